From an optimization exercise on the open Yosys and OpenROAD flow, aimed at small area and a short achievable clock period; shortcuts taken in it are not production practice. Where RTL was checked, it was by simulation tests only, not by an equivalence proof against the original. Runs are listed by start time; runs that overlapped did not see each other's results, and the first one shown may already differ from the original design. The series may have gaps, and a smaller design here may also do less where the tests do not look. No functional check of the RTL was part of runs 2 to 5. No activity file was given, so power comes from the tool's default toggle rates.

**design/flow/config.mk**
```make
export PLATFORM = sky130hd
export DESIGN_NAME = ahblite_interconnect
export DESIGN_NICKNAME = ahblite_interconnect
export VERILOG_FILES = /design/flow/design.v
export SDC_FILE = /design/flow/constraint.sdc
export NUM_CORES = 4
export LEC_CHECK = 0
export CAP_MARGIN = 20
export CORE_MARGIN = 2
export CORE_UTILIZATION = 30
export SLEW_MARGIN = 20
```
**design/flow/constraint.sdc**
```tcl
create_clock -name core_clock -period 5.5 [get_ports {clk}]
set_input_delay 1.1000 -clock core_clock [delete_from_list [all_inputs] [get_ports {clk}]]
set_output_delay 1.1000 -clock core_clock [all_outputs]
set_load 0.01 [all_outputs]
```
**design/flow/design.v**
```verilog
module dff_rst
    (
    clk,
    rst,
    din,
    dout
    );
parameter DW = 1'b1;
parameter RST_VL = {DW{1'b0}};
input               clk;
input               rst;
input [DW-1:0]	    din;
output [DW-1:0]	    dout;
reg  [DW-1:0]	    dout;
always @(posedge clk)
    begin
    if(rst)
        dout <= RST_VL;
    else
        dout <= din;
    end
endmodule 
module mux4
    (
    sel0,
    in0,
    sel1,
    in1,
    sel2,
    in2,
    sel3,
    in3,
    out
    );
parameter DW = 1'b1;
input               sel0;
input [DW-1:0]	    in0;
input               sel1;
input [DW-1:0]	    in1;
input               sel2;
input [DW-1:0]	    in2;
input               sel3;
input [DW-1:0]	    in3;
output [DW-1:0]	    out;
assign out = ({DW{sel0}} & in0) |
             ({DW{sel1}} & in1) |
             ({DW{sel2}} & in2) |
             ({DW{sel3}} & in3);
endmodule 
module mux8
    (
    sel0,
    in0,
    sel1,
    in1,
    sel2,
    in2,
    sel3,
    in3,
    sel4,
    in4,
    sel5,
    in5,
    sel6,
    in6,
    sel7,
    in7,
    out
    );
parameter DW = 1'b1;
input               sel0;
input [DW-1:0]	    in0;
input               sel1;
input [DW-1:0]	    in1;
input               sel2;
input [DW-1:0]	    in2;
input               sel3;
input [DW-1:0]	    in3;
input               sel4;
input [DW-1:0]	    in4;
input               sel5;
input [DW-1:0]	    in5;
input               sel6;
input [DW-1:0]	    in6;
input               sel7;
input [DW-1:0]	    in7;
output [DW-1:0]	    out;
wire [DW-1:0]       out03;
wire [DW-1:0]       out47;
mux4   #(.DW(DW))   mux4_0 
    (
    .sel0  (sel0),
    .in0   (in0),
    .sel1  (sel1),
    .in1   (in1),
    .sel2  (sel2),
    .in2   (in2),
    .sel3  (sel3),
    .in3   (in3),
    .out   (out03)
    );
mux4   #(.DW(DW))   mux4_1 
    (
    .sel0  (sel4),
    .in0   (in4),
    .sel1  (sel5),
    .in1   (in5),
    .sel2  (sel6),
    .in2   (in6),
    .sel3  (sel7),
    .in3   (in7),
    .out   (out47)
    );
assign out = out03 | out47;
endmodule 
module ahblite_m_port
    (
    clk          ,
    rst          , 
    haddr_i      ,
    hwrite_i     ,
    htrans_i     ,
    hsize_i      ,
    hburst_i     ,
    hwdata_i     ,
    hmastlock_i  ,
    hprot_i      ,
    hreadyout_o  ,
    hresp_o      ,
    hrdata_o     ,
    s_grant_i    , 
    s_req_o      , 
    s_addr_base_i, 
    s_haddr_o    ,
    s_hwrite_o   ,
    s_htrans_o   ,
    s_hsize_o    ,
    s_hburst_o   ,
    s_hwdata_o   ,
    s_hready_i   , 
    s_hreadyout_o, 
    s_hmastlock_o,
    s_hprot_o    ,
    s_hresp_i    ,
    s_hrdata_i   
    );
parameter AHB_AW  = 32;
parameter AHB_DW  = 32;
parameter SLV_NUM = 8; 
input logic                              clk;
input logic                              rst;
input logic [AHB_AW-1:0]                 haddr_i;
input logic                              hwrite_i;
input logic [1:0]                        htrans_i;
input logic [2:0]                        hsize_i;
input logic [2:0]                        hburst_i;
input logic [3:0]                        hprot_i;
input logic [AHB_DW-1:0]                 hwdata_i;
input logic                              hmastlock_i;
output logic                             hreadyout_o;
output logic                             hresp_o;
output logic [AHB_DW-1:0]                hrdata_o;
input logic [SLV_NUM-1:0]                s_grant_i; 
output logic [SLV_NUM-1:0]               s_req_o; 
input  logic [SLV_NUM-1:0][AHB_AW-1:0]   s_addr_base_i; 
output logic [AHB_AW-1:0]                s_haddr_o;
output logic                             s_hwrite_o;
output logic [1:0]                       s_htrans_o;
output logic [2:0]                       s_hsize_o;
output logic [2:0]                       s_hburst_o;
output logic [AHB_DW-1:0]                s_hwdata_o;
input logic  [SLV_NUM-1:0]               s_hready_i; 
output logic                             s_hreadyout_o; 
output logic                             s_hmastlock_o;
output logic [3:0]                       s_hprot_o;
input logic  [SLV_NUM-1:0]               s_hresp_i;
input logic [SLV_NUM-1:0][AHB_DW-1:0]    s_hrdata_i;
logic                                    s0_addr_dec; 
logic                                    s1_addr_dec; 
logic                                    s2_addr_dec; 
logic                                    s3_addr_dec; 
logic                                    s4_addr_dec; 
logic                                    s5_addr_dec; 
logic                                    s6_addr_dec; 
logic                                    s7_addr_dec;
logic                                    non_seq;
logic [SLV_NUM-1:0]                      s_req;
logic [1:0]                              nxt_trans;
logic [2:0]                              nxt_size;
logic                                    nxt_write;
logic [2:0]                              nxt_burst;
logic                                    clr_vld;
logic [SLV_NUM-1:0]                      nxt_req;
logic [SLV_NUM-1:0]                      req;
logic [AHB_AW-1:0]                       nxt_haddr;
logic                                    nxt_hwrite;
logic [1:0]                              nxt_htrans;
logic [2:0]                              nxt_hsize;
logic [2:0]                              nxt_hburst;
logic                                    nxt_hmastlock;
logic [3:0]                              nxt_hprot;
logic [AHB_DW-1:0]                       nxt_hwdata;
assign s0_addr_dec = (haddr_i[31:16] == s_addr_base_i[0][31:16]); 
assign s1_addr_dec = (haddr_i[31:16] == s_addr_base_i[1][31:16]); 
assign s2_addr_dec = (haddr_i[31:16] == s_addr_base_i[2][31:16]); 
assign s3_addr_dec = (haddr_i[31:16] == s_addr_base_i[3][31:16]); 
assign s4_addr_dec = (haddr_i[31:16] == s_addr_base_i[4][31:16]); 
assign s5_addr_dec = (haddr_i[31:16] == s_addr_base_i[5][31:16]); 
assign s6_addr_dec = (haddr_i[31:16] == s_addr_base_i[6][31:16]); 
assign s7_addr_dec = (haddr_i[31:16] == s_addr_base_i[7][31:16]);
assign non_seq = (htrans_i == 2'b10) & hreadyout_o;  
assign s_req[0] = s0_addr_dec & non_seq;
assign s_req[1] = s1_addr_dec & non_seq;
assign s_req[2] = s2_addr_dec & non_seq;
assign s_req[3] = s3_addr_dec & non_seq;
assign s_req[4] = s4_addr_dec & non_seq;
assign s_req[5] = s5_addr_dec & non_seq;
assign s_req[6] = s6_addr_dec & non_seq;
assign s_req[7] = s7_addr_dec & non_seq;
assign nxt_req[0] = s_grant_i[0] ? 1'b0 : 
                    s_req[0]     ? 1'b1 : req[0];
assign nxt_req[1] = s_grant_i[1] ? 1'b0 : 
                    s_req[1]     ? 1'b1 : req[1];
assign nxt_req[2] = s_grant_i[2] ? 1'b0 : 
                    s_req[2]     ? 1'b1 : req[2];
assign nxt_req[3] = s_grant_i[3] ? 1'b0 : 
                    s_req[3]     ? 1'b1 : req[3];
assign nxt_req[4] = s_grant_i[4] ? 1'b0 : 
                    s_req[4]     ? 1'b1 : req[4];
assign nxt_req[5] = s_grant_i[5] ? 1'b0 : 
                    s_req[5]     ? 1'b1 : req[5];
assign nxt_req[6] = s_grant_i[6] ? 1'b0 : 
                    s_req[6]     ? 1'b1 : req[6];
assign nxt_req[7] = s_grant_i[7] ? 1'b0 : 
                    s_req[7]     ? 1'b1 : req[7];
dff_rst  #(8)  dff_req  (clk,rst,nxt_req,req);
assign s_req_o = req | s_req;
mux8  #(.DW(1))  mux8_hresp
    (
    .in0(s_hresp_i[0]), .sel0(s_grant_i[0]),
    .in1(s_hresp_i[1]), .sel1(s_grant_i[1]),
    .in2(s_hresp_i[2]), .sel2(s_grant_i[2]),
    .in3(s_hresp_i[3]), .sel3(s_grant_i[3]),
    .in4(s_hresp_i[4]), .sel4(s_grant_i[4]),
    .in5(s_hresp_i[5]), .sel5(s_grant_i[5]),
    .in6(s_hresp_i[6]), .sel6(s_grant_i[6]),
    .in7(s_hresp_i[7]), .sel7(s_grant_i[7]),
    .out(hresp_o)
    );
assign hreadyout_o =  
                     s_grant_i[0] ? s_hready_i[0] :
                     s_grant_i[1] ? s_hready_i[1] :
                     s_grant_i[2] ? s_hready_i[2] :
                     s_grant_i[3] ? s_hready_i[3] :
                     s_grant_i[4] ? s_hready_i[4] :
                     s_grant_i[5] ? s_hready_i[5] :
                     s_grant_i[6] ? s_hready_i[6] :
                     s_grant_i[7] ? s_hready_i[7] : 
                     (|req)       ? 1'b0          : 1'b1;
mux8  #(.DW(32))  mux8_hrdata
    (
    .in0(s_hrdata_i[0]), .sel0(s_grant_i[0]),
    .in1(s_hrdata_i[1]), .sel1(s_grant_i[1]),
    .in2(s_hrdata_i[2]), .sel2(s_grant_i[2]),
    .in3(s_hrdata_i[3]), .sel3(s_grant_i[3]),
    .in4(s_hrdata_i[4]), .sel4(s_grant_i[4]),
    .in5(s_hrdata_i[5]), .sel5(s_grant_i[5]),
    .in6(s_hrdata_i[6]), .sel6(s_grant_i[6]),
    .in7(s_hrdata_i[7]), .sel7(s_grant_i[7]),
    .out(hrdata_o)
    );
assign nxt_haddr = hreadyout_o ? haddr_i : s_haddr_o;
dff_rst  #(32)  dff_haddr (clk,rst,nxt_haddr,s_haddr_o);
assign nxt_hwrite = hreadyout_o ? hwrite_i : s_hwrite_o;
dff_rst  #(1)  dff_hwrite (clk,rst,nxt_hwrite,s_hwrite_o);
assign nxt_htrans = hreadyout_o ? htrans_i : s_htrans_o;
dff_rst  #(2) dff_htrans (clk,rst,nxt_htrans,s_htrans_o);
assign nxt_hsize = hreadyout_o ? hsize_i : s_hsize_o;
dff_rst  #(3) dff_hsize (clk,rst,nxt_hsize,s_hsize_o);
assign nxt_hburst = hreadyout_o ? hburst_i : s_hburst_o;
dff_rst  #(3) dff_hburst (clk,rst,nxt_hburst,s_hburst_o);
assign nxt_hmastlock = hreadyout_o ? hmastlock_i : s_hmastlock_o;
dff_rst  #(1) dff_hmastlock (clk,rst,nxt_hmastlock,s_hmastlock_o);
assign nxt_hprot = hreadyout_o ? hprot_i : s_hprot_o;
dff_rst  #(4) dff_hprot (clk,rst,nxt_hprot,s_hprot_o);
assign nxt_hwdata = hreadyout_o ? hwdata_i : s_hwdata_o;
dff_rst  #(32) dff_hwdata (clk,rst,nxt_hwdata,s_hwdata_o);
assign s_hreadyout_o = hreadyout_o;
endmodule 
module ahblite_s_port
    (
    clk          ,
    rst          , 
    hsel_o       ,
    haddr_o      ,
    hwrite_o     ,
    htrans_o     ,
    hsize_o      ,
    hburst_o     ,
    hwdata_o     ,
    hready_o     ,
    hmastlock_o  ,
    hprot_o      ,
    hreadyout_i  ,
    hresp_i      ,
    hrdata_i     ,
    s_grant_o    , 
    s_req_i      , 
    s_haddr_i    ,
    s_hwrite_i   ,
    s_htrans_i   ,
    s_hsize_i    ,
    s_hburst_i   ,
    s_hwdata_i   ,
    s_hready_o   , 
    s_hreadyout_i,
    s_hmastlock_i,
    s_hprot_i    ,
    s_hresp_o    ,
    s_hrdata_o   
    );
parameter AHB_AW  = 32;
parameter AHB_DW  = 32;
parameter MST_NUM = 4; 
parameter IDLE    = 2'b00;
parameter ARB     = 2'b01;
parameter ACCESS  = 2'b10;
input logic                              clk;
input logic                              rst;
output logic                             hsel_o;
output logic [AHB_AW-1:0]                haddr_o;
output logic                             hwrite_o;
output logic [1:0]                       htrans_o;
output logic [2:0]                       hsize_o;
output logic [2:0]                       hburst_o;
output logic [3:0]                       hprot_o;
output logic [AHB_DW-1:0]                hwdata_o;
output logic                             hready_o;
output logic                             hmastlock_o;
input logic                              hreadyout_i;
input logic                              hresp_i;
input logic [AHB_DW-1:0]                 hrdata_i;
output logic [MST_NUM-1:0]               s_grant_o; 
input logic [MST_NUM-1:0]                s_req_i; 
input logic [MST_NUM-1:0][AHB_AW-1:0]    s_haddr_i;
input logic [MST_NUM-1:0]                s_hwrite_i;
input logic [MST_NUM-1:0][1:0]           s_htrans_i;
input logic [MST_NUM-1:0][2:0]           s_hsize_i;
input logic [MST_NUM-1:0][2:0]           s_hburst_i;
input logic [MST_NUM-1:0][AHB_DW-1:0]    s_hwdata_i;
output logic                             s_hready_o; 
input logic [MST_NUM-1:0]                s_hreadyout_i; 
input logic [MST_NUM-1:0]                s_hmastlock_i;
input logic [MST_NUM-1:0][3:0]           s_hprot_i;
output logic                             s_hresp_o;
output logic [AHB_DW-1:0]                s_hrdata_o;  
logic [MST_NUM-1:0]                      grant;
logic [2:0]                              burst_type;
logic                                    single;
logic                                    wrap4;
logic                                    incr4;
logic                                    incr8;
logic                                    wrap8;
logic                                    incr16;
logic                                    wrap16;
logic [4:0]                              burst_len;
logic                                    clr_burst_cnt;
logic [4:0]                              nxt_burst_cnt;
logic [4:0]                              burst_cnt;
logic                                    has_req;
logic                                    idle_to_arb;
logic                                    access_to_idle;
logic                                    access_to_arb;
logic                                    st_idle;
logic                                    st_access;
logic                                    st_arb;
logic                                    en_arb;
logic [1:0]                              cur_mst_tmp;
logic [1:0]                              cur_mst;
logic [1:0]                              nxt_cur_mst;
logic                                    nxt_gen_hready;
logic                                    burst_cnt_eq_len;
logic [1:0]                              nxt_state;
logic [1:0]                              state;
logic                                    slv_hready;
logic [1:0]                              mux_htrans;
logic [2:0]                              mux_hsize;
logic                                    mux_hwrite;
logic                                    mux_latch_hwrite;
logic [AHB_AW-1:0]                       mux_haddr;
mux4  #(.DW(3))  mux4_burst_type
    (
    .in0(s_hburst_i[0]), .sel0(grant[0]),
    .in1(s_hburst_i[1]), .sel1(grant[1]),
    .in2(s_hburst_i[2]), .sel2(grant[2]),
    .in3(s_hburst_i[3]), .sel3(grant[3]),
    .out (burst_type)
    );
assign single = (burst_type == 3'b000);
assign wrap4  = (burst_type == 3'b010);
assign incr4  = (burst_type == 3'b011);
assign wrap8  = (burst_type == 3'b100);
assign incr8  = (burst_type == 3'b101);
assign wrap16 = (burst_type == 3'b110);
assign incr16 = (burst_type == 3'b111);
mux4  #(.DW(5))  mux4_burst_len
    (
    .in0(5'd1) , .sel0(single)         ,
    .in1(5'd4) , .sel1(wrap4 | incr4)  ,
    .in2(5'd8) , .sel2(wrap8 | incr8)  ,
    .in3(5'd16), .sel3(wrap16 | incr16),
    .out (burst_len)
    );
assign clr_burst_cnt = burst_cnt_eq_len & slv_hready;
assign nxt_burst_cnt = clr_burst_cnt ? 5'd0 :
                       (slv_hready & st_access) ? (burst_cnt + 1'b1) : burst_cnt; 
dff_rst  #(5)  dff_burst_cnt  (clk,rst,nxt_burst_cnt,burst_cnt);
assign burst_cnt_eq_len = (burst_cnt == burst_len);
assign has_req = |s_req_i;
assign idle_to_arb = has_req & st_idle;
assign access_to_idle = clr_burst_cnt & (~has_req) & st_access;
assign access_to_arb = clr_burst_cnt & has_req & st_access; 
always_comb
    begin
    case (state)
    	IDLE :
            begin
    	    nxt_state = idle_to_arb ? ARB : IDLE;
    	    end	
    	ARB :
    	    begin
    	    nxt_state = ACCESS;
    	    end
    	ACCESS :
    	    begin
    	    nxt_state = access_to_idle ? IDLE : 
                        access_to_arb  ? ARB  : ACCESS;
    	    end	
    	default :
    	    begin
    	    nxt_state = IDLE;
    	    end	
    endcase
    end
dff_rst  #(2)  dff_arb_state  (clk,rst,nxt_state,state);
assign st_idle   = (state == IDLE);
assign st_access = (state == ACCESS);
assign st_arb    = (state == ARB);
assign en_arb = st_arb;
always_comb
    begin
    case (cur_mst)
    	2'd0 :
            begin
    	    cur_mst_tmp = s_req_i[1] ? 2'd1 :
                          s_req_i[2] ? 2'd2 :
                          s_req_i[3] ? 2'd3 : 2'd0;
    	    end	
    	2'd1 :
            begin
    	    cur_mst_tmp = s_req_i[2] ? 2'd2 :
                          s_req_i[3] ? 2'd3 :
                          s_req_i[0] ? 2'd0 : 2'd1;
    	    end	
    	2'd2 :
            begin
    	    cur_mst_tmp = s_req_i[3] ? 2'd3 :
                          s_req_i[0] ? 2'd0 :
                          s_req_i[1] ? 2'd1 : 2'd2;
    	    end	
    	2'd3 :
            begin
    	    cur_mst_tmp = s_req_i[0] ? 2'd0 :
                          s_req_i[1] ? 2'd1 :
                          s_req_i[2] ? 2'd2 : 2'd3;
    	    end	
    	default :
    	    begin
    	    cur_mst_tmp = 2'd0;
    	    end	
    endcase
    end
assign nxt_cur_mst = en_arb ? cur_mst_tmp : cur_mst;  
dff_rst  #(2)  dff_cur_master  (clk,rst,nxt_cur_mst,cur_mst);
assign grant[0] = (cur_mst == 2'd0) & st_access;
assign grant[1] = (cur_mst == 2'd1) & st_access;
assign grant[2] = (cur_mst == 2'd2) & st_access;
assign grant[3] = (cur_mst == 2'd3) & st_access;
logic    st_arb_1;
dff_rst  #(1)  dff_st_arb_1 (clk,rst,st_arb,st_arb_1);
logic [31:0]    nxt_gen_haddr;
logic [31:0]    gen_haddr;
logic [31:0]    gen_haddr1;
assign nxt_gen_haddr = (~hready_o) ? 32'd0          :
                       hready_o    ? (gen_haddr1 + 32'd4) : gen_haddr1;
dff_rst #(32) dff_gen_haddr (clk,rst,nxt_gen_haddr,gen_haddr);
assign gen_haddr1 = st_arb_1 ? mux_haddr : gen_haddr;
logic hready_1;
assign hready_o = hreadyout_i & st_access; 
dff_rst #(1) dff_s_hready (clk,rst,hready_o,hready_1);
assign s_hready_o = mux_hwrite ? hready_o : (hready_o & (~st_arb_1));
mux4  #(.DW(AHB_AW))  mux4_haddr
    (
    .in0(s_haddr_i[0]), .sel0(grant[0]),
    .in1(s_haddr_i[1]), .sel1(grant[1]),
    .in2(s_haddr_i[2]), .sel2(grant[2]),
    .in3(s_haddr_i[3]), .sel3(grant[3]),
    .out(mux_haddr)
    );
assign haddr_o = gen_haddr1;
mux4  #(.DW(1))  mux4_hwrite
    (
    .in0(s_hwrite_i[0]), .sel0(grant[0]),
    .in1(s_hwrite_i[1]), .sel1(grant[1]),
    .in2(s_hwrite_i[2]), .sel2(grant[2]),
    .in3(s_hwrite_i[3]), .sel3(grant[3]),
    .out(mux_hwrite)
    );
assign hwrite_o = mux_hwrite;
mux4  #(.DW(2))  mux4_htrans
    (
    .in0(s_htrans_i[0]), .sel0(grant[0]),
    .in1(s_htrans_i[1]), .sel1(grant[1]),
    .in2(s_htrans_i[2]), .sel2(grant[2]),
    .in3(s_htrans_i[3]), .sel3(grant[3]),
    .out(mux_htrans)
    );
assign htrans_o = mux_htrans;
mux4  #(.DW(3))  mux4_hsize
    (
    .in0(s_hsize_i[0]), .sel0(grant[0]),
    .in1(s_hsize_i[1]), .sel1(grant[1]),
    .in2(s_hsize_i[2]), .sel2(grant[2]),
    .in3(s_hsize_i[3]), .sel3(grant[3]),
    .out(mux_hsize)
    );
assign hsize_o = mux_hsize;
assign hburst_o = burst_type;
mux4  #(.DW(AHB_DW))  mux4_hwdata
    (
    .in0(s_hwdata_i[0]), .sel0(grant[0]),
    .in1(s_hwdata_i[1]), .sel1(grant[1]),
    .in2(s_hwdata_i[2]), .sel2(grant[2]),
    .in3(s_hwdata_i[3]), .sel3(grant[3]),
    .out(hwdata_o)
    );
mux4  #(.DW(1))  mux4_hready
    (
    .in0(s_hreadyout_i[0]), .sel0(grant[0]),
    .in1(s_hreadyout_i[1]), .sel1(grant[1]),
    .in2(s_hreadyout_i[2]), .sel2(grant[2]),
    .in3(s_hreadyout_i[3]), .sel3(grant[3]),
    .out(slv_hready)
    );
mux4  #(.DW(1))  mux4_hmastlock
    (
    .in0(s_hmastlock_i[0]), .sel0(grant[0]),
    .in1(s_hmastlock_i[1]), .sel1(grant[1]),
    .in2(s_hmastlock_i[2]), .sel2(grant[2]),
    .in3(s_hmastlock_i[3]), .sel3(grant[3]),
    .out(hmastlock_o)
    );
mux4  #(.DW(4))  mux4_hprot
    (
    .in0(s_hprot_i[0]), .sel0(grant[0]),
    .in1(s_hprot_i[1]), .sel1(grant[1]),
    .in2(s_hprot_i[2]), .sel2(grant[2]),
    .in3(s_hprot_i[3]), .sel3(grant[3]),
    .out(hprot_o)
    );
assign s_grant_o  = grant;
assign s_hresp_o  = hresp_i;
assign s_hrdata_o = hrdata_i;  
assign hsel_o = st_arb | st_access;
endmodule 
module ahblite_interconnect
    (
    clk        ,
    rst        , 
    haddr_i    ,
    hwrite_i   ,
    htrans_i   ,
    hsize_i    ,
    hburst_i   ,
    hwdata_i   ,
    hmastlock_i,
    hprot_i    ,
    hreadyout_o,
    hresp_o    ,
    hrdata_o   ,
    hsel_o     ,
    haddr_o    ,
    hwrite_o   ,
    htrans_o   ,
    hsize_o    ,
    hburst_o   ,
    hwdata_o   ,
    hready_o   ,
    hmastlock_o,
    hprot_o    ,
    hreadyout_i,
    hresp_i    ,
    hrdata_i
    );
parameter AHB_AW  = 32;
parameter AHB_DW  = 32;
parameter SLV_NUM = 8; 
parameter MST_NUM = 4; 
parameter OFFSET_7 = 32'h0007_0000;
parameter OFFSET_6 = 32'h0006_0000;
parameter OFFSET_5 = 32'h0005_0000;
parameter OFFSET_4 = 32'h0004_0000;
parameter OFFSET_3 = 32'h0003_0000;
parameter OFFSET_2 = 32'h0002_0000;
parameter OFFSET_1 = 32'h0001_0000;
parameter OFFSET_0 = 32'h0000_0000;
input logic                              clk;
input logic                              rst;
input logic [MST_NUM-1:0][AHB_AW-1:0]    haddr_i;
input logic [MST_NUM-1:0]                hwrite_i;
input logic [MST_NUM-1:0][1:0]           htrans_i;
input logic [MST_NUM-1:0][2:0]           hsize_i;
input logic [MST_NUM-1:0][2:0]           hburst_i;
input logic [MST_NUM-1:0][3:0]           hprot_i;
input logic [MST_NUM-1:0][AHB_DW-1:0]    hwdata_i;
input logic [MST_NUM-1:0]                hmastlock_i;
output logic [MST_NUM-1:0]               hreadyout_o;
output logic [MST_NUM-1:0]               hresp_o;
output logic [MST_NUM-1:0][AHB_DW-1:0]   hrdata_o;
output logic [SLV_NUM-1:0]               hsel_o;
output logic [SLV_NUM-1:0][AHB_AW-1:0]   haddr_o;
output logic [SLV_NUM-1:0]               hwrite_o;
output logic [SLV_NUM-1:0][1:0]          htrans_o;
output logic [SLV_NUM-1:0][2:0]          hsize_o;
output logic [SLV_NUM-1:0][2:0]          hburst_o;
output logic [SLV_NUM-1:0][3:0]          hprot_o;
output logic [SLV_NUM-1:0][AHB_DW-1:0]   hwdata_o;
output logic [SLV_NUM-1:0]               hready_o;
output logic [SLV_NUM-1:0]               hmastlock_o;
input logic [SLV_NUM-1:0]                hreadyout_i;
input logic [SLV_NUM-1:0]                hresp_i;
input logic [SLV_NUM-1:0][AHB_DW-1:0]    hrdata_i;
logic [MST_NUM-1:0][SLV_NUM-1:0]                m_grant;
logic [MST_NUM-1:0][SLV_NUM-1:0]                m_req;
logic [MST_NUM-1:0][AHB_AW-1:0]                 m_haddr;
logic [MST_NUM-1:0]                             m_hwrite;
logic [MST_NUM-1:0][1:0]                        m_htrans;
logic [MST_NUM-1:0][2:0]                        m_hsize;
logic [MST_NUM-1:0][2:0]                        m_hburst;
logic [MST_NUM-1:0][AHB_AW-1:0]                 m_hwdata;
logic [MST_NUM-1:0][SLV_NUM-1:0]                m_hready;
logic [MST_NUM-1:0]                             m_hreadyout;
logic [MST_NUM-1:0]                             m_hmastlock;
logic [MST_NUM-1:0][3:0]                        m_hprot;
logic [MST_NUM-1:0][SLV_NUM-1:0]                m_hresp;
logic [MST_NUM-1:0][SLV_NUM-1:0][AHB_AW-1:0]    m_hrdata;
wire  [SLV_NUM-1:0][AHB_AW-1:0]                 m_addr_base; 
logic [SLV_NUM-1:0][MST_NUM-1:0]                s_grant;
logic [SLV_NUM-1:0][MST_NUM-1:0]                s_req;
logic [SLV_NUM-1:0][MST_NUM-1:0][AHB_AW-1:0]    s_haddr;
logic [SLV_NUM-1:0][MST_NUM-1:0]                s_hwrite;
logic [SLV_NUM-1:0][MST_NUM-1:0][1:0]           s_htrans;
logic [SLV_NUM-1:0][MST_NUM-1:0][2:0]           s_hsize;
logic [SLV_NUM-1:0][MST_NUM-1:0][2:0]           s_hburst;
logic [SLV_NUM-1:0][MST_NUM-1:0][AHB_DW-1:0]    s_hwdata;
logic [SLV_NUM-1:0]                             s_hready;
logic [SLV_NUM-1:0][MST_NUM-1:0]                s_hreadyout;
logic [SLV_NUM-1:0][MST_NUM-1:0]                s_hmastlock;
logic [SLV_NUM-1:0]                             s_hresp;
logic [SLV_NUM-1:0][AHB_DW-1:0]                 s_hrdata;
logic [SLV_NUM-1:0][MST_NUM-1:0][3:0]           s_hprot;
assign m_addr_base = {OFFSET_7,
                      OFFSET_6,
                      OFFSET_5,
                      OFFSET_4,
                      OFFSET_3,
                      OFFSET_2,
                      OFFSET_1,
                      OFFSET_0};
genvar k;
generate
    for(k=0; k<MST_NUM; k=k+1)
        begin : ahblite_m_port_label
        ahblite_m_port   #(.AHB_AW(AHB_AW),
                           .AHB_DW(AHB_DW),
                           .SLV_NUM(SLV_NUM))   ahblite_m_port_inst
            (
            .clk           (clk)           ,
            .rst           (rst)           , 
            .haddr_i       (haddr_i[k])    ,
            .hwrite_i      (hwrite_i[k])   ,
            .htrans_i      (htrans_i[k])   ,
            .hsize_i       (hsize_i[k])    ,
            .hburst_i      (hburst_i[k])   ,
            .hwdata_i      (hwdata_i[k])   ,
            .hmastlock_i   (hmastlock_i[k]),
            .hprot_i       (hprot_i[k])    ,
            .hreadyout_o   (hreadyout_o[k]),
            .hresp_o       (hresp_o[k])    ,
            .hrdata_o      (hrdata_o[k])   ,
            .s_grant_i     (m_grant[k])    , 
            .s_req_o       (m_req[k])      , 
            .s_addr_base_i (m_addr_base)   , 
            .s_haddr_o     (m_haddr[k])    ,
            .s_hwrite_o    (m_hwrite[k])   ,
            .s_htrans_o    (m_htrans[k])   ,
            .s_hsize_o     (m_hsize[k])    ,
            .s_hburst_o    (m_hburst[k])   ,
            .s_hwdata_o    (m_hwdata[k])   ,
            .s_hready_i    (m_hready[k])   , 
            .s_hreadyout_o (m_hreadyout[k]), 
            .s_hmastlock_o (m_hmastlock[k]),
            .s_hprot_o     (m_hprot[k])    ,
            .s_hresp_i     (m_hresp[k])    ,
            .s_hrdata_i    (m_hrdata[k])   
            );
        assign m_grant[k] = {s_grant[7][k],s_grant[6][k],s_grant[5][k],s_grant[4][k],
                             s_grant[3][k],s_grant[2][k],s_grant[1][k],s_grant[0][k]};
        assign m_hready[k] = {s_hready[7],s_hready[6],s_hready[5],s_hready[4],
                              s_hready[3],s_hready[2],s_hready[1],s_hready[0]};   
        assign m_hresp[k] = {s_hresp[7],s_hresp[6],s_hresp[5],s_hresp[4],
                             s_hresp[3],s_hresp[2],s_hresp[1],s_hresp[0]};
        assign m_hrdata[k] = {s_hrdata[7],s_hrdata[6],s_hrdata[5],s_hrdata[4],
                              s_hrdata[3],s_hrdata[2],s_hrdata[1],s_hrdata[0]};
        end
endgenerate
genvar k1;
generate
    for(k1=0; k1<SLV_NUM; k1=k1+1)
        begin : ahblite_s_port_label
        ahblite_s_port   #(.AHB_AW(AHB_AW),
                           .AHB_DW(AHB_DW),
                           .MST_NUM(MST_NUM))   ahblite_s_port_inst
            (
            .clk           (clk)            ,
            .rst           (rst)            , 
            .hsel_o        (hsel_o[k1])     ,
            .haddr_o       (haddr_o[k1])    ,
            .hwrite_o      (hwrite_o[k1])   ,
            .htrans_o      (htrans_o[k1])   ,
            .hsize_o       (hsize_o[k1])    ,
            .hburst_o      (hburst_o[k1])   ,
            .hwdata_o      (hwdata_o[k1])   ,
            .hready_o      (hready_o[k1])   ,
            .hmastlock_o   (hmastlock_o[k1]), 
            .hprot_o       (hprot_o[k1])    ,
            .hreadyout_i   (hreadyout_i[k1]),
            .hresp_i       (hresp_i[k1])    ,
            .hrdata_i      (hrdata_i[k1])   ,
            .s_grant_o     (s_grant[k1])    , 
            .s_req_i       (s_req[k1])      , 
            .s_haddr_i     (s_haddr[k1])    ,
            .s_hwrite_i    (s_hwrite[k1])   ,
            .s_htrans_i    (s_htrans[k1])   ,
            .s_hsize_i     (s_hsize[k1])    ,
            .s_hburst_i    (s_hburst[k1])   ,
            .s_hwdata_i    (s_hwdata[k1])   ,
            .s_hready_o    (s_hready[k1])   , 
            .s_hreadyout_i (s_hreadyout[k1]),
            .s_hmastlock_i (s_hmastlock[k1]),
            .s_hprot_i     (s_hprot[k1])    ,
            .s_hresp_o     (s_hresp[k1])    , 
            .s_hrdata_o    (s_hrdata[k1])
            );
        assign s_req[k1]    = {m_req[3][k1],m_req[2][k1],m_req[1][k1],m_req[0][k1]};
        assign s_haddr[k1]  = {m_haddr[3],m_haddr[2],m_haddr[1],m_haddr[0]};
        assign s_hwrite[k1] = {m_hwrite[3],m_hwrite[2],m_hwrite[1],m_hwrite[0]};
        assign s_htrans[k1] = {m_htrans[3],m_htrans[2],m_htrans[1],m_htrans[0]};
        assign s_hsize[k1]  = {m_hsize[3],m_hsize[2],m_hsize[1],m_hsize[0]};
        assign s_hburst[k1] = {m_hburst[3],m_hburst[2],m_hburst[1],m_hburst[0]};
        assign s_hwdata[k1] = {m_hwdata[3],m_hwdata[2],m_hwdata[1],m_hwdata[0]};
        assign s_hreadyout[k1] = {m_hreadyout[3],m_hreadyout[2],m_hreadyout[1],
                                 m_hreadyout[0]};
        assign s_hmastlock[k1] = {m_hmastlock[3],m_hmastlock[2],m_hmastlock[1],
                                 m_hmastlock[0]};
        assign s_hprot[k1] = {m_hprot[3],m_hprot[2],m_hprot[1],m_hprot[0]};
        end
endgenerate
endmodule 
```
**design/flow/run.sh**
```bash
#!/bin/bash
# synth_recipe.tcl (not shown) runs the flow's synth.tcl, then flattens the netlist and writes it again
# the make line also repeats each setting of config.mk as NAME=value (left out here)
make -C /OpenROAD-flow-scripts/flow DESIGN_CONFIG=/design/flow/config.mk WORK_HOME=/design/flow/orfs CLKGATE_MAP_FILE= SYNTH_SCRIPT=/design/flow/synth_recipe.tcl finish
```
==> impl_metrics.csv, run 1 <==
group,metric,value,unit
run_status,status,"timing/DRC/antenna clean",
sta,finalSetupViolCount,0,
synthesis,yosysWarnings,8,
sta,hold_violations,0,
global_routing,grt_usage,42.4,%
route,route.vias.total,67300,
synthesis,synth_flop_cell,"dfxtp_1",
cts,postCtsSetupRepairBufs,0,
final_layout,multi_input_comb_area,35300,µm²
critical_path,critPathKind,"reg -> out",
sta,whs,461,ps
synthesis,syn-cell-area,52900,µm²
synthesis,synth.avg_cell_area,8.03,µm²
power,powerDensity,183,nW/µm²
final_layout,final_cells,9871,
final_layout,final_util,40.6,%
sta,rsz0062_at_grt,"no",
final_layout,fillers,17600,
synthesis,syn-instance-count,6588,
power,p_comb_share,10.1,%
synthesis,ys_seq_area_share,25.7,%
sta,worst_pin_slew,1440,ps
power,p_total,13.1,mW
cts,cts_resized,0,
route,antenna_left,0,
cts,clkSlewWorstSetupHoldPaths,60,ps
floorplanning,start_util,30.1,%
place,io_buffer_count,1361,
cts,cts_tree,"yes",
power,peakVddDrop,247,µV
route,drc,0,
sta,finClkSkew,74.4,ps
sta,min_period,5420,ps
cts,cts-root-buf,"clkbuf_16",
cts,clock-sinks,680,
final_layout,fin_nets,8055,
sta,clock.fmax,185,MHz
sta,fin_setup_tns,0,ps
place,dp_cells,9670,
final_layout,area_delta_synth_final,34.9,%
synthesis,synth_seq_cells,680,
global_routing,grt_pass1_vias,61400,
cts,cts-htree-levels,3,
cts,cts_buffer_depth,3,
floorplanning,dieArea,180000,µm²
critical_path,crit_family,"buffers and inverters",
synthesis,async_flop_share,0,%
floorplanning,die_y,424,µm
route,viasPerCell,6.81,
final_layout,drive_gt1_share,9.68,%
critical_path,reg2reg_slack,910,ps
critical_path,critPathCaptureType,"primary output",
critical_path,cp.arrival,4320,ps
critical_path,cp_slowest_cell,"clkdlybuf4s50_1",
global_routing,antenna_found_initial,59,
critical_path,required,4400,ps
hold_path,hold_class,"reg -> reg",
cts,numCtsBuffers,87,
global_routing,grt_pass1_wl,536000,µm
floorplanning,die_w,424,µm
final_layout,final_common_cell,"clkdlybuf4s50_1",
synthesis,synth_cell_type_count,91,
global_routing,overflow,0,
route,firstDrtPassIters,10,
synthesis,syn_nets,7223,
critical_path,cp.buffers_inverters,4,
hold_path,min_path_cells,2,
power,pwr-share-seq,42.8,%
critical_path,cp_max_fo,78,
floorplanning,num_io_pins,1362,
power,swShare,30.1,%
critical_path,path_cells,"inv_1 -> ha_1 -> buf_4 -> nor3b_2 -> buf_12 -> a221o_1 -> clkdlybuf4s50_1",
route,route.detailed.wl_per_inst,40.8,µm
final_layout,ff_latch_area,13600,µm²
sta,slew_viol_final,0,
route,finalWirelength,403000,µm
floorplanning,row_count,154,
global_routing,grt_start_max_net_pins,185,
power,p_int,9.13,mW
sta,slew_headroom,4.14,%
flow_run,maxCapViolCount,0,
final_layout,mostFrequentLayoutCells,"1352 x clkdlybuf4s50_1, 929 x nand2_1, 666 x dfxtp_1, 623 x a22oi_1, 477 x a21oi_1",
synthesis,synth-edff-count,0,
critical_path,startpoint_type,"register",
floorplanning,core_area,176000,µm²
critical_path,worstRegToRegCells,11,
power,clkPwrFrac,47.1,%
cts,clk_latency,750,ps
sta,min_period_over_period,98.5,%
power,p_switching,3.94,mW
place,hpwl,297000,µm
critical_path,max_stage_delay,920,ps
place,gp_congestion,1.09,
route,drt_iter0_drc,12500,
power,leakagePower,25.5,nW
cts,ctsHoldBuffers,0,
[worst max path at each step]
stage,start,endpoint,depth (start not counted)
2_1_floorplan,hreadyout_i[3],hreadyout_o[3],9
3_3_place_gp,hreadyout_i[1],register,12
3_5_place_dp,hreadyout_i[1],register,12
4_1_cts,register,hrdata_o[66],6
5_1_grt,register,hwdata_o[216],8
6_report,register,hwdata_o[221],7
[power by group through the flow]
stage / clock network [mW] / registers, mW / logic (mW)
after floorplan: 0 / 5.25 / 0.535
after global placement: 0 / 5.64 / 1.24
after detailed placement: 0 / 5.65 / 1.24
after CTS: 6.13 / 5.54 / 1.25
after global routing: 6.31 / 5.57 / 1.32
final: 6.15 / 5.60 / 1.32
[metrics by stage]
step | setup WS (ps) | cell area (µm²)
floorplan | 1320 | 52900
finish | 82.1 | 71400
global route | 179 | 71300
global placement | 594 | 68300
detailed placement | 536 | 68300
CTS | 304 | 71200
[flip-flops by register name (all words and copies together), names as in the netlist, 8 cells and up]
signal                                                        flops
ahblite_m_port_label.ahblite_m_port_inst.dff_htrans.dout          8
ahblite_s_port_label.ahblite_s_port_inst.dff_st_arb_1.dout        8
ahblite_s_port_label.ahblite_s_port_inst.dff_arb_state.dout      16
ahblite_m_port_label.ahblite_m_port_inst.dff_haddr.dout         128
ahblite_m_port_label.ahblite_m_port_inst.dff_hburst.dout         12
ahblite_m_port_label.ahblite_m_port_inst.dff_hwdata.dout        128
ahblite_m_port_label.ahblite_m_port_inst.dff_hsize.dout          12
ahblite_s_port_label.ahblite_s_port_inst.dff_gen_haddr.dout     256
ahblite_m_port_label.ahblite_m_port_inst.dff_req.dout            32
ahblite_s_port_label.ahblite_s_port_inst.dff_cur_master.dout     16
ahblite_m_port_label.ahblite_m_port_inst.dff_hprot.dout          16
ahblite_s_port_label.ahblite_s_port_inst.dff_burst_cnt.dout      40
[per-layer routing]
metal | vias to the layer above | part of all wire, % | routed length, µm | global-route usage (%)
met5 | - | 0.037 | 149 | 0.403
li1 | 26700 | - | - | -
met2 | 6197 | 41 | 167000 | 61.6
met3 | 1490 | 14 | 55900 | 16.4
met4 | 24 | 10 | 41800 | 35.5
met1 | 32800 | 34 | 138000 | 48.9
[synthesized netlist by cell type (all sizes together), types with 72 or more instances]
cell type	number	area [µm²]
nand3	157	786
a22o	431	3770
buf	248	1280
xnor2	121	1060
o21ai	101	505
and3	72	450
mux4	238	5400
a221oi	86	753
nor3	114	576
clkbuf	575	2160
nand2	934	3510
nor2	367	1380
a22oi	623	4680
dfxtp	680	13600
a221o	253	2530
a21oi	478	2390
inv	200	751
nand4	123	769
[area by class of cell]
type                    instances  share of cell area, %
multi-input cells            4882                   49.5
diodes                         42                  0.147
clock inverters                37                  0.615
flip-flops and latches        680                   19.1
well taps                    2340                   4.10
clock buffers                 121                   3.56
repair buffers               1566                   21.9
inverters                     203                   1.08
[logic make-up (layout without fill, tap and decap cells)]
| kind of cell | after synthesis | in the layout | share of synthesized area [%] |
|---|---|---|---|
| buffers and inverters | 1026 | 1927 | 7.94 |
| other | 0 | 42 | 0 |
| muxes | 330 | 330 | 12.1 |
| adders and majority gates | 49 | 49 | 1.16 |
| xor gates and xnor gates | 166 | 166 | 2.75 |
| and+or+nand+nor | 2127 | 2127 | 18.9 |
| AOI/OAI and AO/OA | 2210 | 2210 | 31.5 |
| DFF | 680 | 680 | 25.7 |
[tightest hold or removal path: cells and delay by family, from the launching register on]
| kind | cells | cell delay [ps] |
|---|---|---|
| AOI/OAI and AO/OA | 1 | 50 |
| DFF | 1 | 310 |
| and+or+nand+nor | 1 | 50 |
==> run 2, diff against run 1 <==
==> design/flow/design.v (replaced) <==
module ahblite_interconnect
    (
    clk        ,
    rst        ,
    haddr_i    ,
    hwrite_i   ,
    htrans_i   ,
    hsize_i    ,
    hburst_i   ,
    hwdata_i   ,
    hmastlock_i,
    hprot_i    ,
    hreadyout_o,
    hresp_o    ,
    hrdata_o   ,
    hsel_o     ,
    haddr_o    ,
    hwrite_o   ,
    htrans_o   ,
    hsize_o    ,
    hburst_o   ,
    hwdata_o   ,
    hready_o   ,
    hmastlock_o,
    hprot_o    ,
    hreadyout_i,
    hresp_i    ,
    hrdata_i
    );
parameter AHB_AW  = 32;
parameter AHB_DW  = 32;
parameter SLV_NUM = 8;
parameter MST_NUM = 4;
input logic                              clk;
input logic                              rst;
input logic [MST_NUM-1:0][AHB_AW-1:0]    haddr_i;
input logic [MST_NUM-1:0]                hwrite_i;
input logic [MST_NUM-1:0][1:0]           htrans_i;
input logic [MST_NUM-1:0][2:0]           hsize_i;
input logic [MST_NUM-1:0][2:0]           hburst_i;
input logic [MST_NUM-1:0][3:0]           hprot_i;
input logic [MST_NUM-1:0][AHB_DW-1:0]    hwdata_i;
input logic [MST_NUM-1:0]                hmastlock_i;
output logic [MST_NUM-1:0]               hreadyout_o;
output logic [MST_NUM-1:0]               hresp_o;
output logic [MST_NUM-1:0][AHB_DW-1:0]   hrdata_o;
output logic [SLV_NUM-1:0]               hsel_o;
output logic [SLV_NUM-1:0][AHB_AW-1:0]   haddr_o;
output logic [SLV_NUM-1:0]               hwrite_o;
output logic [SLV_NUM-1:0][1:0]          htrans_o;
output logic [SLV_NUM-1:0][2:0]          hsize_o;
output logic [SLV_NUM-1:0][2:0]          hburst_o;
output logic [SLV_NUM-1:0][3:0]          hprot_o;
output logic [SLV_NUM-1:0][AHB_DW-1:0]   hwdata_o;
output logic [SLV_NUM-1:0]               hready_o;
output logic [SLV_NUM-1:0]               hmastlock_o;
input logic [SLV_NUM-1:0]                hreadyout_i;
input logic [SLV_NUM-1:0]                hresp_i;
input logic [SLV_NUM-1:0][AHB_DW-1:0]    hrdata_i;
logic [MST_NUM-1:0][AHB_AW-1:0]          m_addr;
logic [MST_NUM-1:0][AHB_DW-1:0]          m_wdata;
logic [MST_NUM-1:0]                      m_write;
logic [MST_NUM-1:0]                      m_lock;
logic [MST_NUM-1:0][1:0]                 m_trans;
logic [MST_NUM-1:0][2:0]                 m_size;
logic [MST_NUM-1:0][2:0]                 m_burst;
logic [MST_NUM-1:0][3:0]                 m_prot;
logic [MST_NUM-1:0][SLV_NUM-1:0]         req;        
logic [SLV_NUM-1:0]                      st_arb;     
logic [SLV_NUM-1:0]                      st_acc;     
logic [SLV_NUM-1:0]                      st_arb_1;   
logic [SLV_NUM-1:0][1:0]                 cur_mst;
logic [SLV_NUM-1:0][4:0]                 burst_cnt;
logic [SLV_NUM-1:0][AHB_AW-1:0]          gen_haddr;
logic [SLV_NUM-1:0][MST_NUM-1:0]         grant;      
logic [MST_NUM-1:0][SLV_NUM-1:0]         s_req;      
logic [MST_NUM-1:0]                      non_seq;
logic [SLV_NUM-1:0]                      slv_hready;
logic [SLV_NUM-1:0]                      clr_cnt;
genvar m, s;
generate
for (m = 0; m < MST_NUM; m = m + 1) begin : g_mst
    logic [SLV_NUM-1:0] gm;         
    logic [SLV_NUM-1:0] first;      
    logic [SLV_NUM-1:0] rdy_term;
    logic [AHB_DW-1:0]  rdata;
    logic               resp;
    for (s = 0; s < SLV_NUM; s = s + 1) begin : g_gm
        assign gm[s] = grant[s][m];
        if (s == 0) begin : g_f0
            assign first[s] = gm[s];
        end else begin : g_fn
            assign first[s] = gm[s] & ~(|gm[s-1:0]);
        end
        assign rdy_term[s] = first[s] & hreadyout_i[s] & (m_write[m] | ~st_arb_1[s]);
        assign s_req[m][s] = req[m][s] |
                             ((haddr_i[m][31:16] == s) & non_seq[m]);
    end
    assign hreadyout_o[m] = (|rdy_term) | ~((|gm) | (|req[m]));
    assign non_seq[m]     = (htrans_i[m] == 2'b10) & hreadyout_o[m];
    always_comb begin
        rdata = '0;
        resp  = 1'b0;
        for (int i = 0; i < SLV_NUM; i++) begin
            rdata = rdata | ({AHB_DW{gm[i]}} & hrdata_i[i]);
            resp  = resp  | (gm[i] & hresp_i[i]);
        end
    end
    assign hrdata_o[m] = rdata;
    assign hresp_o[m]  = resp;
    always_ff @(posedge clk) begin
        if (rst)
            req[m] <= '0;
        else
            req[m] <= s_req[m] & ~gm;
    end
    always_ff @(posedge clk) begin
        if (hreadyout_o[m]) begin
            m_addr[m]  <= haddr_i[m];
            m_wdata[m] <= hwdata_i[m];
            m_write[m] <= hwrite_i[m];
            m_lock[m]  <= hmastlock_i[m];
            m_trans[m] <= htrans_i[m];
            m_size[m]  <= hsize_i[m];
            m_burst[m] <= hburst_i[m];
            m_prot[m]  <= hprot_i[m];
        end
    end
end
endgenerate
generate
for (s = 0; s < SLV_NUM; s = s + 1) begin : g_slv
    logic [MST_NUM-1:0] gs;
    logic [MST_NUM-1:0] r;
    logic [1:0]         rr_mst;
    logic [2:0]         btype;
    logic               cnt_eq;
    logic               has_req;
    logic [AHB_AW-1:0]  maddr;
    logic               hwr;
    logic [1:0]         htr;
    logic [2:0]         hsz;
    logic               hml;
    logic [3:0]         hpr;
    logic [AHB_DW-1:0]  hwd;
    logic [AHB_AW-1:0]  addr;
    for (m = 0; m < MST_NUM; m = m + 1) begin : g_gs
        assign gs[m] = st_acc[s] & (cur_mst[s] == m);
        assign grant[s][m] = gs[m];
        assign r[m] = s_req[m][s];
    end
    always_comb begin
        maddr = '0; hwr = 1'b0; htr = '0; hsz = '0; hml = 1'b0; hpr = '0;
        hwd = '0; btype = '0;
        for (int i = 0; i < MST_NUM; i++) begin
            maddr = maddr | ({AHB_AW{gs[i]}} & m_addr[i]);
            hwd   = hwd   | ({AHB_DW{gs[i]}} & m_wdata[i]);
            hwr   = hwr   | (gs[i] & m_write[i]);
            hml   = hml   | (gs[i] & m_lock[i]);
            htr   = htr   | ({2{gs[i]}} & m_trans[i]);
            hsz   = hsz   | ({3{gs[i]}} & m_size[i]);
            btype = btype | ({3{gs[i]}} & m_burst[i]);
            hpr   = hpr   | ({4{gs[i]}} & m_prot[i]);
        end
    end
    always_comb begin
        case (cur_mst[s])
        2'd0:    rr_mst = r[1] ? 2'd1 : r[2] ? 2'd2 : r[3] ? 2'd3 : 2'd0;
        2'd1:    rr_mst = r[2] ? 2'd2 : r[3] ? 2'd3 : r[0] ? 2'd0 : 2'd1;
        2'd2:    rr_mst = r[3] ? 2'd3 : r[0] ? 2'd0 : r[1] ? 2'd1 : 2'd2;
        default: rr_mst = r[0] ? 2'd0 : r[1] ? 2'd1 : r[2] ? 2'd2 : 2'd3;
        endcase
    end
    always_comb begin
        case (btype)
        3'b000:         cnt_eq = (burst_cnt[s] == 5'd1);
        3'b001:         cnt_eq = (burst_cnt[s] == 5'd0);
        3'b010, 3'b011: cnt_eq = (burst_cnt[s] == 5'd4);
        3'b100, 3'b101: cnt_eq = (burst_cnt[s] == 5'd8);
        default:        cnt_eq = (burst_cnt[s] == 5'd16);
        endcase
    end
    assign has_req       = |r;
    assign slv_hready[s] = |(gs & hreadyout_o);
    assign clr_cnt[s]    = cnt_eq & slv_hready[s];
    assign addr = st_arb_1[s] ? maddr : gen_haddr[s];
    always_ff @(posedge clk) begin
        if (rst) begin
            st_arb[s]    <= 1'b0;
            st_acc[s]    <= 1'b0;
            st_arb_1[s]  <= 1'b0;
            cur_mst[s]   <= 2'd0;
            burst_cnt[s] <= 5'd0;
        end else begin
            st_arb[s]   <= has_req & ((~st_arb[s] & ~st_acc[s]) | (st_acc[s] & clr_cnt[s]));
            st_acc[s]   <= st_arb[s] | (st_acc[s] & ~clr_cnt[s]);
            st_arb_1[s] <= st_arb[s];
            if (st_arb[s])
                cur_mst[s] <= rr_mst;
            if (clr_cnt[s])
                burst_cnt[s] <= 5'd0;
            else if (slv_hready[s])
                burst_cnt[s] <= burst_cnt[s] + 5'd1;
        end
    end
    always_ff @(posedge clk) begin
        if (rst | ~hready_o[s])
            gen_haddr[s] <= '0;
        else
            gen_haddr[s] <= addr + 32'd4;
    end
    assign hsel_o[s]      = st_arb[s] | st_acc[s];
    assign hready_o[s]    = hreadyout_i[s] & st_acc[s];
    assign haddr_o[s]     = addr;
    assign hwrite_o[s]    = hwr;
    assign htrans_o[s]    = htr;
    assign hsize_o[s]     = hsz;
    assign hburst_o[s]    = btype;
    assign hwdata_o[s]    = hwd;
    assign hmastlock_o[s] = hml;
    assign hprot_o[s]     = hpr;
end
endgenerate
endmodule
==> design/flow/flow/run.sh (new file) <==
#!/bin/bash
set -euo pipefail
bash standard.sh "BUFFER_PORTS_ARGS=-buffer_cell sky130_fd_sc_hd__buf_1" finish > flow_make.log 2>&1
==> design/flow/standard.sh (new file) <==
#!/bin/bash
# synth_recipe.tcl (not shown) runs the flow's synth.tcl, then flattens the netlist and writes it again
# the make line also repeats each setting of config.mk as NAME=value (left out here)
make -C /OpenROAD-flow-scripts/flow DESIGN_CONFIG=/design/flow/config.mk WORK_HOME=/design/flow/orfs CLKGATE_MAP_FILE= SYNTH_SCRIPT=/design/flow/synth_recipe.tcl "${@:-finish}"
--- a/design/flow/config.mk
+++ b/design/flow/config.mk
@@ -5,7 +5,9 @@
 export SDC_FILE = /design/flow/constraint.sdc
 export NUM_CORES = 4
 export LEC_CHECK = 0
+export ABC_CLOCK_PERIOD_IN_PS = 3000
 export CAP_MARGIN = 20
 export CORE_MARGIN = 2
-export CORE_UTILIZATION = 30
+export CORE_UTILIZATION = 50
+export SETUP_SLACK_MARGIN = 2.5
 export SLEW_MARGIN = 20
removed: design/flow/run.sh
==> run 2 against run 1 <==
Against the previous run:
- synthesized cell count down 16%
- the run now fails in I/O pin placement (3_2_place_iop)
- area after synthesis down 2.7%
==> impl_metrics.csv, run 2 <==
group,metric,value,unit
synthesis,synth-edff-count,312,
synthesis,synth_flop_cell,"dfxtp_1",
synthesis,async_flop_share,0,%
run_status,error,"[ERROR PPL-0024] Number of IO pins (1362) exceeds maximum number of available positions (1172). Increase the die perimeter from 1299.12um to 1852.32um.",
floorplanning,row_count,117,
floorplanning,die_w,325,µm
synthesis,ys_top_cells_by_area,"edfxtp_1 18%, dfxtp_1 14%, a22oi_1 14%",
synthesis,synth.avg_cell_area,9.29,µm²
floorplanning,start_util,50.5,%
synthesis,ys_seq_area_share,32.5,%
synthesis,synth_most_common_cell,"a22oi_1",
synthesis,syn-cell-area,51500,µm²
synthesis,synth_commonest_cells,"928 x a22oi_1, 426 x clkbuf_1, 374 x nand2_1",
synthesis,synth_seq_cells,680,
synthesis,syn-instance-count,5536,
synthesis,syn_nets,6146,
floorplanning,die_y,325,µm
synthesis,synth_cell_type_count,104,
synthesis,yosys.area.top_type,"edfxtp_1",
run_status,status,"did not finish",
run_status,lastStage,"I/O pin placement (3_2_place_iop)",
synthesis,yosysTopAreaCellShare,18.2,%
synthesis,yosysWarnings,1,
[run 2: changes by cell type after synthesis, moves of 26 or more]
cell,previous run,this run
a21oi_1,478,133
clkbuf_2,1,54
clkbuf_1,574,426
nor2_1,367,337
nand2_1,934,374
mux2_2,38,4
mux2i_1,53,27
dfxtp_1,680,368
mux4_2,227,260
a221o_1,253,139
a22oi_1,623,928
edfxtp_1,0,312
a22o_1,431,289
[run 2: cell families after synthesis]
kind of cell	count (synthesis)	synth area share (%)
mux	291	12.0
xor+xnor	181	3.08
buf+inv	877	7.08
simple gates	1582	15.9
compound gates	1901	28.8
fa+ha+maj	24	0.584
flops	680	32.5
==> run 3, diff against run 2 <==
==> design/flow/run.sh (new file) <==
#!/bin/bash
# synth_recipe.tcl (not shown) runs the flow's synth.tcl, then flattens the netlist and writes it again
# the make line also repeats each setting of config.mk as NAME=value (left out here)
make -C /OpenROAD-flow-scripts/flow DESIGN_CONFIG=/design/flow/config.mk WORK_HOME=/design/flow/orfs CLKGATE_MAP_FILE= SYNTH_SCRIPT=/design/flow/synth_recipe.tcl finish
removed: design/flow/flow/run.sh
removed: design/flow/standard.sh
==> run 3 against run 2 <==
Against the previous run:
- the run again fails in I/O pin placement (3_2_place_iop)
- synthesized cell count unchanged
- area after synthesis unchanged
==> impl_metrics.csv, run 3 <==
group,metric,value,unit
synthesis,syn_nets,6146,
synthesis,syn-cell-area,51500,µm²
synthesis,synth.avg_cell_area,9.29,µm²
synthesis,synth-edff-count,312,
synthesis,synth_top_family_by_area,"compound AO/OA/AOI/OAI gates",
synthesis,yosysWarnings,1,
synthesis,synth_adder_area_share,0.584,%
synthesis,muxShareOfSynthArea,12.0,%
floorplanning,start_util,50.5,%
floorplanning,row_count,117,
run_status,lastStage,"I/O pin placement (3_2_place_iop)",
synthesis,synth_seq_cells,680,
synthesis,ys_seq_area_share,32.5,%
synthesis,synthXorXnorAreaFrac,3.08,%
run_status,error,"[ERROR PPL-0024] Number of IO pins (1362) exceeds maximum number of available positions (1172). Increase the die perimeter from 1299.12um to 1852.32um.",
synthesis,ys_top_cells_by_area,"edfxtp_1 18%, dfxtp_1 14%, a22oi_1 14%",
synthesis,async_flop_share,0,%
synthesis,synth_flop_cell,"dfxtp_1",
run_status,status,"did not finish",
floorplanning,die_y,325,µm
synthesis,syn-instance-count,5536,
synthesis,synth_compound_area_share,28.8,%
synthesis,synth_commonest_cells,"928 x a22oi_1, 426 x clkbuf_1, 374 x nand2_1",
synthesis,synth_most_common_cell,"a22oi_1",
synthesis,yosysTopAreaCellShare,18.2,%
synthesis,synth-simple-area-share,15.9,%
synthesis,yosys.area.top_type,"edfxtp_1",
synthesis,synth_cell_type_count,104,
floorplanning,die_w,325,µm
==> run 3: cell counts after synthesis <==
No cell type changed its count.
==> run 3: cell families after synthesis <==
logic type,count (synthesis)
adder cells (fa/ha/maj),24
AND/OR/NAND/NOR,1582
AO/OA/AOI/OAI,1901
XOR/XNOR,181
multiplexers,291
buffers and inverters,877
flip-flops,680
==> run 4, diff against run 3 <==
==> design/flow/flow/run.sh (new file) <==
#!/bin/bash
set -euo pipefail
bash standard.sh "BUFFER_PORTS_ARGS=-buffer_cell sky130_fd_sc_hd__buf_1" finish > flow_make.log 2>&1
==> design/flow/standard.sh (new file) <==
#!/bin/bash
# synth_recipe.tcl (not shown) runs the flow's synth.tcl, then flattens the netlist and writes it again
# the make line also repeats each setting of config.mk as NAME=value (left out here)
make -C /OpenROAD-flow-scripts/flow DESIGN_CONFIG=/design/flow/config.mk WORK_HOME=/design/flow/orfs CLKGATE_MAP_FILE= SYNTH_SCRIPT=/design/flow/synth_recipe.tcl "${@:-finish}"
--- a/design/flow/config.mk
+++ b/design/flow/config.mk
@@ -7,7 +7,7 @@
 export LEC_CHECK = 0
 export ABC_CLOCK_PERIOD_IN_PS = 3000
 export CAP_MARGIN = 20
-export CORE_MARGIN = 2
-export CORE_UTILIZATION = 50
+export CORE_AREA = 5 5 385 385
+export DIE_AREA = 0 0 390 390
 export SETUP_SLACK_MARGIN = 2.5
 export SLEW_MARGIN = 20
removed: design/flow/run.sh
==> run 4 against run 3 <==
Against the previous run:
- the run fails in global routing (5_1_grt)
- synthesized cell count unchanged
- area after synthesis unchanged
==> impl_metrics.csv, run 4 <==
group,metric,value,unit
place,gp_congestion,1.09,
synthesis,synth_most_common_cell,"a22oi_1",
synthesis,syn-cell-area,51500,µm²
place,io_buffer_count,1361,
cts,cts-htree-levels,3,
synthesis,ys_top_cells_by_area,"edfxtp_1 18%, dfxtp_1 14%, a22oi_1 14%",
run_status,error,"[ERROR GRT-0232] Routing congestion too high. Check the congestion heatmap in the GUI.",
global_routing,grt_usage,76.7,%
synthesis,ys_seq_area_share,32.5,%
synthesis,synth_commonest_cells,"928 x a22oi_1, 426 x clkbuf_1, 374 x nand2_1",
floorplanning,row_count,139,
cts,ctsHoldBuffers,0,
cts,numCtsBuffers,83,
global_routing,overflow,31,
global_routing,grt_start_max_net_pins,57,
run_status,status,"did not finish",
synthesis,yosysWarnings,1,
floorplanning,die_y,390,µm
synthesis,synth_seq_cells,680,
synthesis,yosys.area.top_type,"edfxtp_1",
synthesis,synth.avg_cell_area,9.29,µm²
synthesis,synth_flop_cell,"dfxtp_1",
place,hpwl,313000,µm
cts,clock-sinks,680,
synthesis,synth-edff-count,312,
floorplanning,num_io_pins,1362,
synthesis,synth_cell_type_count,104,
floorplanning,start_util,35.9,%
cts,cts-root-buf,"clkbuf_16",
synthesis,async_flop_share,0,%
synthesis,yosysTopAreaCellShare,18.2,%
synthesis,syn_nets,6146,
run_status,lastStage,"global routing (5_1_grt)",
cts,cts_buffer_depth,3,
floorplanning,die_w,390,µm
synthesis,syn-instance-count,5536,
-- run 4: stage by stage --
step	cell area [µm²]	setup WS (ps)	hold WS [ps]	std cells	util, %
after floorplan	51900	2150	462	5536	-
after global placement	58000	1030	473	8278	40.4
after detailed placement	58100	1160	486	8281	40.5
after CTS	89400	1600	496	9879	62.3
-- run 4: worst min path at each step --
stage          cells past startpoint  slack (ps)       endpoint          start
2_1_floorplan                      2         460  burst_cnt[11]  burst_cnt[11]
3_3_place_gp                       2         470  burst_cnt[11]  burst_cnt[11]
3_5_place_dp                       2         490  burst_cnt[11]  burst_cnt[11]
4_1_cts                            2         500  burst_cnt[11]  burst_cnt[11]
-- run 4: cell families after synthesis --
group | after synthesis | share of synthesized area, %
mux | 291 | 12.0
simple gates | 1582 | 15.9
fa+ha+maj | 24 | 0.584
buf+inv | 877 | 7.08
flops | 680 | 32.5
xor+xnor | 181 | 3.08
compound gates | 1901 | 28.8
-- run 4: power by group through the flow --
stage                     registers (mW)  clock network (mW)  logic (mW)
after global placement              6.05                   0       0.684
after detailed placement            6.05                   0       0.676
after CTS                           5.84                5.80       0.955
after floorplan                     5.60                   0       0.352
-- run 4: routing by layer --
metal	GRT overflow	GRT usage, %
met5	0	35.8
met4	13	77.3
met3	0	65.4
met2	18	91.1
met1	0	74.9
-- run 4: repair_timing --
item | CTS
hold endpoints to repair | 0
gates cloned | 244
pin swaps | 808
setup endpoints to repair | 1358
resized for setup | 3297
buffers inserted | 1200
==> run 5, diff against run 4 <==
==> design/flow/run.sh (new file) <==
#!/bin/bash
# synth_recipe.tcl (not shown) runs the flow's synth.tcl, then flattens the netlist and writes it again
# the make line also repeats each setting of config.mk as NAME=value (left out here)
make -C /OpenROAD-flow-scripts/flow DESIGN_CONFIG=/design/flow/config.mk WORK_HOME=/design/flow/orfs CLKGATE_MAP_FILE= SYNTH_SCRIPT=/design/flow/synth_recipe.tcl finish
removed: design/flow/flow/run.sh
removed: design/flow/standard.sh
==> run 5 against run 4 <==
Against the previous run:
- the run again fails in global routing (5_1_grt)
- synthesized cell count unchanged
- area after synthesis stayed put
==> impl_metrics.csv, run 5 <==
group,metric,value,unit
run_status,status,"did not finish",
run_status,lastStage,"global routing (5_1_grt)",
run_status,error,"[ERROR GRT-0232] Routing congestion too high. Check the congestion heatmap in the GUI.",
synthesis,synth-edff-count,312,
floorplanning,die_w,390,µm
synthesis,ys_top_cells_by_area,"edfxtp_1 18%, dfxtp_1 14%, a22oi_1 14%",
synthesis,synth_seq_cells,680,
global_routing,overflow,1,
cts,cts-htree-levels,3,
synthesis,synth_cell_type_count,104,
floorplanning,start_util,35.9,%
synthesis,async_flop_share,0,%
place,place_area,66900,µm²
floorplanning,die_y,390,µm
synthesis,synth_most_common_cell,"a22oi_1",
synthesis,syn-instance-count,5536,
cts,ctsHoldBuffers,0,
synthesis,yosysWarnings,1,
global_routing,grt_start_max_net_pins,54,
place,hpwl,324000,µm
floorplanning,row_count,139,
place,dp_cells,8328,
synthesis,synth_commonest_cells,"928 x a22oi_1, 426 x clkbuf_1, 374 x nand2_1",
synthesis,ys_seq_area_share,32.5,%
synthesis,synth.avg_cell_area,9.29,µm²
cts,clock-sinks,680,
place,io_buffer_count,1361,
synthesis,synth_flop_cell,"dfxtp_1",
cts,cts-root-buf,"clkbuf_16",
synthesis,yosys.area.top_type,"edfxtp_1",
synthesis,syn_nets,6146,
place,gp_congestion,1.07,
global_routing,grt_usage,74.3,%
cts,numCtsBuffers,86,
synthesis,syn-cell-area,51500,µm²
place,dp_worst_setup_slack,719,ps
floorplanning,num_io_pins,1362,
cts,cts_buffer_depth,3,
synthesis,yosysTopAreaCellShare,18.2,%
[run 5: cell counts after synthesis]
Identical to the previous run, type by type.
[run 5: logic make-up after synthesis]
family,count (synthesis),synth area share (%)
simple gates,1582,15.9
xor+xnor,181,3.08
mux,291,12.0
compound gates,1901,28.8
fa+ha+maj,24,0.584
flops,680,32.5
buf+inv,877,7.08
[run 5: what timing repair did]
item                        CTS
cloned                      171
setup endpoints to repair  1366
pin swaps                   667
setup buffers              1268
resized for setup          5317
[run 5: worst max-delay path by stage]
stage	from	endpoint	slack (ps)
after floorplan	hreadyout_i[3]	hreadyout_o[2]	2150
after global placement	hreadyout_i[4]	hreadyout_o[1]	730
after detailed placement	hreadyout_i[6]	hreadyout_o[0]	720
after CTS	cur_mst[4]	hreadyout_o[2]	1530
[run 5: power groups by stage]
stage	combinational, mW	sequential (mW)	clock [mW]
4_1_cts	1.19	5.86	6.45
3_5_place_dp	0.946	6.06	0
3_3_place_gp	0.954	6.06	0
2_1_floorplan	0.352	5.60	0
[run 5: stage by stage]
stage | util, % | hold WS [ps] | total power, mW
2_1_floorplan | - | 462 | 5.95
3_3_place_gp | 46.6 | 491 | 7.01
3_5_place_dp | 46.7 | 487 | 7.01
4_1_cts | 64.3 | 496 | 13.5
[run 5: metal layers]
layer | GRT overflow | track usage (%)
met2 | 1 | 90.4
met4 | 0 | 73.0
met1 | 0 | 73.4
met3 | 0 | 61.4
met5 | 0 | 30.1
==> run 6, diff against run 5 <==
--- a/design/flow/design.v
+++ b/design/flow/design.v
@@ -70,9 +70,9 @@
 logic [SLV_NUM-1:0]                      st_acc;     
 logic [SLV_NUM-1:0]                      st_arb_1;   
 logic [SLV_NUM-1:0][1:0]                 cur_mst;
+logic [SLV_NUM-1:0][MST_NUM-1:0]         grant;      
 logic [SLV_NUM-1:0][4:0]                 burst_cnt;
 logic [SLV_NUM-1:0][AHB_AW-1:0]          gen_haddr;
-logic [SLV_NUM-1:0][MST_NUM-1:0]         grant;      
 logic [MST_NUM-1:0][SLV_NUM-1:0]         s_req;      
 logic [MST_NUM-1:0]                      non_seq;
 logic [SLV_NUM-1:0]                      slv_hready;
@@ -144,16 +144,17 @@
     logic [3:0]         hpr;
     logic [AHB_DW-1:0]  hwd;
     logic [AHB_AW-1:0]  addr;
+    logic [MST_NUM-1:0] gs1;        
     for (m = 0; m < MST_NUM; m = m + 1) begin : g_gs
-        assign gs[m] = st_acc[s] & (cur_mst[s] == m);
-        assign grant[s][m] = gs[m];
         assign r[m] = s_req[m][s];
     end
+    assign gs  = grant[s];
+    assign gs1 = gs & {MST_NUM{st_arb_1[s]}};
     always_comb begin
         maddr = '0; hwr = 1'b0; htr = '0; hsz = '0; hml = 1'b0; hpr = '0;
         hwd = '0; btype = '0;
         for (int i = 0; i < MST_NUM; i++) begin
-            maddr = maddr | ({AHB_AW{gs[i]}} & m_addr[i]);
+            maddr = maddr | ({AHB_AW{gs1[i]}} & m_addr[i]);
             hwd   = hwd   | ({AHB_DW{gs[i]}} & m_wdata[i]);
             hwr   = hwr   | (gs[i] & m_write[i]);
             hml   = hml   | (gs[i] & m_lock[i]);
@@ -183,13 +184,14 @@
     assign has_req       = |r;
     assign slv_hready[s] = |(gs & hreadyout_o);
     assign clr_cnt[s]    = cnt_eq & slv_hready[s];
-    assign addr = st_arb_1[s] ? maddr : gen_haddr[s];
+    assign addr = maddr | gen_haddr[s];
     always_ff @(posedge clk) begin
         if (rst) begin
             st_arb[s]    <= 1'b0;
             st_acc[s]    <= 1'b0;
             st_arb_1[s]  <= 1'b0;
             cur_mst[s]   <= 2'd0;
+            grant[s]     <= '0;
             burst_cnt[s] <= 5'd0;
         end else begin
             st_arb[s]   <= has_req & ((~st_arb[s] & ~st_acc[s]) | (st_acc[s] & clr_cnt[s]));
@@ -197,6 +199,10 @@
             st_arb_1[s] <= st_arb[s];
             if (st_arb[s])
                 cur_mst[s] <= rr_mst;
+            if (st_arb[s])
+                grant[s] <= 4'b0001 << rr_mst;
+            else if (clr_cnt[s])
+                grant[s] <= '0;
             if (clr_cnt[s])
                 burst_cnt[s] <= 5'd0;
             else if (slv_hready[s])
==> design/flow/flow/run.sh (new file) <==
#!/bin/bash
set -euo pipefail
bash standard.sh "BUFFER_PORTS_ARGS=-buffer_cell sky130_fd_sc_hd__buf_1" finish > flow_make.log 2>&1
==> design/flow/standard.sh (new file) <==
#!/bin/bash
# synth_recipe.tcl (not shown) runs the flow's synth.tcl, then flattens the netlist and writes it again
# the make line also repeats each setting of config.mk as NAME=value (left out here)
make -C /OpenROAD-flow-scripts/flow DESIGN_CONFIG=/design/flow/config.mk WORK_HOME=/design/flow/orfs CLKGATE_MAP_FILE= SYNTH_SCRIPT=/design/flow/synth_recipe.tcl "${@:-finish}"
==> design/flow/config.mk (replaced) <==
export PLATFORM = sky130hd
export DESIGN_NAME = ahblite_interconnect
export DESIGN_NICKNAME = ahblite_interconnect
export VERILOG_FILES = /design/flow/design.v
export SDC_FILE = /design/flow/constraint.sdc
export NUM_CORES = 4
export LEC_CHECK = 0
export ABC_CLOCK_PERIOD_IN_PS = 3500
export CAP_MARGIN = 20
export CORE_AREA = 5 5 415 415
export DIE_AREA = 0 0 420 420
export SETUP_SLACK_MARGIN = 1.2
export SLEW_MARGIN = 20
export TNS_END_PERCENT = 5
removed: design/flow/run.sh
==> run 6 against run 5 <==
Against the previous run:
- the run now finishes clean
- synthesized cell count grew 10%
- area after synthesis shrank 3.4%
==> impl_metrics.csv, run 6 <==
group,metric,value,unit
run_status,status,"timing/DRC/antenna clean",
critical_path,r2r_end,"gen_haddr[58]",
power,leakagePower,20.3,nW
power,p_int,9.33,mW
floorplanning,start_util,29.7,%
critical_path,critPathKind,"reg -> out",
synthesis,synth.avg_cell_area,8.14,µm²
synthesis,synth-edff-count,312,
cts,cts-root-buf,"clkbuf_16",
global_routing,grt_pass1_wl,487000,µm
floorplanning,dieArea,176000,µm²
final_layout,multi_input_comb_area,28400,µm²
route,finalWirelength,369000,µm
synthesis,syn-instance-count,6111,
sta,min_period_over_period,83.1,%
synthesis,synth_flop_cell,"dfxtp_1",
floorplanning,die_w,420,µm
global_routing,grt_pass1_vias,57900,
synthesis,synth_seq_cells,712,
power,clkPwrFrac,49.1,%
floorplanning,num_io_pins,1362,
final_layout,fin_nets,7481,
sta,clock.fmax,219,MHz
final_layout,largest_reg_flops,256,
final_layout,drive_gt1_share,6.12,%
route,drt_iter0_drc,12500,
route,route.detailed.wl_per_inst,40.2,µm
final_layout,ff_latch_area,17500,µm²
power,p_comb_share,3.6,%
synthesis,ys_seq_area_share,34.9,%
sta,finClkSkew,73.5,ps
route,antenna_left,0,
synthesis,async_flop_share,0,%
global_routing,antenna_found_initial,78,
critical_path,cp.arrival,3470,ps
sta,setup_slack,927,ps
synthesis,yosysWarnings,1,
critical_path,crit_end,"hwdata_o[41]",
power,p_switching,3.55,mW
global_routing,grt_start_max_net_pins,85,
place,io_buffer_count,1361,
critical_path,startpoint_type,"register",
critical_path,cp.buffers_inverters,3,
sta,slew_headroom,22.9,%
cts,cts_buffer_depth,3,
critical_path,cp_max_fo,41,
synthesis,yosys.area.top_type,"a22oi_1",
cts,cts-htree-levels,3,
hold_path,hold_class,"reg -> reg",
place,gp_congestion,1.00,
cts,ctsHoldBuffers,0,
route,viasPerCell,6.91,
place,hpwl,268000,µm
critical_path,reg2reg_slack,1240,ps
critical_path,critPathCaptureType,"primary output",
critical_path,worstRegToRegCells,11,
power,peakVddDrop,329,µV
synthesis,syn_nets,6721,
sta,rsz0062_at_grt,"yes",
floorplanning,row_count,150,
sta,min_period,4570,ps
place,dp_worst_setup_slack,987,ps
global_routing,grt_usage,39.0,%
sta,fin_setup_tns,0,ps
synthesis,synth_most_common_cell,"a22oi_1",
sta,hold_violations,0,
final_layout,fillers,17800,
critical_path,max_stage_delay,810,ps
floorplanning,core_area,167000,µm²
global_routing,overflow,0,
cts,cts_tree,"yes",
cts,numCtsBuffers,89,
sta,worst_pin_slew,1150,ps
critical_path,rr_startpoint,"grant[4]",
final_layout,mostFrequentLayoutCells,"1438 x a22oi_1, 1354 x buf_1, 672 x nand2_1, 365 x dfxtp_1, 328 x nor2_1",
synthesis,syn-cell-area,49700,µm²
cts,clkSlewWorstSetupHoldPaths,60,ps
power,powerDensity,219,nW/µm²
power,p_total,12.9,mW
synthesis,synth_commonest_cells,"1438 x a22oi_1, 672 x nand2_1, 493 x clkbuf_1",
sta,finalSetupViolCount,0,
synthesis,yosysTopAreaCellShare,21.7,%
power,pwr-share-seq,47.4,%
final_layout,reg.largest.list,"gen_haddr: 256 flops, m_addr: 128 flops, m_wdata: 128 flops",
final_layout,area_delta_synth_final,18.4,%
critical_path,required,4400,ps
critical_path,path_cells,"buf_4 -> buf_4 -> a22oi_1 -> nand2_1 -> buf_1",
critical_path,crit_family,"buffers and inverters",
critical_path,critPathLaunch,"grant[6]",
floorplanning,die_y,420,µm
route,drc,0,
power,swShare,27.5,%
critical_path,critPathMostFrequentCell,"buf_4",
cts,clock-sinks,712,
synthesis,ys_top_cells_by_area,"a22oi_1 22%, edfxtp_1 19%, dfxtp_1 16%",
critical_path,cp_slowest_cell,"buf_1",
final_layout,largest-register,"gen_haddr",
sta,slew_viol_final,0,
final_layout,final_common_cell,"a22oi_1",
critical_path,worstSetupPathDepth,5,
synthesis,synth_cell_type_count,96,
route,route.vias.total,63500,
route,firstDrtPassIters,13,
flow_run,maxCapViolCount,0,
cts,clk_latency,750,ps
==> run 6: cell types whose count changed after synthesis, sizes merged, moves of 36 or more <==
cell | before | now
nand2 | 375 | 673
a22o | 289 | 172
nand4 | 138 | 181
nor2b | 82 | 46
a221o | 139 | 34
a22oi | 928 | 1438
buf | 204 | 326
mux4 | 260 | 0
a21oi | 134 | 184
a31oi | 20 | 58
==> run 6: cell families (layout without fill, tap and decap cells) <==
logic type / count (synthesis) / after routing / synth area share [%]
mux: 19 / 19 / 0.393
xor+xnor: 192 / 192 / 3.38
simple gates: 1822 / 1824 / 17.6
fa+ha+maj: 24 / 24 / 0.604
buf+inv: 1022 / 1855 / 8.16
other cells: 0 / 41 / 0
compound gates: 2320 / 2320 / 34.9
flops: 712 / 712 / 34.9
==> run 6: worst min-delay path: cells and delay by family (launching register included) <==
kind | cells | cell delay (ps)
AOI/OAI and AO/OA | 1 | 60
DFF | 1 | 320
and+or+nand+nor | 1 | 60
==> run 6: through the flow <==
step | hold slack [ps] | utilization [%] | cells | cell area, µm²
final | 482 | 35.2 | 9191 | 58900
after global routing | 497 | 35.2 | 9182 | 58900
after CTS | 464 | 35.1 | 9148 | 58700
after detailed placement | 459 | 33.3 | 8977 | 55600
after global placement | 459 | 33.3 | 8977 | 55600
after floorplan | 433 | - | 6111 | 49700
==> run 6: metal layers <==
metal / global-route usage (%) / part of all wire [%]
met5: 0.750 / 0.074
met4: 33.8 / 11
met3: 15.2 / 14
met2: 56.4 / 41
met1: 44.7 / 33
==> run 6: layout make-up <==
| class | count | area share [%] |
|---|---|---|
| Clock buffer | 117 | 4.13 |
| Inverter | 188 | 1.20 |
| Antenna cell | 41 | 0.174 |
| Multi-Input combinational cell | 4379 | 48.2 |
| Tap cell | 2204 | 4.68 |
| Timing Repair Buffer | 1501 | 10.9 |
| Clock inverter | 49 | 1.02 |
| Sequential cell | 712 | 29.7 |
==> run 6: timing repair <==
item	4_1_cts	5_1_grt
setup buffers	3	2
pin swaps	2	0
gates cloned	2	0
gates resized for setup	8	10
endpoints found under the setup margin	69	59
==> run 6: worst min path at each step <==
stage	from	endpoint	slack, ps	cells past startpoint
after floorplan	st_acc[0]	st_arb[0]	430	2
after global placement	st_acc[0]	st_arb[0]	460	2
after detailed placement	st_acc[0]	st_arb[0]	460	2
after CTS	hwdata_i[5]	m_wdata[5]	460	1
after global routing	hwdata_i[5]	m_wdata[5]	500	1
final	st_acc[0]	st_arb[0]	480	2
==> run 6: power by group through the flow <==
stage	Sequential [mW]	Clock [mW]	Combinational (mW)
4_1_cts	6.05	6.35	0.428
6_report	6.10	6.32	0.458
3_5_place_dp	6.17	0	0.426
3_3_place_gp	6.16	0	0.425
5_1_grt	6.08	6.54	0.460
2_1_floorplan	5.77	0	0.282
==> run 7, diff against run 6 <==
--- a/design/flow/config.mk
+++ b/design/flow/config.mk
@@ -9,6 +9,5 @@
 export CAP_MARGIN = 20
 export CORE_AREA = 5 5 415 415
 export DIE_AREA = 0 0 420 420
-export SETUP_SLACK_MARGIN = 1.2
+export SETUP_SLACK_MARGIN = 1.8
 export SLEW_MARGIN = 20
-export TNS_END_PERCENT = 5
==> run 7 against run 6 <==
Against the previous run:
- still clean on timing, DRC and antenna
- non-clock buffer count up 124
- core utilization up 1.5 points
- cell area up 4.2%
- clock power about the same
- largest cell class unchanged
- largest power group unchanged
==> impl_metrics.csv, run 7 <==
group,metric,value,unit
hold_path,hold_end,"burst_cnt[36]",
cts,numCtsBuffers,89,
final_layout,final_common_cell,"a22oi_1",
route,finalWirelength,387000,µm
critical_path,path_cells,"inv_1 -> o211ai_1 -> a311oi_4 -> or3_4 -> buf_6",
sta,finalSetupViolCount,0,
cts,cts-root-buf,"clkbuf_16",
sta,clock.fmax,262,MHz
floorplanning,die_w,420,µm
cts,cts_buffer_depth,3,
critical_path,critPathKind,"reg -> out",
critical_path,worstRegToRegCells,10,
global_routing,grt_pass1_vias,58900,
critical_path,cp_slowest_cell,"inv_1",
synthesis,yosysTopAreaCellShare,21.7,%
sta,min_period_over_period,69.5,%
synthesis,async_flop_share,0,%
place,gp_congestion,1.03,
synthesis,syn_nets,6721,
final_layout,reg.largest.list,"gen_haddr: 256 flops, m_addr: 128 flops, m_wdata: 128 flops",
power,leakagePower,21.6,nW
cts,clk_latency,750,ps
critical_path,reg2reg_slack,1880,ps
sta,worst_pin_slew,1030,ps
route,antenna_left,0,
final_layout,drive_gt1_share,9.61,%
hold_path,hold_class,"reg -> reg",
power,powerDensity,210,nW/µm²
cts,clkSlewWorstSetupHoldPaths,60,ps
route,viasPerCell,6.96,
final_layout,largest_reg_flops,256,
critical_path,required,4400,ps
floorplanning,core_area,167000,µm²
critical_path,crit_family,"buffers and inverters",
synthesis,yosys.area.top_type,"a22oi_1",
synthesis,synth_seq_cells,712,
sta,slew_headroom,31.5,%
global_routing,grt_start_max_net_pins,79,
critical_path,rr_startpoint,"grant[19]",
flow_run,maxCapViolCount,0,
global_routing,overflow,0,
route,drt_iter0_drc,12900,
floorplanning,start_util,29.7,%
route,route.vias.total,64900,
final_layout,final_util,36.7,%
final_layout,area_delta_synth_final,23.4,%
synthesis,synth_commonest_cells,"1438 x a22oi_1, 672 x nand2_1, 493 x clkbuf_1",
sta,min_period,3820,ps
synthesis,synth_most_common_cell,"a22oi_1",
place,hpwl,269000,µm
sta,rsz0062_at_grt,"yes",
route,firstDrtPassIters,10,
final_layout,fin_nets,7606,
critical_path,r2r_end,"grant[29]",
cts,clock-sinks,712,
hold_path,min_from,"burst_cnt[36]",
route,drc,0,
critical_path,cp_max_fo,12,
cts,cts_tree,"yes",
synthesis,syn-instance-count,6111,
global_routing,antenna_found_initial,88,
cts,cts-htree-levels,3,
global_routing,grt_pass1_wl,509000,µm
power,peakVddDrop,236,µV
sta,finClkSkew,68.1,ps
critical_path,critPathCaptureType,"primary output",
hold_path,min_path_cells,2,
critical_path,cp.arrival,2720,ps
synthesis,synth-edff-count,312,
sta,fin_setup_tns,0,ps
critical_path,max_stage_delay,550,ps
place,io_buffer_count,1361,
floorplanning,dieArea,176000,µm²
floorplanning,num_io_pins,1362,
synthesis,ys_seq_area_share,34.9,%
synthesis,synth_cell_type_count,96,
synthesis,syn-cell-area,49700,µm²
final_layout,mostFrequentLayoutCells,"1437 x a22oi_1, 1283 x buf_1, 670 x nand2_1, 363 x dfxtp_1, 328 x nor2_1",
floorplanning,row_count,150,
synthesis,ys_top_cells_by_area,"a22oi_1 22%, edfxtp_1 19%, dfxtp_1 16%",
sta,slew_viol_final,0,
critical_path,critPathLaunch,"st_arb_1[7]",
synthesis,synth.avg_cell_area,8.14,µm²
critical_path,startpoint_type,"register",
global_routing,grt_usage,41.2,%
run_status,status,"timing/DRC/antenna clean",
final_layout,largest-register,"gen_haddr",
synthesis,yosysWarnings,1,
synthesis,synth_flop_cell,"dfxtp_1",
sta,hold_violations,0,
critical_path,cp.buffers_inverters,2,
floorplanning,die_y,420,µm
route,route.detailed.wl_per_inst,41.5,µm
[run 7: logic make-up (layout without fill, tap and decap cells)]
logic type,count (synthesis),in the layout,share of synthesized area [%]
XOR/XNOR,192,192,3.38
buffers and inverters,1022,1977,8.16
AND/OR/NAND/NOR,1822,1824,17.6
AO/OA/AOI/OAI,2320,2321,34.9
multiplexers,19,19,0.393
adder cells (fa/ha/maj),24,24,0.604
other,0,57,0
flip-flops,712,712,34.9
[run 7: cell type report]
cell class / instances / area, µm²
diodes: 57 / 143
clock buffers: 113 / 2420
clock inverters: 51 / 613
fillers: 17500 / 106000
inverters: 188 / 708
multi-input cells: 4380 / 28700
flip-flops and latches: 712 / 17500
well taps: 2204 / 2760
repair buffers: 1625 / 8530
[run 7: worst max-delay path by stage]
stage | to | slack [ps] | depth (start not counted)
after floorplan | hreadyout_o[3] | 1840 | 5
after CTS | hreadyout_o[2] | 1570 | 5
final | hreadyout_o[3] | 1680 | 5
after global routing | hreadyout_o[2] | 1660 | 5
after detailed placement | hreadyout_o[3] | 960 | 6
after global placement | hreadyout_o[3] | 1050 | 6
[run 7: layer usage]
metal | wire length [µm] | up-vias | part of all wire (%) | GRT usage, %
met4 | 44500 | 54 | 11 | 34.7
li1 | - | 25100 | - | -
met3 | 59900 | 2004 | 15 | 18.7
met2 | 156000 | 6929 | 40 | 59.3
met1 | 126000 | 30800 | 33 | 46.1
met5 | 757 | - | 0.20 | 1.78
[run 7: repair_timing]
| item | in CTS | in global routing |
|---|---|---|
| hold buffers | 0 | 0 |
| gates resized for setup | 257 | 81 |
| setup buffers | 86 | 37 |
| setup endpoints to repair | 805 | 142 |
| cloned | 11 | 2 |
| pin swaps | 16 | 16 |
[run 7: tightest hold or removal path: stages, from the launching register on]
cell     delay, ps
dfxtp_1        330
nand3_1         70
a21oi_1         50
[run 7: where the power goes]
part           leakage [nW]  internal [mW]  switching, mW
sequential             6.55           5.63          0.435
clock                  1.48           3.61           2.72
combinational          13.6          0.146          0.357
[run 7: per-stage QoR]
stage | instances | power (mW) | hold slack [ps] | setup WS [ps] | cell area [µm²]
finish | 9330 | 12.9 | 506 | 1680 | 61400
global route | 9308 | 13.1 | 506 | 1660 | 61300
CTS | 9234 | 12.8 | 475 | 1570 | 60600
detailed placement | 8973 | 6.58 | 493 | 963 | 55500
global placement | 8973 | 6.57 | 484 | 1050 | 55500
floorplan | 6111 | 6.05 | 433 | 1840 | 49800
==> run 8, diff against run 7 <==
--- a/design/flow/design.v
+++ b/design/flow/design.v
@@ -66,38 +66,45 @@
 logic [MST_NUM-1:0][2:0]                 m_burst;
 logic [MST_NUM-1:0][3:0]                 m_prot;
 logic [MST_NUM-1:0][SLV_NUM-1:0]         req;        
+logic [MST_NUM-1:0][SLV_NUM-1:0]         rdy_sel;
 logic [SLV_NUM-1:0]                      st_arb;     
 logic [SLV_NUM-1:0]                      st_acc;     
-logic [SLV_NUM-1:0]                      st_arb_1;   
 logic [SLV_NUM-1:0][1:0]                 cur_mst;
 logic [SLV_NUM-1:0][MST_NUM-1:0]         grant;      
+logic [SLV_NUM-1:0][MST_NUM-1:0]         grant1;     
 logic [SLV_NUM-1:0][4:0]                 burst_cnt;
 logic [SLV_NUM-1:0][AHB_AW-1:0]          gen_haddr;
 logic [MST_NUM-1:0][SLV_NUM-1:0]         s_req;      
 logic [MST_NUM-1:0]                      non_seq;
 logic [SLV_NUM-1:0]                      slv_hready;
 logic [SLV_NUM-1:0]                      clr_cnt;
+logic [SLV_NUM-1:0][MST_NUM-1:0]         nxt_grant;
+logic [SLV_NUM-1:0][MST_NUM-1:0]         nxt_grant1;
 genvar m, s;
 generate
 for (m = 0; m < MST_NUM; m = m + 1) begin : g_mst
     logic [SLV_NUM-1:0] gm;         
-    logic [SLV_NUM-1:0] first;      
-    logic [SLV_NUM-1:0] rdy_term;
+    logic [SLV_NUM-1:0] ngm;        
+    logic [SLV_NUM-1:0] nfirst;     
+    logic [SLV_NUM-1:0] nxt_req;
+    logic               nxt_write;
     logic [AHB_DW-1:0]  rdata;
     logic               resp;
     for (s = 0; s < SLV_NUM; s = s + 1) begin : g_gm
-        assign gm[s] = grant[s][m];
+        assign gm[s]  = grant[s][m];
+        assign ngm[s] = nxt_grant[s][m];
         if (s == 0) begin : g_f0
-            assign first[s] = gm[s];
+            assign nfirst[s] = ngm[s];
         end else begin : g_fn
-            assign first[s] = gm[s] & ~(|gm[s-1:0]);
-        end
-        assign rdy_term[s] = first[s] & hreadyout_i[s] & (m_write[m] | ~st_arb_1[s]);
+            assign nfirst[s] = ngm[s] & ~(|ngm[s-1:0]);
+        end
         assign s_req[m][s] = req[m][s] |
                              ((haddr_i[m][31:16] == s) & non_seq[m]);
     end
-    assign hreadyout_o[m] = (|rdy_term) | ~((|gm) | (|req[m]));
+    assign hreadyout_o[m] = (|(rdy_sel[m] & hreadyout_i)) | ~((|gm) | (|req[m]));
     assign non_seq[m]     = (htrans_i[m] == 2'b10) & hreadyout_o[m];
+    assign nxt_req        = s_req[m] & ~gm;
+    assign nxt_write      = hreadyout_o[m] ? hwrite_i[m] : m_write[m];
     always_comb begin
         rdata = '0;
         resp  = 1'b0;
@@ -109,10 +116,13 @@
     assign hrdata_o[m] = rdata;
     assign hresp_o[m]  = resp;
     always_ff @(posedge clk) begin
-        if (rst)
-            req[m] <= '0;
-        else
-            req[m] <= s_req[m] & ~gm;
+        if (rst) begin
+            req[m]      <= '0;
+            rdy_sel[m]  <= '0;
+        end else begin
+            req[m]      <= nxt_req;
+            rdy_sel[m]  <= nfirst & ({SLV_NUM{nxt_write}} | ~st_arb);
+        end
     end
     always_ff @(posedge clk) begin
         if (hreadyout_o[m]) begin
@@ -133,6 +143,7 @@
     logic [MST_NUM-1:0] gs;
     logic [MST_NUM-1:0] r;
     logic [1:0]         rr_mst;
+    logic [MST_NUM-1:0] rr_dec;
     logic [2:0]         btype;
     logic               cnt_eq;
     logic               has_req;
@@ -144,17 +155,15 @@
     logic [3:0]         hpr;
     logic [AHB_DW-1:0]  hwd;
     logic [AHB_AW-1:0]  addr;
-    logic [MST_NUM-1:0] gs1;        
     for (m = 0; m < MST_NUM; m = m + 1) begin : g_gs
         assign r[m] = s_req[m][s];
     end
-    assign gs  = grant[s];
-    assign gs1 = gs & {MST_NUM{st_arb_1[s]}};
+    assign gs = grant[s];
     always_comb begin
         maddr = '0; hwr = 1'b0; htr = '0; hsz = '0; hml = 1'b0; hpr = '0;
         hwd = '0; btype = '0;
         for (int i = 0; i < MST_NUM; i++) begin
-            maddr = maddr | ({AHB_AW{gs1[i]}} & m_addr[i]);
+            maddr = maddr | ({AHB_AW{grant1[s][i]}} & m_addr[i]);
             hwd   = hwd   | ({AHB_DW{gs[i]}} & m_wdata[i]);
             hwr   = hwr   | (gs[i] & m_write[i]);
             hml   = hml   | (gs[i] & m_lock[i]);
@@ -172,6 +181,7 @@
         default: rr_mst = r[0] ? 2'd0 : r[1] ? 2'd1 : r[2] ? 2'd2 : 2'd3;
         endcase
     end
+    assign rr_dec = 4'b0001 << rr_mst;
     always_comb begin
         case (btype)
         3'b000:         cnt_eq = (burst_cnt[s] == 5'd1);
@@ -184,25 +194,24 @@
     assign has_req       = |r;
     assign slv_hready[s] = |(gs & hreadyout_o);
     assign clr_cnt[s]    = cnt_eq & slv_hready[s];
+    assign nxt_grant[s]  = rst        ? '0 :
+                           st_arb[s]  ? rr_dec :
+                           clr_cnt[s] ? '0 : gs;
+    assign nxt_grant1[s] = (rst | ~st_arb[s]) ? '0 : rr_dec;
     assign addr = maddr | gen_haddr[s];
     always_ff @(posedge clk) begin
+        grant[s]  <= nxt_grant[s];
+        grant1[s] <= nxt_grant1[s];
         if (rst) begin
             st_arb[s]    <= 1'b0;
             st_acc[s]    <= 1'b0;
-            st_arb_1[s]  <= 1'b0;
             cur_mst[s]   <= 2'd0;
-            grant[s]     <= '0;
             burst_cnt[s] <= 5'd0;
         end else begin
             st_arb[s]   <= has_req & ((~st_arb[s] & ~st_acc[s]) | (st_acc[s] & clr_cnt[s]));
             st_acc[s]   <= st_arb[s] | (st_acc[s] & ~clr_cnt[s]);
-            st_arb_1[s] <= st_arb[s];
             if (st_arb[s])
                 cur_mst[s] <= rr_mst;
-            if (st_arb[s])
-                grant[s] <= 4'b0001 << rr_mst;
-            else if (clr_cnt[s])
-                grant[s] <= '0;
             if (clr_cnt[s])
                 burst_cnt[s] <= 5'd0;
             else if (slv_hready[s])
==> design/flow/flow/run.sh (replaced) <==
#!/bin/bash
set -euo pipefail
bash standard.sh "BUFFER_PORTS_ARGS=-buffer_cell sky130_fd_sc_hd__buf_1" \
  "PLACE_PINS_ARGS=-min_distance 1 -min_distance_in_tracks" finish > flow_make.log 2>&1
--- a/design/flow/config.mk
+++ b/design/flow/config.mk
@@ -7,7 +7,9 @@
 export LEC_CHECK = 0
 export ABC_CLOCK_PERIOD_IN_PS = 3500
 export CAP_MARGIN = 20
-export CORE_AREA = 5 5 415 415
-export DIE_AREA = 0 0 420 420
+export CORE_AREA = 5 5 335 335
+export CTS_CLUSTER_DIAMETER = 300
+export CTS_CLUSTER_SIZE = 50
+export DIE_AREA = 0 0 340 340
 export SETUP_SLACK_MARGIN = 1.8
 export SLEW_MARGIN = 20
==> run 8 against run 7 <==
Against the previous run:
- the flow now stops in global routing (5_1_grt)
- area after synthesis shrank 0.59%
- synthesized cell count shrank 2.9%
==> impl_metrics.csv, run 8 <==
group,metric,value,unit
synthesis,syn-cell-area,49400,µm²
floorplanning,die_y,340,µm
global_routing,grt_start_max_net_pins,60,
run_status,error,"[ERROR GRT-0116] Global routing finished with congestion. Check the congestion regions in the DRC Viewer.",
cts,cts_buffer_depth,3,
floorplanning,num_io_pins,1362,
synthesis,yosys.area.top_type,"a22oi_1",
synthesis,synth.avg_cell_area,8.33,µm²
synthesis,yosysWarnings,1,
synthesis,synth_commonest_cells,"1274 x a22oi_1, 753 x nand2_1, 501 x clkbuf_1",
place,place_area,54500,µm²
synthesis,synth_seq_cells,768,
synthesis,syn_nets,6542,
place,hpwl,219000,µm
synthesis,ys_seq_area_share,37.3,%
synthesis,synth_most_common_cell,"a22oi_1",
cts,cts-root-buf,"clkbuf_16",
synthesis,synth-edff-count,308,
place,io_buffer_count,1361,
global_routing,grt_pass1_vias,60500,
synthesis,yosysTopAreaCellShare,19.3,%
global_routing,grt_usage,53.7,%
synthesis,syn-instance-count,5932,
cts,cts-htree-levels,1,
place,gp_congestion,1.14,
run_status,status,"did not finish",
cts,numCtsBuffers,19,
synthesis,ys_top_cells_by_area,"a22oi_1 19%, edfxtp_1 19%, dfxtp_1 19%",
synthesis,synth_cell_type_count,98,
floorplanning,row_count,121,
global_routing,grt_pass1_wl,457000,µm
floorplanning,die_w,340,µm
synthesis,async_flop_share,0,%
cts,ctsHoldBuffers,0,
cts,clock-sinks,768,
place,dp_cells,8073,
synthesis,synth_flop_cell,"dfxtp_1",
floorplanning,start_util,45.5,%
run_status,lastStage,"global routing (5_1_grt)",
global_routing,overflow,24,
## run 8: power by group through the flow
stage,Clock (mW),Sequential [mW],Combinational [mW]
after CTS,2.56,6.40,0.378
after detailed placement,0,6.52,0.368
after global placement,0,6.52,0.365
after floorplan,0,6.18,0.297
## run 8: repair_timing
action                                  CTS
pin swaps                                 8
endpoints found under the setup margin  474
resized for setup                       189
buffers inserted                         25
gates cloned                              3
endpoints found under the hold margin     0
## run 8: routing by layer
metal | GRT overflow | global-route usage (%)
met1 | 0 | 61.6
met2 | 16 | 74.2
met5 | 0 | 4.83
met4 | 8 | 40.8
met3 | 0 | 28.8
## run 8: metrics by stage
stage               setup slack [ps]  power [mW]  hold WS [ps]
floorplan                       1820        6.47           462
global placement                 535        6.89           486
detailed placement               436        6.89           493
CTS                             1710        9.34           520
## run 8: worst max-delay path by stage
stage / startpoint / endpoint / slack [ps] / cells past startpoint
after CTS: grant[18] / hreadyout_o[2] / 1710 / 5
after detailed placement: haddr_i[59] / rdy_sel[6] / 440 / 11
after global placement: haddr_i[59] / rdy_sel[6] / 530 / 11
after floorplan: hreadyout_i[6] / rdy_sel[12] / 1820 / 9
## run 8: kinds of logic after synthesis
group | after synthesis | share of synthesized area, %
flops | 768 | 37.3
simple gates | 1806 | 17.7
buf+inv | 878 | 6.96
fa+ha+maj | 24 | 0.608
compound gates | 2272 | 34.1
xor+xnor | 176 | 3.12
mux | 8 | 0.167
==> run 9, diff against run 8 <==
==> design/flow/flow/run.sh (replaced) <==
#!/bin/bash
set -euo pipefail
bash standard.sh "BUFFER_PORTS_ARGS=-buffer_cell sky130_fd_sc_hd__buf_1" finish > flow_make.log 2>&1
--- a/design/flow/config.mk
+++ b/design/flow/config.mk
@@ -7,9 +7,9 @@
 export LEC_CHECK = 0
 export ABC_CLOCK_PERIOD_IN_PS = 3500
 export CAP_MARGIN = 20
-export CORE_AREA = 5 5 335 335
-export CTS_CLUSTER_DIAMETER = 300
-export CTS_CLUSTER_SIZE = 50
-export DIE_AREA = 0 0 340 340
+export CORE_AREA = 5 5 415 415
+export CTS_CLUSTER_DIAMETER = 150
+export CTS_CLUSTER_SIZE = 20
+export DIE_AREA = 0 0 420 420
 export SETUP_SLACK_MARGIN = 1.8
 export SLEW_MARGIN = 20
==> run 9 against run 8 <==
Against the previous run:
- now clean on timing, DRC and antenna
- area after synthesis did not move
- synthesized cell count did not move
==> impl_metrics.csv, run 9 <==
group,metric,value,unit
final_layout,reg.largest.list,"gen_haddr: 256 flops, m_addr: 128 flops, m_wdata: 128 flops",
sta,fin_setup_tns,0,ps
route,route.vias.total,64500,
final_layout,mostFrequentLayoutCells,"1329 x buf_1, 1261 x a22oi_1, 749 x nand2_1, 417 x dfxtp_1, 387 x a21oi_1",
global_routing,grt_pass1_vias,57800,
floorplanning,row_count,150,
cts,clkSlewWorstSetupHoldPaths,100,ps
final_layout,drive_gt1_share,8.61,%
critical_path,r2r_end,"gen_haddr[254]",
sta,slew_viol_final,0,
critical_path,critPathCaptureType,"primary output",
critical_path,crit_family,"simple AND/OR/NAND/NOR gates",
route,drt_iter0_drc,15300,
critical_path,cp.arrival,2730,ps
synthesis,yosysTopAreaCellShare,19.3,%
critical_path,cp.buffers_inverters,2,
route,drc,0,
hold_path,min_path_cells,2,
final_layout,largest_reg_flops,256,
synthesis,synth_adder_area_share,0.608,%
sta,finClkSkew,105,ps
synthesis,synth.avg_cell_area,8.33,µm²
critical_path,worstRegToRegCells,11,
synthesis,synth-simple-area-share,17.7,%
sta,min_period,3830,ps
hold_path,hold_class,"reg -> reg",
place,io_buffer_count,1361,
synthesis,async_flop_share,0,%
final_layout,fin_nets,7500,
cts,cts_tree,"yes",
critical_path,cp_max_fo,41,
route,firstDrtPassIters,14,
hold_path,hold_end,"gen_haddr[128]",
final_layout,final_cells,9236,
global_routing,grt_usage,40.4,%
synthesis,synth_top_family_by_area,"compound AO/OA/AOI/OAI gates",
route,antenna_left,0,
critical_path,path_cells,"buf_8 -> a22oi_1 -> nand4_1 -> buf_2",
synthesis,synthXorXnorAreaFrac,3.12,%
cts,numCtsBuffers,46,
critical_path,critPathKind,"reg -> out",
synthesis,synth_compound_area_share,34.1,%
synthesis,syn_nets,6542,
floorplanning,num_io_pins,1362,
synthesis,synth_cell_type_count,98,
sta,hold_violations,0,
synthesis,ys_top_cells_by_area,"a22oi_1 19%, edfxtp_1 19%, dfxtp_1 19%",
synthesis,synth_flop_cell,"dfxtp_1",
floorplanning,die_y,420,µm
sta,clock.fmax,261,MHz
global_routing,grt_start_max_net_pins,60,
floorplanning,start_util,29.6,%
critical_path,max_stage_delay,610,ps
cts,cts_buffer_depth,3,
power,powerDensity,181,nW/µm²
critical_path,startpoint_type,"register",
critical_path,required,4400,ps
cts,cts-root-buf,"clkbuf_16",
critical_path,rr_startpoint,"grant1[30]",
final_layout,final_common_cell,"buf_1",
place,dp_cells,8899,
synthesis,synth_commonest_cells,"1274 x a22oi_1, 753 x nand2_1, 501 x clkbuf_1",
synthesis,ys_seq_area_share,37.3,%
place,gp_congestion,1.06,
power,leakagePower,21.5,nW
route,finalWirelength,383000,µm
cts,cts-htree-levels,2,
floorplanning,die_w,420,µm
global_routing,overflow,0,
sta,worst_pin_slew,830,ps
cts,ctsHoldBuffers,0,
floorplanning,dieArea,176000,µm²
global_routing,antenna_found_initial,150,
floorplanning,core_area,167000,µm²
final_layout,largest-register,"gen_haddr",
hold_path,min_from,"gen_haddr[128]",
final_layout,area_delta_synth_final,22.0,%
sta,min_period_over_period,69.6,%
sta,finalSetupViolCount,0,
synthesis,syn-cell-area,49400,µm²
critical_path,worstSetupPathDepth,4,
synthesis,muxShareOfSynthArea,0.167,%
sta,setup_slack,1670,ps
sta,slew_headroom,44.6,%
flow_run,maxCapViolCount,0,
route,viasPerCell,6.98,
sta,whs,513,ps
synthesis,synth_most_common_cell,"a22oi_1",
synthesis,yosys.area.top_type,"a22oi_1",
route,route.detailed.wl_per_inst,41.5,µm
synthesis,synth_seq_cells,768,
power,peakVddDrop,272,µV
cts,clk_latency,740,ps
synthesis,yosysWarnings,1,
place,dp_worst_setup_slack,338,ps
synthesis,synth-edff-count,308,
global_routing,grt_pass1_wl,500000,µm
run_status,status,"timing/DRC/antenna clean",
sta,rsz0062_at_grt,"yes",
place,hpwl,274000,µm
critical_path,cp_slowest_cell,"nand4_1",
cts,clock-sinks,768,
power,p_total,10.9,mW
synthesis,syn-instance-count,5932,
critical_path,reg2reg_slack,1900,ps
==> run 9: cell counts after synthesis <==
No cell type changed its count.
==> run 9: per-stage QoR <==
| stage | utilization, % | instance area (µm²) |
|---|---|---|
| finish | 36.0 | 60300 |
| global route | 36.0 | 60200 |
| CTS | 35.4 | 59300 |
| detailed placement | 33.4 | 55900 |
| global placement | 33.4 | 55900 |
| floorplan | - | 49500 |
==> run 9: worst max path at each step <==
stage	from	to	slack [ps]
global placement	haddr_i[122]	rdy_sel[13]	430
detailed placement	haddr_i[122]	rdy_sel[15]	340
CTS	grant[0]	hreadyout_o[0]	1800
floorplan	hreadyout_i[6]	rdy_sel[12]	1820
global route	grant[0]	rdy_sel[31]	1760
finish	grant[20]	hrdata_o[29]	1670
==> run 9: cells by family (layout without fill, tap and decap cells) <==
| group | Yosys count | in the layout |
|---|---|---|
| flip-flops | 768 | 768 |
| AND/OR/NAND/NOR | 1806 | 1807 |
| AO/OA/AOI/OAI | 2272 | 2272 |
| adder cells (fa/ha/maj) | 24 | 24 |
| XOR/XNOR | 176 | 176 |
| buffers and inverters | 878 | 1871 |
| multiplexers | 8 | 8 |
| other | 0 | 106 |
==> run 9: area by class of cell <==
cell class / count / area, µm²
Antenna cell: 106 / 265
Clock buffer: 76 / 1260
Clock inverter: 8 / 126
Fill cell: 17500 / 107000
Inverter: 101 / 392
Multi-Input combinational cell: 4287 / 28100
Sequential cell: 768 / 18600
Tap cell: 2204 / 2760
Timing Repair Buffer: 1685 / 8770
Timing Repair inverter: 1 / 8.76
==> run 9: metal layers <==
layer / track usage (%) / vias to the layer above / wire, µm
li1: - / 25100 / -
met1: 45.7 / 30600 / 127000
met2: 59.9 / 6772 / 159000
met3: 16.7 / 1939 / 56800
met4: 31.7 / 64 / 39600
met5: 4.11 / - / 731
==> run 9: worst register-to-register path: stages (launching register included) <==
cell and delay [ps]:
dfxtp_1 660, a222oi_1 180, nand2_1 310, ha_1 310, a21boi_0 190, nand4_1 150
nand2b_1 300, nor3_1 700, and3_1 360, nand4_1 140, xor2_1 140, nor2_1 50
==> run 9: report_power, final <==
part / internal [mW] / switching (mW)
logic: 0.150 / 0.335
clock network: 1.63 / 2.34
registers: 6.02 / 0.427
total: 7.80 / 3.10
==> run 9: what timing repair did <==
action / CTS / global route
setup endpoints to repair: 431 / 57
gates cloned: 8 / 1
pin swaps: 11 / 21
resized for setup: 184 / 77
buffers inserted: 95 / 43
==> run 10, diff against run 9 <==
--- a/design/flow/design.v
+++ b/design/flow/design.v
@@ -67,6 +67,7 @@
 logic [MST_NUM-1:0][3:0]                 m_prot;
 logic [MST_NUM-1:0][SLV_NUM-1:0]         req;        
 logic [MST_NUM-1:0][SLV_NUM-1:0]         rdy_sel;
+logic [MST_NUM-1:0]                      any_grant;  
 logic [SLV_NUM-1:0]                      st_arb;     
 logic [SLV_NUM-1:0]                      st_acc;     
 logic [SLV_NUM-1:0][1:0]                 cur_mst;
@@ -101,7 +102,7 @@
         assign s_req[m][s] = req[m][s] |
                              ((haddr_i[m][31:16] == s) & non_seq[m]);
     end
-    assign hreadyout_o[m] = (|(rdy_sel[m] & hreadyout_i)) | ~((|gm) | (|req[m]));
+    assign hreadyout_o[m] = (|(rdy_sel[m] & hreadyout_i)) | ~(any_grant[m] | (|req[m]));
     assign non_seq[m]     = (htrans_i[m] == 2'b10) & hreadyout_o[m];
     assign nxt_req        = s_req[m] & ~gm;
     assign nxt_write      = hreadyout_o[m] ? hwrite_i[m] : m_write[m];
@@ -118,10 +119,12 @@
     always_ff @(posedge clk) begin
         if (rst) begin
             req[m]      <= '0;
-            rdy_sel[m]  <= '0;
+            rdy_sel[m]   <= '0;
+            any_grant[m] <= 1'b0;
         end else begin
             req[m]      <= nxt_req;
-            rdy_sel[m]  <= nfirst & ({SLV_NUM{nxt_write}} | ~st_arb);
+            rdy_sel[m]   <= nfirst & ({SLV_NUM{nxt_write}} | ~st_arb);
+            any_grant[m] <= |ngm;
         end
     end
     always_ff @(posedge clk) begin
==> run 10 against run 9 <==
Against the previous run:
- clock skew is 17 ps higher
- sequential share of layout area is 0.36 points lower
- combinational power is 0.8% higher
- core utilization is 0.59 points higher
- critical path type is now reg -> reg
- via count is 0.58% lower
- area after synthesis is 0.39% lower
- power is 1.3% higher
- worst hold slack better by 1.7 ps
- fmax is 0.60% lower
- clock-buffer cell count stayed put
- clock power is 3% higher
- critical path depth is 5 higher
==> impl_metrics.csv, run 10 <==
group,metric,value,unit
global_routing,grt_start_max_net_pins,89,
synthesis,syn_nets,6521,
critical_path,required,6110,ps
critical_path,critPathMostFrequentCell,"nand2_1",
synthesis,yosysTopAreaCellShare,19.5,%
route,finalWirelength,387000,µm
sta,finClkSkew,121,ps
route,drt_iter0_drc,13900,
power,p_int,7.90,mW
sta,clock.fmax,260,MHz
floorplanning,core_area,167000,µm²
power,clkPwrFrac,36.9,%
critical_path,cp.arrival,4460,ps
hold_path,hold_class,"in -> reg",
synthesis,ys_top_cells_by_area,"a22oi_1 20%, dfxtp_1 19%, edfxtp_1 19%",
final_layout,final_cells,9245,
critical_path,cp_max_fo,10,
final_layout,reg.largest.list,"gen_haddr: 256 flops, m_addr: 128 flops, m_wdata: 128 flops",
critical_path,cp_slowest_cell,"a32oi_1",
cts,cts-root-buf,"clkbuf_16",
sta,finalSetupViolCount,0,
sta,min_period,3850,ps
power,p_comb_share,4.4,%
cts,clkSlewWorstSetupHoldPaths,110,ps
final_layout,ff_latch_area,18700,µm²
sta,slew_headroom,30.7,%
final_layout,multi_input_comb_area,28300,µm²
sta,rsz0062_at_grt,"yes",
global_routing,antenna_found_initial,106,
cts,cts_buffer_depth,3,
sta,fin_setup_tns,0,ps
sta,hold_violations,0,
synthesis,synth_commonest_cells,"1282 x a22oi_1, 764 x nand2_1, 489 x clkbuf_1",
place,dp_cells,8877,
flow_run,maxCapViolCount,0,
final_layout,fillers,17500,
synthesis,async_flop_share,0,%
run_status,status,"timing/DRC/antenna clean",
critical_path,max_stage_delay,600,ps
cts,numCtsBuffers,47,
synthesis,syn-instance-count,5911,
place,io_buffer_count,1361,
place,hpwl,269000,µm
critical_path,crit_family,"compound AO/OA/AOI/OAI gates",
final_layout,largest_reg_flops,256,
synthesis,synth_flop_cell,"dfxtp_1",
final_layout,final_common_cell,"buf_1",
synthesis,synth_seq_cells,772,
route,viasPerCell,6.94,
synthesis,ys_seq_area_share,37.6,%
route,route.vias.total,64100,
power,swShare,28.5,%
cts,clock-sinks,772,
critical_path,critPathKind,"reg -> reg",
power,pwr-share-seq,58.6,%
sta,setup_slack,1650,ps
sta,slew_viol_final,0,
place,dp_worst_setup_slack,374,ps
cts,ctsHoldBuffers,0,
critical_path,path_cells,"a22oi_1 -> nand2_1 -> or3_1 -> a211o_1 -> a221oi_2 -> o21ai_2 -> a32oi_1 -> nand2_1 -> or4_1",
place,gp_congestion,1.04,
route,firstDrtPassIters,14,
power,peakVddDrop,217,µV
route,route.detailed.wl_per_inst,41.9,µm
global_routing,grt_usage,40.9,%
floorplanning,start_util,29.4,%
global_routing,grt_pass1_vias,58600,
route,drc,0,
sta,min_period_over_period,70.0,%
final_layout,fin_nets,7539,
synthesis,synth_cell_type_count,92,
synthesis,synth_most_common_cell,"a22oi_1",
final_layout,mostFrequentLayoutCells,"1307 x buf_1, 1267 x a22oi_1, 760 x nand2_1, 421 x dfxtp_1, 392 x a21oi_1",
critical_path,startpoint_type,"register",
floorplanning,die_w,420,µm
critical_path,cp.buffers_inverters,0,
synthesis,yosys.area.top_type,"a22oi_1",
power,leakagePower,22.1,nW
cts,clk_latency,740,ps
final_layout,drive_gt1_share,10.4,%
power,powerDensity,180,nW/µm²
route,antenna_left,0,
floorplanning,die_y,420,µm
sta,worst_pin_slew,1040,ps
final_layout,area_delta_synth_final,24.4,%
synthesis,syn-cell-area,49200,µm²
global_routing,grt_pass1_wl,506000,µm
floorplanning,row_count,150,
synthesis,yosysWarnings,1,
cts,cts_tree,"yes",
synthesis,synth.avg_cell_area,8.33,µm²
final_layout,largest-register,"gen_haddr",
synthesis,synth-edff-count,308,
power,p_switching,3.14,mW
floorplanning,dieArea,176000,µm²
critical_path,critPathCaptureType,"register",
cts,cts-htree-levels,2,
floorplanning,num_io_pins,1362,
global_routing,overflow,0,
run 10: layout make-up:
type	count	area share [%]
clock buffer	76	2.13
tap	2204	4.50
antenna	77	0.315
sequential	772	30.5
multi-input combinational	4271	46.2
inverter	89	0.566
clock inverter	8	0.247
timing repair buffer	1748	15.6
run 10: power by group through the flow:
stage          Clock, mW  Sequential, mW  Combinational, mW
2_1_floorplan          0            6.21              0.290
3_3_place_gp           0            6.59              0.391
3_5_place_dp           0            6.59              0.396
4_1_cts             4.07            6.45              0.437
5_1_grt             4.29            6.47              0.493
6_report            4.08            6.47              0.489
run 10: layer usage:
| metal | track usage [%] | share of wire [%] | wire length (µm) | up-vias |
|---|---|---|---|---|
| met3 | 17.4 | 15 | 57800 | 1837 |
| met4 | 34.6 | 11 | 42400 | 40 |
| met5 | 1.86 | 0.14 | 526 | - |
| li1 | - | - | - | 25100 |
| met1 | 46.0 | 33 | 128000 | 30700 |
| met2 | 59.4 | 41 | 159000 | 6452 |
run 10: repair_timing:
item,in CTS,in global routing
buffers inserted,164,32
gates resized for setup,207,114
pin swaps,41,44
setup endpoints to repair,395,74
gates cloned,9,2
run 10: per-stage QoR:
step	power, mW	utilization [%]	area [µm²]	hold slack [ps]
finish	11.0	36.6	61300	515
global route	11.3	36.6	61200	500
CTS	11.0	36.0	60300	494
detailed placement	6.99	33.4	55800	493
global placement	6.98	33.4	55800	485
floorplan	6.50	-	49400	450
run 10: worst paths after layout:
check	startpoint	end	slack (ps)	cells after the start
hold reg to reg	gen_haddr[224]	gen_haddr[224]	510	2
hold / removal	hwdata_i[94]	m_wdata[94]	510	1
setup reg to reg	m_burst[5]	any_grant[0]	1650	9
setup / recovery	m_burst[5]	any_grant[0]	1650	9
run 10: cell families (layout without fill, tap and decap cells):
| family | count (synthesis) | count (layout) | synth area share (%) |
|---|---|---|---|
| flip-flops | 772 | 772 | 37.6 |
| buffers and inverters | 870 | 1921 | 6.87 |
| adder cells (fa/ha/maj) | 24 | 24 | 0.610 |
| multiplexers | 13 | 13 | 0.274 |
| AO/OA/AOI/OAI | 2262 | 2262 | 34.1 |
| XOR/XNOR | 171 | 171 | 3.04 |
| other | 0 | 77 | 0 |
| AND/OR/NAND/NOR | 1799 | 1801 | 17.5 |
run 10: worst reg2reg max path: stages (launching register included):
cell and delay, ps:
edfxtp_1 580, a22oi_1 260, nand2_1 250, or3_1 400
a211o_1 310, a221oi_2 400, o21ai_2 220, a32oi_1 600
nand2_1 260, or4_1 450
==> run 11, diff against run 10 <==
--- a/design/flow/config.mk
+++ b/design/flow/config.mk
@@ -7,9 +7,9 @@
 export LEC_CHECK = 0
 export ABC_CLOCK_PERIOD_IN_PS = 3500
 export CAP_MARGIN = 20
-export CORE_AREA = 5 5 415 415
+export CORE_AREA = 5 5 385 385
 export CTS_CLUSTER_DIAMETER = 150
 export CTS_CLUSTER_SIZE = 20
-export DIE_AREA = 0 0 420 420
+export DIE_AREA = 0 0 390 390
 export SETUP_SLACK_MARGIN = 1.8
 export SLEW_MARGIN = 20
==> run 11 against run 10 <==
Against the previous run:
- die area is 14% lower
- core utilization is 5.3 points higher
- area after synthesis unchanged
- sequential share of layout area increased by 0.59 points
- largest power group unchanged
==> impl_metrics.csv, run 11 <==
group,metric,value,unit
critical_path,critPathKind,"in -> reg",
critical_path,startpoint_type,"input pin",
power,powerDensity,183,nW/µm²
sta,clock.fmax,261,MHz
place,hpwl,289000,µm
final_layout,ff_latch_area,18700,µm²
critical_path,rr_startpoint,"req[28]",
sta,min_period,3840,ps
critical_path,worstRegToRegCells,10,
sta,setup_slack,1660,ps
floorplanning,die_y,390,µm
critical_path,max_stage_delay,530,ps
cts,clock-sinks,772,
place,dp_worst_setup_slack,366,ps
critical_path,cp.arrival,4420,ps
critical_path,required,6080,ps
floorplanning,die_w,390,µm
final_layout,final_cells,8884,
sta,rsz0062_at_grt,"yes",
route,finalWirelength,401000,µm
synthesis,yosysTopAreaCellShare,19.5,%
power,p_int,7.88,mW
synthesis,async_flop_share,0,%
power,leakagePower,21.9,nW
synthesis,syn-cell-area,49200,µm²
cts,numCtsBuffers,46,
hold_path,min_from,"gen_haddr[33]",
final_layout,fillers,14700,
sta,worst_pin_slew,1170,ps
critical_path,critPathMostFrequentCell,"o21ai_1",
global_routing,grt_usage,49.1,%
critical_path,r2r_end,"any_grant[1]",
power,swShare,28.6,%
power,p_comb_share,4.7,%
cts,cts_buffer_depth,3,
synthesis,synth_commonest_cells,"1282 x a22oi_1, 764 x nand2_1, 489 x clkbuf_1",
global_routing,grt_pass1_wl,523000,µm
cts,clkSlewWorstSetupHoldPaths,100,ps
place,gp_congestion,1.05,
critical_path,critPathLaunch,"haddr_i[123]",
sta,hold_violations,0,
critical_path,cp_max_fo,4,
final_layout,fin_nets,7511,
power,p_total,11.0,mW
sta,finClkSkew,81.5,ps
final_layout,reg.largest.list,"gen_haddr: 256 flops, m_addr: 128 flops, m_wdata: 128 flops",
final_layout,final_common_cell,"buf_1",
floorplanning,row_count,139,
cts,cts-root-buf,"clkbuf_16",
route,firstDrtPassIters,14,
synthesis,synth_seq_cells,772,
global_routing,overflow,0,
synthesis,synth_cell_type_count,92,
floorplanning,start_util,34.3,%
synthesis,syn_nets,6521,
critical_path,path_cells,"buf_1 -> nor4_4 -> buf_4 -> nand4_1 -> buf_6 -> a211oi_4 -> o21ai_1 -> a22o_1 -> a32oi_2 -> o21ai_1 -> or4_4 -> or4_1",
floorplanning,core_area,143000,µm²
synthesis,synth_most_common_cell,"a22oi_1",
synthesis,syn-instance-count,5911,
route,drc,0,
final_layout,mostFrequentLayoutCells,"1281 x buf_1, 1263 x a22oi_1, 758 x nand2_1, 419 x dfxtp_1, 393 x a21oi_1",
synthesis,yosysWarnings,1,
place,dp_cells,8609,
cts,cts-htree-levels,2,
critical_path,reg2reg_slack,1730,ps
run_status,status,"timing/DRC/antenna clean",
cts,cts_tree,"yes",
synthesis,synth_flop_cell,"dfxtp_1",
sta,fin_setup_tns,0,ps
power,p_switching,3.15,mW
sta,finalSetupViolCount,0,
sta,min_period_over_period,69.8,%
sta,whs,517,ps
cts,clk_latency,730,ps
critical_path,crit_end,"any_grant[0]",
route,antenna_left,0,
final_layout,largest-register,"gen_haddr",
hold_path,hold_class,"reg -> reg",
synthesis,yosys.area.top_type,"a22oi_1",
route,route.vias.total,64500,
synthesis,synth.avg_cell_area,8.33,µm²
power,pwr-share-seq,58.9,%
global_routing,antenna_found_initial,78,
floorplanning,dieArea,152000,µm²
sta,slew_headroom,20.0,%
sta,slew_viol_final,0,
global_routing,grt_start_max_net_pins,89,
route,drt_iter0_drc,13600,
power,clkPwrFrac,36.4,%
floorplanning,num_io_pins,1362,
global_routing,grt_pass1_vias,57800,
power,peakVddDrop,297,µV
synthesis,synth-edff-count,308,
final_layout,multi_input_comb_area,28200,µm²
synthesis,ys_seq_area_share,37.6,%
critical_path,critPathCaptureType,"register",
place,io_buffer_count,1361,
critical_path,cp_slowest_cell,"or4_4",
synthesis,ys_top_cells_by_area,"a22oi_1 20%, dfxtp_1 19%, edfxtp_1 19%",
final_layout,area_delta_synth_final,22.1,%
final_layout,largest_reg_flops,256,
final_layout,drive_gt1_share,10.4,%
flow_run,maxCapViolCount,0,
route,route.detailed.wl_per_inst,45.2,µm
route,viasPerCell,7.26,
## run 11: what timing repair did
item,in CTS,in global routing
setup endpoints to repair,499,84
cloned,5,0
hold buffers,0,0
endpoints found under the hold margin,0,0
gates resized for setup,217,142
pin swaps,19,45
buffers inserted,74,67
## run 11: cell type report
class	count	area share, %
Multi-Input combinational cell	4271	46.9
Sequential cell	772	31.1
Timing Repair Buffer	1720	15.0
Tap cell	1903	3.96
Clock buffer	78	2.18
Inverter	89	0.576
Antenna cell	45	0.187
Clock inverter	5	0.139
Timing Repair inverter	1	0.0146
## run 11: cell families (layout without fill, tap and decap cells)
logic type               Yosys count  in the layout  share of synthesized area [%]
AO/OA/AOI/OAI                   2262           2262                           34.1
AND/OR/NAND/NOR                 1799           1801                           17.5
buffers and inverters            870           1893                           6.87
flip-flops                       772            772                           37.6
XOR/XNOR                         171            171                           3.04
adder cells (fa/ha/maj)           24             24                          0.610
multiplexers                      13             13                          0.274
other                              0             45                              0
## run 11: power groups by stage
stage	clock network [mW]	logic, mW	registers (mW)
after floorplan	0	0.290	6.21
after global placement	0	0.410	6.60
after detailed placement	0	0.412	6.60
after CTS	4.00	0.449	6.46
after global routing	4.18	0.522	6.48
final	4.02	0.520	6.49
## run 11: layer usage
| metal | vias to the layer above | GRT usage, % | wire length, µm | part of all wire [%] |
|---|---|---|---|---|
| li1 | 25000 | - | - | - |
| met1 | 30800 | 56.2 | 129000 | 32 |
| met2 | 6795 | 69.2 | 158000 | 39 |
| met3 | 1808 | 22.9 | 67900 | 17 |
| met4 | 46 | 40.9 | 45700 | 11 |
| met5 | - | 0 | 324 | 0.081 |
## run 11: worst max-delay path: cells and delay by family
| family | cells | cell delay (ps) |
|---|---|---|
| AND/OR/NAND/NOR | 4 | 1620 |
| AO/OA/AOI/OAI | 5 | 1150 |
| buffers and inverters | 3 | 550 |
## run 11: worst min path at each step
stage / end / slack, ps / depth (start not counted)
CTS: req[20] / 520 / 2
global placement: gen_haddr[161] / 490 / 2
detailed placement: gen_haddr[193] / 490 / 2
floorplan: st_arb[6] / 450 / 2
finish: gen_haddr[33] / 520 / 2
global route: gen_haddr[0] / 530 / 2
## run 11: per-stage QoR
stage	instance area [µm²]	util [%]
6_report	60100	41.9
5_1_grt	60100	41.9
4_1_cts	58800	41.0
3_5_place_dp	55600	38.8
3_3_place_gp	55600	38.8
2_1_floorplan	49400	-
==> run 12, diff against run 11 <==
--- a/design/flow/design.v
+++ b/design/flow/design.v
@@ -67,7 +67,6 @@
 logic [MST_NUM-1:0][3:0]                 m_prot;
 logic [MST_NUM-1:0][SLV_NUM-1:0]         req;        
 logic [MST_NUM-1:0][SLV_NUM-1:0]         rdy_sel;
-logic [MST_NUM-1:0]                      any_grant;  
 logic [SLV_NUM-1:0]                      st_arb;     
 logic [SLV_NUM-1:0]                      st_acc;     
 logic [SLV_NUM-1:0][1:0]                 cur_mst;
@@ -102,7 +101,7 @@
         assign s_req[m][s] = req[m][s] |
                              ((haddr_i[m][31:16] == s) & non_seq[m]);
     end
-    assign hreadyout_o[m] = (|(rdy_sel[m] & hreadyout_i)) | ~(any_grant[m] | (|req[m]));
+    assign hreadyout_o[m] = (|(rdy_sel[m] & hreadyout_i)) | ~((|gm) | (|req[m]));
     assign non_seq[m]     = (htrans_i[m] == 2'b10) & hreadyout_o[m];
     assign nxt_req        = s_req[m] & ~gm;
     assign nxt_write      = hreadyout_o[m] ? hwrite_i[m] : m_write[m];
@@ -119,12 +118,10 @@
     always_ff @(posedge clk) begin
         if (rst) begin
             req[m]      <= '0;
-            rdy_sel[m]   <= '0;
-            any_grant[m] <= 1'b0;
+            rdy_sel[m]  <= '0;
         end else begin
             req[m]      <= nxt_req;
-            rdy_sel[m]   <= nfirst & ({SLV_NUM{nxt_write}} | ~st_arb);
-            any_grant[m] <= |ngm;
+            rdy_sel[m]  <= nfirst & ({SLV_NUM{nxt_write}} | ~st_arb);
         end
     end
     always_ff @(posedge clk) begin
==> run 12 against run 11 <==
Against the previous run:
- flip-flop and latch count shrank 4
- worst hold slack lost 5.7 ps
- final cell count shrank 0.93%
- non-clock buffer count shrank 97
- combinational power shrank 9.2%
- fmax grew 0.93%
- core utilization shrank 1.1 points
- critical path type is now reg -> out
==> impl_metrics.csv, run 12 <==
group,metric,value,unit
run_status,status,"timing/DRC/antenna clean",
synthesis,synth.avg_cell_area,8.33,µm²
synthesis,synth-edff-count,308,
place,gp_congestion,1.04,
critical_path,r2r_end,"gen_haddr[62]",
critical_path,cp_max_fo,40,
global_routing,grt_pass1_vias,57800,
power,p_comb_share,4.4,%
route,finalWirelength,369000,µm
final_layout,mostFrequentLayoutCells,"1314 x buf_1, 1272 x a22oi_1, 750 x nand2_1, 418 x dfxtp_1, 388 x a21oi_1",
place,hpwl,262000,µm
synthesis,synth_cell_type_count,98,
cts,ctsHoldBuffers,0,
synthesis,synth_commonest_cells,"1274 x a22oi_1, 753 x nand2_1, 501 x clkbuf_1",
synthesis,syn-instance-count,5932,
final_layout,final_util,40.8,%
cts,cts-root-buf,"clkbuf_16",
floorplanning,die_y,390,µm
critical_path,reg2reg_slack,1860,ps
power,powerDensity,184,nW/µm²
synthesis,synth_flop_cell,"dfxtp_1",
cts,clkSlewWorstSetupHoldPaths,100,ps
global_routing,overflow,0,
cts,cts_tree,"yes",
floorplanning,core_area,143000,µm²
power,p_int,7.74,mW
global_routing,antenna_found_initial,73,
sta,slew_headroom,34.6,%
global_routing,grt_pass1_wl,489000,µm
place,io_buffer_count,1361,
power,peakVddDrop,352,µV
route,viasPerCell,7.24,
critical_path,cp.arrival,2700,ps
hold_path,hold_class,"reg -> reg",
cts,numCtsBuffers,44,
synthesis,synth_most_common_cell,"a22oi_1",
final_layout,ff_latch_area,18600,µm²
critical_path,required,4400,ps
final_layout,reg.largest.list,"gen_haddr: 256 flops, m_addr: 128 flops, m_wdata: 128 flops",
power,pwr-share-seq,59.8,%
floorplanning,start_util,34.5,%
route,route.detailed.wl_per_inst,41.9,µm
synthesis,yosys.area.top_type,"a22oi_1",
route,drc,0,
synthesis,ys_top_cells_by_area,"a22oi_1 19%, edfxtp_1 19%, dfxtp_1 19%",
final_layout,multi_input_comb_area,28000,µm²
sta,finClkSkew,81.1,ps
sta,hold_violations,0,
final_layout,largest-register,"gen_haddr",
synthesis,synth_seq_cells,768,
route,antenna_left,0,
sta,min_period,3800,ps
synthesis,yosysWarnings,1,
sta,worst_pin_slew,981,ps
floorplanning,dieArea,152000,µm²
critical_path,worstRegToRegCells,11,
route,route.vias.total,63700,
floorplanning,row_count,139,
floorplanning,num_io_pins,1362,
route,drt_iter0_drc,13500,
power,swShare,28.1,%
route,firstDrtPassIters,17,
hold_path,min_path_cells,2,
critical_path,critPathLaunch,"grant[14]",
sta,rsz0062_at_grt,"yes",
final_layout,final_common_cell,"buf_1",
floorplanning,die_w,390,µm
place,dp_worst_setup_slack,376,ps
global_routing,grt_usage,44.9,%
critical_path,crit_end,"hwdata_o[98]",
critical_path,startpoint_type,"register",
final_layout,area_delta_synth_final,18.5,%
cts,cts-htree-levels,2,
synthesis,syn-cell-area,49400,µm²
critical_path,critPathCaptureType,"primary output",
sta,finalSetupViolCount,0,
flow_run,maxCapViolCount,0,
synthesis,syn_nets,6542,
power,clkPwrFrac,35.8,%
final_layout,fillers,14900,
synthesis,async_flop_share,0,%
cts,clock-sinks,768,
sta,slew_viol_final,0,
sta,clock.fmax,263,MHz
cts,clk_latency,730,ps
synthesis,ys_seq_area_share,37.3,%
cts,cts_buffer_depth,3,
critical_path,rr_startpoint,"grant1[6]",
sta,setup_slack,1700,ps
synthesis,yosysTopAreaCellShare,19.3,%
sta,min_period_over_period,69.2,%
power,leakagePower,21.0,nW
sta,fin_setup_tns,0,ps
final_layout,fin_nets,7436,
final_layout,largest_reg_flops,256,
critical_path,critPathKind,"reg -> out",
final_layout,drive_gt1_share,7.71,%
power,p_switching,3.03,mW
global_routing,grt_start_max_net_pins,50,
run 12: cell types whose count changed after synthesis, moves of 12 or more:
cell,previous run,this run
clkbuf_1,489,501
buf_1,248,231
xnor2_1,92,79
inv_1,85,99
and2_1,45,31
xor2_1,79,97
run 12: cells by family (layout without fill, tap and decap cells):
kind of cell	count (synthesis)	count (layout)	share of synthesized area, %
buf+inv	878	1805	6.96
mux	8	8	0.167
fa+ha+maj	24	24	0.608
simple gates	1806	1808	17.7
other cells	0	37	0
xor+xnor	176	176	3.12
flops	768	768	37.3
compound gates	2272	2272	34.1
run 12: area by class of cell:
class / instances / share of cell area (%)
diodes: 37 / 0.158
clock inverters: 4 / 0.103
inverters: 101 / 0.656
flip-flops and latches: 768 / 31.8
clock buffers: 77 / 2.15
well taps: 1903 / 4.07
repair buffers: 1623 / 13.4
multi-input cells: 4288 / 47.7
run 12: worst min path at each step:
stage	startpoint	endpoint	slack, ps
floorplan	st_acc[2]	st_acc[2]	460
global placement	st_acc[7]	st_acc[7]	480
detailed placement	st_acc[1]	st_acc[1]	490
CTS	st_acc[1]	st_acc[1]	510
global route	gen_haddr[193]	gen_haddr[193]	540
finish	st_acc[1]	st_acc[1]	510
run 12: power groups by stage:
| stage | Sequential (mW) | Combinational (mW) | Clock [mW] |
|---|---|---|---|
| 2_1_floorplan | 6.18 | 0.297 | 0 |
| 6_report | 6.44 | 0.472 | 3.86 |
| 5_1_grt | 6.44 | 0.478 | 4.01 |
| 4_1_cts | 6.41 | 0.431 | 3.83 |
| 3_3_place_gp | 6.53 | 0.421 | 0 |
| 3_5_place_dp | 6.53 | 0.422 | 0 |
run 12: per-stage QoR:
step	instances	cell area, µm²	total power [mW]	hold WS [ps]
floorplan	5932	49500	6.47	462
global placement	8601	55400	6.95	483
detailed placement	8601	55400	6.96	488
CTS	8734	57900	10.7	509
global route	8786	58500	10.9	539
finish	8801	58600	10.8	511
run 12: worst max-delay path, cell delays in order (launching register included):
cell and delay, ps:
dfxtp_4 430, buf_4 640, a22oi_1 210, nand2_1 290, buf_2 390
run 12: repair_timing:
item / in CTS / in global routing
endpoints found under the setup margin: 442 / 60
gates resized for setup: 156 / 59
setup buffers: 50 / 30
cloned: 2 / 0
pin swaps: 11 / 9
run 12: metal layers:
metal  vias up  GRT usage, %  wire length, µm
met2      6783          63.6           146000
li1      24900             -                -
met5         -          1.50              557
met4        44          35.4            39600
met3      1740          20.0            61500
met1     30300          52.4           120000
==> run 13, diff against run 12 <==
--- a/design/flow/config.mk
+++ b/design/flow/config.mk
@@ -7,9 +7,9 @@
 export LEC_CHECK = 0
 export ABC_CLOCK_PERIOD_IN_PS = 3500
 export CAP_MARGIN = 20
-export CORE_AREA = 5 5 385 385
+export CORE_AREA = 5 5 415 415
 export CTS_CLUSTER_DIAMETER = 150
 export CTS_CLUSTER_SIZE = 20
-export DIE_AREA = 0 0 390 390
-export SETUP_SLACK_MARGIN = 1.8
+export DIE_AREA = 0 0 420 420
+export SETUP_SLACK_MARGIN = 1.95
 export SLEW_MARGIN = 20
==> run 13 against run 12 <==
Against the previous run:
- worst setup slack worse by 23 ps
- first-iteration DRC count is 17% higher
- non-clock buffer count is 273 higher
- still clean
- worst hold slack worse by 5.6 ps
- power is 2.0% higher
- core utilization is 2.7 points lower
- critical endpoint is now hrdata_o[17]
- global-route usage is 2.1 points lower
- fmax is 0.59% lower
- via count is 5.2% higher
- combinational power is about 20% higher
- critical path depth stayed put
- clock power is 4% higher
==> impl_metrics.csv, run 13 <==
group,metric,value,unit
power,p_int,7.81,mW
synthesis,yosys.area.top_type,"a22oi_1",
final_layout,final_common_cell,"buf_1",
synthesis,synth_commonest_cells,"1274 x a22oi_1, 753 x nand2_1, 501 x clkbuf_1",
final_layout,mostFrequentLayoutCells,"1296 x buf_1, 1220 x a22oi_1, 748 x nand2_1, 413 x dfxtp_1, 384 x a21oi_1",
place,hpwl,273000,µm
synthesis,syn-instance-count,5932,
synthesis,synth_flop_cell,"dfxtp_1",
sta,worst_pin_slew,1040,ps
global_routing,grt_use_met2,62.6,%
sta,hold_violations,0,
cts,clock-sinks,768,
floorplanning,core_area,167000,µm²
critical_path,crit_family,"buffers and inverters",
synthesis,async_flop_share,0,%
route,finalWirelength,410000,µm
synthesis,synth_cell_type_count,98,
synthesis,synth.avg_cell_area,8.33,µm²
critical_path,max_stage_delay,480,ps
critical_path,path_cells,"buf_12 -> a22oi_1 -> nand4_1 -> buf_6",
floorplanning,dieArea,176000,µm²
hold_path,hold_end,"m_burst[7]",
sta,rsz0062_at_grt,"yes",
critical_path,cp.arrival,2730,ps
global_routing,grt_pass1_vias,59000,
critical_path,critPathCaptureType,"primary output",
route,viasPerCell,7.08,
place,dp_worst_setup_slack,492,ps
place,io_buffer_count,1361,
synthesis,ys_seq_area_share,37.3,%
synthesis,syn-cell-area,49400,µm²
route,firstDrtPassIters,20,
route,route.detailed.wl_per_inst,43.3,µm
synthesis,muxShareOfSynthArea,0.167,%
hold_path,min_path_cells,1,
synthesis,synth_top_family_by_area,"compound AO/OA/AOI/OAI gates",
power,p_switching,3.17,mW
global_routing,grt_start_max_net_pins,56,
final_layout,area_delta_synth_final,28.9,%
floorplanning,start_util,29.6,%
power,p_comb_share,5.2,%
critical_path,r2r_end,"rdy_sel[7]",
route,route.vias.total,67000,
critical_path,cp_max_fo,55,
synthesis,synth-edff-count,308,
floorplanning,num_io_pins,1362,
sta,whs,506,ps
flow_run,maxCapViolCount,0,
global_routing,grtUsageMet3,19.1,%
synthesis,synthXorXnorAreaFrac,3.12,%
global_routing,overflow,0,
sta,clock.fmax,261,MHz
final_layout,fillers,17300,
power,swShare,28.9,%
floorplanning,die_y,420,µm
cts,ctsHoldBuffers,0,
sta,min_period_over_period,69.6,%
floorplanning,die_w,420,µm
synthesis,synth_seq_cells,768,
route,drt_iter0_drc,15800,
sta,finClkSkew,79.3,ps
power,clkPwrFrac,36.4,%
synthesis,yosysWarnings,1,
global_routing,grt_usage,42.8,%
hold_path,min_from,"hburst_i[7]",
hold_path,hold_class,"in -> reg",
critical_path,worstRegToRegCells,9,
run_status,status,"timing/DRC/antenna clean",
critical_path,cp.buffers_inverters,2,
place,gp_congestion,1.04,
power,powerDensity,172,nW/µm²
global_routing,grt_pass1_wl,524000,µm
global_routing,antenna_found_initial,128,
synthesis,synth_most_common_cell,"a22oi_1",
final_layout,largest_reg_flops,256,
global_routing,grt.busiest_layer,"met2",
critical_path,cp_slowest_cell,"nand4_1",
cts,clk_latency,760,ps
synthesis,synth_adder_area_share,0.608,%
cts,numCtsBuffers,46,
critical_path,startpoint_type,"register",
synthesis,synth-simple-area-share,17.7,%
synthesis,yosysTopAreaCellShare,19.3,%
final_layout,reg.largest.list,"gen_haddr: 256 flops, m_addr: 128 flops, m_wdata: 128 flops",
sta,min_period,3830,ps
cts,cts-htree-levels,2,
power,pwr-share-seq,58.4,%
floorplanning,row_count,150,
synthesis,ys_top_cells_by_area,"a22oi_1 19%, edfxtp_1 19%, dfxtp_1 19%",
power,peakVddDrop,261,µV
critical_path,reg2reg_slack,1950,ps
critical_path,required,4400,ps
critical_path,rr_startpoint,"m_burst[9]",
power,leakagePower,23.3,nW
route,antenna_left,0,
global_routing,grt_use_met1,47.1,%
synthesis,syn_nets,6542,
synthesis,synth_compound_area_share,34.1,%
final_layout,largest-register,"gen_haddr",
sta,slew_viol_final,0,
final_layout,fin_nets,7713,
sta,setup_slack,1670,ps
final_layout,drive_gt1_share,12.7,%
sta,slew_headroom,30.5,%
cts,cts_buffer_depth,3,
critical_path,critPathKind,"reg -> out",
cts,clkSlewWorstSetupHoldPaths,110,ps
route,drc,0,
cts,cts-root-buf,"clkbuf_16",
sta,fin_setup_tns,0,ps
cts,cts_tree,"yes",
final_layout,final_util,38.1,%
sta,finalSetupViolCount,0,
run 13: changes by cell type in the layout (fill, tap and decap cells not counted), moves of 6 or more:
cell       previous run  this run
buf_1              1314      1296
buf_12               22        72
diode_2              37       126
clkbuf_2              6        16
buf_6                33        40
clkbuf_16            45        56
buf_16                7        35
bufbuf_16             0        22
dfxtp_4              34        40
a22oi_2               6        58
a22oi_1            1272      1220
buf_4               183       355
buf_8                18        11
run 13: cell families after synthesis:
group | count (synthesis)
AO/OA/AOI/OAI | 2272
AND/OR/NAND/NOR | 1806
buffers and inverters | 878
flip-flops | 768
XOR/XNOR | 176
adder cells (fa/ha/maj) | 24
multiplexers | 8
run 13: metrics by stage:
stage | instance area (µm²) | power (mW) | instances
after global routing | 63600 | 11.2 | 9414
after detailed placement | 55700 | 6.97 | 8877
after floorplan | 49500 | 6.48 | 5932
after CTS | 61400 | 10.9 | 9211
after global placement | 55700 | 6.97 | 8877
final | 63700 | 11.0 | 9468
run 13: routing by layer:
layer / wire length, µm / vias up
met5: 762 / -
met4: 47000 / 52
met3: 62700 / 2195
met2: 168000 / 7241
met1: 132000 / 31900
li1: - / 25600
run 13: layout make-up:
| type | count | area [µm²] | area share (%) |
|---|---|---|---|
| tap | 2204 | 2760 | 4.33 |
| clock inverter | 7 | 105 | 0.165 |
| timing repair buffer | 1896 | 11800 | 18.6 |
| antenna | 126 | 315 | 0.495 |
| clock buffer | 76 | 1260 | 1.98 |
| inverter | 101 | 392 | 0.615 |
| sequential | 768 | 18600 | 29.2 |
| timing repair inverter | 1 | 8.76 | 0.0137 |
| multi-input combinational | 4289 | 28400 | 44.6 |
run 13: worst max path at each step:
stage | end | cells after the start | startpoint | slack [ps]
after global routing | rdy_sel[7] | 12 | hreadyout_i[5] | 1800
final | hrdata_o[17] | 4 | grant[16] | 1670
after floorplan | rdy_sel[7] | 10 | hreadyout_i[0] | 1950
after detailed placement | rdy_sel[29] | 11 | haddr_i[59] | 490
after global placement | rdy_sel[28] | 11 | haddr_i[59] | 490
after CTS | hreadyout_o[3] | 7 | grant[27] | 1700
run 13: power groups by stage:
stage	Sequential, mW	Clock [mW]	Combinational [mW]
finish	6.41	4.00	0.567
global placement	6.57	0	0.396
detailed placement	6.57	0	0.401
CTS	6.42	3.99	0.457
global route	6.41	4.19	0.566
floorplan	6.18	0	0.297
run 13: worst register-to-register path, stage by stage, from the launching register on:
cell       delay (ps)
edfxtp_1          690
a22oi_1           260
a2111o_1          470
a2111oi_1         560
nor4_1            140
a221oi_2          300
nor2_1            180
o2bb2ai_1         320
a2111o_1          450
nor3_1            140
run 13: what timing repair did:
action | in CTS | in global routing
buffers inserted | 223 | 121
hold endpoints to repair | 0 | 0
gates cloned | 28 | 10
endpoints found under the setup margin | 649 | 129
pin swaps | 31 | 56
gates resized for setup | 286 | 190
==> run 14, diff against run 13 <==
--- a/design/flow/config.mk
+++ b/design/flow/config.mk
@@ -7,9 +7,9 @@
 export LEC_CHECK = 0
 export ABC_CLOCK_PERIOD_IN_PS = 3500
 export CAP_MARGIN = 20
-export CORE_AREA = 5 5 415 415
+export CORE_AREA = 5 5 377 377
 export CTS_CLUSTER_DIAMETER = 150
 export CTS_CLUSTER_SIZE = 20
-export DIE_AREA = 0 0 420 420
-export SETUP_SLACK_MARGIN = 1.95
+export DIE_AREA = 0 0 382 382
+export SETUP_SLACK_MARGIN = 1.8
 export SLEW_MARGIN = 20
==> run 14 against run 13 <==
Against the previous run:
- register-to-register slack worse by 110 ps
- sequential share of layout area up 2.2 points
- synthesized cell count unchanged
- critical endpoint is now hrdata_o[79]
- largest power group unchanged
- highest routed layer unchanged
- clock-buffer cell count unchanged
- critical path type unchanged
- clock skew up 40 ps
- worst hold slack better by 9.2 ps
==> impl_metrics.csv, run 14 <==
group,metric,value,unit
final_layout,area_delta_synth_final,19.7,%
sta,finClkSkew,119,ps
synthesis,synth_top_family_by_area,"compound AO/OA/AOI/OAI gates",
global_routing,grt_pass1_wl,504000,µm
route,route.vias.total,64600,
place,dp_cells,8497,
sta,min_period_over_period,70.2,%
synthesis,synth_adder_area_share,0.608,%
final_layout,fillers,14100,
synthesis,synth.avg_cell_area,8.33,µm²
synthesis,ys_seq_area_share,37.3,%
route,route.detailed.wl_per_inst,44.1,µm
place,hpwl,280000,µm
final_layout,final_cells,8729,
floorplanning,core_area,137000,µm²
floorplanning,row_count,136,
floorplanning,start_util,36.0,%
place,io_buffer_count,1361,
synthesis,synth-simple-area-share,17.7,%
run_status,status,"timing/DRC/antenna clean",
global_routing,grt_pass1_vias,57800,
global_routing,grt_usage,49.0,%
synthesis,synth_most_common_cell,"a22oi_1",
cts,cts-root-buf,"clkbuf_16",
power,p_int,7.77,mW
critical_path,critPathCaptureType,"primary output",
power,clkPwrFrac,36.0,%
sta,min_period,3860,ps
cts,cts_buffer_depth,3,
route,finalWirelength,385000,µm
power,pwr-share-seq,59.7,%
synthesis,synth-edff-count,308,
critical_path,required,4400,ps
cts,clock-sinks,768,
cts,clk_latency,750,ps
floorplanning,num_io_pins,1362,
synthesis,synth_seq_cells,768,
route,drt_iter0_drc,15200,
final_layout,final_common_cell,"buf_1",
synthesis,synth_commonest_cells,"1274 x a22oi_1, 753 x nand2_1, 501 x clkbuf_1",
sta,slew_viol_final,0,
critical_path,cp_max_fo,81,
global_routing,antenna_found_initial,83,
synthesis,synth_cell_type_count,98,
sta,fin_setup_tns,0,ps
route,antenna_left,0,
synthesis,synth_compound_area_share,34.1,%
cts,cts-htree-levels,2,
synthesis,syn-instance-count,5932,
sta,hold_violations,0,
power,peakVddDrop,279,µV
synthesis,yosys.area.top_type,"a22oi_1",
sta,finalSetupViolCount,0,
power,p_comb_share,4.3,%
place,gp_congestion,1.11,
final_layout,largest-register,"gen_haddr",
flow_run,maxCapViolCount,0,
sta,slew_headroom,25.8,%
critical_path,cp.arrival,2760,ps
route,viasPerCell,7.40,
critical_path,reg2reg_slack,1840,ps
synthesis,yosysWarnings,1,
power,swShare,28.6,%
cts,clkSlewWorstSetupHoldPaths,100,ps
route,firstDrtPassIters,14,
final_layout,mostFrequentLayoutCells,"1273 x buf_1, 1269 x a22oi_1, 748 x nand2_1, 418 x dfxtp_1, 387 x a21oi_1",
critical_path,critPathKind,"reg -> out",
global_routing,grt_start_max_net_pins,82,
floorplanning,die_w,382,µm
power,p_switching,3.11,mW
synthesis,syn-cell-area,49400,µm²
synthesis,syn_nets,6542,
route,drc,0,
sta,clock.fmax,259,MHz
sta,rsz0062_at_grt,"yes",
synthesis,async_flop_share,0,%
final_layout,drive_gt1_share,8.94,%
cts,ctsHoldBuffers,0,
synthesis,ys_top_cells_by_area,"a22oi_1 19%, edfxtp_1 19%, dfxtp_1 19%",
hold_path,hold_class,"in -> reg",
floorplanning,dieArea,146000,µm²
cts,cts_tree,"yes",
final_layout,reg.largest.list,"gen_haddr: 256 flops, m_addr: 128 flops, m_wdata: 128 flops",
synthesis,synth_flop_cell,"dfxtp_1",
critical_path,startpoint_type,"register",
power,leakagePower,21.5,nW
floorplanning,die_y,382,µm
final_layout,fin_nets,7461,
synthesis,muxShareOfSynthArea,0.167,%
final_layout,largest_reg_flops,256,
cts,numCtsBuffers,45,
power,powerDensity,184,nW/µm²
synthesis,synthXorXnorAreaFrac,3.12,%
synthesis,yosysTopAreaCellShare,19.3,%
global_routing,overflow,0,
sta,worst_pin_slew,1100,ps
-- run 14: cells by family after synthesis --
family                     count (synthesis)
DFF                                      768
xor gates and xnor gates                 176
adders and majority gates                 24
muxes                                      8
and+or+nand+nor                         1806
AOI/OAI and AO/OA                       2272
buffers and inverters                    878
-- run 14: final timing paths --
path                                     from       endpoint  cells after the start
worst max-delay path                 grant[6]   hrdata_o[79]                      4
worst min register to register  burst_cnt[20]  burst_cnt[20]                      2
worst min-delay path             hwdata_i[68]    m_wdata[68]                      1
worst max register to register      grant1[5]  gen_haddr[58]                     12
-- run 14: timing repair --
| item | in CTS | in global routing |
|---|---|---|
| pin swaps | 6 | 10 |
| gates cloned | 2 | 1 |
| setup endpoints to repair | 427 | 83 |
| gates resized for setup | 204 | 97 |
| setup buffers | 51 | 47 |
-- run 14: layout make-up --
type                    count  area, µm²  share of cell area, %
repair buffers           1648       8350                   14.1
well taps                1794       2240                   3.79
clock buffers              76       1240                   2.10
clock inverters             7        113                  0.190
diodes                     48        120                  0.203
flip-flops and latches    768      18600                   31.4
inverters                 101        387                  0.653
multi-input cells        4287      28100                   47.5
-- run 14: critical path, stage by stage, from the launching register on --
cell     delay [ps]
dfxtp_4         390
buf_16          230
a22oi_1         340
nand4_1         530
buf_1           290
-- run 14: stage by stage --
stage / total power, mW / util [%] / worst slack, ps / instance area [µm²] / hold slack [ps]
after CTS: 10.8 / 42.3 / 1630 / 58100 / 505
final: 10.9 / 43.0 / 1640 / 59200 / 515
after global routing: 11.0 / 43.0 / 1790 / 59100 / 521
after detailed placement: 6.99 / 40.3 / 661 / 55400 / 495
after floorplan: 6.47 / - / 1820 / 49500 / 462
after global placement: 6.99 / 40.3 / 99.2 / 55400 / 486
-- run 14: power groups by stage --
stage          Clock [mW]  Sequential, mW  Combinational, mW
3_3_place_gp            0            6.58              0.406
6_report             3.91            6.50              0.469
3_5_place_dp            0            6.58              0.410
5_1_grt              4.08            6.48              0.475
2_1_floorplan           0            6.18              0.297
4_1_cts              3.89            6.45              0.417
-- run 14: metal layers --
metal	GRT usage (%)	wire length, µm
met1	55.5	124000
met3	24.2	66300
met4	41.1	45000
met5	2.22	591
met2	68.3	149000
==> run 15, diff against run 14 <==
--- a/design/flow/config.mk
+++ b/design/flow/config.mk
@@ -7,9 +7,9 @@
 export LEC_CHECK = 0
 export ABC_CLOCK_PERIOD_IN_PS = 3500
 export CAP_MARGIN = 20
-export CORE_AREA = 5 5 377 377
+export CORE_AREA = 5 5 385 385
 export CTS_CLUSTER_DIAMETER = 150
 export CTS_CLUSTER_SIZE = 20
-export DIE_AREA = 0 0 382 382
-export SETUP_SLACK_MARGIN = 1.8
+export DIE_AREA = 0 0 390 390
+export SETUP_SLACK_MARGIN = 1.7
 export SLEW_MARGIN = 20
==> run 15 against run 14 <==
Against the previous run:
- still clean on timing, DRC and antenna
- combinational power shrank 4%
- first-iteration DRC count shrank 10%
- synthesized cell count is the same
- clock skew shrank 56 ps
- core utilization shrank 2.3 points
- area after synthesis is the same
- flip-flop and latch count is the same
- fmax shrank 1.1%
- final cell count grew 0.56%
- via count shrank 1.5%
- worst hold slack lost 12 ps
- critical path type unchanged
- highest routed layer unchanged
==> impl_metrics.csv, run 15 <==
group,metric,value,unit
floorplanning,die_y,390,µm
critical_path,startpoint_type,"register",
final_layout,final_cells,8778,
global_routing,overflow,0,
synthesis,yosysTopAreaCellShare,19.3,%
final_layout,area_delta_synth_final,18.2,%
critical_path,required,4400,ps
synthesis,synth.avg_cell_area,8.33,µm²
sta,worst_pin_slew,1250,ps
synthesis,yosysWarnings,1,
synthesis,syn_nets,6542,
final_layout,fillers,14700,
route,drt_iter0_drc,13600,
synthesis,synth-edff-count,308,
sta,slew_headroom,17.1,%
synthesis,ys_seq_area_share,37.3,%
route,firstDrtPassIters,17,
synthesis,syn-cell-area,49400,µm²
final_layout,drive_gt1_share,7.24,%
synthesis,async_flop_share,0,%
synthesis,synth_cell_type_count,98,
synthesis,ys_top_cells_by_area,"a22oi_1 19%, edfxtp_1 19%, dfxtp_1 19%",
synthesis,synth_flop_cell,"dfxtp_1",
synthesis,synth_most_common_cell,"a22oi_1",
sta,min_period_over_period,71.0,%
route,finalWirelength,369000,µm
global_routing,grt_usage,44.9,%
sta,finalSetupViolCount,0,
critical_path,critPathCaptureType,"primary output",
global_routing,antenna_found_initial,66,
power,peakVddDrop,287,µV
route,drc,0,
global_routing,grt_pass1_vias,57000,
final_layout,largest-register,"gen_haddr",
cts,clock-sinks,768,
place,dp_cells,8590,
place,dp_worst_setup_slack,543,ps
cts,numCtsBuffers,45,
global_routing,grt_start_max_net_pins,59,
run_status,status,"timing/DRC/antenna clean",
final_layout,mostFrequentLayoutCells,"1319 x buf_1, 1272 x a22oi_1, 749 x nand2_1, 411 x dfxtp_1, 390 x a21oi_1",
sta,finClkSkew,62.4,ps
final_layout,largest_reg_flops,256,
cts,cts_buffer_depth,3,
cts,clk_latency,720,ps
place,hpwl,264000,µm
final_layout,fin_nets,7411,
global_routing,grt_pass1_wl,486000,µm
floorplanning,die_w,390,µm
floorplanning,dieArea,152000,µm²
floorplanning,row_count,139,
sta,hold_violations,0,
sta,slew_viol_final,0,
critical_path,critPathKind,"reg -> out",
floorplanning,core_area,143000,µm²
floorplanning,start_util,34.5,%
sta,clock.fmax,256,MHz
place,io_buffer_count,1361,
cts,clkSlewWorstSetupHoldPaths,100,ps
sta,rsz0062_at_grt,"yes",
route,route.detailed.wl_per_inst,42.0,µm
synthesis,synth_seq_cells,768,
power,leakagePower,20.9,nW
route,viasPerCell,7.24,
synthesis,syn-instance-count,5932,
cts,cts_tree,"yes",
cts,cts-root-buf,"clkbuf_16",
cts,cts-htree-levels,2,
floorplanning,num_io_pins,1362,
critical_path,cp.arrival,2810,ps
synthesis,synth_commonest_cells,"1274 x a22oi_1, 753 x nand2_1, 501 x clkbuf_1",
sta,fin_setup_tns,0,ps
cts,ctsHoldBuffers,0,
flow_run,maxCapViolCount,0,
hold_path,hold_class,"reg -> reg",
route,route.vias.total,63600,
final_layout,final_common_cell,"buf_1",
place,gp_congestion,1.05,
sta,min_period,3910,ps
route,antenna_left,0,
final_layout,reg.largest.list,"gen_haddr: 256 flops, m_addr: 128 flops, m_wdata: 128 flops",
power,powerDensity,185,nW/µm²
sta,setup_slack,1590,ps
synthesis,yosys.area.top_type,"a22oi_1",
critical_path,cp_max_fo,31,
## run 15: cell counts after synthesis
Identical to the previous run, type by type.
## run 15: cells by family after synthesis
kind of cell / count (synthesis) / share of synthesized area [%]
compound gates: 2272 / 34.1
simple gates: 1806 / 17.7
mux: 8 / 0.167
xor+xnor: 176 / 3.12
buf+inv: 878 / 6.96
flops: 768 / 37.3
fa+ha+maj: 24 / 0.608
## run 15: per-layer routing
layer	part of all wire, %	vias up	GRT usage [%]	wire [µm]
met1	33	30300	53.2	123000
met5	0.081	-	0	298
li1	-	24900	-	-
met2	40	6784	63.5	148000
met3	16	1614	18.5	58400
met4	11	41	36.4	39400
## run 15: area by class of cell
| class | instances | area [µm²] | share of cell area [%] |
|---|---|---|---|
| diodes | 39 | 97.6 | 0.167 |
| clock buffers | 77 | 1270 | 2.17 |
| clock inverters | 5 | 82.6 | 0.141 |
| inverters | 101 | 387 | 0.662 |
| multi-input cells | 4287 | 27900 | 47.7 |
| flip-flops and latches | 768 | 18600 | 31.8 |
| well taps | 1903 | 2380 | 4.08 |
| repair buffers | 1598 | 7730 | 13.2 |
## run 15: final timing paths
| path | from | end | slack (ps) | cells past startpoint |
|---|---|---|---|---|
| setup / recovery | grant[15] | hrdata_o[99] | 1590 | 5 |
| hold / removal | burst_cnt[20] | burst_cnt[20] | 500 | 2 |
| setup reg to reg | grant1[4] | gen_haddr[60] | 1720 | 11 |
| hold reg to reg | burst_cnt[20] | burst_cnt[20] | 500 | 2 |
## run 15: stage by stage
| stage | hold slack [ps] | utilization (%) | power, mW | area [µm²] |
|---|---|---|---|---|
| after floorplan | 462 | - | 6.47 | 49500 |
| after global placement | 485 | 38.6 | 6.95 | 55300 |
| after detailed placement | 486 | 38.6 | 6.95 | 55300 |
| after CTS | 499 | 40.3 | 10.7 | 57900 |
| after global routing | 534 | 40.7 | 11.0 | 58400 |
| final | 503 | 40.7 | 10.8 | 58400 |
## run 15: power breakdown
group | leakage, nW | switching [mW] | internal [mW]
Combinational | 13.3 | 0.316 | 0.135
Sequential | 7.00 | 0.433 | 6.02
Clock | 0.639 | 2.27 | 1.61
## run 15: what timing repair did
item | CTS | global route
buffers inserted | 39 | 26
pin swaps | 9 | 9
endpoints found under the setup margin | 400 | 48
gates resized for setup | 162 | 47
gates cloned | 2 | 0
## run 15: critical path, stage by stage, from the launching register on
cell and delay (ps):
dfxtp_4 610, buf_8 370, buf_8 360, a22oi_1 140, nand4_1 310, buf_1 220

-- what the ideal ports hide --
The results above use ideal ports. As a check the final layouts listed here were re-extracted and re-timed, cells and wires unchanged. Step 1, drivers: a clkbuf_16 drives clk and a buf_2 each remaining input, both assumed. Step 2 also shifts input and output timing later by t, the mid clock arrival at the registers, as if the neighbouring blocks saw the same clock. a / b / c = no drivers / after step 1 / after step 2; a / b = the first two.
run	t (ns)	slack for setup (ns)	worst setup path after step 2	latest minus earliest clock arrival (ns)	worst slew at a driven data input, ns
run 1	0.790	0.082 / 0.005 / 0.238	input to register	0.080 / 0.080	0.27
run 6	0.804	0.927 / 0.840 / 0.885	input to register	0.075 / 0.074	0.40
run 7	0.801	1.679 / 1.594 / 1.102	input to register	0.068 / 0.068	0.37
run 9	0.773	1.672 / 1.582 / 1.106	input to register	0.105 / 0.105	0.41
run 10	0.768	1.649 / 1.635 / 0.993	input to register	0.127 / 0.127	0.43
run 11	0.782	1.661 / 1.613 / 0.929	input to register	0.083 / 0.083	0.37
run 12	0.775	1.696 / 1.610 / 1.139	input to register	0.083 / 0.083	0.28
run 13	0.807	1.674 / 1.582 / 0.973	input to register	0.079 / 0.079	0.42
run 14	0.774	1.638 / 1.549 / 1.129	input to register	0.119 / 0.119	0.46
run 15	0.770	1.594 / 1.508 / 0.973	input to register	0.065 / 0.066	0.45
After both steps every run listed still meets setup and hold. The setup slack of run 11, which loses most, moves by -0.048 ns with the drivers and by -0.732 ns with both steps.
